From an optimization exercise on the open Yosys and OpenROAD flow, aimed at small area; shortcuts taken in it are not production practice. In this exercise RTL edits were held to simulation tests only and were not proved equivalent to the original. Runs are listed by start time; runs that overlapped did not see each other's results, and the first one shown may already differ from the original design. The series may have gaps, and a smaller design here may also do less where the tests do not look. The clock cells of runs 6 to 8, 10 and 12 to 17 come from the design's own scripts or RTL, not from TritonCTS. The clock input has no modelled driver; a real chip could not lean on it and would need a root buffer or a full tree.

### design/flow/config.mk
export PLATFORM = sky130hd
export DESIGN_NAME = Simon
export DESIGN_NICKNAME = Simon
export VERILOG_FILES = /design/flow/design.v
export SDC_FILE = /design/flow/constraint.sdc
export NUM_CORES = 4
export LEC_CHECK = 0
export CAP_MARGIN = 20
export CORE_MARGIN = 2
export CORE_UTILIZATION = 40
export SLEW_MARGIN = 20
### design/flow/constraint.sdc
create_clock -name core_clock -period 10.0 [get_ports {clk}]
set_input_delay 2.0000 -clock core_clock [delete_from_list [all_inputs] [get_ports {clk}]]
set_output_delay 2.0000 -clock core_clock [all_outputs]
set_load 0.01 [all_outputs]
### design/flow/design.v
`timescale 1ns / 1ns
module Debounce(
    output level_out,
    input clk,
    input rst_n,       
    input n_reset,     
    input button_in
    );
reg DB_out;
   parameter N = 11 ;
   reg  [N-1 : 0]  delaycount_reg;
   reg  [N-1 : 0]  delaycount_next;
   reg DFF1, DFF2;
   wire q_add;
   wire q_reset;
reg  delay_reg ;  
       always @ ( posedge clk )
       begin
           if(n_reset ==  0)  
               begin
                   DFF1 <= 1'b0;
                   DFF2 <= 1'b0;
                   delay_reg  <=  1'b0;
                   delaycount_reg <= { N {1'b0} };
               end
           else
               begin
                   DFF1 <= button_in;
                   DFF2 <= DFF1;
                   delaycount_reg <= delaycount_next;
                   delay_reg  <=  DB_out; 
               end
       end
   assign q_reset = (DFF1  ^ DFF2);  
   assign  q_add = ~(delaycount_reg[N-1]);  
   always @ ( q_reset, q_add, delaycount_reg)
       begin
           case( {q_reset , q_add})
               2'b00 :
                       delaycount_next <= delaycount_reg;
               2'b01 :
                       delaycount_next <= delaycount_reg + 1;
               default :
                       delaycount_next <= { N {1'b0} };
           endcase
       end
   always @ ( posedge clk )
       begin
           if(rst_n == 1'b0)
                   DB_out <= 1'b0;
           else if(delaycount_reg[N-1] == 1'b1)
                   DB_out <= DFF2;
           else
                   DB_out <= DB_out;
       end
   assign  level_out  =  (delay_reg)  &  (~DB_out);
endmodule
`timescale 1ns / 1ps
module Random_number_generator(
    output [7:0]    bit_gen_sequence,
    input           clock,
    input           rst_n,     
    input           enable,    
    input           start      
    );
reg [7:0] ran_bits;
reg [7:0] bit_gen_reg;
always @(posedge clock) begin
    if(rst_n == 0) begin
        ran_bits    <= 0;
        bit_gen_reg <= 0;
        end
    else begin
    if(ran_bits == 8'hff) 
        ran_bits    <= 0;
    else 
        ran_bits    <= ran_bits + 1;
    if((start == 0) && (enable == 1)) 
        bit_gen_reg <= ran_bits;   
    end
    end
assign bit_gen_sequence = bit_gen_reg;
endmodule
`timescale 1ns / 1ps
module Display_flash_bits #(
    parameter W = 11                 
    )(
    output [1:0]    led_flash,
    output          display_done,
    input           clock,
    input           rst_n,           
    input           enable,
    input  [2:0]    bit_count,
    input  [7:0]    bit_gen
    );
reg [3:0]   i;
reg [W-1:0] j;
reg [1:0]   led_stat;
reg         done;
assign led_flash    = led_stat;
assign display_done = done;
always @(posedge clock) begin
    if(rst_n == 0) begin
        led_stat    <= 2'b00;
        i           <= 0;
        j           <= 0;
        done        <= 0;
        end
    else if(enable == 1) begin
        if(i > bit_count) begin
            done        <= 1;
            led_stat    <= 2'b00;
            i           <= i;
            end
        else begin
            if (j < {W{1'b1}}) begin
                j       <= j + 1;
                if(j[W-1] == 1) begin
                    if(bit_gen[i] == 1)
                        led_stat    <= 2'b01;   
                    else if(bit_gen[i] == 0)
                        led_stat    <= 2'b10;    
                    end
                else
                    led_stat        <= 2'b00;
                end
            else if(j >= {W{1'b1}}) begin
                i       <= i + 1;
                j       <= 0;
                end
            done    <= 0;
            end
        end
    else if (enable == 0) begin
        led_stat    <= 2'b00;
        i           <= 0;
        done        <= 0;
        end
    end
endmodule
module Display_message #(
    parameter W = 13,                
    parameter S = 6                  
    )(
    output [3:0]    an_stat,
    output [6:0]    seg_stat,
    output          display_finish,   
    input           clock,
    input           rst_n,           
    input           start,           
    input           result           
    );
reg [W-1:0] i;    
reg [3:0]   an_reg;
reg [6:0]   seg_reg;
reg         finish;
assign an_stat          = an_reg;
assign seg_stat         = seg_reg;
assign display_finish   = finish;
always @(posedge clock) begin
    if(rst_n == 0 || start == 0) begin
        an_reg  <= 4'b1111;
        seg_reg <= 7'b1111111;
        i       <= 0;
        finish  <= 0;
        end
    else if(start == 1) begin
        if(i < {W{1'b1}}) begin
            case(i[S+1:S])
                2'b00:  begin
                    an_reg          <= 4'b0111;
                    if(result == 0)     
                        seg_reg     <= 7'b1000111;
                    else
                        seg_reg     <= 7'b0011001;
                    end
                2'b01:  begin
                    an_reg          <= 4'b1011;
                    if(result == 0)
                        seg_reg     <= 7'b1000000;
                    else
                        seg_reg     <= 7'b0000110;
                    end
                2'b10:  begin
                    an_reg          <= 4'b1101;
                    if(result == 0)
                        seg_reg     <= 7'b0010010;
                    else
                        seg_reg     <= 7'b0001000;
                    end
                2'b11:  begin
                    an_reg          <= 4'b1110;
                    if(result == 0)
                        seg_reg     <= 7'b0000110;
                    else
                        seg_reg     <= 7'b0001001;
                    end
                default:begin
                    an_reg          <= 4'b1111;
                    seg_reg         <= 7'b1111111;
                    end
                endcase
            i       <= i + 1;
            finish  <= 0;
            end
        else begin
            an_reg  <= 4'b1111;
            seg_reg <= 7'b1111111;
            finish  <= 1;
            i       <= i;
            end
        end
    end
 endmodule
`timescale 1ns / 1ps
module Simon(
    output [3:0]    an,
    output [6:0]    seg,
    output [15:0]   led,
    input  [3:0]    sw,
    input           clk,
    input           btnR,      
    input           btnL,      
    input           btnC       
    );
wire        right_pressed;
wire        left_pressed;
wire        center_pressed;
reg         resetC;
reg         resetR;
reg         resetL;
wire [7:0]  ran_gen;
reg  [7:0]  bit_gen;
reg         ran_enable;
wire [1:0]  led_flash;
wire        flash_done;
reg         flash_enable;
reg         correct;
reg         correct_reg;
wire [3:0]  an_stat;
wire [6:0]  seg_stat;
wire        display_finish;
reg         display_start;
reg  [2:0]  round;
reg  [2:0]  nround;
reg  [2:0]  count;
reg  [2:0]  ncount;
reg  [1:0]  state;
reg  [1:0]  nstate;
reg  [15:0] led_reg;
wire        rst_n = sw[3];
wire [1:0]  state_next = rst_n ? nstate : 2'b00;
assign      led = led_reg;
assign      an  = an_stat;
assign      seg = seg_stat;
wire        run_C = rst_n && (state == 2'd0) && (state_next == 2'd0);
wire        run_R = rst_n && (state == 2'd2) && (state_next == 2'd2);
wire        run_L = run_R;
Debounce                    DR(right_pressed, clk, rst_n, run_R, btnR);
Debounce                    DL(left_pressed, clk, rst_n, run_L, btnL);
Debounce                    DC(center_pressed, clk, rst_n, run_C, btnC);
Random_number_generator     RNG(ran_gen, clk, rst_n, ran_enable, center_pressed);
Display_flash_bits          DB(led_flash, flash_done, clk, rst_n, flash_enable, round, bit_gen);
Display_message             DM(an_stat, seg_stat, display_finish, clk, rst_n, display_start, correct_reg);
always @(posedge clk) begin
    if (sw[3] == 0) begin
        state           <= 2'b00;
        round           <= 3'b000;
        count           <= 3'b000;
        bit_gen         <= 8'h00;
        correct_reg     <= 1'b1;
        end
    else begin
        state           <= nstate;
        round           <= nround;
        count           <= ncount;
        if (state == 0 && center_pressed == 1)
            bit_gen     <= ran_gen;
        if (state == 0 || state == 2)
            correct_reg <= correct;
        end
    end
always @* begin
    nstate              = state;
    nround              = round;
    ncount              = count;
    resetC              = 0;
    resetR              = 0;
    resetL              = 0;
    ran_enable          = 0;
    correct             = correct_reg;
    flash_enable        = 0;
    display_start       = 0;
    led_reg [5:4]       = led_flash;
    led_reg [3]         = 1'b0;
    if (sw[0] == 1)     led_reg [15:8]  = ran_gen;
    else                led_reg [15:8]  = 0;
    if (sw[1] == 1)     led_reg [7:6]   = state;
    else                led_reg [7:6]   = 0;
    if (sw[2] == 1)     led_reg [2:0]   = round;
    else                led_reg [2:0]   = count;
    case (state)
        0: begin
            nround              = 0;
            ncount              = 0;
            resetC              = 1;
            resetR              = 0;
            resetL              = 0;
            ran_enable          = 1;
            correct             = 1;
            flash_enable        = 0;
            display_start       = 0;
            if (center_pressed == 1) begin
                nstate          = 1;
                end
            else begin
                ran_enable      = 1;
                end
            end
        1: begin
            nround              = round;
            ncount              = 0;
            resetC              = 0;
            resetR              = 0;
            resetL              = 0;
            ran_enable          = 0;
            flash_enable        = 1;
            display_start       = 0;
            if (flash_done == 1) begin
                nstate          = 2;
                end
            else
                nstate          = 1;
            end
        2: begin
            nround              = round;
            ncount              = count;
            resetC              = 0;
            resetR              = 1;
            resetL              = 1;
            ran_enable          = 0;
            flash_enable        = 0;
            display_start       = 0;
            correct             = 1;
            if ((right_pressed == 1 && bit_gen[count] == 0) || (left_pressed == 1 && bit_gen[count] == 1)) begin
                correct         = 0;
                nstate          = 3;
                end
            else if (right_pressed == 0 && left_pressed == 0)
                nstate          = 2;
            else if (count == round) begin
                if (round == 7) begin
                    correct     = 1;
                    nstate      = 3;
                    end
                else begin
                    nround      = round + 1;
                    nstate      = 1;
                    end
                end
            else begin
                ncount          = count + 1;
                nstate          = 2;
                end
            end
        3: begin
            resetC              = 0;
            resetR              = 0;
            resetL              = 0;
            ran_enable          = 0;
            flash_enable        = 0;
            display_start       = 1;
            if (display_finish == 1) begin
                nstate          = 0;
                end
            else
                nstate          = 3;
            end
        endcase
    end
endmodule
### design/flow/run.sh
#!/bin/bash
# synth_recipe.tcl (not shown) runs the flow's synth.tcl, then flattens the netlist and writes it again
# the make line also repeats each setting of config.mk as NAME=value (left out here)
make -C /OpenROAD-flow-scripts/flow DESIGN_CONFIG=/design/flow/config.mk WORK_HOME=/design/flow/orfs CLKGATE_MAP_FILE= SYNTH_SCRIPT=/design/flow/synth_recipe.tcl finish
==> reports/metrics.csv, run 1 <==
stage;metric;value;unit
run_status;status;finished clean;
floorplan;io pins;35;
clocking;clk root buf;clkbuf_16;
timing;fin worst setup slack;4.640;ns
grt;initial antenna violation count;0;
floorplan;Die Footprint;14190;µm²
placed_design;Port Buffers;33;
floorplan;Initial Utilization;40.50;%
grt;All-Layer GR Usage;15.00;%
placed_design;gpl congestion;0.8174;
placed_design;Placement Cell Area;5747;µm²
clocking;total CTS buffers;17;
drt;DR vias;3899;
timing;Final Hold Vio Count;0;
drt;wire per inst;12.33;µm
clocking;CTS tree;done;
timing;final setup vio count;0;
worst_setup_path;required time worst endpoint;8.00;ns
timing;Max-slew headroom;30.21;%
yosys;Synth Instances;582;
worst_setup_path;data arrival time of the worst path;3.36;ns
cells_and_area;largest reg by FF count;DM.i;
placed_design;worst slack at placement;4.647;ns
clocking;Sink Count;121;
drt;First-pass DRT Iterations;4;
timing;Final Hold Slack;0.4587;ns
clocking;clock tree buffer depth;2;
worst_setup_path;CP Launch Type;input port;
clocking;H-tree levels;4;
yosys;synth unique cells;52;
timing;final worst path period need;5.360;ns
grt;largest net degree at the start of global routing;41;
yosys;Main synth FF type;dfxtp_1;
yosys;Synth Net Count;603;
worst_setup_path;CP Capture Type;output pin;
worst_setup_path;crit path kind;in -> out;
timing;RSZ-0062 raised after global routing;no;
yosys;Post-synth EDFFs;0;
timing;setup TNS;0;ns
drt;post-route antenna net violation count;0;
yosys;Post-Synthesis Mean Instance Area;9.107;µm²
yosys;Synth area leader;dfxtp_1;
yosys;synthesized area;5300;µm²
timing;crit share post-route;53.60;%
worst_setup_path;Max FO, Critical Path;3;
yosys;Ys Warns;5;
yosys;synth top area cells;dfxtp_1 (46%), xnor2_1 (6.1%), nor2_1 (5.9%);
cells_and_area;max FFs per register;13;
clocking;Clk Latency, worst-skew pair;0.41;ns
yosys;Seq/Total Area, Yosys;45.70;%
floorplan;Rows;42;
drt;Post-Route WL;9900;µm
yosys;Post-synth ARST share;0;%
grt;remaining global-route overflow;0;
floorplan;core box area;13090;µm²
yosys;post-synth top area share;45.70;%
timing;Max Slew Vio Count;0;
drt;vias per cell;4.856;
clocking;Worst-path clk slew;0.05;ns
clocking;number of post-CTS setup repair buffers;0;
clocking;post-CTS sizing;0;
yosys;most instantiated library cell after synthesis;dfxtp_1;
drt;initial DRC count;259;
floorplan;height of the chip;119.1;µm
cells_and_area;# fillers;1215;
cells_and_area;area grow syn2layout;20.61;%
yosys;synthesized flop and latch total;121;
grt;global-route wire length before repair;17160;µm
grt;vias in the first global route;3682;
placed_design;DP HPWL;6625;µm
worst_hold_path;class of the worst hold path;reg -> reg;
drt;drc violations;0;
run;max-cap viol count;0;
cells_and_area;ratio of cells with drive above 1 in the final layout;8.946;%
cells_and_area;# nets final;634;
yosys;synth cell count leaders;dfxtp_1 (121), nor2_1 (84), nand2_1 (68), xnor2_1 (37), xor2_1 (26);
timing;clk_skew;0.006232;ns
cells_and_area;post-route cell area;6392;µm²
timing;Worst-Margin Slew;1.038;ns
floorplan;die span in x;119.1;µm
timing;f_max;186.6;MHz
clocking;Hold Buf Count CTS;0;
## through the flow
step,utilization (%),cells
after CTS,48.78,801
final,48.85,803
after detailed placement,43.92,769
after global routing,48.83,802
after global placement,43.92,769
after floorplan,-,582
## logic make-up (layout without fill, tap and decap cells)
family	after synthesis	after routing	share of synthesized area [%]
AOI/OAI and AO/OA	42	42	5.548
xor gates and xnor gates	63	63	10.41
adders and majority gates	13	13	3.069
buffers and inverters	33	77	2.880
DFF	121	121	45.70
muxes	31	31	6.893
other	1	2	0.07075
and+or+nand+nor	278	278	25.43
## path summary, 6_finish.rpt
path         slack, ns                     endpoint                   startpoint  cells after the start
min               0.46  DB.led_stat[0]$_SDFFE_PP0N_  DB.led_stat[0]$_SDFFE_PP0N_                      2
max               4.64                       led[1]                        sw[2]                      3
min reg2reg       0.46  DB.led_stat[0]$_SDFFE_PP0N_  DB.led_stat[0]$_SDFFE_PP0N_                      2
max reg2reg       7.32         DB.j[4]$_SDFFE_PN0P_        round[1]$_SDFFE_PN0P_                      8
## final cells by class
cell class / instances / area [µm²] / area share, %
multi-input combinational: 428 / 2725 / 42.63
sequential: 121 / 2422 / 37.89
clock buffer: 25 / 525.5 / 8.221
timing repair buffer: 36 / 352.8 / 5.520
tap: 176 / 220.2 / 3.445
clock inverter: 7 / 110.1 / 1.722
inverter: 9 / 33.78 / 0.5285
antenna: 1 / 2.502 / 0.03915
## routing by layer
metal,GRT usage (%),wire length (µm),vias up
met4,7.589,193,0
li1,-,-,2003
met1,19.50,4898,1795
met2,22.74,4243,84
met3,4.215,565,17
met5,0,0,-
## layout by cell type (no fill, tap or decap), types with 6 or more instances in the layout
master,count
clkbuf_8,7
clkbuf_16,17
nor3_1,13
and2_1,24
nand3_1,20
ha_1,13
xor2_1,26
nor2b_1,21
nand4_1,8
xnor2_1,37
a21boi_0,8
clkdlybuf4s50_1,33
inv_1,9
nor2_1,84
a21oi_1,7
and3_1,13
mux2i_1,23
nand2_1,68
dfxtp_1,121
o21ai_0,8
and2_2,6
## worst max-delay path: stages
cell,delay [ns]
clkdlybuf4s50_1,0.52
mux2_2,0.35
clkdlybuf4s50_1,0.49
Power of run 1 is not shown: the default activity estimate is doubtful for this run.
==> run 2: changes to the inputs <==
==> design/flow/design.v (replaced) <==
`timescale 1ns / 1ps
module Simon(
    output [3:0]    an,
    output [6:0]    seg,
    output [15:0]   led,
    input  [3:0]    sw,
    input           clk,
    input           btnR,      
    input           btnL,      
    input           btnC       
    );
wire        rst_n = sw[3];
reg  [1:0]  state;
reg  [2:0]  round;
reg  [2:0]  count;
reg  [7:0]  ran;
reg  [7:0]  seq;
reg  [10:0] t;
reg  [10:0] t2;
reg         s1, s2, dly;
reg         s1l, s2l, q;
reg         dbr, dbl;
wire        st0 = (state == 2'd0);
wire        st1 = (state == 2'd1);
wire        st2 = (state == 2'd2);
wire        st3 = (state == 2'd3);
wire [14:0] x = {t2[3:0], t};
wire        cp = dly & ~q;       
wire        rp = dly & ~dbr;     
wire        lp = q & ~dbl;       
wire        bitc   = seq[count];
wire        wrong  = (rp & ~bitc) | (lp & bitc);
wire        anyp   = rp | lp;
wire        last   = (count == round);
wire        done   = (x[14:11] == {1'b0, round} + 4'd1);
wire        finish = ~x[14] & ~x[13] & (&x[12:0]);
reg  [1:0]  nstate;
always @* begin
    case (state)
        2'd0: nstate = cp ? 2'd1 : 2'd0;
        2'd1: nstate = done ? 2'd2 : 2'd1;
        2'd2: nstate = wrong ? 2'd3 :
                       (!anyp || !last) ? 2'd2 :
                       (round == 3'd7) ? 2'd3 : 2'd1;
        default: nstate = finish ? 2'd0 : 2'd3;
    endcase
end
wire        chg  = ~rst_n | (nstate != state);
wire        fill = rst_n & nstate[0];           
wire        run  = ~chg & ~state[0];            
wire        inc1 = state[0] | ~t[10];
wire        clr1 = ~state[0] & (s1 ^ s2);
wire        inc2 = state[0] ? (&t) : ~t2[10];
wire        clr2 = ~state[0] & (s1l ^ s2l);
always @(posedge clk) begin
    if (chg)        t <= {11{fill}};
    else if (clr1)  t <= 11'd0;
    else            t <= t + inc1;
    if (chg)        t2 <= {fill & ~wrong, 6'd0, {4{fill}}};
    else if (clr2)  t2 <= 11'd0;
    else            t2 <= t2 + inc2;
    s1  <= run & (state[1] ? btnR : btnC);
    s2  <= run & s1;
    dly <= run & (state[1] ? dbr : q);
    s1l <= run & btnL;
    s2l <= run & s1l;
    q   <= rst_n & (st2 ? (run & dbl) : st0 ? (t[10] ? s2 : q) : 1'b0);
    dbr <= rst_n & ((st2 & t[10]) ? s2 : dbr);
    dbl <= rst_n & ((st2 & t2[10]) ? s2l : dbl);
    if (!rst_n) begin
        ran     <= 8'd0;
        seq     <= 8'd0;
        state   <= 2'd0;
        round   <= 3'd0;
        count   <= 3'd0;
    end else begin
        ran     <= ran + 8'd1;
        if (st0 & ~cp)
            seq <= ran;
        state   <= nstate;
        case (state)
            2'd0: begin
                round <= 3'd0;
                count <= 3'd0;
            end
            2'd1: count <= 3'd0;
            2'd2: if (anyp & ~wrong) begin
                if (last) begin
                    if (round != 3'd7) round <= round + 3'd1;
                end else
                    count <= count + 3'd1;
            end
            default: ;
        endcase
    end
end
wire        lit = st1 & x[10] & ~x[14];
wire        fb  = seq[x[13:11]];
wire        act = st3 & ~x[14] & ~x[13] & ~(&x[12:0]);
wire        res = t2[10];
reg  [3:0]  an_d;
reg  [6:0]  seg_d;
always @* begin
    case (x[7:6])
        2'b00: begin an_d = 4'b0111; seg_d = res ? 7'b0011001 : 7'b1000111; end
        2'b01: begin an_d = 4'b1011; seg_d = res ? 7'b0000110 : 7'b1000000; end
        2'b10: begin an_d = 4'b1101; seg_d = res ? 7'b0001000 : 7'b0010010; end
        default: begin an_d = 4'b1110; seg_d = res ? 7'b0001001 : 7'b0000110; end
    endcase
end
assign an         = act ? an_d : 4'b1111;
assign seg        = act ? seg_d : 7'b1111111;
assign led[15:8]  = sw[0] ? seq : 8'd0;
assign led[7:6]   = sw[1] ? state : 2'd0;
assign led[5:4]   = {lit & ~fb, lit & fb};
assign led[3]     = 1'b0;
assign led[2:0]   = sw[2] ? round : count;
endmodule
==> reports/metrics.csv, run 2 <==
stage;metric;value;unit;change
yosys;Post-Synthesis Mean Instance Area;9.423;µm²;+3.5%
yosys;Post-synth EDFFs;0;;unchanged
drt;drc violations;0;;unchanged
worst_setup_path;critical-path cell list;clkdlybuf4s50_1 -> mux2_2 -> clkdlybuf4s50_1;;
worst_hold_path;Worst Hold Endpoint;s2l$_DFF_P_;;
floorplan;height of the chip;92.57;µm;-22%
cells_and_area;area grow syn2layout;14.71;%;
grt;global-route wire length before repair;11130;µm;-35%
timing;final worst path period need;5.368;ns;+0.007280 ns
clocking;number of post-CTS setup repair buffers;0;;unchanged
yosys;Synth Net Count;349;;-42%
floorplan;Die Footprint;8569;µm²;-40%
worst_setup_path;critical path's top delay family;buffers and inverters;;
grt;All-Layer GR Usage;15.98;%;+0.99 points
worst_setup_path;Crit. path cell count;3;;unchanged
placed_design;Port Buffers;33;;unchanged
worst_setup_path;Max FO, Critical Path;3;;unchanged
timing;setup TNS;0;ns;unchanged
timing;crit share post-route;53.68;%;+0.073 points
worst_setup_path;slowest stage cell, crit path;clkdlybuf4s50_1;;
worst_hold_path;HP Start;s1l$_DFF_P_;;
placed_design;gpl congestion;0.7731;;-5.4%
cells_and_area;commonest non-fill, non-tap cell in the layout;dfxtp_1;;
grt;initial antenna violation count;0;;unchanged
clocking;post-CTS sizing;0;;unchanged
yosys;synth top area cells;dfxtp_1 (34%), xnor2_1 (5.9%), o41ai_2 (4.7%);;
cells_and_area;post-route cell area;3600;µm²;-44%
timing;f_max;186.3;MHz;-0.14%
yosys;Post-synth ARST share;0;%;unchanged
drt;vias per cell;5.220;;+7.5%
placed_design;Placement Cell Area;3507;µm²;-39%
clocking;clk root buf;clkbuf_8;;
cells_and_area;commonest cells after routing, fill and taps aside;dfxtp_1 (54), clkdlybuf4s50_1 (32), nand2_1 (28);;
worst_setup_path;crit path kind;in -> out;;
grt;largest net degree at the start of global routing;31;;-24%
drt;Post-Route WL;6456;µm;-35%
clocking;Clk Latency, worst-skew pair;0.32;ns;-0.09 ns
yosys;synth cell count leaders;dfxtp_1 (54), nand2_1 (28), and2_1 (23), nand3_1 (21), xnor2_1 (21);;
grt;Top Usage Layer GRT;met2;;
timing;Worst-Margin Slew;0.9442;ns;-0.09386 ns
clocking;clock tree buffer depth;2;;unchanged
clocking;CTS tree;done;;
clocking;Hold Buf Count CTS;0;;unchanged
timing;Max-slew headroom;36.82;%;+6.6 points
timing;Max Slew Vio Count;0;;unchanged
timing;RSZ-0062 raised after global routing;no;;
worst_hold_path;cell count of the worst hold path;1;;-1
yosys;synth unique cells;52;;unchanged
clocking;H-tree levels;2;;-2
drt;initial DRC count;121;;-53%
yosys;Synth area leader;dfxtp_1;;
worst_setup_path;required time worst endpoint;8.00;ns;about the same
drt;First-pass DRT Iterations;4;;unchanged
timing;final setup vio count;0;;unchanged
grt;vias in the first global route;2280;;-38%
yosys;synthesized flop and latch total;54;;-55%
worst_setup_path;CP Capture Type;output pin;;
floorplan;die span in x;92.57;µm;-22%
drt;post-route antenna net violation count;0;;unchanged
yosys;Synth Instances;333;;-43%
floorplan;core box area;7647;µm²;-42%
worst_setup_path;most numerous cell on the critical path;clkdlybuf4s50_1;;
timing;clk_skew;0.01302;ns;+0.006790 ns
worst_hold_path;class of the worst hold path;reg -> reg;;
yosys;post-synth top area share;34.45;%;-11 points
floorplan;Rows;32;;-24%
cells_and_area;ratio of cells with drive above 1 in the final layout;10.36;%;+1.4 points
clocking;total CTS buffers;5;;-12
floorplan;Initial Utilization;41.03;%;+0.53 points
cells_and_area;Largest regs;t2 x11, t x11;;
cells_and_area;# diodes;0;;-1
yosys;synthesized area;3138;µm²;-41%
yosys;Ys Warns;1;;-4
clocking;Sink Count;54;;-55%
clocking;Worst-path clk slew;0.11;ns;+0.06 ns
worst_setup_path;critical path's largest stage delay;0.53;ns;about the same
grt;Global Route met3 Usage;2.604;%;-1.6 points
grt;met2 Usage GRT;25.79;%;+3.1 points
cells_and_area;# nets final;372;;-41%
grt;remaining global-route overflow;0;;unchanged
run;max-cap viol count;0;;unchanged
placed_design;DP HPWL;4614;µm;-30%
worst_setup_path;R2R Path Start;count[0]$_SDFFE_PN0P_;;
grt;M1 GR Usage;22.25;%;+2.7 points
floorplan;io pins;35;;unchanged
yosys;Main synth FF type;dfxtp_1;;
worst_setup_path;R2R Setup Slk;7.10;ns;-0.22 ns
timing;Final Hold Vio Count;0;;unchanged
run_status;status;finished clean;;
yosys;Seq/Total Area, Yosys;34.45;%;-11 points
drt;wire per inst;14.07;µm;+14%
yosys;most instantiated library cell after synthesis;dfxtp_1;;
worst_setup_path;Buf/Inv on CP;2;;unchanged
drt;DR vias;2396;;-39%
worst_setup_path;CP Launch Type;input port;;
worst_setup_path;data arrival time of the worst path;3.37;ns;about the same
worst_setup_path;FF-to-FF End;t[2]$_DFF_P_;;
worst_setup_path;R2R depth;6;;-2
-- run 2: cell types whose count changed in the layout (fill, tap and decap cells not counted), sizes merged, moves of 16 or more --
cell and delta:
xnor2 -16, nand2 -41, nor2 -68, clkbuf -20
dfxtp -67
-- run 2: through the flow --
| step | setup WS [ns] | hold WS (ns) | instances | utilization, % |
|---|---|---|---|---|
| 2_1_floorplan | 5.665 | 0.4320 | 333 | - |
| 6_report | 4.632 | 0.4911 | 459 | 47.07 |
| 5_1_grt | 4.596 | 0.5165 | 459 | 47.07 |
| 3_3_place_gp | 4.675 | 0.4630 | 451 | 45.86 |
| 4_1_cts | 4.636 | 0.4964 | 459 | 47.14 |
| 3_5_place_dp | 4.639 | 0.4699 | 451 | 45.86 |
-- run 2: final cells by class --
type	instances	area [µm²]
clock inverters	3	28.78
fillers	759	4048
clock buffers	5	68.82
multi-input cells	253	1927
well taps	102	127.6
repair buffers	35	340.3
inverters	7	26.28
flip-flops and latches	54	1081
-- run 2: logic make-up (layout without fill, tap and decap cells) --
group / count (synthesis) / in the layout / synth area share, %
other: 1 / 1 / 0.1195
multiplexers: 22 / 22 / 9.290
XOR/XNOR: 37 / 37 / 10.33
AND/OR/NAND/NOR: 146 / 146 / 26.59
flip-flops: 54 / 54 / 34.45
adder cells (fa/ha/maj): 8 / 8 / 3.190
buffers and inverters: 26 / 50 / 4.147
AO/OA/AOI/OAI: 39 / 39 / 11.88
-- run 2: how the worst max path moves through the flow --
stage | to | slack [ns] | startpoint
2_1_floorplan | led[0] | 5.66 | sw[2]
3_3_place_gp | led[0] | 4.68 | sw[2]
3_5_place_dp | led[1] | 4.64 | sw[2]
4_1_cts | led[1] | 4.64 | sw[2]
5_1_grt | led[2] | 4.60 | sw[2]
6_report | led[1] | 4.63 | sw[2]
-- run 2: layer usage --
metal  part of all wire, %  vias up  routed length (µm)
li1                      -     1214                   -
met5                     0        -                   0
met1                    50     1130                3246
met2                    44       47                2850
met4                   1.1        0                  72
met3                   4.4        5                 287
Power of run 2 is not shown: the default activity estimate is doubtful for this run.
==> run 3: changes to the inputs <==
==> design/flow/flow/run.sh (new file) <==
#!/bin/bash
# Own layout flow: the standard layout (standard.sh) with three changes:
#  1. synthesis maps the logic with an area-oriented ABC script (flow/abc.script)
#     instead of ORFS's speed script; everything else in the synthesis
#     (synth_recipe.tcl, ORFS synth.tcl) is unchanged, so registers keep their
#     names and cell types;
#  2. ports are buffered with sky130_fd_sc_hd__buf_1;
#  3. clock tree synthesis inserts no dummy loads.
# Each tool's output goes to a log file of its own in this folder.
set -euo pipefail
W=$(pwd)
F=$W/flow

sed 's#log_cmd abc {\*}$abc_args#log_cmd abc -script '"$F"'/abc.script {*}$lib_args {*}$lib_dont_use_args#' \
    "$FLOW_HOME/scripts/synth.tcl" > "$W/area_synth.tcl"
grep -q "$F/abc.script" "$W/area_synth.tcl"
sed "s#source \$::env(SCRIPTS_DIR)/synth.tcl#source $W/area_synth.tcl#" \
    "$W/synth_recipe.tcl" > "$W/area_synth_recipe.tcl"
grep -q "source $W/area_synth.tcl" "$W/area_synth_recipe.tcl"

sed -E "s#SYNTH_SCRIPT=[^ ']*synth_recipe.tcl#SYNTH_SCRIPT=$W/area_synth_recipe.tcl#" \
    "$W/standard.sh" > "$W/area_standard.sh"
grep -q "SYNTH_SCRIPT=$W/area_synth_recipe.tcl" "$W/area_standard.sh"

export BUFFER_PORTS_ARGS="-buffer_cell sky130_fd_sc_hd__buf_1"
CTS="-sink_clustering_enable -repair_clock_nets -dont_use_dummy_load"
if [[ -f "$F/cts_args" ]]; then CTS="$CTS $(cat "$F/cts_args")"; fi
export CTS_ARGS="$CTS"

bash "$W/area_standard.sh" > "$W/flow_make.log" 2>&1 || { tail -50 "$W/flow_make.log"; exit 1; }
tail -5 "$W/flow_make.log"
# copy each ORFS step log beside this script's log
mkdir -p "$W/flow_logs"
cp -r "$W"/orfs/logs/* "$W/flow_logs/" 2>/dev/null || true
test -f "$W/out/final.def"
==> design/flow/flow/abc.script (new file) <==
strash
dch
map -a
strash
dch
map -a
strash
dch
map -a
topo
==> design/flow/standard.sh (new file) <==
#!/bin/bash
# synth_recipe.tcl (not shown) runs the flow's synth.tcl, then flattens the netlist and writes it again
# the make line also repeats each setting of config.mk as NAME=value (left out here)
make -C /OpenROAD-flow-scripts/flow DESIGN_CONFIG=/design/flow/config.mk WORK_HOME=/design/flow/orfs CLKGATE_MAP_FILE= SYNTH_SCRIPT=/design/flow/synth_recipe.tcl "${@:-finish}"
removed: design/flow/run.sh
==> reports/metrics.csv, run 3 <==
stage;metric;value;unit;change
run_status;status;finished clean;;
grt;vias in the first global route;2089;;-8.4%
placed_design;Placement Cell Area;2855;µm²;-19%
worst_setup_path;CP Capture Type;output pin;;
drt;initial DRC count;118;;-2.5%
floorplan;die span in x;85.28;µm;-7.9%
cells_and_area;# diodes;0;;unchanged
worst_setup_path;R2R Setup Slk;7.11;ns;about the same
worst_hold_path;cell count of the worst hold path;2;;+1
timing;setup TNS;0;ns;unchanged
worst_setup_path;data arrival time of the worst path;2.52;ns;-0.85 ns
yosys;Synth area leader;dfxtp_1;;
timing;Max-slew headroom;59.52;%;+23 points
timing;final worst path period need;4.516;ns;-0.8512 ns
clocking;CTS tree;done;;
timing;fin worst setup slack;5.484;ns;+0.8512 ns
clocking;clk root buf;clkbuf_8;;
placed_design;DP HPWL;4164;µm;-9.7%
clocking;Hold Buf Count CTS;0;;unchanged
placed_design;gpl congestion;0.7652;;-1.0%
placed_design;worst slack at placement;5.480;ns;+0.8406 ns
worst_setup_path;critical path's largest stage delay;0.16;ns;-0.37 ns
floorplan;Die Footprint;7273;µm²;-15%
cells_and_area;commonest non-fill, non-tap cell in the layout;clkinv_1;;
floorplan;Rows;29;;-9.4%
placed_design;Port Buffers;33;;unchanged
timing;crit share post-route;45.16;%;-8.5 points
floorplan;io pins;35;;unchanged
grt;All-Layer GR Usage;15.50;%;-0.48 points
cells_and_area;ratio of cells with drive above 1 in the final layout;1.975;%;-8.4 points
floorplan;height of the chip;85.28;µm;-7.9%
worst_setup_path;required time worst endpoint;8.00;ns;about the same
grt;initial antenna violation count;0;;unchanged
cells_and_area;Largest regs;t2 x11, t x11;;
worst_hold_path;HP Start;s1l$_DFF_P_;;
drt;drc violations;0;;unchanged
grt;largest net degree at the start of global routing;19;;-39%
yosys;Post-Synthesis Mean Instance Area;7.181;µm²;-24%
worst_setup_path;slowest stage cell, crit path;clkinv_1;;
yosys;Synth Net Count;384;;+10%
floorplan;Initial Utilization;41.38;%;+0.35 points
worst_setup_path;crit path kind;in -> out;;
worst_hold_path;class of the worst hold path;reg -> reg;;
drt;Post-Route WL;5515;µm;-15%
clocking;Worst-path clk slew;0.08;ns;-0.03 ns
worst_setup_path;CP Launch Type;input port;;
grt;global-route wire length before repair;9439;µm;-15%
drt;post-route antenna net violation count;0;;unchanged
grt;remaining global-route overflow;0;;unchanged
timing;Final Hold Slack;0.4464;ns;-0.04462 ns
yosys;synth unique cells;25;;-52%
worst_setup_path;critical-path cell list;buf_1 -> clkinv_1 -> nor2_1 -> buf_1;;
yosys;synth top area cells;dfxtp_1 (41%), o21ai_0 (8.3%), clkinv_1 (8.0%);;
timing;final setup vio count;0;;unchanged
timing;Final Hold Vio Count;0;;unchanged
yosys;synthesized area;2643;µm²;-16%
yosys;most instantiated library cell after synthesis;clkinv_1;;
drt;First-pass DRT Iterations;4;;unchanged
worst_setup_path;R2R depth;17;;+11
drt;wire per inst;11.44;µm;-19%
cells_and_area;commonest cells after routing, fill and taps aside;clkinv_1 (56), dfxtp_1 (54), nor2_1 (51);;
clocking;Clk Latency, worst-skew pair;0.30;ns;-0.02 ns
worst_hold_path;Worst Hold Endpoint;s2l$_DFF_P_;;
clocking;number of post-CTS setup repair buffers;0;;unchanged
yosys;Main synth FF type;dfxtp_1;;
yosys;Ys Warns;1;;unchanged
timing;clk_skew;0.02471;ns;+0.01169 ns
worst_setup_path;FF-to-FF End;t2[10]$_DFF_P_;;
yosys;post-synth top area share;40.91;%;+6.5 points
timing;RSZ-0062 raised after global routing;no;;
yosys;synthesized flop and latch total;54;;unchanged
timing;Worst-Margin Slew;0.6072;ns;-0.3370 ns
yosys;Synth Instances;368;;+11%
timing;Max Slew Vio Count;0;;unchanged
clocking;total CTS buffers;5;;unchanged
yosys;Post-synth ARST share;0;%;unchanged
drt;DR vias;2416;;+0.83%
cells_and_area;# nets final;423;;+14%
clocking;post-CTS sizing;0;;unchanged
worst_setup_path;Max FO, Critical Path;8;;+5
worst_setup_path;R2R Path Start;t[7]$_DFF_P_;;
worst_setup_path;most numerous cell on the critical path;buf_1;;
yosys;synth cell count leaders;clkinv_1 (56), dfxtp_1 (54), nor2_1 (51), nand2_1 (44), o21ai_0 (44);;
floorplan;core box area;6386;µm²;-16%
clocking;H-tree levels;2;;unchanged
drt;vias per cell;5.012;;-4.0%
clocking;clock tree buffer depth;2;;unchanged
cells_and_area;post-route cell area;2924;µm²;-19%
cells_and_area;area grow syn2layout;10.65;%;
timing;f_max;221.4;MHz;+19%
run;max-cap viol count;0;;unchanged
yosys;Seq/Total Area, Yosys;40.91;%;+6.5 points
clocking;Sink Count;54;;unchanged
yosys;Post-synth EDFFs;0;;unchanged
-- run 3: changes by cell type after synthesis, sizes merged, moves of 9 or more --
cell,delta
clkinv,+56
o21ai,+38
nor2,+35
a21oi,+31
and2,-21
nand2,+16
nor2b,-15
mux2i,-14
xnor2,-14
o41ai,-11
clkbuf,-10
nor3,+10
xor2,-9
-- run 3: area by class of cell --
cell class | instances | area [µm²]
fillers | 672 | 3462
multi-input cells | 257 | 1344
well taps | 77 | 96.34
inverters | 56 | 210.2
flip-flops and latches | 54 | 1081
clock buffers | 5 | 68.82
repair buffers | 33 | 123.9
-- run 3: cells by family after synthesis --
family | count (synthesis) | share of synthesized area [%]
buffers and inverters | 57 | 8.239
XOR/XNOR | 14 | 4.640
other | 1 | 0.1419
adder cells (fa/ha/maj) | 8 | 3.788
flip-flops | 54 | 40.91
AO/OA/AOI/OAI | 97 | 19.93
AND/OR/NAND/NOR | 137 | 22.35
-- run 3: worst max path at each step --
stage | startpoint | end | depth (start not counted)
after floorplan | sw[0] | led[10] | 2
after global placement | sw[0] | led[12] | 4
after detailed placement | sw[0] | led[15] | 4
after CTS | sw[0] | led[15] | 4
after global routing | sw[0] | led[11] | 4
final | sw[0] | led[15] | 4
-- run 3: metal layers --
layer | track usage [%] | share of wire, %
met1 | 21.68 | 52
met3 | 2.918 | 3.4
met4 | 3.463 | 0.44
met5 | 0 | 0
met2 | 24.86 | 44
-- run 3: critical path, delay by kind of cell --
family | cells | cell delay [ns]
AND/OR/NAND/NOR | 1 | 0.13
buffers and inverters | 3 | 0.39
-- run 3: metrics by stage --
stage,utilization [%],instances
after floorplan,-,368
after global placement,44.71,477
after detailed placement,44.71,477
after CTS,45.79,482
after global routing,45.79,482
final,45.79,482
Power of run 3 is not shown: the default activity estimate is doubtful for this run.
==> run 4: changes to the inputs <==
==> design/flow/flow/cts_args (new file) <==
-buf_list sky130_fd_sc_hd__clkbuf_8 -root_buf sky130_fd_sc_hd__clkbuf_8 -sink_clustering_size 60 -sink_clustering_max_diameter 300
==> reports/metrics.csv, run 4 <==
stage;metric;value;unit;change
clocking;clk root buf;clkbuf_8;;
yosys;synthesized area;2643;µm²;unchanged
worst_setup_path;data arrival time of the worst path;2.52;ns;about the same
cells_and_area;commonest non-fill, non-tap cell in the layout;clkinv_1;;
yosys;Post-Synthesis Mean Instance Area;7.181;µm²;unchanged
yosys;post-synth top area share;40.91;%;unchanged
floorplan;Rows;29;;unchanged
clocking;H-tree levels;2;;unchanged
grt;largest net degree at the start of global routing;19;;unchanged
worst_setup_path;CP Launch Type;input port;;
clocking;Hold Buf Count CTS;0;;unchanged
floorplan;Die Footprint;7273;µm²;unchanged
worst_setup_path;Buf/Inv on CP;3;;unchanged
yosys;Main synth FF type;dfxtp_1;;
worst_setup_path;required time worst endpoint;8.00;ns;about the same
worst_setup_path;critical-path cell list;buf_1 -> clkinv_1 -> nor2_1 -> buf_1;;
yosys;Synth Net Count;384;;unchanged
grt;All-Layer GR Usage;15.50;%;unchanged
grt;vias in the first global route;2089;;unchanged
worst_setup_path;Worst Setup SP;sw[0];;
grt;global-route wire length before repair;9439;µm;unchanged
cells_and_area;area grow syn2layout;10.65;%;unchanged
run_status;status;finished clean;;
yosys;post-synthesis mux area share;0;%;unchanged
worst_hold_path;class of the worst hold path;reg -> reg;;
timing;Final Hold Vio Count;0;;unchanged
placed_design;Port Buffers;33;;unchanged
worst_setup_path;Max FO, Critical Path;8;;unchanged
drt;DR vias;2416;;unchanged
yosys;Ys Warns;1;;unchanged
worst_setup_path;most numerous cell on the critical path;buf_1;;
timing;Final Hold Slack;0.4464;ns;unchanged
drt;vias per cell;5.012;;unchanged
floorplan;die span in x;85.28;µm;unchanged
timing;setup TNS;0;ns;unchanged
drt;wire per inst;11.44;µm;unchanged
worst_setup_path;crit path kind;in -> out;;
clocking;Clk Latency, worst-skew pair;0.30;ns;about the same
yosys;synthesized flop and latch total;54;;unchanged
cells_and_area;ratio of cells with drive above 1 in the final layout;1.975;%;unchanged
worst_hold_path;HP Start;s1l$_DFF_P_;;
floorplan;height of the chip;85.28;µm;unchanged
cells_and_area;# diodes;0;;unchanged
worst_setup_path;CP Capture Type;output pin;;
run;max-cap viol count;0;;unchanged
drt;drc violations;0;;unchanged
yosys;Post-synth EDFFs;0;;unchanged
clocking;clock tree buffer depth;2;;unchanged
floorplan;io pins;35;;unchanged
placed_design;gpl congestion;0.7652;;unchanged
yosys;compound-cell area share of the yosys netlist;19.93;%;unchanged
drt;First-pass DRT Iterations;4;;unchanged
cells_and_area;# fillers;672;;unchanged
grt;initial antenna violation count;0;;unchanged
timing;Worst-Margin Slew;0.6072;ns;unchanged
worst_setup_path;critical path's largest stage delay;0.16;ns;about the same
timing;final worst path period need;4.516;ns;unchanged
yosys;synth cell count leaders;clkinv_1 (56), dfxtp_1 (54), nor2_1 (51), nand2_1 (44), o21ai_0 (44);;
timing;Max-slew headroom;59.52;%;unchanged
clocking;Sink Count;54;;unchanged
drt;initial DRC count;118;;unchanged
yosys;synth unique cells;25;;unchanged
worst_setup_path;critical path's top delay family;buffers and inverters;;
clocking;post-CTS sizing;0;;unchanged
floorplan;Initial Utilization;41.38;%;unchanged
worst_setup_path;slowest stage cell, crit path;clkinv_1;;
placed_design;DP HPWL;4164;µm;unchanged
cells_and_area;Largest regs;t2 x11, t x11;;
drt;post-route antenna net violation count;0;;unchanged
yosys;combinational family with the most area after synthesis;simple AND/OR/NAND/NOR gates;;
cells_and_area;commonest cells after routing, fill and taps aside;clkinv_1 (56), dfxtp_1 (54), nor2_1 (51);;
timing;final setup vio count;0;;unchanged
floorplan;core box area;6386;µm²;unchanged
clocking;Worst-path clk slew;0.08;ns;about the same
cells_and_area;# nets final;423;;unchanged
yosys;Post-Synth Adder-Cell Area;3.788;%;unchanged
yosys;synth top area cells;dfxtp_1 (41%), o21ai_0 (8.3%), clkinv_1 (8.0%);;
timing;Max Slew Vio Count;0;;unchanged
timing;f_max;221.4;MHz;unchanged
yosys;Seq/Total Area, Yosys;40.91;%;unchanged
grt;remaining global-route overflow;0;;unchanged
yosys;Synth Instances;368;;unchanged
yosys;Synth area leader;dfxtp_1;;
cells_and_area;post-route insts no fill;482;;unchanged
yosys;Synth Area in Simple Gates;22.35;%;unchanged
timing;RSZ-0062 raised after global routing;no;;
drt;Post-Route WL;5515;µm;unchanged
yosys;most instantiated library cell after synthesis;clkinv_1;;
yosys;Post-synth ARST share;0;%;unchanged
clocking;number of post-CTS setup repair buffers;0;;unchanged
timing;crit share post-route;45.16;%;unchanged
yosys;Post-Synth XOR/XNOR Area;4.640;%;unchanged
clocking;total CTS buffers;5;;unchanged
timing;clk_skew;0.02471;ns;unchanged
worst_setup_path;R2R Path Start;t[7]$_DFF_P_;;
clocking;CTS tree;done;;
placed_design;placed cells;477;;unchanged
-- run 4: cell counts after synthesis --
Identical to the previous run, type by type.
-- run 4: cells by family (layout without fill, tap and decap cells) --
| group | Yosys count | in the layout |
|---|---|---|
| compound gates | 97 | 97 |
| buf+inv | 57 | 94 |
| flops | 54 | 54 |
| simple gates | 137 | 137 |
| fa+ha+maj | 8 | 8 |
| other cells | 1 | 1 |
| xor+xnor | 14 | 14 |
-- run 4: final cells by class --
cell class              count  area (µm²)  share of cell area (%)
multi-input cells         257        1344                   45.96
flip-flops and latches     54        1081                   36.97
repair buffers             33       123.9                   4.236
well taps                  77       96.34                   3.295
clock buffers               5       68.82                   2.353
inverters                  56       210.2                   7.189
-- run 4: per-layer routing --
metal / global-route usage [%] / wire length [µm]
met1: 21.68 / 2861
met2: 24.86 / 2442
met3: 2.918 / 187
met4: 3.463 / 24
met5: 0 / 0
-- run 4: through the flow --
step	util, %	worst slack [ns]	cell area (µm²)
after CTS	45.79	5.480	2924
after global placement	44.71	5.510	2855
after floorplan	-	5.671	2643
after detailed placement	44.71	5.480	2855
final	45.79	5.484	2924
after global routing	45.79	5.397	2924
-- run 4: worst min-delay path, delay by kind of cell, from the launching register on --
| kind | cells | cell delay (ns) |
|---|---|---|
| buf+inv | 1 | 0.05 |
| flops | 1 | 0.33 |
| simple gates | 1 | 0.03 |
-- run 4: final timing paths --
kind | slack [ns] | depth (start not counted) | to
setup / recovery | 5.48 | 4 | led[15]
setup reg to reg | 7.11 | 17 | t2[10]$_DFF_P_
hold / removal | 0.45 | 2 | s2l$_DFF_P_
hold reg to reg | 0.45 | 2 | s2l$_DFF_P_
Power of run 4 is not shown: the default activity estimate is doubtful for this run.
==> run 5: changes to the inputs <==
--- a/design/flow/design.v
+++ b/design/flow/design.v
@@ -13,8 +13,8 @@
 reg  [1:0]  state;
 reg  [2:0]  round;
 reg  [2:0]  count;
-reg  [7:0]  ran;
-reg  [7:0]  seq;
+reg  [7:0]  ran_n;       
+reg  [7:0]  seq_n;       
 reg  [10:0] t;
 reg  [10:0] t2;
 reg         s1, s2, dly;
@@ -28,8 +28,9 @@
 wire        cp = dly & ~q;       
 wire        rp = dly & ~dbr;     
 wire        lp = q & ~dbl;       
-wire        bitc   = seq[count];
-wire        wrong  = (rp & ~bitc) | (lp & bitc);
+wire [2:0]  bsel   = state[1] ? count : x[13:11];
+wire        bitn   = seq_n[bsel];      
+wire        wrong  = (rp & bitn) | (lp & ~bitn);
 wire        anyp   = rp | lp;
 wire        last   = (count == round);
 wire        done   = (x[14:11] == {1'b0, round} + 4'd1);
@@ -46,17 +47,16 @@
     endcase
 end
 wire        chg  = ~rst_n | (nstate != state);
-wire        fill = rst_n & nstate[0];           
+wire        fill = rst_n & ~state[0];           
 wire        run  = ~chg & ~state[0];            
-wire        inc1 = state[0] | ~t[10];
 wire        clr1 = ~state[0] & (s1 ^ s2);
-wire        inc2 = state[0] ? (&t) : ~t2[10];
+wire        inc2 = ~state[0] | (&t);
 wire        clr2 = ~state[0] & (s1l ^ s2l);
 always @(posedge clk) begin
     if (chg)        t <= {11{fill}};
     else if (clr1)  t <= 11'd0;
-    else            t <= t + inc1;
-    if (chg)        t2 <= {fill & ~wrong, 6'd0, {4{fill}}};
+    else            t <= t + 11'd1;
+    if (chg)        t2 <= {~state[0] & ~wrong, 6'd0, {4{~state[0]}}};
     else if (clr2)  t2 <= 11'd0;
     else            t2 <= t2 + inc2;
     s1  <= run & (state[1] ? btnR : btnC);
@@ -68,15 +68,15 @@
     dbr <= rst_n & ((st2 & t[10]) ? s2 : dbr);
     dbl <= rst_n & ((st2 & t2[10]) ? s2l : dbl);
     if (!rst_n) begin
-        ran     <= 8'd0;
-        seq     <= 8'd0;
+        ran_n   <= 8'hff;
+        seq_n   <= 8'hff;
         state   <= 2'd0;
         round   <= 3'd0;
         count   <= 3'd0;
     end else begin
-        ran     <= ran + 8'd1;
+        ran_n   <= ran_n - 8'd1;
         if (st0 & ~cp)
-            seq <= ran;
+            seq_n <= ran_n;
         state   <= nstate;
         case (state)
             2'd0: begin
@@ -95,7 +95,6 @@
     end
 end
 wire        lit = st1 & x[10] & ~x[14];
-wire        fb  = seq[x[13:11]];
 wire        act = st3 & ~x[14] & ~x[13] & ~(&x[12:0]);
 wire        res = t2[10];
 reg  [3:0]  an_d;
@@ -110,9 +109,9 @@
 end
 assign an         = act ? an_d : 4'b1111;
 assign seg        = act ? seg_d : 7'b1111111;
-assign led[15:8]  = sw[0] ? seq : 8'd0;
+assign led[15:8]  = sw[0] ? ~seq_n : 8'd0;
 assign led[7:6]   = sw[1] ? state : 2'd0;
-assign led[5:4]   = {lit & ~fb, lit & fb};
+assign led[5:4]   = {lit & bitn, lit & ~bitn};
 assign led[3]     = 1'b0;
 assign led[2:0]   = sw[2] ? round : count;
 endmodule
removed: design/flow/flow/cts_args
==> reports/metrics.csv, run 5 <==
stage;metric;value;unit;change
yosys;Post-Synthesis Mean Instance Area;7.274;µm²;+1.3%
yosys;Post-synth EDFFs;0;;unchanged
worst_hold_path;class of the worst hold path;reg -> reg;;
cells_and_area;# diodes;0;;unchanged
clocking;H-tree levels;2;;unchanged
floorplan;die span in x;84.24;µm;-1.2%
yosys;synthesized flop and latch total;54;;unchanged
timing;Max-slew headroom;54.27;%;-5.2 points
placed_design;Placement Cell Area;2788;µm²;-2.4%
drt;drc violations;0;;unchanged
timing;f_max;209.8;MHz;-5.2%
cells_and_area;area grow syn2layout;10.93;%;
timing;Worst-Margin Slew;0.6859;ns;+0.07875 ns
yosys;Synth area leader;dfxtp_1;;
run;max-cap viol count;0;;unchanged
worst_setup_path;CP Capture Type;output pin;;
worst_setup_path;CP Launch Type;flip-flop;;
clocking;Hold Buf Count CTS;0;;unchanged
drt;initial DRC count;87;;-26%
worst_setup_path;critical path's largest stage delay;0.58;ns;+0.42 ns
cells_and_area;post-route cell area;2856;µm²;-2.3%
worst_setup_path;data arrival time of the worst path;2.77;ns;+0.25 ns
clocking;clock tree buffer depth;2;;unchanged
yosys;Main synth FF type;dfxtp_1;;
worst_setup_path;Max FO, Critical Path;11;;+3
grt;global-route wire length before repair;9625;µm;+2.0%
yosys;Post-Synth Adder-Cell Area;3.401;%;-0.39 points
yosys;Seq/Total Area, Yosys;41.98;%;+1.1 points
yosys;Synth Instances;354;;-3.8%
worst_setup_path;critical-path cell list;clkinv_1 -> nor2_1 -> nor2_1 -> o21ai_0 -> a21oi_1 -> or3b_2 -> nand2_1 -> clkinv_1 -> nor2_1 -> buf_1;;
clocking;Clk Latency, worst-skew pair;0.31;ns;about the same
cells_and_area;# fillers;666;;-0.89%
worst_setup_path;most numerous cell on the critical path;nor2_1;;
cells_and_area;Largest regs;t2 x11, t x11;;
timing;Max Slew Vio Count;0;;unchanged
floorplan;Rows;29;;unchanged
grt;largest net degree at the start of global routing;22;;+3
clocking;total CTS buffers;5;;unchanged
yosys;most instantiated library cell after synthesis;dfxtp_1;;
run_status;status;finished clean;;
floorplan;core box area;6277;µm²;-1.7%
floorplan;Initial Utilization;41.02;%;-0.36 points
yosys;post-synthesis mux area share;0.4373;%;+0.44 points
drt;Post-Route WL;5706;µm;+3.5%
clocking;CTS tree;done;;
yosys;post-synth top area share;41.98;%;+1.1 points
timing;clk_skew;0.01869;ns;-0.006014 ns
drt;wire per inst;12.19;µm;+6.6%
yosys;synth unique cells;31;;+24%
yosys;Ys Warns;1;;unchanged
timing;crit share post-route;47.65;%;+2.5 points
grt;All-Layer GR Usage;16.55;%;+1.0 points
timing;final worst path period need;4.765;ns;+0.2489 ns
timing;setup TNS;0;ns;unchanged
clocking;Sink Count;54;;unchanged
yosys;compound-cell area share of the yosys netlist;20.21;%;+0.28 points
floorplan;io pins;35;;unchanged
grt;vias in the first global route;2064;;-1.2%
yosys;synthesized area;2575;µm²;-2.6%
worst_setup_path;required time worst endpoint;8.00;ns;about the same
worst_setup_path;slowest stage cell, crit path;dfxtp_1;;
placed_design;DP HPWL;4324;µm;+3.8%
cells_and_area;commonest cells after routing, fill and taps aside;dfxtp_1 (54), nand2_1 (53), clkinv_1 (52);;
yosys;Post-Synth XOR/XNOR Area;3.401;%;-1.2 points
clocking;number of post-CTS setup repair buffers;0;;unchanged
clocking;clk root buf;clkbuf_8;;
timing;Final Hold Vio Count;0;;unchanged
grt;initial antenna violation count;0;;unchanged
floorplan;Die Footprint;7096;µm²;-2.4%
drt;post-route antenna net violation count;0;;unchanged
yosys;Post-synth ARST share;0;%;unchanged
timing;final setup vio count;0;;unchanged
cells_and_area;# nets final;408;;-3.5%
worst_setup_path;crit path kind;reg -> out;;
placed_design;gpl congestion;0.7975;;+4.2%
drt;vias per cell;5.009;;about the same
floorplan;height of the chip;84.24;µm;-1.2%
yosys;synth cell count leaders;dfxtp_1 (54), nand2_1 (53), clkinv_1 (52), nor2_1 (47), o21ai_0 (36);;
grt;remaining global-route overflow;0;;unchanged
cells_and_area;multi-input logic area;1291;µm²;-3.9%
cells_and_area;FF+latch area;1081;µm²;unchanged
cells_and_area;commonest non-fill, non-tap cell in the layout;dfxtp_1;;
timing;RSZ-0062 raised after global routing;no;;
cells_and_area;ratio of cells with drive above 1 in the final layout;3.069;%;+1.1 points
drt;First-pass DRT Iterations;4;;unchanged
yosys;synth top area cells;dfxtp_1 (42%), nand2_1 (7.7%), clkinv_1 (7.6%);;
yosys;combinational family with the most area after synthesis;simple AND/OR/NAND/NOR gates;;
yosys;Synth Net Count;369;;-3.9%
clocking;post-CTS sizing;0;;unchanged
clocking;Worst-path clk slew;0.09;ns;about the same
placed_design;Port Buffers;33;;unchanged
drt;DR vias;2344;;-3.0%
yosys;Synth Area in Simple Gates;22.55;%;+0.20 points
-- run 5: changes by cell type in the layout (fill, tap and decap cells not counted), moves of 2 or more --
cell	previous run	this run
a21oi_1	35	31
a31oi_1	3	5
clkinv_1	56	52
nand2_1	44	53
nand3_1	15	11
nor2_1	51	47
nor3_1	13	11
o211ai_1	1	3
o21ai_0	44	36
o221ai_1	0	2
or2_2	0	2
xnor2_1	7	4
-- run 5: worst paths after layout --
| kind | start | end | slack, ns | cells past startpoint |
|---|---|---|---|---|
| worst max-delay path | state[1]$_SDFF_PN0_ | led[4] | 5.23 | 10 |
| worst min-delay path | ran_n[0]$_SDFF_PN1_ | ran_n[0]$_SDFF_PN1_ | 0.40 | 1 |
| worst max register to register | state[1]$_SDFF_PN0_ | t[10]$_DFF_P_ | 5.88 | 17 |
| worst min register to register | ran_n[0]$_SDFF_PN1_ | ran_n[0]$_SDFF_PN1_ | 0.40 | 1 |
-- run 5: logic make-up (layout without fill, tap and decap cells) --
family,count (synthesis),in the layout
multiplexers,1,1
XOR/XNOR,10,10
AND/OR/NAND/NOR,136,136
buffers and inverters,53,90
other,1,1
flip-flops,54,54
adder cells (fa/ha/maj),7,7
AO/OA/AOI/OAI,92,92
-- run 5: layout make-up --
class / instances / area share [%]
flip-flops and latches: 54 / 37.85
multi-input cells: 247 / 45.20
clock buffers: 5 / 2.409
inverters: 52 / 6.833
well taps: 77 / 3.373
repair buffers: 33 / 4.336
-- run 5: worst max-delay path: cells and delay by family (launching register included) --
kind	cells	cell delay, ns
simple gates	5	1.08
buf+inv	3	0.65
flops	1	0.58
compound gates	2	0.14
-- run 5: metrics by stage --
step / utilization (%) / hold slack [ns] / std cells / setup WS [ns]
finish: 45.51 / 0.3961 / 468 / 5.235
global route: 45.51 / 0.4118 / 468 / 4.946
CTS: 45.51 / 0.4009 / 468 / 5.250
detailed placement: 44.41 / 0.3783 / 463 / 5.371
global placement: 44.41 / 0.3729 / 463 / 5.385
floorplan: - / 0.3620 / 354 / 5.665
-- run 5: per-layer routing --
layer	wire (µm)	up-vias	GRT usage, %	share of wire [%]
met2	2410	41	24.89	42
li1	-	1279	-	-
met5	0	-	0	0
met3	218	5	3.540	3.8
met1	3015	1019	24.04	53
met4	61	0	4.399	1.1
Power of run 5 is not shown: the default activity estimate is doubtful for this run.
==> run 6: changes to the inputs <==
--- a/design/flow/flow/run.sh
+++ b/design/flow/flow/run.sh
@@ -5,7 +5,10 @@
 #     (synth_recipe.tcl, ORFS synth.tcl) is unchanged, so registers keep their
 #     names and cell types;
 #  2. ports are buffered with sky130_fd_sc_hd__buf_1;
-#  3. clock tree synthesis inserts no dummy loads.
+#  3. clock tree synthesis inserts no dummy loads, or, when flow/one_clk_buf
+#     names a buffer cell, flow/cts_hook.tcl replaces the clock tree with
+#     a few such buffers (flow/one_clk_n of them, default 2), each driving
+#     the clock pins of one cluster of registers.
 # Each tool's output goes to a log file of its own in this folder.
 set -euo pipefail
 W=$(pwd)
@@ -26,6 +29,13 @@
 CTS="-sink_clustering_enable -repair_clock_nets -dont_use_dummy_load"
 if [[ -f "$F/cts_args" ]]; then CTS="$CTS $(cat "$F/cts_args")"; fi
 export CTS_ARGS="$CTS"
+if [[ -f "$F/one_clk_buf" ]]; then
+  export PRE_CTS_TCL="$F/cts_hook.tcl"
+  export ONE_CLK_NET=clk
+  export ONE_CLK_BUF="$(cat "$F/one_clk_buf")"
+  export ONE_CLK_N=2
+  if [[ -f "$F/one_clk_n" ]]; then ONE_CLK_N="$(cat "$F/one_clk_n")"; fi
+fi
 
 bash "$W/area_standard.sh" > "$W/flow_make.log" 2>&1 || { tail -50 "$W/flow_make.log"; exit 1; }
 tail -5 "$W/flow_make.log"
==> design/flow/flow/abc.script (replaced) <==
strash
&get -n
&deepsyn -T 20
&put
&get -n
&st
&dch -f
&nf -a -R 1000
&put
topo
==> design/flow/flow/cts_hook.tcl (new file) <==
# Sourced by ORFS's cts.tcl (PRE_CTS_TCL) just before it calls
# clock_tree_synthesis. The design has few registers, so instead of a
# buffer tree the clock port drives ONE_CLK_N clock buffers (ONE_CLK_BUF),
# each placed at the centre of a cluster of registers (k-means on the
# placed register positions) and driving the clock pins of that cluster.
# The rest of cts.tcl (legalisation, timing repair, outputs) runs unchanged.
proc clock_tree_synthesis { args } {
  set db [ord::get_db]
  set block [ord::get_db_block]
  set clk [$block findNet $::env(ONE_CLK_NET)]
  set master [$db findMaster $::env(ONE_CLK_BUF)]
  set k $::env(ONE_CLK_N)
  set sinks {}
  foreach it [$clk getITerms] {
    set bb [[$it getInst] getBBox]
    lappend sinks [list $it [expr { ([$bb xMin] + [$bb xMax]) / 2.0 }] \
      [expr { ([$bb yMin] + [$bb yMax]) / 2.0 }]]
  }
  set n [llength $sinks]
  # initial centres: sinks spread along x
  set sorted [lsort -real -index 1 $sinks]
  set cx {}
  set cy {}
  for { set c 0 } { $c < $k } { incr c } {
    set s [lindex $sorted [expr { int(($c + 0.5) * $n / $k) }]]
    lappend cx [lindex $s 1]
    lappend cy [lindex $s 2]
  }
  for { set iter 0 } { $iter < 20 } { incr iter } {
    set assign {}
    foreach s $sinks {
      set best 0
      set bd 1e30
      for { set c 0 } { $c < $k } { incr c } {
        set d [expr { abs([lindex $s 1] - [lindex $cx $c]) + abs([lindex $s 2] - [lindex $cy $c]) }]
        if { $d < $bd } {
          set bd $d
          set best $c
        }
      }
      lappend assign $best
    }
    for { set c 0 } { $c < $k } { incr c } {
      set sx 0.0
      set sy 0.0
      set m 0
      foreach s $sinks a $assign {
        if { $a == $c } {
          set sx [expr { $sx + [lindex $s 1] }]
          set sy [expr { $sy + [lindex $s 2] }]
          incr m
        }
      }
      if { $m > 0 } {
        lset cx $c [expr { $sx / $m }]
        lset cy $c [expr { $sy / $m }]
      }
    }
  }
  for { set c 0 } { $c < $k } { incr c } {
    set buf [odb::dbInst_create $block $master clkbuf_${c}_clk]
    set net [odb::dbNet_create $block clknet_${c}_clk]
    $net setSigType CLOCK
    set m 0
    foreach s $sinks a $assign {
      if { $a == $c } {
        set it [lindex $s 0]
        $it disconnect
        $it connect $net
        incr m
      }
    }
    [$buf findITerm A] connect $clk
    [$buf findITerm X] connect $net
    $buf setLocation [expr { int([lindex $cx $c]) }] [expr { int([lindex $cy $c]) }]
    $buf setPlacementStatus PLACED
    puts "clock buffer clkbuf_${c}_clk ($::env(ONE_CLK_BUF)) drives $m clock pins"
  }
  set_propagated_clock [all_clocks]
}
==> design/flow/flow/one_clk_buf (new file) <==
sky130_fd_sc_hd__clkbuf_16
--- a/design/flow/config.mk
+++ b/design/flow/config.mk
@@ -7,5 +7,5 @@
 export LEC_CHECK = 0
 export CAP_MARGIN = 20
 export CORE_MARGIN = 2
-export CORE_UTILIZATION = 40
+export CORE_UTILIZATION = 70
 export SLEW_MARGIN = 20
==> reports/metrics.csv, run 6 <==
stage;metric;value;unit;change
worst_setup_path;data arrival time of the worst path;2.80;ns;+0.03 ns
grt;largest net degree at the start of global routing;32;;+45%
worst_setup_path;most numerous cell on the critical path;and3_1;;
floorplan;Rows;21;;-28%
timing;Worst-Margin Slew;0.8698;ns;+0.1838 ns
worst_setup_path;required time worst endpoint;8.00;ns;about the same
yosys;Synth Area in Simple Gates;21.80;%;-0.75 points
floorplan;core box area;3363;µm²;-46%
grt;vias in the first global route;1921;;-6.9%
yosys;Seq/Total Area, Yosys;43.59;%;+1.6 points
yosys;Post-synth EDFFs;0;;unchanged
yosys;synthesized area;2480;µm²;-3.7%
grt;initial antenna violation count;0;;unchanged
yosys;Synth Net Count;287;;-22%
timing;setup TNS;0;ns;unchanged
placed_design;gpl congestion;0.8476;;+6.3%
yosys;Synth area leader;dfxtp_1;;
yosys;synthesized flop and latch total;54;;unchanged
worst_hold_path;cell count of the worst hold path;1;;unchanged
floorplan;die span in x;63.52;µm;-25%
yosys;most instantiated library cell after synthesis;dfxtp_1;;
cells_and_area;ratio of cells with drive above 1 in the final layout;1.307;%;-1.8 points
grt;global-route wire length before repair;8480;µm;-12%
yosys;Ys Warns;1;;unchanged
yosys;Main synth FF type;dfxtp_1;;
drt;wire per inst;14.17;µm;+16%
floorplan;Initial Utilization;73.74;%;+33 points
timing;RSZ-0062 raised after global routing;no;;
yosys;post-synth top area share;43.59;%;+1.6 points
timing;crit share post-route;47.96;%;+0.30 points
yosys;Post-synth ARST share;0;%;unchanged
drt;DR vias;2121;;-9.5%
cells_and_area;# fillers;242;;-64%
timing;final setup vio count;0;;unchanged
floorplan;io pins;35;;unchanged
cells_and_area;post-route cell area;2704;µm²;-5.3%
cells_and_area;commonest cells after routing, fill and taps aside;dfxtp_1 (54), buf_1 (33), nand2_1 (20);;
drt;vias per cell;6.026;;+20%
drt;initial DRC count;131;;+51%
worst_setup_path;CP Launch Type;flip-flop;;
yosys;synth unique cells;35;;+13%
floorplan;height of the chip;63.52;µm;-25%
yosys;Synth Instances;272;;-23%
run_status;status;finished clean;;
yosys;compound-cell area share of the yosys netlist;17.10;%;-3.1 points
yosys;Post-Synth Adder-Cell Area;3.532;%;+0.13 points
timing;f_max;208.5;MHz;-0.63%
cells_and_area;commonest non-fill, non-tap cell in the layout;dfxtp_1;;
clocking;Worst-path clk slew;0.11;ns;+0.02 ns
yosys;post-synthesis mux area share;6.458;%;+6.0 points
worst_hold_path;class of the worst hold path;reg -> reg;;
clocking;post-CTS sizing;0;;unchanged
yosys;synth top area cells;dfxtp_1 (44%), o21ai_0 (3.8%), ha_1 (3.5%);;
clocking;Hold Buf Count CTS;0;;unchanged
yosys;combinational family with the most area after synthesis;simple AND/OR/NAND/NOR gates;;
timing;Max Slew Vio Count;0;;unchanged
yosys;Post-Synth XOR/XNOR Area;4.945;%;+1.5 points
drt;Post-Route WL;4987;µm;-13%
worst_setup_path;crit path kind;reg -> out;;
floorplan;Die Footprint;4035;µm²;-43%
run;max-cap viol count;0;;unchanged
clocking;Clk Latency, worst-skew pair;0.17;ns;-0.14 ns
drt;First-pass DRT Iterations;4;;unchanged
worst_setup_path;Max FO, Critical Path;9;;-2
grt;All-Layer GR Usage;24.69;%;+8.1 points
placed_design;DP HPWL;3642;µm;-16%
worst_setup_path;R2R depth;11;;-6
worst_setup_path;slowest stage cell, crit path;a31oi_1;;
cells_and_area;# nets final;323;;-21%
timing;Max-slew headroom;41.74;%;-13 points
drt;post-route antenna net violation count;0;;unchanged
cells_and_area;# diodes;0;;unchanged
worst_setup_path;critical path's largest stage delay;0.52;ns;-0.06 ns
cells_and_area;post-route insts no fill;352;;-25%
placed_design;Placement Cell Area;2654;µm²;-4.8%
clocking;number of post-CTS setup repair buffers;0;;unchanged
timing;Final Hold Vio Count;0;;unchanged
yosys;synth cell count leaders;dfxtp_1 (54), nand2_1 (20), o21ai_0 (19), a21oi_1 (15);;
cells_and_area;area grow syn2layout;9.031;%;
cells_and_area;Largest regs;t2 x11, t x11;;
grt;remaining global-route overflow;0;;unchanged
timing;clk_skew;0.01312;ns;-0.005572 ns
placed_design;placed cells;350;;-24%
placed_design;Port Buffers;33;;unchanged
drt;drc violations;0;;unchanged
yosys;Post-Synthesis Mean Instance Area;9.117;µm²;+25%
worst_setup_path;critical-path cell list;ha_1 -> and4_1 -> and3_1 -> and3_1 -> and3_1 -> a31oi_1 -> clkinv_1 -> or3_1 -> buf_1;;
timing;final worst path period need;4.796;ns;+0.03043 ns
worst_setup_path;CP Capture Type;output pin;;
## run 6: cell types whose count changed after synthesis, sizes merged, moves of 7 or more
cell    before  now
a21oi       31   15
clkinv      52   14
o21ai       36   19
o22a         0    8
nand2b       0    7
nor2        47   11
nor2b        0    9
mux2i        0    7
nand2       53   20
and3         1   10
## run 6: layer usage
layer | up-vias | part of all wire (%) | track usage (%)
met5 | - | 0 | 0
met4 | 0 | 1.4 | 3.804
met3 | 8 | 3.6 | 1.071
met2 | 51 | 47 | 45.13
met1 | 997 | 48 | 32.84
li1 | 1065 | - | -
## run 6: final cells by class
type | instances | area, µm² | area share [%]
well taps | 46 | 57.56 | 2.129
multi-input cells | 203 | 1339 | 49.51
flip-flops and latches | 54 | 1081 | 39.98
repair buffers | 33 | 123.9 | 4.581
plain buffers | 2 | 50.05 | 1.851
inverters | 14 | 52.55 | 1.944
## run 6: final timing paths
kind / end / from / slack [ns]
setup / recovery: an[3] / t[0]$_DFF_P_ / 5.20
hold / removal: ran_n[0]$_SDFF_PN1_ / ran_n[0]$_SDFF_PN1_ / 0.45
setup reg to reg: seq_n[6]$_SDFFE_PN1P_ / state[1]$_SDFF_PN0_ / 5.67
hold reg to reg: ran_n[0]$_SDFF_PN1_ / ran_n[0]$_SDFF_PN1_ / 0.45
## run 6: stage by stage
| step | util (%) | worst slack, ns | hold WS [ns] |
|---|---|---|---|
| after floorplan | - | 5.598 | 0.3949 |
| after detailed placement | 78.91 | 5.391 | 0.4288 |
| after global placement | 78.91 | 5.416 | 0.4111 |
| after CTS | 80.39 | 5.196 | 0.4541 |
| final | 80.39 | 5.204 | 0.4507 |
| after global routing | 80.39 | 4.962 | 0.4800 |
## run 6: cells by family (layout without fill, tap and decap cells)
kind of cell | after synthesis | in the layout
and+or+nand+nor | 101 | 101
AOI/OAI and AO/OA | 67 | 67
DFF | 54 | 54
buffers and inverters | 15 | 49
xor gates and xnor gates | 14 | 14
muxes | 13 | 13
adders and majority gates | 7 | 7
other | 1 | 1
## run 6: worst max-delay path, delay by kind of cell (launching register included)
kind / cells / cell delay (ns)
adder cells (fa/ha/maj): 1 / 0.25
buffers and inverters: 2 / 0.30
AND/OR/NAND/NOR: 5 / 1.21
flip-flops: 1 / 0.35
AO/OA/AOI/OAI: 1 / 0.52
Power of run 6 is not shown: the default activity estimate is doubtful for this run.
==> run 7: changes to the inputs <==
--- a/design/flow/design.v
+++ b/design/flow/design.v
@@ -9,6 +9,7 @@
     input           btnL,      
     input           btnC       
     );
+localparam [10:0] LHIT = 11'h2bf;
 wire        rst_n = sw[3];
 reg  [1:0]  state;
 reg  [2:0]  round;
@@ -16,7 +17,7 @@
 reg  [7:0]  ran_n;       
 reg  [7:0]  seq_n;       
 reg  [10:0] t;
-reg  [10:0] t2;
+reg  [10:0] lf;          
 reg         s1, s2, dly;
 reg         s1l, s2l, q;
 reg         dbr, dbl;
@@ -24,17 +25,18 @@
 wire        st1 = (state == 2'd1);
 wire        st2 = (state == 2'd2);
 wire        st3 = (state == 2'd3);
-wire [14:0] x = {t2[3:0], t};
+wire [3:0]  xh = {s2l, s1l, s2, s1};    
+wire        tc = &t;                     
 wire        cp = dly & ~q;       
 wire        rp = dly & ~dbr;     
 wire        lp = q & ~dbl;       
-wire [2:0]  bsel   = state[1] ? count : x[13:11];
+wire [2:0]  bsel   = state[1] ? count : xh[2:0];
 wire        bitn   = seq_n[bsel];      
 wire        wrong  = (rp & bitn) | (lp & ~bitn);
 wire        anyp   = rp | lp;
 wire        last   = (count == round);
-wire        done   = (x[14:11] == {1'b0, round} + 4'd1);
-wire        finish = ~x[14] & ~x[13] & (&x[12:0]);
+wire        done   = (xh == {1'b0, round} + 4'd1);
+wire        finish = ~xh[3] & ~xh[2] & xh[1] & xh[0] & tc;
 reg  [1:0]  nstate;
 always @* begin
     case (state)
@@ -50,23 +52,33 @@
 wire        fill = rst_n & ~state[0];           
 wire        run  = ~chg & ~state[0];            
 wire        clr1 = ~state[0] & (s1 ^ s2);
-wire        inc2 = ~state[0] | (&t);
-wire        clr2 = ~state[0] & (s1l ^ s2l);
+wire        clrl = ~st2 | chg | (s1l ^ s2l);
+wire [3:0]  xh_inc = xh + {3'd0, tc};
 always @(posedge clk) begin
     if (chg)        t <= {11{fill}};
     else if (clr1)  t <= 11'd0;
     else            t <= t + 11'd1;
-    if (chg)        t2 <= {~state[0] & ~wrong, 6'd0, {4{~state[0]}}};
-    else if (clr2)  t2 <= 11'd0;
-    else            t2 <= t2 + inc2;
-    s1  <= run & (state[1] ? btnR : btnC);
-    s2  <= run & s1;
+    if (clrl)       lf <= 11'd0;
+    else            lf <= {lf[9:0], ~(lf[10] ^ lf[8])};
+    if (chg) begin
+        s1  <= fill;
+        s2  <= fill;
+        s1l <= fill;
+        s2l <= fill;
+    end else if (state[0]) begin
+        {s2l, s1l, s2, s1} <= xh_inc;
+    end else begin
+        s1  <= state[1] ? btnR : btnC;
+        s2  <= s1;
+        s1l <= btnL;
+        s2l <= s1l;
+    end
     dly <= run & (state[1] ? dbr : q);
-    s1l <= run & btnL;
-    s2l <= run & s1l;
-    q   <= rst_n & (st2 ? (run & dbl) : st0 ? (t[10] ? s2 : q) : 1'b0);
+    q   <= rst_n & (st0 ? (t[10] ? s2 : q) :
+                    st2 ? (chg ? ~wrong : dbl) :
+                    st3 & ~chg & q);
     dbr <= rst_n & ((st2 & t[10]) ? s2 : dbr);
-    dbl <= rst_n & ((st2 & t2[10]) ? s2l : dbl);
+    dbl <= rst_n & ((st2 & (lf == LHIT)) ? s2l : dbl);
     if (!rst_n) begin
         ran_n   <= 8'hff;
         seq_n   <= 8'hff;
@@ -94,13 +106,13 @@
         endcase
     end
 end
-wire        lit = st1 & x[10] & ~x[14];
-wire        act = st3 & ~x[14] & ~x[13] & ~(&x[12:0]);
-wire        res = t2[10];
+wire        lit = st1 & t[10] & ~xh[3];
+wire        act = st3 & ~xh[3] & ~xh[2] & ~(xh[1] & xh[0] & tc);
+wire        res = q;
 reg  [3:0]  an_d;
 reg  [6:0]  seg_d;
 always @* begin
-    case (x[7:6])
+    case (t[7:6])
         2'b00: begin an_d = 4'b0111; seg_d = res ? 7'b0011001 : 7'b1000111; end
         2'b01: begin an_d = 4'b1011; seg_d = res ? 7'b0000110 : 7'b1000000; end
         2'b10: begin an_d = 4'b1101; seg_d = res ? 7'b0001000 : 7'b0010010; end
==> reports/metrics.csv, run 7 <==
stage;metric;value;unit;change
cells_and_area;# nets final;328;;+1.5%
grt;All-Layer GR Usage;25.07;%;+0.38 points
floorplan;core box area;3363;µm²;unchanged
yosys;Post-synth EDFFs;0;;unchanged
timing;final worst path period need;4.853;ns;+0.05690 ns
yosys;Synth area leader;dfxtp_1;;
cells_and_area;area grow syn2layout;9.960;%;
worst_setup_path;FF-to-FF End;t[9]$_DFF_P_;;
drt;vias per cell;5.907;;-2.0%
worst_setup_path;CP Launch Type;flip-flop;;
drt;DR vias;2097;;-1.1%
run;max-cap viol count;0;;unchanged
worst_hold_path;Worst Hold Endpoint;ran_n[0]$_SDFF_PN1_;;
drt;Post-Route WL;4803;µm;-3.7%
drt;First-pass DRT Iterations;4;;unchanged
worst_setup_path;CP Capture Type;output pin;;
grt;global-route wire length before repair;8514;µm;+0.40%
yosys;synth unique cells;41;;+17%
yosys;post-synthesis mux area share;5.157;%;-1.3 points
yosys;Synth Area in Simple Gates;24.42;%;+2.6 points
drt;top layer in use;met4;;
yosys;most instantiated library cell after synthesis;dfxtp_1;;
floorplan;Rows;21;;unchanged
clocking;Hold Buf Count CTS;0;;unchanged
timing;clk_skew;0.01546;ns;+0.002334 ns
yosys;Seq/Total Area, Yosys;43.68;%;+0.088 points
timing;final setup vio count;0;;unchanged
grt;largest net degree at the start of global routing;30;;-6.3%
timing;Worst-Margin Slew;1.007;ns;+0.1368 ns
floorplan;die span in x;63.46;µm;about the same
drt;initial DRC count;161;;+23%
cells_and_area;Largest regs;lf x11, t x11;;
floorplan;Initial Utilization;73.59;%;-0.15 points
yosys;synth top area cells;dfxtp_1 (44%), ha_1 (4.6%), nand2_1 (3.9%);;
yosys;Post-Synth XOR/XNOR Area;3.893;%;-1.1 points
grt;vias in the first global route;1883;;-2.0%
floorplan;io pins;35;;unchanged
yosys;combinational family with the most area after synthesis;simple AND/OR/NAND/NOR gates;;
drt;routed length on met3;259;µm;+46%
cells_and_area;# diodes;0;;unchanged
worst_setup_path;required time worst endpoint;8.00;ns;about the same
placed_design;gpl congestion;0.8395;;-0.96%
worst_setup_path;R2R depth;10;;-1
yosys;Synth Net Count;290;;+1.0%
grt;remaining global-route overflow;0;;unchanged
worst_setup_path;R2R Setup Slk;6.11;ns;+0.44 ns
timing;Max Slew Vio Count;0;;unchanged
yosys;Post-Synth Adder-Cell Area;4.550;%;+1.0 points
worst_setup_path;Max FO, Critical Path;9;;unchanged
worst_hold_path;HP Start;ran_n[0]$_SDFF_PN1_;;
timing;Final Hold Vio Count;0;;unchanged
placed_design;DP HPWL;3597;µm;-1.2%
cells_and_area;ratio of cells with drive above 1 in the final layout;1.942;%;+0.63 points
yosys;Post-synth ARST share;0;%;unchanged
floorplan;height of the chip;63.46;µm;about the same
yosys;Ys Warns;1;;unchanged
cells_and_area;commonest cells after routing, fill and taps aside;dfxtp_1 (54), buf_1 (33), nand2_1 (26);;
drt;post-route antenna net violation count;0;;unchanged
grt;initial antenna violation count;0;;unchanged
drt;WL met2;2322;µm;-1.6%
clocking;Clk Latency, worst-skew pair;0.17;ns;about the same
worst_setup_path;R2R Path Start;state[1]$_SDFF_PN0_;;
timing;crit share post-route;48.53;%;+0.57 points
yosys;post-synth top area share;43.68;%;+0.088 points
clocking;post-CTS sizing;0;;unchanged
cells_and_area;commonest non-fill, non-tap cell in the layout;dfxtp_1;;
yosys;Main synth FF type;dfxtp_1;;
drt;wl on met1;2165;µm;-8.9%
worst_setup_path;crit path kind;reg -> out;;
worst_hold_path;cell count of the worst hold path;1;;unchanged
timing;RSZ-0062 raised after global routing;no;;
timing;setup TNS;0;ns;unchanged
yosys;synth cell count leaders;dfxtp_1 (54), nand2_1 (26), nor2_1 (16), and2_0 (15), o21ai_0 (15);;
run_status;status;finished clean;;
clocking;number of post-CTS setup repair buffers;0;;unchanged
yosys;synthesized area;2475;µm²;-0.20%
timing;Max-slew headroom;32.18;%;-9.6 points
yosys;synthesized flop and latch total;54;;unchanged
placed_design;Port Buffers;33;;unchanged
yosys;Post-Synthesis Mean Instance Area;9.065;µm²;-0.57%
timing;f_max;206.1;MHz;-1.2%
drt;wire per inst;13.53;µm;-4.5%
drt;drc violations;0;;unchanged
clocking;Worst-path clk slew;0.11;ns;about the same
worst_setup_path;data arrival time of the worst path;2.85;ns;+0.05 ns
yosys;Synth Instances;273;;+0.37%
yosys;compound-cell area share of the yosys netlist;16.48;%;-0.62 points
floorplan;Die Footprint;4027;µm²;-0.19%
worst_hold_path;class of the worst hold path;reg -> reg;;
-- run 7: cell count changes after synthesis, moves of 3 or more --
cell / change
and3_1: -5
nor3_1: -4
nor2_1: +5
nor4_1: +3
and2_0: +9
o21ai_0: -4
clkinv_1: -5
xnor2_1: -6
nand2_1: +6
xor2_1: +3
-- run 7: logic make-up after synthesis --
family | Yosys count
simple gates | 115
compound gates | 62
flops | 54
xor+xnor | 11
mux | 11
buf+inv | 10
fa+ha+maj | 9
other cells | 1
-- run 7: worst max-delay path by stage --
stage,start,endpoint,cells after the start
after floorplan,t[0]$_DFF_P_,an[3],8
after global placement,sw[2],led[2],3
after detailed placement,t[0]$_DFF_P_,an[3],10
after CTS,t[0]$_DFF_P_,an[3],10
after global routing,t[0]$_DFF_P_,an[3],10
final,t[0]$_DFF_P_,an[3],10
-- run 7: layer usage --
layer	vias to the layer above	global-route usage, %
li1	1065	-
met1	951	35.67
met2	75	43.16
met3	6	1.071
met4	0	4.076
met5	-	0
-- run 7: critical path, stage by stage (launching register included) --
cell	delay (ns)
dfxtp_1	0.35
ha_1	0.24
and4_1	0.22
and3_1	0.20
and3_1	0.21
and3_1	0.23
a2111oi_1	0.49
buf_4	0.24
clkinv_1	0.08
or3_1	0.30
buf_1	0.13
-- run 7: final cells by class --
class                   instances  area, µm²
plain buffers                   2      50.05
fillers                       245      641.9
inverters                       9      33.78
multi-input cells             209       1360
flip-flops and latches         54       1081
well taps                      46      57.56
repair buffers                 35      138.9
-- run 7: through the flow --
| step | instance area, µm² | std cells | hold WS, ns | worst slack, ns | utilization, % |
|---|---|---|---|---|---|
| 2_1_floorplan | 2475 | 273 | 0.3949 | 4.559 | - |
| 3_3_place_gp | 2665 | 353 | 0.4211 | 5.416 | 79.24 |
| 3_5_place_dp | 2671 | 353 | 0.4299 | 5.367 | 79.43 |
| 4_1_cts | 2721 | 355 | 0.4546 | 5.159 | 80.92 |
| 5_1_grt | 2721 | 355 | 0.4639 | 4.934 | 80.92 |
| 6_report | 2721 | 355 | 0.4514 | 5.147 | 80.92 |
Power of run 7 is not shown: the default activity estimate is doubtful for this run.
==> run 8: changes to the inputs <==
==> design/flow/design.v: back to that of run 5 <==
--- a/design/flow/flow/run.sh
+++ b/design/flow/flow/run.sh
@@ -1,8 +1,10 @@
 #!/bin/bash
 # Own layout flow: the standard layout (standard.sh) with three changes:
 #  1. synthesis maps the logic with an area-oriented ABC script (flow/abc.script)
-#     instead of ORFS's speed script; everything else in the synthesis
-#     (synth_recipe.tcl, ORFS synth.tcl) is unchanged, so registers keep their
+#     instead of ORFS's speed script, and leaves adders to ABC too
+#     (ADDER_MAP_FILE empty, so no half/full adder cells are extracted
+#     first); everything else in the synthesis (synth_recipe.tcl, ORFS
+#     synth.tcl) is unchanged, so registers keep their
 #     names and cell types;
 #  2. ports are buffered with sky130_fd_sc_hd__buf_1;
 #  3. clock tree synthesis inserts no dummy loads, or, when flow/one_clk_buf
@@ -21,7 +23,7 @@
     "$W/synth_recipe.tcl" > "$W/area_synth_recipe.tcl"
 grep -q "source $W/area_synth.tcl" "$W/area_synth_recipe.tcl"
 
-sed -E "s#SYNTH_SCRIPT=[^ ']*synth_recipe.tcl#SYNTH_SCRIPT=$W/area_synth_recipe.tcl#" \
+sed -E "s#SYNTH_SCRIPT=[^ ']*synth_recipe.tcl#SYNTH_SCRIPT=$W/area_synth_recipe.tcl ADDER_MAP_FILE=#" \
     "$W/standard.sh" > "$W/area_standard.sh"
 grep -q "SYNTH_SCRIPT=$W/area_synth_recipe.tcl" "$W/area_standard.sh"
 
==> reports/metrics.csv, run 8 <==
stage;metric;value;unit;change
run_status;status;finished clean;;
placed_design;gpl congestion;0.8526;;+1.6%
clocking;Hold Buf Count CTS;0;;unchanged
worst_setup_path;required time worst endpoint;8.00;ns;about the same
timing;final setup vio count;0;;unchanged
cells_and_area;FF+latch area;1081;µm²;unchanged
floorplan;Initial Utilization;72.03;%;-1.6 points
clocking;Worst-path clk slew;0.10;ns;about the same
grt;All-Layer GR Usage;24.52;%;-0.55 points
cells_and_area;commonest cells after routing, fill and taps aside;dfxtp_1 (54), buf_1 (33), o21ai_0 (29);;
run;max-cap viol count;0;;unchanged
clocking;number of post-CTS setup repair buffers;0;;unchanged
worst_setup_path;CP Capture Type;output pin;;
floorplan;io pins;35;;unchanged
yosys;synth cell count leaders;dfxtp_1 (54), o21ai_0 (31), nand2_1 (21);;
yosys;Post-synth ARST share;0;%;unchanged
yosys;Synth area leader;dfxtp_1;;
worst_setup_path;crit path kind;reg -> out;;
worst_hold_path;class of the worst hold path;reg -> reg;;
timing;RSZ-0062 raised after global routing;no;;
worst_setup_path;CP Launch Type;flip-flop;;
grt;global-route wire length before repair;8224;µm;-3.4%
timing;crit share post-route;47.92;%;-0.60 points
drt;drc violations;0;;unchanged
placed_design;worst slack at placement;5.341;ns;-0.02596 ns
yosys;Post-Synthesis Mean Instance Area;8.800;µm²;-2.9%
drt;Post-Route WL;4820;µm;+0.35%
cells_and_area;area grow syn2layout;9.706;%;
timing;final worst path period need;4.792;ns;-0.06048 ns
floorplan;core box area;3311;µm²;-1.6%
grt;largest net degree at the start of global routing;30;;unchanged
drt;First-pass DRT Iterations;4;;unchanged
timing;fin worst setup slack;5.208;ns;+0.06048 ns
cells_and_area;post-route insts no fill;352;;-0.85%
timing;Max Slew Vio Count;0;;unchanged
drt;vias per cell;5.875;;-0.54%
grt;initial antenna violation count;0;;unchanged
drt;post-route antenna net violation count;0;;unchanged
yosys;Synth Instances;271;;-0.73%
yosys;synth unique cells;37;;-9.8%
yosys;Seq/Total Area, Yosys;45.33;%;+1.7 points
clocking;post-CTS sizing;0;;unchanged
yosys;post-synth top area share;45.33;%;+1.7 points
yosys;most instantiated library cell after synthesis;dfxtp_1;;
yosys;Post-synth EDFFs;0;;unchanged
floorplan;Rows;21;;unchanged
grt;remaining global-route overflow;0;;unchanged
cells_and_area;ratio of cells with drive above 1 in the final layout;1.307;%;-0.63 points
worst_setup_path;critical path's largest stage delay;0.40;ns;-0.09 ns
placed_design;placed cells;350;;-0.85%
timing;clk_skew;0.005330;ns;-0.01013 ns
drt;DR vias;2068;;-1.4%
grt;vias in the first global route;1901;;+0.96%
yosys;synthesized flop and latch total;54;;unchanged
worst_setup_path;critical path's top delay family;simple AND/OR/NAND/NOR gates;;
yosys;Main synth FF type;dfxtp_1;;
yosys;Synth Net Count;279;;-3.8%
yosys;synthesized area;2385;µm²;-3.6%
cells_and_area;# nets final;316;;-3.7%
floorplan;height of the chip;62.37;µm;-1.7%
placed_design;Port Buffers;33;;unchanged
clocking;Clk Latency, worst-skew pair;0.16;ns;about the same
placed_design;DP HPWL;3487;µm;-3.1%
timing;Max-slew headroom;48.42;%;+16 points
worst_setup_path;slowest stage cell, crit path;dfxtp_1;;
yosys;Ys Warns;1;;unchanged
cells_and_area;Largest regs;t2 x11, t x11;;
cells_and_area;multi-input logic area;1255;µm²;-7.7%
cells_and_area;commonest non-fill, non-tap cell in the layout;dfxtp_1;;
timing;Worst-Margin Slew;0.7685;ns;-0.2381 ns
floorplan;Die Footprint;3890;µm²;-3.4%
worst_setup_path;most numerous cell on the critical path;and3_1;;
timing;Final Hold Vio Count;0;;unchanged
worst_setup_path;Max FO, Critical Path;9;;unchanged
timing;setup TNS;0;ns;unchanged
drt;wire per inst;13.69;µm;+1.2%
cells_and_area;# fillers;263;;+7.3%
drt;initial DRC count;97;;-40%
worst_setup_path;data arrival time of the worst path;2.79;ns;-0.06 ns
worst_setup_path;Buf/Inv on CP;2;;-1
yosys;synth top area cells;dfxtp_1 (45%), o21ai_0 (6.5%), xnor2_1 (5.9%);;
floorplan;die span in x;62.37;µm;-1.7%
timing;f_max;208.7;MHz;+1.3%
cells_and_area;# diodes;0;;unchanged
worst_setup_path;critical-path cell list;and3_1 -> and2_0 -> and3_1 -> and4_1 -> and3_1 -> nand3_1 -> and2_0 -> and3_1 -> clkinv_1 -> and2_0 -> buf_1;;
-- run 8: layout make-up --
| class | instances | area share, % |
|---|---|---|
| buffer | 2 | 1.913 |
| inverter | 11 | 1.578 |
| multi-input combinational | 205 | 47.97 |
| sequential | 54 | 41.32 |
| tap | 46 | 2.200 |
| timing repair buffer | 34 | 5.022 |
-- run 8: final timing paths --
kind | start | endpoint | slack (ns) | cells after the start
worst max-delay path | t[0]$_DFF_P_ | seg[2] | 5.21 | 11
worst min-delay path | ran_n[0]$_SDFF_PN1_ | ran_n[0]$_SDFF_PN1_ | 0.45 | 1
worst max register to register | state[1]$_SDFF_PN0_ | t2[10]$_DFF_P_ | 6.09 | 11
worst min register to register | ran_n[0]$_SDFF_PN1_ | ran_n[0]$_SDFF_PN1_ | 0.45 | 1
-- run 8: metrics by stage --
step	utilization, %	cell area (µm²)	hold slack [ns]
final	79.02	2616	0.4516
after global routing	79.02	2616	0.5030
after CTS	79.02	2616	0.4561
after detailed placement	77.51	2566	0.4304
after global placement	77.51	2566	0.4220
after floorplan	-	2385	0.3985
-- run 8: cell families (layout without fill, tap and decap cells) --
group	after synthesis	count (layout)	share of synthesized area, %
AND/OR/NAND/NOR	99	99	21.35
other	1	1	0.1572
multiplexers	9	9	4.407
buffers and inverters	12	47	2.046
AO/OA/AOI/OAI	77	77	19.73
XOR/XNOR	19	19	6.978
flip-flops	54	54	45.33
-- run 8: worst register-to-register path: stages, from the launching register on --
cell and delay (ns):
dfxtp_1 0.63, mux2i_1 0.40, mux4_2 0.54, mux2i_1 0.32
o21ai_0 0.28, nor2b_1 0.26, o21ai_0 0.22, and3_1 0.23
o21ai_1 0.62, a21oi_1 0.07, o21ai_0 0.10, o21ai_0 0.10
-- run 8: routing by layer --
layer	routed length, µm	up-vias	global-route usage [%]
li1	-	1049	-
met1	2245	952	33.10
met2	2286	60	44.97
met3	233	7	1.261
met4	54	0	3.056
met5	0	-	0
Power of run 8 is not shown: the default activity estimate is doubtful for this run.
==> run 9: changes to the inputs <==
==> design/flow/flow/one_clk_buf (replaced) <==
sky130_fd_sc_hd__clkbuf_8
==> design/flow/flow/one_clk_n (new file) <==
3
--- a/design/flow/config.mk
+++ b/design/flow/config.mk
@@ -7,5 +7,5 @@
 export LEC_CHECK = 0
 export CAP_MARGIN = 20
 export CORE_MARGIN = 2
-export CORE_UTILIZATION = 70
+export CORE_UTILIZATION = 85
 export SLEW_MARGIN = 20
==> reports/metrics.csv, run 9 <==
stage;metric;value;unit;change
run_status;status;did not finish;;
run_status;Failed at;global placement;;
run_status;First Err;[ERROR GPL-0301] Utilization 103.019 % exceeds 100%.;;
yosys;synth top area cells;dfxtp_1 (45%), o21ai_0 (6.5%), xnor2_1 (5.9%);;
yosys;Synth Instances;271;;unchanged
yosys;Seq/Total Area, Yosys;45.33;%;unchanged
yosys;Post-Synthesis Mean Instance Area;8.800;µm²;unchanged
floorplan;Initial Utilization;88.00;%;+16 points
yosys;Post-synth ARST share;0;%;unchanged
yosys;synth unique cells;37;;unchanged
placed_design;Port Buffers;33;;unchanged
floorplan;die span in x;56.97;µm;-8.7%
yosys;synthesized area;2385;µm²;unchanged
yosys;Synth area leader;dfxtp_1;;
yosys;Main synth FF type;dfxtp_1;;
yosys;post-synth top area share;45.33;%;unchanged
yosys;Synth Net Count;279;;unchanged
floorplan;io pins;35;;unchanged
floorplan;Rows;19;;-9.5%
floorplan;height of the chip;56.97;µm;-8.7%
yosys;most instantiated library cell after synthesis;dfxtp_1;;
yosys;synthesized flop and latch total;54;;unchanged
yosys;Post-synth EDFFs;0;;unchanged
yosys;Ys Warns;1;;unchanged
yosys;synth cell count leaders;dfxtp_1 (54), o21ai_0 (31), nand2_1 (21);;
## run 9: cell counts after synthesis
No cell type changed its count.
## run 9: logic make-up after synthesis
kind of cell | count (synthesis) | synth area share, %
other | 1 | 0.1572
XOR/XNOR | 19 | 6.978
AND/OR/NAND/NOR | 99 | 21.35
AO/OA/AOI/OAI | 77 | 19.73
flip-flops | 54 | 45.33
buffers and inverters | 12 | 2.046
multiplexers | 9 | 4.407
==> run 10: changes to the inputs <==
==> design/flow/flow/abc.script (replaced) <==
strash
&get -n
&deepsyn -T 20
&put
dch -f
amap
topo
==> design/flow/flow/one_clk_buf (replaced) <==
sky130_fd_sc_hd__clkbuf_16
==> design/flow/flow/one_clk_n (replaced) <==
2
--- a/design/flow/config.mk
+++ b/design/flow/config.mk
@@ -7,5 +7,5 @@
 export LEC_CHECK = 0
 export CAP_MARGIN = 20
 export CORE_MARGIN = 2
-export CORE_UTILIZATION = 85
+export CORE_UTILIZATION = 70
 export SLEW_MARGIN = 20
==> reports/metrics.csv, run 10 <==
stage;metric;value;unit;change
grt;global-route wire length before repair;8121;µm;
timing;Max Slew Vio Count;0;;
cells_and_area;# nets final;355;;
worst_setup_path;critical path's top delay family;simple AND/OR/NAND/NOR gates;;
worst_setup_path;CP Capture Type;output pin;;
timing;setup TNS;0;ns;
worst_setup_path;R2R depth;15;;
timing;final worst path period need;4.961;ns;
drt;DR vias;2290;;
worst_setup_path;most numerous cell on the critical path;clkinv_1;;
timing;final setup vio count;0;;
yosys;synth unique cells;31;;-16%
worst_setup_path;slowest stage cell, crit path;a31oi_1;;
yosys;synthesized flop and latch total;54;;unchanged
cells_and_area;area grow syn2layout;9.511;%;
floorplan;height of the chip;62;µm;+8.8%
floorplan;io pins;35;;unchanged
floorplan;die span in x;62;µm;+8.8%
cells_and_area;Largest regs;t2 x11, t x11;;
placed_design;DP HPWL;3929;µm;
clocking;Hold Buf Count CTS;0;;
run_status;status;finished clean;;
cells_and_area;ratio of cells with drive above 1 in the final layout;0.5797;%;
worst_setup_path;Buf/Inv on CP;9;;
worst_setup_path;CP Launch Type;flip-flop;;
run;max-cap viol count;0;;
yosys;Post-synth ARST share;0;%;unchanged
grt;initial antenna violation count;0;;
worst_setup_path;data arrival time of the worst path;2.96;ns;
floorplan;Rows;21;;+2
clocking;number of post-CTS setup repair buffers;0;;
timing;Final Hold Vio Count;0;;
timing;clk_skew;0.007398;ns;
grt;All-Layer GR Usage;27.13;%;
yosys;synth top area cells;dfxtp_1 (46%), nor2_1 (8.3%), o21ai_0 (7.4%);;
yosys;Main synth FF type;dfxtp_1;;
yosys;most instantiated library cell after synthesis;dfxtp_1;;
yosys;synth cell count leaders;dfxtp_1 (54), nor2_1 (52), clkinv_1 (43), o21ai_0 (35), nand2_1 (32);;
yosys;Synth Instances;311;;+15%
yosys;Post-Synthesis Mean Instance Area;7.572;µm²;-14%
yosys;Post-synth EDFFs;0;;unchanged
yosys;Seq/Total Area, Yosys;45.91;%;+0.58 points
cells_and_area;# diodes;0;;
drt;drc violations;0;;
cells_and_area;# fillers;261;;
floorplan;core box area;3284;µm²;
drt;Post-Route WL;5194;µm;
yosys;Ys Warns;1;;unchanged
yosys;Synth Net Count;319;;+14%
grt;largest net degree at the start of global routing;28;;
worst_setup_path;critical-path cell list;nand2_1 -> clkinv_1 -> nand2_1 -> clkinv_1 -> nand2_1 -> clkinv_1 -> nand2_1 -> clkinv_1 -> nand2_1 -> nor2_1 -> clkinv_1 -> nor2_1 -> nand2_1 -> clkinv_1 -> nand2_1 -> nor2_1 -> a31oi_1 -> clkinv_1 -> nor3_1 -> clkinv_1 -> buf_1;;
grt;remaining global-route overflow;0;;
worst_setup_path;critical path's largest stage delay;0.47;ns;
worst_setup_path;required time worst endpoint;8.00;ns;
worst_hold_path;cell count of the worst hold path;1;;
clocking;post-CTS sizing;0;;
drt;wire per inst;13.28;µm;
timing;f_max;201.6;MHz;
yosys;synthesized area;2355;µm²;-1.3%
yosys;Synth area leader;dfxtp_1;;
timing;Final Hold Slack;0.4307;ns;
worst_setup_path;crit path kind;reg -> out;;
timing;Worst-Margin Slew;0.9812;ns;
drt;initial DRC count;213;;
grt;vias in the first global route;1960;;
placed_design;gpl congestion;0.9684;;
cells_and_area;commonest non-fill, non-tap cell in the layout;dfxtp_1;;
drt;vias per cell;5.857;;
placed_design;Port Buffers;33;;unchanged
timing;crit share post-route;49.61;%;
timing;Max-slew headroom;33.90;%;
clocking;Worst-path clk slew;0.10;ns;
cells_and_area;commonest cells after routing, fill and taps aside;dfxtp_1 (54), nor2_1 (52), clkinv_1 (43);;
drt;post-route antenna net violation count;0;;
worst_setup_path;Max FO, Critical Path;7;;
yosys;post-synth top area share;45.91;%;+0.58 points
worst_hold_path;class of the worst hold path;reg -> reg;;
clocking;Clk Latency, worst-skew pair;0.16;ns;
worst_setup_path;R2R Setup Slk;5.48;ns;
drt;First-pass DRT Iterations;5;;
worst_setup_path;Crit. path cell count;21;;
timing;RSZ-0062 raised after global routing;no;;
floorplan;Die Footprint;3844;µm²;
floorplan;Initial Utilization;71.70;%;-16 points
run 10: final cells by class:
type | instances | area (µm²) | area share, %
inverter | 43 | 161.4 | 6.259
buffer | 2 | 50.05 | 1.941
multi-input combinational | 213 | 1105 | 42.84
tap | 46 | 57.56 | 2.232
sequential | 54 | 1081 | 41.92
timing repair buffer | 33 | 123.9 | 4.804
run 10: per-layer routing:
layer | global-route usage [%] | part of all wire (%)
met1 | 34.72 | 42
met2 | 49.70 | 52
met3 | 2.070 | 5.1
met4 | 5.775 | 1.7
met5 | 0 | 0
run 10: kinds of logic (layout without fill, tap and decap cells):
kind of cell,Yosys count,count (layout),share of synthesized area (%)
AND/OR/NAND/NOR,120,120,21.94
AO/OA/AOI/OAI,92,92,24.82
flip-flops,54,54,45.91
buffers and inverters,44,78,7.173
other,1,1,0.1593
run 10: worst paths after layout:
kind,endpoint,startpoint
setup / recovery,an[1],t[0]$_DFF_P_
hold / removal,ran_n[0]$_SDFF_PN1_,ran_n[0]$_SDFF_PN1_
setup reg to reg,t[9]$_DFF_P_,state[1]$_SDFF_PN0_
hold reg to reg,ran_n[0]$_SDFF_PN1_,ran_n[0]$_SDFF_PN1_
run 10: metrics by stage:
stage          setup slack [ns]  cells  area (µm²)  util [%]
5_1_grt                   4.523    391        2579     78.51
4_1_cts                   5.023    391        2579     78.51
3_5_place_dp              5.243    389        2529     76.99
3_3_place_gp              5.349    389        2529     76.99
6_report                  5.039    391        2579     78.51
2_1_floorplan             5.561    311        2355         -
Power of run 10 is not shown: the default activity estimate is doubtful for this run.
==> run 11: changes to the inputs <==
==> design/flow/flow/one_clk_buf (replaced) <==
sky130_fd_sc_hd__clkbuf_8
==> design/flow/flow/one_clk_n (replaced) <==
3
--- a/design/flow/config.mk
+++ b/design/flow/config.mk
@@ -7,5 +7,5 @@
 export LEC_CHECK = 0
 export CAP_MARGIN = 20
 export CORE_MARGIN = 2
-export CORE_UTILIZATION = 70
+export CORE_UTILIZATION = 78
 export SLEW_MARGIN = 20
==> reports/metrics.csv, run 11 <==
stage;metric;value;unit;change
yosys;most instantiated library cell after synthesis;dfxtp_1;;
yosys;post-synth top area share;45.91;%;unchanged
yosys;Synth Area in Simple Gates;21.94;%;unchanged
yosys;post-synthesis mux area share;0;%;unchanged
run_status;Failed at;global placement;;
floorplan;Rows;19;;-9.5%
run_status;status;did not finish;;
yosys;Post-synth EDFFs;0;;unchanged
yosys;synthesized flop and latch total;54;;unchanged
yosys;Post-Synthesis Mean Instance Area;7.572;µm²;unchanged
yosys;compound-cell area share of the yosys netlist;24.81;%;unchanged
yosys;Synth area leader;dfxtp_1;;
yosys;Post-synth ARST share;0;%;unchanged
yosys;Seq/Total Area, Yosys;45.91;%;unchanged
yosys;synth top area cells;dfxtp_1 (46%), nor2_1 (8.3%), o21ai_0 (7.4%);;
yosys;synth cell count leaders;dfxtp_1 (54), nor2_1 (52), clkinv_1 (43), o21ai_0 (35), nand2_1 (32);;
floorplan;die span in x;58.95;µm;-4.9%
floorplan;Initial Utilization;83.94;%;+12 points
yosys;synth unique cells;31;;unchanged
yosys;combinational family with the most area after synthesis;compound AO/OA/AOI/OAI gates;;
run_status;First Err;[ERROR GPL-0301] Utilization 101.189 % exceeds 100%.;;
floorplan;io pins;35;;unchanged
yosys;Synth Instances;311;;unchanged
yosys;synthesized area;2355;µm²;unchanged
floorplan;height of the chip;58.95;µm;-4.9%
yosys;Post-Synth XOR/XNOR Area;0;%;unchanged
yosys;Main synth FF type;dfxtp_1;;
yosys;Synth Net Count;319;;unchanged
yosys;Post-Synth Adder-Cell Area;0;%;unchanged
yosys;Ys Warns;1;;unchanged
placed_design;Port Buffers;33;;unchanged
-- run 11: cell counts after synthesis --
Identical to the previous run, type by type.
-- run 11: cells by family after synthesis --
| logic type | after synthesis |
|---|---|
| DFF | 54 |
| other | 1 |
| and+or+nand+nor | 120 |
| AOI/OAI and AO/OA | 92 |
| buffers and inverters | 44 |
==> run 12: changes to the inputs <==
==> design/flow/flow/abc.script (replaced) <==
strash
&get -n
&deepsyn -T 20
&put
dch -f
amap
strash
dch -f
amap
topo
==> design/flow/flow/one_clk_buf (replaced) <==
sky130_fd_sc_hd__clkbuf_16
==> design/flow/flow/one_clk_n (replaced) <==
2
--- a/design/flow/config.mk
+++ b/design/flow/config.mk
@@ -7,5 +7,5 @@
 export LEC_CHECK = 0
 export CAP_MARGIN = 20
 export CORE_MARGIN = 2
-export CORE_UTILIZATION = 78
+export CORE_UTILIZATION = 70
 export SLEW_MARGIN = 20
==> reports/metrics.csv, run 12 <==
stage;metric;value;unit;change
cells_and_area;ratio of cells with drive above 1 in the final layout;0.5780;%;
cells_and_area;commonest cells after routing, fill and taps aside;dfxtp_1 (54), nor2_1 (51), clkinv_1 (41);;
drt;post-route antenna net violation count;0;;
worst_setup_path;CP Capture Type;output pin;;
drt;vias per cell;5.622;;
yosys;Synth Net Count;320;;+0.31%
timing;Final Hold Slack;0.4294;ns;
floorplan;Die Footprint;3834;µm²;
run;max-cap viol count;0;;
yosys;synth unique cells;29;;-6.5%
cells_and_area;commonest non-fill, non-tap cell in the layout;dfxtp_1;;
yosys;Main synth FF type;dfxtp_1;;
yosys;Synth Instances;312;;+0.32%
cells_and_area;post-route cell area;2572;µm²;
yosys;synth top area cells;dfxtp_1 (46%), nor2_1 (8.2%), o21ai_0 (8.1%);;
clocking;Clk Latency, worst-skew pair;0.18;ns;
floorplan;height of the chip;61.92;µm;+5.0%
worst_setup_path;critical path's largest stage delay;0.36;ns;
placed_design;gpl congestion;0.8930;;
worst_setup_path;Buf/Inv on CP;8;;
yosys;post-synth top area share;46.03;%;+0.12 points
cells_and_area;Largest regs;t2 x11, t x11;;
yosys;Post-Synthesis Mean Instance Area;7.527;µm²;-0.59%
drt;initial DRC count;204;;
clocking;Hold Buf Count CTS;0;;
drt;DR vias;2204;;
drt;Post-Route WL;5129;µm;
yosys;Ys Warns;1;;unchanged
yosys;Seq/Total Area, Yosys;46.03;%;+0.12 points
grt;All-Layer GR Usage;27.50;%;
grt;vias in the first global route;1925;;
yosys;most instantiated library cell after synthesis;dfxtp_1;;
floorplan;core box area;3284;µm²;
timing;Max Slew Vio Count;0;;
timing;Max-slew headroom;31.18;%;
worst_setup_path;Max FO, Critical Path;6;;
cells_and_area;# diodes;0;;
timing;final worst path period need;4.919;ns;
drt;First-pass DRT Iterations;4;;
placed_design;DP HPWL;3845;µm;
run_status;status;finished clean;;
clocking;Worst-path clk slew;0.12;ns;
worst_setup_path;required time worst endpoint;8.00;ns;
timing;RSZ-0062 raised after global routing;no;;
grt;remaining global-route overflow;0;;
cells_and_area;area grow syn2layout;9.537;%;
clocking;post-CTS sizing;0;;
yosys;Synth area leader;dfxtp_1;;
drt;drc violations;0;;
worst_setup_path;CP Launch Type;flip-flop;;
timing;clk_skew;0.02914;ns;
clocking;number of post-CTS setup repair buffers;0;;
yosys;Post-synth ARST share;0;%;unchanged
drt;wire per inst;13.08;µm;
worst_hold_path;class of the worst hold path;reg -> reg;;
timing;final setup vio count;0;;
floorplan;Initial Utilization;71.50;%;-12 points
grt;initial antenna violation count;0;;
grt;global-route wire length before repair;8217;µm;
worst_setup_path;data arrival time of the worst path;2.92;ns;
yosys;synthesized area;2349;µm²;-0.27%
worst_setup_path;critical path's top delay family;simple AND/OR/NAND/NOR gates;;
timing;setup TNS;0;ns;
worst_setup_path;crit path kind;reg -> out;;
yosys;Post-synth EDFFs;0;;unchanged
placed_design;Port Buffers;33;;unchanged
yosys;synth cell count leaders;dfxtp_1 (54), nor2_1 (51), clkinv_1 (41), o21ai_0 (38), nand2_1 (35);;
timing;f_max;203.3;MHz;
worst_setup_path;critical-path cell list;nand2_1 -> clkinv_1 -> nand2_1 -> clkinv_1 -> nand2_1 -> clkinv_1 -> nand2_1 -> clkinv_1 -> nand2_1 -> nor2_1 -> clkinv_1 -> nor2_1 -> nand2_1 -> clkinv_1 -> nand2_1 -> nor2_1 -> nand3_1 -> nand4_1 -> clkinv_1 -> o21ai_0 -> nor2_1 -> nor2_1 -> buf_1;;
worst_setup_path;slowest stage cell, crit path;dfxtp_1;;
floorplan;io pins;35;;unchanged
floorplan;Rows;21;;+2
timing;Worst-Margin Slew;1.022;ns;
floorplan;die span in x;61.92;µm;+5.0%
grt;largest net degree at the start of global routing;35;;
yosys;synthesized flop and latch total;54;;unchanged
timing;Final Hold Vio Count;0;;
cells_and_area;# nets final;356;;
placed_design;Placement Cell Area;2522;µm²;
timing;crit share post-route;49.19;%;
cells_and_area;post-layout util;78.32;%;
## run 12: cell families (layout without fill, tap and decap cells)
kind of cell           Yosys count  in the layout  synth area share [%]
AOI/OAI and AO/OA               94             94                 24.83
buffers and inverters           42             76                 6.873
DFF                             54             54                 46.03
other                            1              1                0.1597
and+or+nand+nor                121            121                 22.11
## run 12: per-layer routing
layer  share of wire, %  vias to the layer above  track usage, %  wire, µm
met5                  0                        -               0         0
met4               0.78                        0           4.255        40
met3                3.5                        4           2.484       181
met2                 50                       40           48.72      2539
met1                 46                     1003           37.34      2368
li1                   -                     1157               -         -
## run 12: final cells by class
cell class                 count  area [µm²]
sequential                    54        1081
inverter                      41       153.9
multi-input combinational    216        1106
tap                           46       57.56
fill                         260       711.9
buffer                         2       50.05
timing repair buffer          33       123.9
## run 12: final timing paths
path,from,to,slack (ns),cells past startpoint
max reg2reg,state[1]$_SDFF_PN0_,t2[1]$_DFF_P_,5.61,17
max,t[0]$_DFF_P_,seg[0],5.08,23
min,ran_n[0]$_SDFF_PN1_,ran_n[0]$_SDFF_PN1_,0.43,1
min reg2reg,ran_n[0]$_SDFF_PN1_,ran_n[0]$_SDFF_PN1_,0.43,1
## run 12: stage by stage
| step | std cells | setup WS [ns] |
|---|---|---|
| floorplan | 312 | 5.587 |
| global placement | 390 | 5.362 |
| detailed placement | 390 | 5.279 |
| CTS | 392 | 5.069 |
| global route | 392 | 4.520 |
| finish | 392 | 5.081 |
Power of run 12 is not shown: the default activity estimate is doubtful for this run.
==> run 13: changes to the inputs <==
--- a/design/flow/design.v
+++ b/design/flow/design.v
@@ -9,6 +9,7 @@
     input           btnL,      
     input           btnC       
     );
+localparam [10:0] LHIT = 11'h2bf;
 wire        rst_n = sw[3];
 reg  [1:0]  state;
 reg  [2:0]  round;
@@ -16,7 +17,7 @@
 reg  [7:0]  ran_n;       
 reg  [7:0]  seq_n;       
 reg  [10:0] t;
-reg  [10:0] t2;
+reg  [10:0] lf;          
 reg         s1, s2, dly;
 reg         s1l, s2l, q;
 reg         dbr, dbl;
@@ -24,17 +25,19 @@
 wire        st1 = (state == 2'd1);
 wire        st2 = (state == 2'd2);
 wire        st3 = (state == 2'd3);
-wire [14:0] x = {t2[3:0], t};
+wire [3:0]  xh = {s2l, s1l, s2, s1};    
+wire        tc = &t;                     
 wire        cp = dly & ~q;       
 wire        rp = dly & ~dbr;     
 wire        lp = q & ~dbl;       
-wire [2:0]  bsel   = state[1] ? count : x[13:11];
+wire [2:0]  bsel   = state[1] ? count : xh[2:0];
 wire        bitn   = seq_n[bsel];      
 wire        wrong  = (rp & bitn) | (lp & ~bitn);
 wire        anyp   = rp | lp;
 wire        last   = (count == round);
-wire        done   = (x[14:11] == {1'b0, round} + 4'd1);
-wire        finish = ~x[14] & ~x[13] & (&x[12:0]);
+wire [3:0]  rp1    = {1'b0, round} + 4'd1;
+wire        done   = (xh == rp1);
+wire        finish = ~xh[3] & ~xh[2] & xh[1] & xh[0] & tc;
 reg  [1:0]  nstate;
 always @* begin
     case (state)
@@ -50,23 +53,33 @@
 wire        fill = rst_n & ~state[0];           
 wire        run  = ~chg & ~state[0];            
 wire        clr1 = ~state[0] & (s1 ^ s2);
-wire        inc2 = ~state[0] | (&t);
-wire        clr2 = ~state[0] & (s1l ^ s2l);
+wire        clrl = ~st2 | chg | (s1l ^ s2l);
+wire [3:0]  xh_inc = xh + {3'd0, tc};
 always @(posedge clk) begin
     if (chg)        t <= {11{fill}};
     else if (clr1)  t <= 11'd0;
     else            t <= t + 11'd1;
-    if (chg)        t2 <= {~state[0] & ~wrong, 6'd0, {4{~state[0]}}};
-    else if (clr2)  t2 <= 11'd0;
-    else            t2 <= t2 + inc2;
-    s1  <= run & (state[1] ? btnR : btnC);
-    s2  <= run & s1;
+    if (clrl)       lf <= 11'd0;
+    else            lf <= {lf[9:0], ~(lf[10] ^ lf[8])};
+    if (chg) begin
+        s1  <= fill;
+        s2  <= fill;
+        s1l <= fill;
+        s2l <= fill;
+    end else if (state[0]) begin
+        {s2l, s1l, s2, s1} <= xh_inc;
+    end else begin
+        s1  <= state[1] ? btnR : btnC;
+        s2  <= s1;
+        s1l <= btnL;
+        s2l <= s1l;
+    end
     dly <= run & (state[1] ? dbr : q);
-    s1l <= run & btnL;
-    s2l <= run & s1l;
-    q   <= rst_n & (st2 ? (run & dbl) : st0 ? (t[10] ? s2 : q) : 1'b0);
+    q   <= rst_n & (st0 ? (t[10] ? s2 : q) :
+                    st2 ? (chg ? ~wrong : dbl) :
+                    st3 & ~chg & q);
     dbr <= rst_n & ((st2 & t[10]) ? s2 : dbr);
-    dbl <= rst_n & ((st2 & t2[10]) ? s2l : dbl);
+    dbl <= rst_n & ((st2 & (lf == LHIT)) ? s2l : dbl);
     if (!rst_n) begin
         ran_n   <= 8'hff;
         seq_n   <= 8'hff;
@@ -86,7 +99,7 @@
             2'd1: count <= 3'd0;
             2'd2: if (anyp & ~wrong) begin
                 if (last) begin
-                    if (round != 3'd7) round <= round + 3'd1;
+                    if (!rp1[3]) round <= rp1[2:0];
                 end else
                     count <= count + 3'd1;
             end
@@ -94,13 +107,13 @@
         endcase
     end
 end
-wire        lit = st1 & x[10] & ~x[14];
-wire        act = st3 & ~x[14] & ~x[13] & ~(&x[12:0]);
-wire        res = t2[10];
+wire        lit = st1 & t[10] & ~xh[3];
+wire        act = st3 & ~xh[3] & ~xh[2] & ~(xh[1] & xh[0] & tc);
+wire        res = q;
 reg  [3:0]  an_d;
 reg  [6:0]  seg_d;
 always @* begin
-    case (x[7:6])
+    case (t[7:6])
         2'b00: begin an_d = 4'b0111; seg_d = res ? 7'b0011001 : 7'b1000111; end
         2'b01: begin an_d = 4'b1011; seg_d = res ? 7'b0000110 : 7'b1000000; end
         2'b10: begin an_d = 4'b1101; seg_d = res ? 7'b0001000 : 7'b0010010; end
==> reports/metrics.csv, run 13 <==
stage;metric;value;unit;change
clocking;Clk Latency, worst-skew pair;0.16;ns;-0.02 ns
floorplan;die span in x;61.57;µm;-0.57%
grt;global-route wire length before repair;8342;µm;+1.5%
worst_setup_path;Max FO, Critical Path;7;;+1
grt;remaining global-route overflow;0;;unchanged
yosys;combinational family with the most area after synthesis;compound AO/OA/AOI/OAI gates;;
run_status;status;finished clean;;
timing;crit share post-route;51.42;%;+2.2 points
timing;Worst-Margin Slew;0.9137;ns;-0.1078 ns
yosys;post-synth top area share;46.60;%;+0.57 points
yosys;Synth Instances;307;;-1.6%
drt;Post-Route WL;5225;µm;+1.9%
timing;Final Hold Vio Count;0;;unchanged
placed_design;DP HPWL;3867;µm;+0.58%
yosys;post-synthesis mux area share;0;%;unchanged
worst_setup_path;CP Capture Type;output pin;;
grt;initial antenna violation count;0;;unchanged
placed_design;worst slack at placement;5.098;ns;-0.1814 ns
yosys;synthesized area;2320;µm²;-1.2%
drt;DR vias;2287;;+3.8%
drt;drc violations;0;;unchanged
cells_and_area;# fillers;204;;-22%
yosys;Post-Synth XOR/XNOR Area;0;%;unchanged
drt;First-pass DRT Iterations;6;;+2
grt;All-Layer GR Usage;28.14;%;+0.64 points
timing;clk_skew;0.01067;ns;-0.01847 ns
floorplan;core box area;3103;µm²;-5.5%
clocking;Hold Buf Count CTS;0;;unchanged
drt;initial DRC count;175;;-14%
yosys;Ys Warns;1;;unchanged
yosys;synth top area cells;dfxtp_1 (47%), nor2_1 (9.9%), clkinv_1 (7.4%);;
yosys;Post-synth ARST share;0;%;unchanged
floorplan;Rows;20;;-4.8%
cells_and_area;commonest cells after routing, fill and taps aside;nor2_1 (61), dfxtp_1 (54), clkinv_1 (46);;
worst_hold_path;cell count of the worst hold path;2;;+1
yosys;Post-Synth Adder-Cell Area;0;%;unchanged
cells_and_area;# nets final;351;;-1.4%
yosys;Synth Net Count;315;;-1.6%
timing;setup TNS;0;ns;unchanged
yosys;Post-synth EDFFs;0;;unchanged
floorplan;Initial Utilization;74.76;%;+3.3 points
yosys;compound-cell area share of the yosys netlist;22.82;%;-2.0 points
yosys;Main synth FF type;dfxtp_1;;
grt;vias in the first global route;1945;;+1.0%
worst_setup_path;crit path kind;reg -> out;;
drt;vias per cell;5.940;;+5.7%
drt;post-route antenna net violation count;0;;unchanged
yosys;synthesized flop and latch total;54;;unchanged
timing;final setup vio count;0;;unchanged
worst_setup_path;CP Launch Type;flip-flop;;
yosys;Post-Synthesis Mean Instance Area;7.556;µm²;+0.38%
worst_hold_path;class of the worst hold path;reg -> reg;;
floorplan;height of the chip;61.57;µm;-0.57%
timing;final worst path period need;5.142;ns;+0.2234 ns
timing;Max-slew headroom;38.82;%;+7.6 points
floorplan;Die Footprint;3790;µm²;-1.1%
cells_and_area;commonest non-fill, non-tap cell in the layout;nor2_1;;
yosys;Synth Area in Simple Gates;22.65;%;+0.54 points
drt;wire per inst;13.57;µm;+3.7%
placed_design;Port Buffers;33;;unchanged
clocking;number of post-CTS setup repair buffers;0;;unchanged
worst_setup_path;data arrival time of the worst path;3.14;ns;+0.22 ns
clocking;Worst-path clk slew;0.09;ns;-0.03 ns
cells_and_area;ratio of cells with drive above 1 in the final layout;0.5865;%;+0.0085 points
placed_design;gpl congestion;0.9012;;+0.92%
timing;RSZ-0062 raised after global routing;no;;
cells_and_area;area grow syn2layout;9.547;%;about the same
yosys;most instantiated library cell after synthesis;nor2_1;;
yosys;Seq/Total Area, Yosys;46.60;%;+0.57 points
run;max-cap viol count;0;;unchanged
timing;f_max;194.5;MHz;-4.3%
floorplan;io pins;35;;unchanged
yosys;Synth area leader;dfxtp_1;;
clocking;post-CTS sizing;0;;unchanged
yosys;synth unique cells;26;;-10%
timing;fin worst setup slack;4.858;ns;-0.2234 ns
grt;largest net degree at the start of global routing;29;;-17%
yosys;synth cell count leaders;nor2_1 (61), dfxtp_1 (54), clkinv_1 (46), nand2_1 (29), o21ai_0 (29);;
cells_and_area;# diodes;0;;unchanged
cells_and_area;Largest regs;lf x11, t x11;;
timing;Max Slew Vio Count;0;;unchanged
worst_setup_path;required time worst endpoint;8.00;ns;about the same
worst_setup_path;R2R depth;15;;-2
[run 13: critical path, stage by stage, from the launching register on]
cell      delay, ns
dfxtp_1        0.33
nand2_1        0.07
clkinv_1       0.08
nand2_1        0.10
clkinv_1       0.08
nand2_1        0.09
clkinv_1       0.07
nand2_1        0.08
clkinv_1       0.07
nand2_1        0.09
nor2_1         0.06
clkinv_1       0.07
nor2_1         0.05
nand2_1        0.08
clkinv_1       0.09
nand3_1        0.13
nor2_1         0.08
nand2_1        0.14
clkinv_1       0.13
nor2_1         0.33
clkinv_1       0.19
nor3_1         0.34
clkinv_1       0.10
buf_1          0.14
[run 13: final timing paths]
kind                            start  slack [ns]               end
setup / recovery         t[0]$_DFF_P_        4.86             an[1]
hold / removal       lf[6]$_SDFF_PP0_        0.43  lf[7]$_SDFF_PP0_
setup reg to reg  state[1]$_SDFF_PN0_        5.91      t[2]$_DFF_P_
hold reg to reg      lf[6]$_SDFF_PP0_        0.43  lf[7]$_SDFF_PP0_
[run 13: through the flow]
step	utilization [%]	cells	cell area (µm²)	hold slack, ns
3_3_place_gp	80.28	383	2491	0.4026
3_5_place_dp	80.28	383	2491	0.4182
6_report	81.90	385	2541	0.4296
5_1_grt	81.90	385	2541	0.4465
4_1_cts	81.90	385	2541	0.4351
2_1_floorplan	-	307	2320	0.3854
[run 13: layer usage]
metal / vias to the layer above / part of all wire (%) / wire length, µm / track usage (%)
met5: - / 0 / 0 / 0
met4: 0 / 0.92 / 48 / 3.647
met3: 7 / 5.3 / 279 / 2.311
met2: 86 / 50 / 2613 / 51.43
met1: 1056 / 44 / 2283 / 37.09
li1: 1138 / - / - / -
[run 13: cells by family after synthesis]
kind of cell           after synthesis
AO/OA/AOI/OAI                       82
buffers and inverters               47
other                                1
AND/OR/NAND/NOR                    123
flip-flops                          54
[run 13: layout make-up]
class                   count  area (µm²)  share of cell area, %
well taps                  44       55.05                  2.166
plain buffers               2       50.05                  1.969
repair buffers             33       123.9                  4.874
flip-flops and latches     54        1081                  42.54
multi-input cells         206        1059                  41.65
inverters                  46       172.7                  6.795
Power of run 13 is not shown: the default activity estimate is doubtful for this run.
==> run 14: changes to the inputs <==
==> design/flow/flow/one_clk_buf (replaced) <==
sky130_fd_sc_hd__buf_12
==> reports/metrics.csv, run 14 <==
stage;metric;value;unit;change
yosys;synthesized area;2320;µm²;unchanged
timing;clk_skew;0.009222;ns;-0.001449 ns
worst_setup_path;CP Launch Type;flip-flop;;
drt;initial DRC count;220;;+26%
yosys;Synth area leader;dfxtp_1;;
worst_setup_path;Buf/Inv on CP;10;;unchanged
grt;All-Layer GR Usage;28.05;%;-0.087 points
timing;final setup vio count;0;;unchanged
worst_setup_path;slowest stage cell, crit path;nor3_1;;
cells_and_area;commonest non-fill, non-tap cell in the layout;nor2_1;;
cells_and_area;# nets final;351;;unchanged
worst_setup_path;most numerous cell on the critical path;clkinv_1;;
drt;Post-Route WL;5192;µm;-0.63%
floorplan;Die Footprint;3790;µm²;unchanged
worst_setup_path;critical path's top delay family;simple AND/OR/NAND/NOR gates;;
clocking;Hold Buf Count CTS;0;;unchanged
timing;f_max;195.0;MHz;+0.27%
placed_design;Port Buffers;33;;unchanged
yosys;Post-synth EDFFs;0;;unchanged
drt;wire per inst;13.49;µm;-0.63%
cells_and_area;commonest cells after routing, fill and taps aside;nor2_1 (61), dfxtp_1 (54), clkinv_1 (46);;
timing;Max-slew headroom;37.29;%;-1.5 points
floorplan;io pins;35;;unchanged
worst_setup_path;critical-path cell list;nand2_1 -> clkinv_1 -> nand2_1 -> clkinv_1 -> nand2_1 -> clkinv_1 -> nand2_1 -> clkinv_1 -> nand2_1 -> nor2_1 -> clkinv_1 -> nor2_1 -> nand2_1 -> clkinv_1 -> nand3_1 -> nor2_1 -> nand2_1 -> clkinv_1 -> nor2_1 -> clkinv_1 -> nor3_1 -> clkinv_1 -> buf_1;;
placed_design;gpl congestion;0.9012;;unchanged
yosys;Synth Net Count;315;;unchanged
yosys;synth cell count leaders;nor2_1 (61), dfxtp_1 (54), clkinv_1 (46), nand2_1 (29), o21ai_0 (29);;
floorplan;Rows;20;;unchanged
yosys;Post-synth ARST share;0;%;unchanged
floorplan;core box area;3103;µm²;unchanged
drt;DR vias;2264;;-1.0%
yosys;compound-cell area share of the yosys netlist;22.82;%;unchanged
grt;largest net degree at the start of global routing;29;;unchanged
yosys;Post-Synth XOR/XNOR Area;0;%;unchanged
cells_and_area;area grow syn2layout;9.116;%;
yosys;post-synthesis mux area share;0;%;unchanged
timing;Max Slew Vio Count;0;;unchanged
cells_and_area;# diodes;0;;unchanged
run;max-cap viol count;0;;unchanged
grt;vias in the first global route;1928;;-0.87%
cells_and_area;ratio of cells with drive above 1 in the final layout;0.5865;%;unchanged
yosys;Post-Synth Adder-Cell Area;0;%;unchanged
yosys;most instantiated library cell after synthesis;nor2_1;;
drt;drc violations;0;;unchanged
worst_setup_path;required time worst endpoint;8.00;ns;about the same
yosys;Synth Area in Simple Gates;22.65;%;unchanged
floorplan;Initial Utilization;74.76;%;unchanged
yosys;synth top area cells;dfxtp_1 (47%), nor2_1 (9.9%), clkinv_1 (7.4%);;
yosys;Seq/Total Area, Yosys;46.60;%;unchanged
yosys;Post-Synthesis Mean Instance Area;7.556;µm²;unchanged
yosys;synth unique cells;26;;unchanged
cells_and_area;# fillers;206;;+0.98%
worst_setup_path;data arrival time of the worst path;3.13;ns;about the same
timing;Final Hold Vio Count;0;;unchanged
yosys;post-synth top area share;46.60;%;unchanged
yosys;synthesized flop and latch total;54;;unchanged
drt;post-route antenna net violation count;0;;unchanged
floorplan;die span in x;61.57;µm;unchanged
timing;final worst path period need;5.128;ns;-0.01393 ns
timing;crit share post-route;51.28;%;-0.14 points
run_status;status;finished clean;;
timing;Worst-Margin Slew;0.9365;ns;+0.02275 ns
worst_setup_path;Max FO, Critical Path;7;;unchanged
clocking;Clk Latency, worst-skew pair;0.14;ns;-0.02 ns
drt;vias per cell;5.881;;-1.0%
yosys;combinational family with the most area after synthesis;compound AO/OA/AOI/OAI gates;;
yosys;Ys Warns;1;;unchanged
grt;global-route wire length before repair;8321;µm;-0.25%
grt;initial antenna violation count;0;;unchanged
clocking;Worst-path clk slew;0.10;ns;about the same
worst_setup_path;CP Capture Type;output pin;;
timing;RSZ-0062 raised after global routing;no;;
worst_setup_path;critical path's largest stage delay;0.34;ns;about the same
worst_setup_path;crit path kind;reg -> out;;
cells_and_area;Largest regs;lf x11, t x11;;
grt;remaining global-route overflow;0;;unchanged
clocking;number of post-CTS setup repair buffers;0;;unchanged
yosys;Main synth FF type;dfxtp_1;;
drt;First-pass DRT Iterations;5;;-1
clocking;post-CTS sizing;0;;unchanged
worst_hold_path;class of the worst hold path;reg -> reg;;
timing;setup TNS;0;ns;unchanged
placed_design;DP HPWL;3867;µm;unchanged
yosys;Synth Instances;307;;unchanged
floorplan;height of the chip;61.57;µm;unchanged
-- run 14: layout make-up --
type                    count  area [µm²]  share of cell area [%]
inverters                  46       172.7                   6.822
plain buffers               2       40.04                   1.582
well taps                  44       55.05                   2.175
repair buffers             33       123.9                   4.894
multi-input cells         206        1059                   41.82
flip-flops and latches     54        1081                   42.71
-- run 14: cells by family after synthesis --
kind of cell,after synthesis
compound gates,82
other cells,1
buf+inv,47
simple gates,123
flops,54
-- run 14: worst paths after layout --
kind / startpoint / end / slack (ns) / cells past startpoint
setup / recovery: t[0]$_DFF_P_ / an[1] / 4.87 / 23
hold / removal: lf[6]$_SDFF_PP0_ / lf[7]$_SDFF_PP0_ / 0.43 / 2
setup reg to reg: state[1]$_SDFF_PN0_ / t[2]$_DFF_P_ / 5.92 / 14
hold reg to reg: lf[6]$_SDFF_PP0_ / lf[7]$_SDFF_PP0_ / 0.43 / 2
-- run 14: worst reg2reg max path, cell delays in order (launching register included) --
cell and delay, ns:
dfxtp_1 0.58, clkinv_1 0.33, o22ai_1 0.44, clkinv_1 0.23, a221o_1 0.38, a31oi_1 0.30, clkinv_1 0.14, o22ai_1 0.13
nand2_1 0.11, nor2_1 0.16, nand2_1 0.14, nand4b_1 0.15, nor2b_1 0.13, nor2_1 0.50, o21ai_0 0.21
-- run 14: through the flow --
stage	worst slack [ns]	instance area [µm²]	hold WS, ns	util [%]	instances
6_report	4.872	2531	0.4301	81.57	385
5_1_grt	4.357	2531	0.4470	81.57	385
4_1_cts	4.890	2531	0.4355	81.57	385
3_5_place_dp	5.098	2491	0.4182	80.28	383
3_3_place_gp	5.330	2491	0.4026	80.28	383
2_1_floorplan	5.452	2320	0.3854	-	307
-- run 14: metal layers --
layer,vias to the layer above,track usage (%),wire length (µm)
met4,0,3.647,40
li1,1144,-,-
met5,-,0,0
met1,1038,37.75,2303
met3,5,2.311,280
met2,77,50.38,2568
Power of run 14 is not shown: the default activity estimate is doubtful for this run.
==> run 15: changes to the inputs <==
--- a/design/flow/flow/run.sh
+++ b/design/flow/flow/run.sh
@@ -1,7 +1,8 @@
 #!/bin/bash
 # Own layout flow: the standard layout (standard.sh) with three changes:
-#  1. synthesis maps the logic with an area-oriented ABC script (flow/abc.script)
-#     instead of ORFS's speed script, and leaves adders to ABC too
+#  1. synthesis maps the logic with an area-oriented ABC script (flow/abc.script,
+#     run with several &deepsyn seeds by flow/best_abc.tcl, which keeps the
+#     smallest result) instead of ORFS's speed script, and leaves adders to ABC too
 #     (ADDER_MAP_FILE empty, so no half/full adder cells are extracted
 #     first); everything else in the synthesis (synth_recipe.tcl, ORFS
 #     synth.tcl) is unchanged, so registers keep their
@@ -16,9 +17,11 @@
 W=$(pwd)
 F=$W/flow
 
-sed 's#log_cmd abc {\*}$abc_args#log_cmd abc -script '"$F"'/abc.script {*}$lib_args {*}$lib_dont_use_args#' \
+sed 's#log_cmd abc {\*}$abc_args#source '"$F"'/best_abc.tcl; best_abc $lib_args $lib_dont_use_args#' \
     "$FLOW_HOME/scripts/synth.tcl" > "$W/area_synth.tcl"
-grep -q "$F/abc.script" "$W/area_synth.tcl"
+grep -q "$F/best_abc.tcl" "$W/area_synth.tcl"
+export ABC_SCRIPT_TEMPLATE="$F/abc.script"
+export ABC_SEEDS="0 1 2 3 4 5"
 sed "s#source \$::env(SCRIPTS_DIR)/synth.tcl#source $W/area_synth.tcl#" \
     "$W/synth_recipe.tcl" > "$W/area_synth_recipe.tcl"
 grep -q "source $W/area_synth.tcl" "$W/area_synth_recipe.tcl"
==> design/flow/flow/abc.script (replaced) <==
strash
&get -n
&deepsyn -T 20 -S SEED
&put
dch -f
amap
strash
dch -f
amap
topo
==> design/flow/flow/best_abc.tcl (new file) <==
# Sourced by the flow's copy of ORFS's synth.tcl in place of its single abc
# call. Maps the logic once per seed in ABC_SEEDS, with flow/abc.script and
# that seed for &deepsyn, and keeps the mapping with the smallest cell area.
# Only the combinational logic differs between the tries; the registers are
# mapped before this and are the same in each.
proc best_abc { lib_args lib_dont_use_args } {
  design -save best_abc_pre
  set best -1
  foreach seed $::env(ABC_SEEDS) {
    design -load best_abc_pre
    set script $::env(RESULTS_DIR)/abc_seed_$seed.script
    set fi [open $::env(ABC_SCRIPT_TEMPLATE) r]
    set text [string map [list SEED $seed] [read $fi]]
    close $fi
    set fo [open $script w]
    puts -nonewline $fo $text
    close $fo
    abc -script $script {*}$lib_args {*}$lib_dont_use_args
    set s [tee -q -s result.string stat {*}$lib_args]
    if { ![regexp {Chip area for module '[^']*': ([0-9.]+)} $s -> area] } {
      error "best_abc: no area in stat output"
    }
    puts "best_abc: seed $seed area $area"
    if { $best < 0 || $area < $best } {
      set best $area
      set best_seed $seed
      design -save best_abc_best
    }
  }
  design -load best_abc_best
  puts "best_abc: kept seed $best_seed area $best"
}
==> reports/metrics.csv, run 15 <==
stage;metric;value;unit;change
run_status;status;finished clean;;
worst_setup_path;Critical Path Sink;t[10]$_DFF_P_;;
cells_and_area;multi-input logic area;1045;µm²;-1.3%
yosys;Post-synth ARST share;0;%;unchanged
yosys;Post-Synthesis Mean Instance Area;7.451;µm²;-1.4%
yosys;Main synth FF type;dfxtp_1;;
timing;Final Hold Vio Count;0;;unchanged
yosys;post-synth top area share;46.80;%;+0.20 points
yosys;Post-synth EDFFs;0;;unchanged
clocking;number of post-CTS setup repair buffers;0;;unchanged
cells_and_area;FF+latch area;1081;µm²;unchanged
placed_design;worst slack at placement;4.606;ns;-0.4919 ns
drt;drc violations;0;;unchanged
floorplan;Die Footprint;3775;µm²;-0.41%
yosys;synthesized flop and latch total;54;;unchanged
worst_setup_path;Worst Setup SP;sw[3];;
floorplan;height of the chip;61.44;µm;-0.20%
cells_and_area;post-route insts no fill;388;;+0.78%
worst_hold_path;class of the worst hold path;reg -> reg;;
timing;Max-slew headroom;38.33;%;+1.0 points
cells_and_area;ratio of cells with drive above 1 in the final layout;0.5814;%;-0.0051 points
worst_setup_path;data arrival time of the worst path;5.22;ns;+2.09 ns
clocking;Clk Latency, worst-skew pair;0.13;ns;about the same
drt;Post-Route WL;5140;µm;-1.0%
grt;initial antenna violation count;0;;unchanged
grt;vias in the first global route;1932;;+0.21%
drt;vias per cell;5.843;;-0.64%
timing;final worst path period need;5.249;ns;+0.1210 ns
cells_and_area;commonest non-fill, non-tap cell in the layout;nor2_1;;
timing;RSZ-0062 raised after global routing;no;;
yosys;post-synthesis mux area share;0;%;unchanged
cells_and_area;# diodes;0;;unchanged
worst_setup_path;required time worst endpoint;9.97;ns;+1.97 ns
yosys;most instantiated library cell after synthesis;nor2_1;;
worst_setup_path;FF-to-FF End;lf[0]$_SDFF_PP0_;;
placed_design;placed cells;386;;+0.78%
placed_design;DP HPWL;4016;µm;+3.8%
cells_and_area;Largest regs;lf x11, t x11;;
run;max-cap viol count;0;;unchanged
yosys;synth unique cells;25;;-3.8%
timing;Worst-Margin Slew;0.9154;ns;-0.02111 ns
drt;post-route antenna net violation count;0;;unchanged
worst_setup_path;crit path kind;in -> reg;;
timing;setup TNS;0;ns;unchanged
drt;DR vias;2267;;+0.13%
yosys;combinational family with the most area after synthesis;compound AO/OA/AOI/OAI gates;;
worst_setup_path;R2R Setup Slk;5.26;ns;-0.66 ns
timing;crit share post-route;52.49;%;+1.2 points
placed_design;Port Buffers;33;;unchanged
yosys;Synth Area in Simple Gates;20.53;%;-2.1 points
cells_and_area;# nets final;354;;+0.85%
floorplan;Rows;20;;unchanged
worst_setup_path;CP Capture Type;flip-flop;;
cells_and_area;# fillers;229;;+11%
cells_and_area;area grow syn2layout;9.155;%;about the same
timing;clk_skew;0.004707;ns;-0.004516 ns
worst_setup_path;CP Launch Type;input port;;
grt;All-Layer GR Usage;27.63;%;-0.42 points
timing;f_max;190.5;MHz;-2.3%
clocking;Hold Buf Count CTS;0;;unchanged
yosys;Synth area leader;dfxtp_1;;
clocking;Worst-path clk slew;0.10;ns;about the same
yosys;Synth Instances;310;;+0.98%
yosys;Seq/Total Area, Yosys;46.80;%;+0.20 points
timing;final setup vio count;0;;unchanged
grt;remaining global-route overflow;0;;unchanged
drt;First-pass DRT Iterations;4;;-1
worst_setup_path;Max FO, Critical Path;12;;+5
yosys;Synth Net Count;318;;+0.95%
placed_design;gpl congestion;0.9854;;+9.3%
floorplan;io pins;35;;unchanged
yosys;Post-Synth XOR/XNOR Area;0;%;unchanged
grt;global-route wire length before repair;8100;µm;-2.7%
yosys;synthesized area;2310;µm²;-0.43%
yosys;Post-Synth Adder-Cell Area;0;%;unchanged
clocking;post-CTS sizing;0;;unchanged
drt;initial DRC count;186;;-15%
yosys;synth cell count leaders;nor2_1 (65), dfxtp_1 (54), clkinv_1 (47), o21ai_0 (36), nand2_1 (32);;
cells_and_area;commonest cells after routing, fill and taps aside;nor2_1 (65), dfxtp_1 (54), clkinv_1 (47);;
drt;wire per inst;13.25;µm;-1.8%
yosys;Ys Warns;1;;unchanged
yosys;synth top area cells;dfxtp_1 (47%), nor2_1 (11%), o21ai_0 (7.8%);;
floorplan;Initial Utilization;74.44;%;-0.32 points
placed_design;Placement Cell Area;2481;µm²;-0.40%
grt;largest net degree at the start of global routing;30;;+3.4%
floorplan;die span in x;61.44;µm;-0.20%
cells_and_area;post-route cell area;2521;µm²;-0.40%
timing;fin worst setup slack;4.751;ns;-0.1210 ns
timing;Max Slew Vio Count;0;;unchanged
floorplan;core box area;3103;µm²;unchanged
worst_setup_path;R2R Path Start;state[1]$_SDFF_PN0_;;
worst_setup_path;R2R depth;15;;+1
yosys;compound-cell area share of the yosys netlist;24.54;%;+1.7 points
run 15: layout make-up:
type	count	area share, %
Sequential cell	54	42.88
Buffer	2	1.588
Multi-Input combinational cell	208	41.44
Inverter	47	6.998
Timing Repair Buffer	33	4.913
Tap cell	44	2.184
run 15: cells by family after synthesis:
logic type | after synthesis
compound gates | 90
buf+inv | 48
flops | 54
other cells | 1
simple gates | 117
run 15: per-layer routing:
metal | global-route usage [%] | up-vias | wire length [µm]
li1 | - | 1142 | -
met1 | 37.40 | 1011 | 2289
met2 | 48.33 | 102 | 2443
met3 | 2.731 | 12 | 302
met4 | 5.775 | 0 | 105
met5 | 0 | - | 0
run 15: worst min path at each step:
stage               slack [ns]             endpoint  cells past startpoint                 from
finish                    0.43  ran_n[0]$_SDFF_PN1_                      1  ran_n[0]$_SDFF_PN1_
CTS                       0.44  ran_n[0]$_SDFF_PN1_                      1  ran_n[0]$_SDFF_PN1_
floorplan                 0.39  ran_n[0]$_SDFF_PN1_                      1  ran_n[0]$_SDFF_PN1_
global placement          0.41  ran_n[0]$_SDFF_PN1_                      1  ran_n[0]$_SDFF_PN1_
global route              0.46     lf[5]$_SDFF_PP0_                      2     lf[4]$_SDFF_PP0_
detailed placement        0.41  ran_n[0]$_SDFF_PN1_                      1  ran_n[0]$_SDFF_PN1_
run 15: critical path, stage by stage:
cell      delay, ns
buf_1          0.35
clkinv_1       0.28
nor2_1         0.36
clkinv_1       0.18
nor2_1         0.19
o21ai_0        0.36
nand2_1        0.37
nor3_1         0.23
a31oi_1        0.63
o21ai_0        0.27
run 15: per-stage QoR:
step	hold WS (ns)	util (%)
floorplan	0.3850	-
global placement	0.4058	79.96
detailed placement	0.4099	79.96
CTS	0.4352	81.25
global route	0.4572	81.25
finish	0.4329	81.25
Power of run 15 is not shown: the default activity estimate is doubtful for this run.
==> run 16: changes to the inputs <==
--- a/design/flow/design.v
+++ b/design/flow/design.v
@@ -9,7 +9,7 @@
     input           btnL,      
     input           btnC       
     );
-localparam [10:0] LHIT = 11'h2bf;
+localparam [10:0] LSEED = 11'h55f;
 wire        rst_n = sw[3];
 reg  [1:0]  state;
 reg  [2:0]  round;
@@ -59,7 +59,7 @@
     if (chg)        t <= {11{fill}};
     else if (clr1)  t <= 11'd0;
     else            t <= t + 11'd1;
-    if (clrl)       lf <= 11'd0;
+    if (clrl)       lf <= LSEED;
     else            lf <= {lf[9:0], ~(lf[10] ^ lf[8])};
     if (chg) begin
         s1  <= fill;
@@ -79,7 +79,7 @@
                     st2 ? (chg ? ~wrong : dbl) :
                     st3 & ~chg & q);
     dbr <= rst_n & ((st2 & t[10]) ? s2 : dbr);
-    dbl <= rst_n & ((st2 & (lf == LHIT)) ? s2l : dbl);
+    dbl <= rst_n & ((st2 & (lf == 11'd0)) ? s2l : dbl);
     if (!rst_n) begin
         ran_n   <= 8'hff;
         seq_n   <= 8'hff;
==> reports/metrics.csv, run 16 <==
stage;metric;value;unit;change
clocking;Worst-path clk slew;0.11;ns;about the same
worst_setup_path;R2R depth;16;;+1
worst_hold_path;class of the worst hold path;reg -> reg;;
timing;clk_skew;0.01699;ns;+0.01228 ns
placed_design;DP HPWL;3886;µm;-3.2%
grt;largest net degree at the start of global routing;31;;+3.3%
clocking;Clk Latency, worst-skew pair;0.14;ns;about the same
yosys;synth top area cells;dfxtp_1 (47%), nor2_1 (8.2%), o21ai_0 (7.4%);;
drt;initial DRC count;176;;-5.4%
yosys;Post-synth ARST share;0;%;unchanged
cells_and_area;area grow syn2layout;9.750;%;
run;max-cap viol count;0;;unchanged
yosys;Main synth FF type;dfxtp_1;;
drt;wire per inst;14.15;µm;+6.8%
grt;Global Route met3 Usage;2.101;%;-0.63 points
yosys;synth cell count leaders;dfxtp_1 (54), nor2_1 (50), clkinv_1 (41), o21ai_0 (34), nand2_1 (29);;
yosys;Synth Instances;298;;-3.9%
worst_hold_path;Worst Hold Endpoint;ran_n[0]$_SDFF_PN1_;;
cells_and_area;Largest regs;lf x11, t x11;;
grt;vias in the first global route;1992;;+3.1%
worst_hold_path;cell count of the worst hold path;1;;unchanged
yosys;Seq/Total Area, Yosys;47.06;%;+0.25 points
yosys;Ys Warns;1;;unchanged
drt;First-pass DRT Iterations;4;;unchanged
timing;final worst path period need;5.181;ns;-0.06808 ns
floorplan;Initial Utilization;74.63;%;+0.20 points
worst_setup_path;CP Capture Type;output pin;;
worst_setup_path;R2R Path Start;state[1]$_SDFF_PN0_;;
timing;crit share post-route;51.81;%;-0.68 points
floorplan;Rows;20;;unchanged
worst_setup_path;data arrival time of the worst path;3.18;ns;-2.04 ns
yosys;Post-Synthesis Mean Instance Area;7.709;µm²;+3.5%
clocking;Hold Buf Count CTS;0;;unchanged
drt;DR vias;2240;;-1.2%
yosys;post-synth top area share;47.06;%;+0.25 points
yosys;most instantiated library cell after synthesis;dfxtp_1;;
floorplan;io pins;35;;unchanged
drt;vias per cell;5.926;;+1.4%
worst_setup_path;crit path kind;reg -> out;;
run_status;status;finished clean;;
timing;Final Hold Vio Count;0;;unchanged
yosys;Synth area leader;dfxtp_1;;
worst_setup_path;FF-to-FF End;lf[0]$_SDFF_PP1_;;
yosys;Synth Net Count;306;;-3.8%
worst_setup_path;R2R Setup Slk;5.46;ns;+0.20 ns
worst_setup_path;CP Launch Type;flip-flop;;
timing;f_max;193.0;MHz;+1.3%
cells_and_area;# nets final;344;;-2.8%
grt;M1 GR Usage;37.04;%;-0.36 points
worst_setup_path;required time worst endpoint;8.00;ns;-1.97 ns
cells_and_area;commonest cells after routing, fill and taps aside;dfxtp_1 (54), nor2_1 (50), clkinv_1 (41);;
floorplan;core box area;3078;µm²;-0.81%
floorplan;Die Footprint;3756;µm²;-0.50%
timing;Worst-Margin Slew;0.5970;ns;-0.3183 ns
clocking;number of post-CTS setup repair buffers;0;;unchanged
drt;Post-Route WL;5349;µm;+4.1%
grt;met2 Usage GRT;52.74;%;+4.4 points
worst_setup_path;Worst Setup SP;t[0]$_DFF_P_;;
floorplan;die span in x;61.29;µm;-0.25%
grt;Top Usage Layer GRT;met2;;
grt;global-route wire length before repair;8466;µm;+4.5%
timing;Max-slew headroom;59.17;%;+21 points
cells_and_area;# diodes;0;;unchanged
grt;initial antenna violation count;0;;unchanged
yosys;synthesized flop and latch total;54;;unchanged
placed_design;gpl congestion;0.9759;;-0.96%
worst_hold_path;HP Start;ran_n[0]$_SDFF_PN1_;;
timing;Max Slew Vio Count;0;;unchanged
yosys;synthesized area;2297;µm²;-0.54%
cells_and_area;ratio of cells with drive above 1 in the final layout;1.198;%;+0.62 points
grt;remaining global-route overflow;0;;unchanged
floorplan;height of the chip;61.29;µm;-0.25%
yosys;Post-synth EDFFs;0;;unchanged
drt;drc violations;0;;unchanged
timing;setup TNS;0;ns;unchanged
timing;final setup vio count;0;;unchanged
yosys;synth unique cells;29;;+16%
placed_design;Port Buffers;33;;unchanged
timing;RSZ-0062 raised after global routing;no;;
drt;post-route antenna net violation count;0;;unchanged
worst_setup_path;Max FO, Critical Path;7;;-5
clocking;post-CTS sizing;0;;unchanged
cells_and_area;commonest non-fill, non-tap cell in the layout;dfxtp_1;;
grt;All-Layer GR Usage;28.92;%;+1.3 points
## run 16: cell count changes after synthesis, sizes merged, moves of 3 or more
| cell | delta |
|---|---|
| nor3 | +3 |
| nor2 | -15 |
| o221ai | +3 |
| clkinv | -6 |
| nor2b | -3 |
| nand2 | -3 |
| o22ai | +6 |
| or2 | +8 |
| a22oi | -3 |
| a221oi | -5 |
## run 16: kinds of logic (layout without fill, tap and decap cells)
| group | after synthesis | after routing | share of synthesized area, % |
|---|---|---|---|
| AND/OR/NAND/NOR | 112 | 112 | 21.13 |
| other | 1 | 1 | 0.1632 |
| flip-flops | 54 | 54 | 47.06 |
| AO/OA/AOI/OAI | 89 | 89 | 24.62 |
| buffers and inverters | 42 | 78 | 7.026 |
## run 16: area by class of cell
| class | count | area (µm²) |
|---|---|---|
| sequential | 54 | 1081 |
| multi-input combinational | 202 | 1055 |
| fill | 223 | 556.8 |
| inverter | 41 | 153.9 |
| timing repair buffer | 35 | 136.4 |
| tap | 44 | 55.05 |
| buffer | 2 | 40.04 |
## run 16: layer usage
metal	routed length (µm)	share of wire, %
met1	2268	42
met2	2676	50
met3	307	5.7
met4	96	1.8
met5	0	0
## run 16: per-stage QoR
| stage | hold slack, ns | cells | util (%) | setup WS (ns) | instance area, µm² |
|---|---|---|---|---|---|
| CTS | 0.4287 | 377 | 81.75 | 4.885 | 2516 |
| detailed placement | 0.4022 | 375 | 80.45 | 5.075 | 2476 |
| finish | 0.4340 | 378 | 81.91 | 4.819 | 2521 |
| floorplan | 0.3850 | 298 | - | 5.510 | 2297 |
| global placement | 0.3993 | 375 | 80.45 | 5.359 | 2476 |
| global route | 0.4573 | 378 | 81.91 | 4.411 | 2521 |
## run 16: worst max path at each step
stage / end / depth (start not counted) / slack, ns
after CTS: seg[0] / 23 / 4.88
after floorplan: seg[0] / 22 / 5.51
final: seg[0] / 23 / 4.82
after detailed placement: seg[0] / 23 / 5.07
after global placement: seg[0] / 23 / 5.36
after global routing: seg[0] / 23 / 4.41
## run 16: critical path: stages, from the launching register on
cell      delay (ns)
dfxtp_1         0.36
nand2_1         0.07
clkinv_1        0.05
nand2_1         0.06
clkinv_1        0.05
nand2_1         0.06
clkinv_1        0.06
nand2_1         0.06
clkinv_1        0.05
nand2_1         0.08
nor2_1          0.17
clkinv_1        0.13
nor2_1          0.15
nand2_1         0.10
clkinv_1        0.06
nand2_1         0.08
nor2_1          0.16
clkinv_1        0.12
nor3_1          0.44
nor2_1          0.23
clkinv_1        0.12
nor3_1          0.08
nor2_1          0.12
buf_1           0.18
Power of run 16 is not shown: the default activity estimate is doubtful for this run.
==> run 17: changes to the inputs <==
--- a/design/flow/flow/run.sh
+++ b/design/flow/flow/run.sh
@@ -1,8 +1,9 @@
 #!/bin/bash
 # Own layout flow: the standard layout (standard.sh) with three changes:
-#  1. synthesis maps the logic with an area-oriented ABC script (flow/abc.script,
-#     run with several &deepsyn seeds by flow/best_abc.tcl, which keeps the
-#     smallest result) instead of ORFS's speed script, and leaves adders to ABC too
+#  1. synthesis maps the logic with area-oriented ABC scripts (flow/abc.script
+#     and flow/abc2.script, each run with several &deepsyn seeds by
+#     flow/best_abc.tcl, which keeps the smallest result) instead of ORFS's
+#     speed script, and leaves adders to ABC too
 #     (ADDER_MAP_FILE empty, so no half/full adder cells are extracted
 #     first); everything else in the synthesis (synth_recipe.tcl, ORFS
 #     synth.tcl) is unchanged, so registers keep their
@@ -20,8 +21,8 @@
 sed 's#log_cmd abc {\*}$abc_args#source '"$F"'/best_abc.tcl; best_abc $lib_args $lib_dont_use_args#' \
     "$FLOW_HOME/scripts/synth.tcl" > "$W/area_synth.tcl"
 grep -q "$F/best_abc.tcl" "$W/area_synth.tcl"
-export ABC_SCRIPT_TEMPLATE="$F/abc.script"
-export ABC_SEEDS="0 1 2 3 4 5"
+export ABC_SCRIPT_TEMPLATES="$F/abc.script $F/abc2.script"
+export ABC_SEEDS="0 1 2 3 4"
 sed "s#source \$::env(SCRIPTS_DIR)/synth.tcl#source $W/area_synth.tcl#" \
     "$W/synth_recipe.tcl" > "$W/area_synth_recipe.tcl"
 grep -q "source $W/area_synth.tcl" "$W/area_synth_recipe.tcl"
==> design/flow/flow/abc2.script (new file) <==
strash
&get -n
&deepsyn -T 20 -S SEED
&put
dch -f
amap
topo
==> design/flow/flow/best_abc.tcl (replaced) <==
# Sourced by the flow's copy of ORFS's synth.tcl in place of its single abc
# call. Maps the logic once per ABC script in ABC_SCRIPT_TEMPLATES and seed
# in ABC_SEEDS (the seed goes to &deepsyn), and keeps the mapping with the
# smallest cell area.
# Only the combinational logic differs between the tries; the registers are
# mapped before this and are the same in each.
proc best_abc { lib_args lib_dont_use_args } {
  design -save best_abc_pre
  set best -1
  set n 0
  foreach template $::env(ABC_SCRIPT_TEMPLATES) {
    foreach seed $::env(ABC_SEEDS) {
      design -load best_abc_pre
      incr n
      set script $::env(RESULTS_DIR)/abc_try_$n.script
      set fi [open $template r]
      set text [string map [list SEED $seed] [read $fi]]
      close $fi
      set fo [open $script w]
      puts -nonewline $fo $text
      close $fo
      abc -script $script {*}$lib_args {*}$lib_dont_use_args
      set s [tee -q -s result.string stat {*}$lib_args]
      if { ![regexp {Chip area for module '[^']*': ([0-9.]+)} $s -> area] } {
        error "best_abc: no area in stat output"
      }
      puts "best_abc: [file tail $template] seed $seed area $area"
      if { $best < 0 || $area < $best } {
        set best $area
        set best_seed "[file tail $template] seed $seed"
        design -save best_abc_best
      }
    }
  }
  design -load best_abc_best
  puts "best_abc: kept seed $best_seed area $best"
}
==> reports/metrics.csv, run 17 <==
stage;metric;value;unit;change
worst_setup_path;R2R Path Start;state[1]$_SDFF_PN0_;;
worst_setup_path;Worst Setup SP;t[0]$_DFF_P_;;
clocking;Hold Buf Count CTS;0;;unchanged
timing;Final Hold Vio Count;0;;unchanged
yosys;Post-Synthesis Mean Instance Area;7.709;µm²;unchanged
grt;remaining global-route overflow;0;;unchanged
floorplan;die span in x;61.29;µm;unchanged
clocking;post-CTS sizing;0;;unchanged
floorplan;io pins;35;;unchanged
floorplan;core box area;3078;µm²;unchanged
run_status;status;finished clean;;
yosys;synth top area cells;dfxtp_1 (47%), nor2_1 (8.2%), o21ai_0 (7.4%);;
drt;initial DRC count;176;;unchanged
worst_setup_path;FF-to-FF End;lf[0]$_SDFF_PP1_;;
timing;crit share post-route;51.81;%;unchanged
grt;largest net degree at the start of global routing;31;;unchanged
drt;vias per cell;5.926;;unchanged
timing;fin worst setup slack;4.819;ns;unchanged
grt;initial antenna violation count;0;;unchanged
drt;post-route antenna net violation count;0;;unchanged
placed_design;Port Buffers;33;;unchanged
floorplan;height of the chip;61.29;µm;unchanged
yosys;Main synth FF type;dfxtp_1;;
worst_setup_path;CP Launch Type;flip-flop;;
worst_setup_path;data arrival time of the worst path;3.18;ns;about the same
drt;Post-Route WL;5349;µm;unchanged
grt;All-Layer GR Usage;28.92;%;unchanged
yosys;Synth area leader;dfxtp_1;;
cells_and_area;commonest non-fill, non-tap cell in the layout;dfxtp_1;;
worst_hold_path;class of the worst hold path;reg -> reg;;
worst_setup_path;required time worst endpoint;8.00;ns;about the same
yosys;synth unique cells;29;;unchanged
timing;final setup vio count;0;;unchanged
yosys;Synth Net Count;306;;unchanged
timing;final worst path period need;5.181;ns;unchanged
drt;drc violations;0;;unchanged
floorplan;Rows;20;;unchanged
cells_and_area;Largest regs;lf x11, t x11;;
timing;Final Hold Slack;0.4340;ns;unchanged
clocking;number of post-CTS setup repair buffers;0;;unchanged
worst_setup_path;Critical Path Sink;seg[0];;
yosys;Post-synth ARST share;0;%;unchanged
grt;global-route wire length before repair;8466;µm;unchanged
timing;Max Slew Vio Count;0;;unchanged
drt;wire per inst;14.15;µm;unchanged
cells_and_area;commonest cells after routing, fill and taps aside;dfxtp_1 (54), nor2_1 (50), clkinv_1 (41);;
clocking;Worst-path clk slew;0.11;ns;about the same
placed_design;Placement Cell Area;2476;µm²;unchanged
yosys;synth cell count leaders;dfxtp_1 (54), nor2_1 (50), clkinv_1 (41), o21ai_0 (34), nand2_1 (29);;
yosys;Ys Warns;1;;unchanged
yosys;synthesized area;2297;µm²;unchanged
timing;Max-slew headroom;59.17;%;unchanged
cells_and_area;# nets final;344;;unchanged
yosys;post-synth top area share;47.06;%;unchanged
run;max-cap viol count;0;;unchanged
clocking;Clk Latency, worst-skew pair;0.14;ns;about the same
timing;Worst-Margin Slew;0.5970;ns;unchanged
worst_setup_path;Max FO, Critical Path;7;;unchanged
worst_setup_path;R2R Setup Slk;5.46;ns;about the same
cells_and_area;post-route cell area;2521;µm²;unchanged
cells_and_area;# diodes;0;;unchanged
cells_and_area;area grow syn2layout;9.750;%;unchanged
drt;DR vias;2240;;unchanged
timing;clk_skew;0.01699;ns;unchanged
yosys;Seq/Total Area, Yosys;47.06;%;unchanged
placed_design;gpl congestion;0.9759;;unchanged
yosys;synthesized flop and latch total;54;;unchanged
floorplan;Initial Utilization;74.63;%;unchanged
placed_design;worst slack at placement;5.075;ns;unchanged
timing;f_max;193.0;MHz;unchanged
worst_setup_path;R2R depth;16;;unchanged
placed_design;DP HPWL;3886;µm;unchanged
yosys;most instantiated library cell after synthesis;dfxtp_1;;
timing;setup TNS;0;ns;unchanged
worst_setup_path;CP Capture Type;output pin;;
yosys;Post-synth EDFFs;0;;unchanged
floorplan;Die Footprint;3756;µm²;unchanged
yosys;Synth Instances;298;;unchanged
drt;First-pass DRT Iterations;4;;unchanged
timing;RSZ-0062 raised after global routing;no;;
grt;vias in the first global route;1992;;unchanged
worst_setup_path;crit path kind;reg -> out;;
cells_and_area;ratio of cells with drive above 1 in the final layout;1.198;%;unchanged
[run 17: cell counts after synthesis]
Identical to the previous run, type by type.
[run 17: logic make-up after synthesis]
| logic type | synth area share [%] |
|---|---|
| and+or+nand+nor | 21.13 |
| DFF | 47.06 |
| other | 0.1632 |
| buffers and inverters | 7.026 |
| AOI/OAI and AO/OA | 24.62 |
[run 17: critical path, stage by stage, from the launching register on]
cell	delay [ns]
dfxtp_1	0.36
nand2_1	0.07
clkinv_1	0.05
nand2_1	0.06
clkinv_1	0.05
nand2_1	0.06
clkinv_1	0.06
nand2_1	0.06
clkinv_1	0.05
nand2_1	0.08
nor2_1	0.17
clkinv_1	0.13
nor2_1	0.15
nand2_1	0.10
clkinv_1	0.06
nand2_1	0.08
nor2_1	0.16
clkinv_1	0.12
nor3_1	0.44
nor2_1	0.23
clkinv_1	0.12
nor3_1	0.08
nor2_1	0.12
buf_1	0.18
[run 17: worst min path at each step]
stage,from,to,slack [ns],depth (start not counted)
floorplan,ran_n[0]$_SDFF_PN1_,ran_n[0]$_SDFF_PN1_,0.39,1
global placement,ran_n[0]$_SDFF_PN1_,ran_n[0]$_SDFF_PN1_,0.40,1
detailed placement,ran_n[0]$_SDFF_PN1_,ran_n[0]$_SDFF_PN1_,0.40,1
CTS,ran_n[0]$_SDFF_PN1_,ran_n[0]$_SDFF_PN1_,0.43,1
global route,ran_n[0]$_SDFF_PN1_,ran_n[0]$_SDFF_PN1_,0.46,1
finish,ran_n[0]$_SDFF_PN1_,ran_n[0]$_SDFF_PN1_,0.43,1
[run 17: stage by stage]
step	utilization, %	instances
2_1_floorplan	-	298
3_3_place_gp	80.45	375
3_5_place_dp	80.45	375
4_1_cts	81.75	377
5_1_grt	81.91	378
6_report	81.91	378
[run 17: layout make-up]
class / instances / area [µm²]
fill: 223 / 556.8
timing repair buffer: 35 / 136.4
inverter: 41 / 153.9
multi-input combinational: 202 / 1055
sequential: 54 / 1081
tap: 44 / 55.05
buffer: 2 / 40.04
[run 17: layer usage]
layer | track usage [%] | part of all wire [%]
met3 | 2.101 | 5.7
met4 | 7.143 | 1.8
met2 | 52.74 | 50
met5 | 0 | 0
met1 | 37.04 | 42
Power of run 17 is not shown: the default activity estimate is doubtful for this run.

## static timing again, ports no longer ideal
Ports are ideal in the flow. The routed layouts listed here were re-timed in OpenROAD. Step 1, drivers: a clkbuf_16 drives clk and a buf_2 each remaining input, both assumed. Step 2 also shifts input and output timing later by t, the mid clock arrival at the registers, as if the neighbouring blocks saw the same clock. a / b / c = no drivers / after step 1 / after step 2; a / b = the first two.
run | shift t [ns] | setup slack, ns | worst data-port slew with drivers (ns)
run 1 | 0.447 | 4.640 / 4.521 / 4.521 | 0.11
run 2 | 0.343 | 4.632 / 4.605 / 4.605 | 0.03
run 3 | 0.317 | 5.484 / 5.456 / 5.456 | 0.03
run 4 | 0.317 | 5.484 / 5.456 / 5.456 | 0.03
run 5 | 0.331 | 5.235 / 5.204 / 5.350 | 0.03
run 6 | 0.210 | 5.204 / 5.156 / 5.366 | 0.03
run 7 | 0.205 | 5.147 / 5.103 / 5.308 | 0.03
run 8 | 0.206 | 5.208 / 5.160 / 5.315 | 0.03
run 10 | 0.205 | 5.039 / 4.992 / 5.196 | 0.04
run 12 | 0.205 | 5.081 / 5.038 / 5.242 | 0.04
run 13 | 0.203 | 4.858 / 4.811 / 5.014 | 0.03
run 14 | 0.181 | 4.872 / 4.821 / 5.003 | 0.03
run 15 | 0.178 | 4.751 / 4.777 / 4.599 | 0.03
run 16 | 0.181 | 4.819 / 4.768 / 4.949 | 0.03
run 17 | 0.181 | 4.819 / 4.768 / 4.949 | 0.03
After both steps every run listed still meets setup and hold. The setup slack of run 15, which loses most, moves by +0.026 ns with the drivers and by -0.152 ns with both steps.
